Context: an optimization exercise on an open-source flow, tuned for a short achievable clock period. The choices shown serve that exercise and are no tape-out recipe.
At most, simulation tests tie the RTL to the original design; equivalence was not proved.
The runs stand in the order in which they began. Some may have run side by side, so a run need not build on the results above it, and the first need not be the original design.
The series may have gaps, and a smaller design here may also do less where the tests do not look.
The RTL of run 15 was laid out without a check of its function.
Power is estimated from default activity; no workload was simulated.

--- design.v ---
module UM6845R
(
	input            CLOCK,
	input            CLKEN,
	input            nRESET,
	input            CRTC_TYPE,
	input            ENABLE,
	input            nCS,
	input            R_nW,
	input            RS,
	input      [7:0] DI,
	output reg [7:0] DO,
	output reg       VSYNC,
	output reg       HSYNC,
	output           DE,
	output           FIELD,
	output           CURSOR,
	output    [13:0] MA,
	output     [4:0] RA
);
/*verilator lint_off WIDTH*/
assign FIELD = ~field & interlace[0];
assign MA = row_addr + hcc;
assign RA = line | (field & interlace[0]);
assign DE = de[R8_skew & ~{2{CRTC_TYPE}}];
reg [7:0] R0_h_total;
reg [7:0] R1_h_displayed;
reg [7:0] R2_h_sync_pos;
reg [3:0] R3_v_sync_width;
reg [3:0] R3_h_sync_width;
reg [6:0] R4_v_total;
reg [4:0] R5_v_total_adj;
reg [6:0] R6_v_displayed;
reg [6:0] R7_v_sync_pos;
reg [1:0] R8_skew;
reg [1:0] R8_interlace;
reg [4:0] R9_v_max_line;
reg [1:0] R10_cursor_mode;
reg [4:0] R10_cursor_start;
reg [4:0] R11_cursor_end;
reg [5:0] R12_start_addr_h;
reg [7:0] R13_start_addr_l;
reg [5:0] R14_cursor_h;
reg [7:0] R15_cursor_l;
reg [4:0] addr;
always @(*) begin
	DO = 8'hFF;
	if (ENABLE & ~nCS) begin
		if (RS) begin
			case (addr)
				10: DO = {R10_cursor_mode, R10_cursor_start};
				11: DO = R11_cursor_end;
				12: DO = CRTC_TYPE ? 8'h00 : R12_start_addr_h;
				13: DO = CRTC_TYPE ? 8'h00 : R13_start_addr_l;
				14: DO = R14_cursor_h;
				15: DO = R15_cursor_l;
				31: DO = CRTC_TYPE ? 8'hFF : 8'h00;
			 default: DO = 0;
			endcase
		end
		else if(CRTC_TYPE) begin
			DO = vde ? 8'h00 : 8'h20;  
		end
	end
end
always @(posedge CLOCK) begin
	if (ENABLE & ~nCS & ~R_nW) begin
		if (~RS) addr <= DI[4:0];
		else begin
			case (addr)
				00: R0_h_total <= DI;
				01: R1_h_displayed <= DI;
				02: R2_h_sync_pos <= DI;
				03: {R3_v_sync_width,R3_h_sync_width} <= DI;
				04: R4_v_total <= DI[6:0];
				05: R5_v_total_adj <= DI[4:0];
				06: R6_v_displayed <= DI[6:0];
				07: R7_v_sync_pos <= DI[6:0];
				08: {R8_skew, R8_interlace} <= {DI[5:4],DI[1:0]};
				09: R9_v_max_line <= DI[4:0];
				10: {R10_cursor_mode,R10_cursor_start} <= DI[6:0];
				11: R11_cursor_end <= DI[4:0];
				12: R12_start_addr_h <= DI[5:0];
				13: R13_start_addr_l <= DI[7:0];
				14: R14_cursor_h <= DI[5:0];
				15: R15_cursor_l <= DI[7:0];
			endcase
		end
	end
end
wire [4:0] interlace = &R8_interlace[1:0];
reg        in_adj;
reg  [7:0] hcc;
wire       hcc_last  = (hcc == R0_h_total) && (CRTC_TYPE || R0_h_total);  
wire [7:0] hcc_next  = hcc_last ? 8'h00 : hcc + 1'd1;
reg  [4:0] line;
wire [4:0] line_max  = (in_adj ? R5_v_total_adj-1'd1 : R9_v_max_line) & ~interlace;
wire       line_last = (line == line_max) || !line_max;
wire [4:0] line_next = (line_last ? 5'd0 : line + 1'd1 + interlace) & ~interlace;
wire       line_new  = hcc_last;
reg  [6:0] row;
wire       row_last  = (row == R4_v_total) || !R4_v_total;
wire [6:0] row_next  = (row_last & ~frame_adj) ? 7'd0 : row + 1'd1;
wire       row_new   = line_new & line_last;
wire       frame_adj = row_last && ~in_adj && R5_v_total_adj;
wire       frame_new = row_new & (row_last | in_adj) & ~frame_adj;
reg  field;
always @(posedge CLOCK) begin
	if(~nRESET) begin
		hcc    <= 0;
		line   <= 0;
		row    <= 0;
		in_adj <= 0;
		field  <= 0;
	end
	else if(CLKEN) begin
		hcc <= hcc_next;
		if(line_new) line <= line_next;
		if(row_new) begin
			if(frame_adj) in_adj <= 1;
			else if(frame_new) begin
				in_adj <= 0;
				row <= 0;
				field <= ~field & R8_interlace[0];
			end
			else row <= row_next;
		end
	end
end
wire CRTC1_reload =  CRTC_TYPE & ~line_last & !row & !hcc_next;  
wire CRTC0_reload = ~CRTC_TYPE & line_new & !R4_v_total & !R9_v_max_line;
reg  [13:0] row_addr;
always @(posedge CLOCK) begin
	if(~nRESET) row_addr <= {R12_start_addr_h, R13_start_addr_l};
	else if(CLKEN) begin
		if(hcc_next == R1_h_displayed && line_last) row_addr <= row_addr + R1_h_displayed;
		if(frame_new | CRTC0_reload | CRTC1_reload) row_addr <= {R12_start_addr_h, R13_start_addr_l};
	end
end
reg hde;
always @(posedge CLOCK) begin
	reg [3:0] hsc;
	if(~nRESET) begin
		hsc    <= 0;
		hde    <= 0;
		HSYNC  <= 0;
	end
	else if (CLKEN) begin
		if(line_new)                   hde <= 1;
		if(hcc_next == R1_h_displayed) hde <= 0;
		if(hsc) hsc <= hsc - 1'd1;
		else if (hcc_next == R2_h_sync_pos) begin
			if(R3_h_sync_width) begin
				HSYNC <= 1;
				hsc <= R3_h_sync_width - 1'd1;
			end
		end
		else HSYNC <= 0;
	end
end
reg vde;
always @(posedge CLOCK) begin
	reg  [3:0] vsc;
	reg        vsync_allow;
	if (ENABLE & ~nCS & ~R_nW & addr == 5'd07) vsync_allow <= 1;
	if(~nRESET) begin
		vsc    <= 0;
		vde    <= 0;
		VSYNC  <= 0;
		vsync_allow <= 1;
	end
	else if (CLKEN) begin
		if(row_new) begin
			if((frame_new & row !=0) | row_next != row) vsync_allow <= 1;
			if(frame_new)                  vde <= 1;
			if(row_next == R6_v_displayed) vde <= 0;
		end
		if(field ? (hcc_next == {1'b0, R0_h_total[7:1]}) : line_new) begin
			if(vsc) vsc <= vsc - 1'd1;
			else if (vsync_allow & (field ? (row == R7_v_sync_pos && !line) : (row_next == R7_v_sync_pos && line_last))) begin
				VSYNC <= 1;
				vsync_allow <= 0;
				vsc <= (CRTC_TYPE ? 4'd0 : R3_v_sync_width) - 1'd1;
			end
			else VSYNC <= 0;
		end
	end
end
wire [3:0] de = {1'b0, dde[1:0], hde & vde & |R6_v_displayed};
reg  [1:0] dde;
always @(posedge CLOCK) if (~nRESET) dde <= 2'b00; else if (CLKEN) dde <= {dde[0],de[0]};
reg cursor_line;
assign CURSOR = hde & vde & MA == {R14_cursor_h, R15_cursor_l} & cursor_line;
always @(posedge CLOCK) begin
	if(~nRESET) begin
		cursor_line <= 0;
	end
	else if (CLKEN) begin
		if (line == R10_cursor_start)
			cursor_line <= 1;
		else if (line == R11_cursor_end)
			cursor_line <= 0;
		end
	end
endmodule
--- run.sh ---
#!/bin/bash
# synth_recipe.tcl (not shown) runs the flow's synth.tcl, then flattens the netlist and writes it again
# the make line also repeats each setting of config.mk as NAME=value (left out here)
make -C /OpenROAD-flow-scripts/flow DESIGN_CONFIG=/design/flow/config.mk WORK_HOME=/design/flow/orfs CLKGATE_MAP_FILE= SYNTH_SCRIPT=/design/flow/synth_recipe.tcl finish
--- config.mk ---
export PLATFORM = sky130hd
export DESIGN_NAME = UM6845R
export DESIGN_NICKNAME = UM6845R
export VERILOG_FILES = /design/flow/design.v
export SDC_FILE = /design/flow/constraint.sdc
export NUM_CORES = 4
export LEC_CHECK = 0
export CAP_MARGIN = 20
export CORE_MARGIN = 2
export CORE_UTILIZATION = 40
export PLACE_DENSITY = 0.6
export SLEW_MARGIN = 20
--- constraint.sdc ---
create_clock -name core_clock -period 6.0 [get_ports {CLOCK}]
set_input_delay 1.2000 -clock core_clock [delete_from_list [all_inputs] [get_ports {CLOCK}]]
set_output_delay 1.2000 -clock core_clock [all_outputs]
set_load 0.01 [all_outputs]
==> results of run 1 <==
-- power by group --
group | switching, mW | total, mW | internal, mW
clock | 0.484 | 1.07 | 0.584
combinational | 0.126 | 0.226 | 0.100
sequential | 0.0163 | 1.25 | 1.24
total | 0.627 | 2.55 | 1.92
-- per-layer routing --
layer	vias to the layer above	track usage	routed length, um
met3	46	0.0351	1870
met5	-	0	0
met1	3634	0.306	12500
met2	288	0.339	12500
met4	0	0.0778	733
li1	3524	-	-
-- worst paths after layout --
check | to | slack (ns) | cells past startpoint
hold / removal | dde[1] | 0.50 | 2
setup / recovery | CURSOR | 0.94 | 11
setup reg to reg | row_addr[7] | 2.32 | 9
hold reg to reg | dde[1] | 0.50 | 2
-- cells by family (layout without fill, tap and decap cells) --
| family | count (synthesis) | count (layout) |
|---|---|---|
| compound gates | 201 | 201 |
| simple gates | 334 | 334 |
| xor+xnor | 111 | 111 |
| fa+ha+maj | 26 | 26 |
| buf+inv | 64 | 109 |
| flops | 164 | 164 |
| mux | 21 | 21 |
-- state kept, by name, summed over array words and instances (netlist names), 7 cells and up, named ones only --
| register | cells |
|---|---|
| row | 7 |
| R13_start_addr_l | 8 |
| R15_cursor_l | 8 |
| R2_h_sync_pos | 8 |
| row_addr | 14 |
| hcc | 8 |
| R0_h_total | 8 |
| R1_h_displayed | 8 |
| R7_v_sync_pos | 7 |
| R6_v_displayed | 7 |
| R4_v_total | 7 |
-- synth_stat cells, types with 5 or more instances --
cell / n
clkbuf_1: 19
or4_1: 5
nand3_1: 30
and2_1: 9
a31oi_1: 6
mux2_4: 8
nand4_1: 10
nor4_1: 17
xor2_1: 51
nand2b_1: 15
buf_6: 8
or2_2: 8
buf_4: 5
xnor3_1: 10
a222oi_1: 6
edfxtp_1: 126
nor3_1: 23
or3_1: 5
mux2i_1: 7
a211oi_1: 6
o32ai_1: 8
xnor2_1: 45
nor2_1: 77
nand2_1: 81
dfxtp_1: 38
o21ai_0: 36
nor3b_1: 6
buf_2: 10
nor2b_1: 15
mux2_2: 6
a221oi_1: 7
inv_1: 21
a32oi_1: 7
a21o_1: 5
and3_1: 10
nor4b_1: 5
a21oi_1: 52
ha_1: 24
o31ai_1: 6
-- stage by stage --
step | power [mW] | worst slack (ns) | cells | hold WS [ns]
CTS | 2.56 | 0.859 | 1290 | 0.493
global placement | 1.50 | 1.13 | 1258 | 0.472
finish | 2.55 | 0.937 | 1290 | 0.497
detailed placement | 1.50 | 1.09 | 1258 | 0.475
global route | 2.62 | 0.662 | 1290 | 0.506
floorplan | 1.40 | 2.07 | 921 | 0.449
-- worst reg2reg max path: cells and delay by family (launching register included) --
kind / cells / cell delay, ns
AOI/OAI and AO/OA: 3 / 1.17
buffers and inverters: 3 / 0.73
DFF: 1 / 0.71
and+or+nand+nor: 3 / 0.74
-- cell type report --
| class | instances | share of cell area |
|---|---|---|
| Inverter | 21 | 0.00714 |
| Clock buffer | 18 | 0.0389 |
| Clock inverter | 14 | 0.0129 |
| Multi-Input combinational cell | 693 | 0.444 |
| Timing Repair Buffer | 56 | 0.0487 |
| Tap cell | 324 | 0.0367 |
| Sequential cell | 164 | 0.412 |
==> results_dict.tcl, run 1 <==
set metrics [dict create \
    synth_mux_area_frac 0.0264 \
    synthFlopType "edfxtp_1" \
    fin_area_sq_um 11000 \
    worst_path_max_delay_cell "clkdlybuf4s50_1" \
    synth_top_family_by_area "simple AND/OR/NAND/NOR gates" \
    synth_area_sq_um 9760 \
    cp.arrival_ns 3.86 \
    grt_pass1_wl_um 42200 \
    async_reset_ff_frac 0 \
    grt_usage 0.217 \
    synth_top_area_frac 0.388 \
    end_kind "primary output" \
    regArea_sq_um 4540 \
    layout-drive-gt1-share 0.0932 \
    critPathBufInv 1 \
    cts_resized 0 \
    synth_xor_area_frac 0.118 \
    n_fill_cell 2312 \
    yosys-top-cells-area "edfxtp_1, dfxtp_1, xor2_1, xnor2_1, nand2_1" \
    yosys.area_share.simple 0.175 \
    place_area_sq_um 10500 \
    setup_tns_ns 0 \
    fin_crit_ns 5.06 \
    clkTransAtPathRegs_ns 0.07 \
    fin_nets 995 \
    cts_setup_buffers 0 \
    antenna_cells 0 \
    leakagePower_nw 3.92 \
    drtIter0Drc 769 \
    hold_violations 0 \
    insertion_delay_ns 0.43 \
    dieArea_sq_um 25700 \
    wire_per_inst_um 21.4 \
    clockBufferDepth 2 \
    min_period_over_period 0.844 \
    ys_types 86 \
    ys_ff_latch 164 \
    port_buffers 47 \
    cts_max_level 4 \
    grt_antenna_before_repair 0 \
    rsz0062_at_grt "no" \
    std_cell_rows 57 \
    final_cell_mix "edfxtp_1, nand2_1, nor2_1" \
    io_pins 48 \
    worstHoldStart "dde[1]" \
    cp.required_ns 4.80 \
    dr.pass1.iters 6 \
    multiInputGateArea_sq_um 4900 \
    syn_area_per_cell_sq_um 10.6 \
    detail-route-antenna-nets 0 \
    vias 7492 \
    hp-class "reg -> reg" \
    cts_tree "done" \
    grt_max_degree 23 \
    drc_errors 0 \
    grt-ovfl-total 0 \
    synth_seq_area_share 0.466 \
    cts_made_buffers 17 \
    setup.worst_path.class "reg -> out" \
    syn-instance-count 921 \
    max_freq_mhz 198 \
    slowest_delay_ns 0.53 \
    via_per_inst 5.81 \
    tightest_slew_ns 1.15 \
    fin_util 0.458 \
    die_w_um 160 \
    outcome "finished clean" \
    syn_nets 963 \
    gp_congestion 0.929 \
    power_density_nw_per_um2 231 \
    cts_hold_buffers 0 \
    skew_ns 0.0117 \
    grt_pass1_vias 7036 \
    die_h_um 160 \
    final-setup-viol-count 0 \
    core_area_sq_um 24100 \
    cts_sinks 164 \
    crit_family "compound AO/OA/AOI/OAI gates" \
    startpoint "hcc[0]" \
    reg2reg_from "hcc[6]" \
    drv_slew 0 \
    synth_warnings 1 \
    initial_core_util 0.405 \
    worstSetupStartpointType "register" \
    synth_adder_area_share 0.0349 \
    drt_wl_total_um 27600 \
    slew-limit-headroom 0.228 \
    maxCapViolCount 0 \
    worstPathCellList "ha_1, fa_1, a21o_1, a41oi_1, o21ai_0, o221a_2, xnor3_1, nand4_1, nor4_1, and4_1, clkdlybuf4s50_1" \
    ir_worst_vdd_mv 0.216 \
    clockRootBuffer "clkbuf_16" \
    place_hpwl_um 20200 \
    yosys.area.top_type "edfxtp_1" \
    path_max_fanout 8 \
    area.growth.synth_to_final_pct 13.1 \
    synth_compound_area_frac 0.146 \
    final_common_cell "edfxtp_1" \
    synth_edf_count 126 \
]
==> inputs of run 2 (changes only) <==
==> design.v (replaced) <==
module UM6845R
(
	input            CLOCK,
	input            CLKEN,
	input            nRESET,
	input            CRTC_TYPE,
	input            ENABLE,
	input            nCS,
	input            R_nW,
	input            RS,
	input      [7:0] DI,
	output reg [7:0] DO,
	output reg       VSYNC,
	output reg       HSYNC,
	output           DE,
	output reg       FIELD,
	output reg       CURSOR,
	output reg [13:0] MA,
	output reg  [4:0] RA
);
/*verilator lint_off WIDTH*/
reg [7:0] R0_h_total;
reg [7:0] R1_h_displayed;
reg [7:0] R2_h_sync_pos;
reg [3:0] R3_v_sync_width;
reg [3:0] R3_h_sync_width;
reg [6:0] R4_v_total;
reg [4:0] R5_v_total_adj;
reg [6:0] R6_v_displayed;
reg [6:0] R7_v_sync_pos;
reg [1:0] R8_skew;
reg [1:0] R8_interlace;
reg [4:0] R9_v_max_line;
reg [1:0] R10_cursor_mode;
reg [4:0] R10_cursor_start;
reg [4:0] R11_cursor_end;
reg [5:0] R12_start_addr_h;
reg [7:0] R13_start_addr_l;
reg [5:0] R14_cursor_h;
reg [7:0] R15_cursor_l;
reg [4:0] addr;
reg ct;
always @(posedge CLOCK) ct <= CRTC_TYPE;
wire wr   = ENABLE & ~nCS & ~R_nW;
wire wr_a = wr & ~RS;
wire wr_d = wr & RS;
wire wr8  = wr_d & (addr == 5'd8);
wire wr6  = wr_d & (addr == 5'd6);
wire wr14 = wr_d & (addr == 5'd14);
wire wr15 = wr_d & (addr == 5'd15);
always @(posedge CLOCK) begin
	if (wr_a) addr <= DI[4:0];
	if (wr_d) begin
		case (addr)
			00: R0_h_total <= DI;
			01: R1_h_displayed <= DI;
			02: R2_h_sync_pos <= DI;
			03: {R3_v_sync_width,R3_h_sync_width} <= DI;
			04: R4_v_total <= DI[6:0];
			05: R5_v_total_adj <= DI[4:0];
			06: R6_v_displayed <= DI[6:0];
			07: R7_v_sync_pos <= DI[6:0];
			08: {R8_skew, R8_interlace} <= {DI[5:4],DI[1:0]};
			09: R9_v_max_line <= DI[4:0];
			10: {R10_cursor_mode,R10_cursor_start} <= DI[6:0];
			11: R11_cursor_end <= DI[4:0];
			12: R12_start_addr_h <= DI[5:0];
			13: R13_start_addr_l <= DI[7:0];
			14: R14_cursor_h <= DI[5:0];
			15: R15_cursor_l <= DI[7:0];
		endcase
	end
end
wire [6:0]  R6_n   = wr6  ? DI[6:0] : R6_v_displayed;
wire [1:0]  skew_n = wr8  ? DI[5:4] : R8_skew;
wire        il_n   = wr8  ? &DI[1:0] : &R8_interlace;
wire [13:0] C_n    = {wr14 ? DI[5:0] : R14_cursor_h, wr15 ? DI[7:0] : R15_cursor_l};
function [7:0] rsel0(input [4:0] a, input [6:0] r10, input [4:0] r11, input [5:0] r12,
                     input [7:0] r13, input [5:0] r14, input [7:0] r15);
	case (a)
		10: rsel0 = r10;
		11: rsel0 = r11;
		12: rsel0 = r12;
		13: rsel0 = r13;
		14: rsel0 = r14;
		15: rsel0 = r15;
		default: rsel0 = 8'h00;
	endcase
endfunction
function [7:0] rsel1(input [4:0] a, input [6:0] r10, input [4:0] r11,
                     input [5:0] r14, input [7:0] r15);
	case (a)
		10: rsel1 = r10;
		11: rsel1 = r11;
		14: rsel1 = r14;
		15: rsel1 = r15;
		31: rsel1 = 8'hFF;
		default: rsel1 = 8'h00;
	endcase
endfunction
reg [7:0] rd0, rd1;
always @(posedge CLOCK) begin
	if (wr_a) begin
		rd0 <= rsel0(DI[4:0], {R10_cursor_mode,R10_cursor_start}, R11_cursor_end, R12_start_addr_h,
		             R13_start_addr_l, R14_cursor_h, R15_cursor_l);
		rd1 <= rsel1(DI[4:0], {R10_cursor_mode,R10_cursor_start}, R11_cursor_end,
		             R14_cursor_h, R15_cursor_l);
	end
	else if (wr_d) begin
		case (addr)
			10: begin rd0 <= DI[6:0]; rd1 <= DI[6:0]; end
			11: begin rd0 <= DI[4:0]; rd1 <= DI[4:0]; end
			12: begin rd0 <= DI[5:0]; rd1 <= 8'h00;   end
			13: begin rd0 <= DI[7:0]; rd1 <= 8'h00;   end
			14: begin rd0 <= DI[5:0]; rd1 <= DI[5:0]; end
			15: begin rd0 <= DI[7:0]; rd1 <= DI[7:0]; end
		endcase
	end
end
reg vde;
always @(*) begin
	if (RS) DO = CRTC_TYPE ? rd1 : rd0;
	else    DO = CRTC_TYPE ? {2'b00, ~vde, 5'b00000} : 8'hFF;
end
wire il = &R8_interlace;
reg  [7:0] hcc, hcc1;            
reg  [4:0] line;
reg  [6:0] row;
reg        in_adj;
reg        field;
reg [13:0] row_addr;
wire R0_z = ~|R0_h_total;
wire hcc_last = (hcc == R0_h_total) & (ct | ~R0_z);
wire hn_R1  = hcc_last ? ~|R1_h_displayed : (hcc1 == R1_h_displayed);
wire hn_R2  = hcc_last ? ~|R2_h_sync_pos  : (hcc1 == R2_h_sync_pos);
wire hn_R0h = hcc_last ? ~|R0_h_total[7:1] : (hcc1 == {1'b0, R0_h_total[7:1]});
wire hn_0   = hcc_last | ~|hcc1;
wire [4:0] R5m1   = R5_v_total_adj - 1'd1;
wire [4:0] lmax_a = {R5m1[4:1], R5m1[0] & ~il};
wire [4:0] lmax_n = {R9_v_max_line[4:1], R9_v_max_line[0] & ~il};
wire ll_a = (line == lmax_a) | ~|lmax_a;
wire ll_n = (line == lmax_n) | ~|lmax_n;
wire line_last = in_adj ? ll_a : ll_n;
wire [4:0] line_inc  = line + 1'd1 + il;
wire [4:0] line_next = line_last ? 5'd0 : {line_inc[4:1], line_inc[0] & ~il};
wire R4_z  = ~|R4_v_total;
wire R5_nz = |R5_v_total_adj;
wire row_last  = (row == R4_v_total) | R4_z;
wire frame_adj = row_last & ~in_adj & R5_nz;
wire row_zero  = row_last & (in_adj | ~R5_nz);           
wire fn_c      = in_adj | (row_last & ~R5_nz);            
wire [6:0] row1 = row + 1'd1;
wire rn_R6 = row_zero ? ~|R6_v_displayed : (row1 == R6_v_displayed);
wire rn_R7 = row_zero ? ~|R7_v_sync_pos  : (row1 == R7_v_sync_pos);
wire row_nz = |row;
wire row_new   = hcc_last & line_last;
wire frame_new = row_new & fn_c;
wire CRTC1_reload =  ct & ~line_last & ~row_nz & hn_0;
wire CRTC0_reload = ~ct & hcc_last & R4_z & ~|R9_v_max_line;
wire reload = frame_new | CRTC0_reload | CRTC1_reload;
wire adv    = hn_R1 & line_last;
wire [7:0]  hcc_n   = hcc_last ? 8'd0 : hcc1;
wire [7:0]  hcc1_n  = hcc_last ? 8'd1 : hcc1 + 1'd1;
wire [4:0]  line_n  = hcc_last ? line_next : line;
wire        in_adj_n = row_new ? (frame_adj | (in_adj & ~fn_c)) : in_adj;
wire        field_n = frame_new ? (~field & R8_interlace[0]) : field;
wire [13:0] row_addr_n = reload ? {R12_start_addr_h, R13_start_addr_l} :
                         adv ? row_addr + R1_h_displayed : row_addr;
wire [13:0] MA_inc = MA + 1'd1;
wire [13:0] MA_adv = MA + R1_h_displayed + 1'd1;
wire [13:0] MA_n = reload ? {R12_start_addr_h, R13_start_addr_l} :
                   hn_0 ? row_addr : adv ? MA_adv : MA_inc;
wire        eq_n = reload ? ({R12_start_addr_h, R13_start_addr_l} == C_n) :
                   hn_0 ? (row_addr == C_n) : adv ? (MA_adv == C_n) : (MA_inc == C_n);
wire        eq_h = (MA == C_n);
always @(posedge CLOCK) begin
	if(~nRESET) begin
		hcc    <= 0;
		hcc1   <= 1;
		line   <= 0;
		row    <= 0;
		in_adj <= 0;
		field  <= 0;
	end
	else if(CLKEN) begin
		hcc  <= hcc_n;
		hcc1 <= hcc1_n;
		line <= line_n;
		in_adj <= in_adj_n;
		field <= field_n;
		if (row_new & ~frame_adj) row <= fn_c ? 7'd0 : row1;
	end
end
always @(posedge CLOCK) begin
	if(~nRESET) begin
		row_addr <= {R12_start_addr_h, R13_start_addr_l};
		MA       <= {R12_start_addr_h, R13_start_addr_l};
	end
	else if(CLKEN) begin
		row_addr <= row_addr_n;
		MA       <= MA_n;
	end
end
reg hde;
reg [3:0] hsc;
wire hde_n = hn_R1 ? 1'b0 : hcc_last ? 1'b1 : hde;
always @(posedge CLOCK) begin
	if(~nRESET) begin
		hsc    <= 0;
		hde    <= 0;
		HSYNC  <= 0;
	end
	else if (CLKEN) begin
		hde <= hde_n;
		if(|hsc) hsc <= hsc - 1'd1;
		else if (hn_R2) begin
			if(|R3_h_sync_width) begin
				HSYNC <= 1;
				hsc <= R3_h_sync_width - 1'd1;
			end
		end
		else HSYNC <= 0;
	end
end
reg [3:0] vsc;
reg       vsync_allow;
wire vs_tick  = field ? hn_R0h : hcc_last;
wire vmatch   = field ? ((row == R7_v_sync_pos) & ~|line) : (rn_R7 & line_last);
wire vs_fire  = vs_tick & ~|vsc & vsync_allow & vmatch;
wire vde_n    = row_new ? (rn_R6 ? 1'b0 : frame_new ? 1'b1 : vde) : vde;
always @(posedge CLOCK) begin
	if(~nRESET) begin
		vsc    <= 0;
		vde    <= 0;
		VSYNC  <= 0;
		vsync_allow <= 1;
	end
	else begin
		if (CLKEN & vs_fire) vsync_allow <= 0;
		else if ((wr & addr == 5'd07) | (CLKEN & row_new & (~row_zero | row_nz))) vsync_allow <= 1;
		if (CLKEN) begin
			vde <= vde_n;
			if(vs_tick) begin
				if(|vsc) vsc <= vsc - 1'd1;
				else if (vsync_allow & vmatch) begin
					VSYNC <= 1;
					vsc <= (ct ? 4'd0 : R3_v_sync_width) - 1'd1;
				end
				else VSYNC <= 0;
			end
		end
	end
end
reg cursor_line;
wire cursor_line_n = (line == R10_cursor_start) ? 1'b1 : (line == R11_cursor_end) ? 1'b0 : cursor_line;
reg       de0;                   
reg [1:0] dde;
reg       desk;                  
wire       de0_n = hde_n & vde_n & |R6_n;
wire [1:0] dde_n = {dde[0], de0};
function skewsel(input [1:0] s, input d0, input [1:0] dd);
	case (s)
		2'd0: skewsel = d0;
		2'd1: skewsel = dd[0];
		2'd2: skewsel = dd[1];
		default: skewsel = 1'b0;
	endcase
endfunction
assign DE = CRTC_TYPE ? de0 : desk;
always @(posedge CLOCK) begin
	if(~nRESET) begin
		cursor_line <= 0;
		de0    <= 0;
		dde    <= 2'b00;
		desk   <= 0;
		CURSOR <= 0;
		FIELD  <= il_n;
		RA     <= 5'd0;
	end
	else if (CLKEN) begin
		cursor_line <= cursor_line_n;
		de0    <= de0_n;
		dde    <= dde_n;
		desk   <= skewsel(skew_n, de0_n, dde_n);
		CURSOR <= hde_n & vde_n & cursor_line_n & eq_n;
		FIELD  <= ~field_n & il_n;
		RA     <= {line_n[4:1], line_n[0] | (field_n & il_n)};
	end
	else begin
		desk   <= skewsel(skew_n, hde & vde & |R6_n, dde);
		de0    <= hde & vde & |R6_n;
		CURSOR <= hde & vde & cursor_line & eq_h;
		FIELD  <= ~field & il_n;
		RA     <= {line[4:1], line[0] | (field & il_n)};
	end
end
endmodule
--- a/config.mk
+++ b/config.mk
@@ -7,2 +7,3 @@
 export LEC_CHECK = 0
+export ABC_CLOCK_PERIOD_IN_PS = 2500
 export CAP_MARGIN = 20
@@ -11,2 +12,4 @@
 export PLACE_DENSITY = 0.6
+export SETUP_SLACK_MARGIN = 3.5
 export SLEW_MARGIN = 20
+export TNS_END_PERCENT = 100
==> results_dict.tcl, run 2 <==
set metrics [dict create \
    die_w_um 177 \
    ir_worst_vdd_mv 0.173 \
    setup_tns_ns 0 \
    drt_wl_total_um 41300 \
    syn-instance-count 1173 \
    grt_max_degree 34 \
    ys_types 82 \
    grt_pass1_vias 10228 \
    met2_length_um 20200 \
    top_layer "met4" \
    cts_max_level 1 \
    setup.worst_path.class "reg -> reg" \
    leakagePower_nw 6.16 \
    synthTopCellsByCount "edfxtp_1, nand2_1, nor2_1" \
    cp.required_ns 6.44 \
    grt_usage 0.255 \
    synth_top_area_frac 0.393 \
    cts_made_buffers 24 \
    drv_slew 0 \
    drc_errors 0 \
    gp_congestion 0.935 \
    final_cell_mix "edfxtp_1, buf_4, nand2_1" \
    grt-ovfl-total 0 \
    hold_violations 0 \
    max_freq_mhz 290 \
    syn_area_per_cell_sq_um 10.2 \
    insertion_delay_ns 0.53 \
    startpoint "R0_h_total[1]" \
    final_common_cell "edfxtp_1" \
    dr.pass1.iters 7 \
    dieArea_sq_um 31200 \
    maxCapViolCount 0 \
    path_max_fanout 8 \
    power_density_nw_per_um2 227 \
    layout-drive-gt1-share 0.369 \
    cts_tree "done" \
    top_regs "MA: 14 flops, row_addr: 14 flops" \
    synth_seq_area_share 0.487 \
    cp.arrival_ns 3.89 \
    grt_antenna_before_repair 0 \
    area.growth.synth_to_final_pct 42.7 \
    initial_core_util 0.405 \
    place_hpwl_um 25900 \
    std_cell_rows 63 \
    clockRootBuffer "clkbuf_16" \
    outcome "finished clean" \
    synth_area_sq_um 11900 \
    yosys.area.top_type "edfxtp_1" \
    min_period_over_period 0.575 \
    hp-class "reg -> reg" \
    io_pins 48 \
    antenna_cells 0 \
    end_kind "register" \
    synthFlopType "edfxtp_1" \
    route.met3.wl_um 3110 \
    tightest_slew_ns 0.863 \
    syn_nets 1217 \
    synth_most_common_cell "edfxtp_1" \
    fin_nets 1446 \
    clockBufferDepth 3 \
    power_mw 3.87 \
    synth_warnings 1 \
    core_area_sq_um 29500 \
    die_h_um 177 \
    r2r-end "CURSOR" \
    slew-limit-headroom 0.419 \
    drtIter0Drc 1013 \
    fin_crit_ns 3.45 \
    grt_pass1_wl_um 60500 \
    vias 10664 \
    yosys-top-cells-area "edfxtp_1, dfxtp_1, xnor2_1, xor2_1, nand2_1" \
    clkTransAtPathRegs_ns 0.06 \
    port_buffers 47 \
    skew_ns 0.00898 \
    r2r_cells 14 \
    wire_per_inst_um 22.8 \
    final-setup-viol-count 0 \
    critical_path.endpoint "CURSOR" \
    reg2reg_from "R0_h_total[1]" \
    met1_length_um 16800 \
    worstSetupStartpointType "register" \
    rsz0062_at_grt "yes" \
    rrSetupSlack_ns 2.55 \
    cts_sinks 212 \
    hold_slack_ns 0.475 \
    fin_util 0.577 \
    via_per_inst 5.89 \
    async_reset_ff_frac 0 \
    detail-route-antenna-nets 0 \
    synth_edf_count 156 \
    ys_ff_latch 212 \
]
==> run 2: cell count changes after synthesis, moves of 21 or more <==
cell | previous run | this run
xnor2_1 | 45 | 88
nand2_1 | 81 | 115
edfxtp_1 | 126 | 156
o21ai_0 | 36 | 62
clkbuf_1 | 19 | 40
==> run 2: final cells by class <==
cell class | count | area [sq um]
flip-flops and latches | 212 | 5820
repair buffers | 255 | 2470
fillers | 2408 | 12500
clock inverters | 16 | 244
well taps | 390 | 488
clock buffers | 28 | 667
multi-input cells | 880 | 7210
inverters | 29 | 116
==> run 2: what timing repair did <==
| action | 4_1_cts | 5_1_grt |
|---|---|---|
| gates resized for setup | 290 | 150 |
| endpoints found under the setup margin | 238 | 175 |
| cloned | 5 | 4 |
| hold endpoints to repair | 0 | 0 |
| setup buffers | 137 | 52 |
| hold buffers | 0 | 0 |
| pin swaps | 58 | 60 |
==> run 2: critical path: stages (launching register included) <==
cell and delay, ns:
edfxtp_1 0.45, buf_4 0.17, nor3_2 0.23, nand3_1 0.16, nor3b_4 0.19, buf_6 0.14
mux2_4 0.35, buf_4 0.18, and4_1 0.23, o31ai_4 0.23, mux2i_1 0.13, xor2_1 0.19
a2111oi_4 0.34, o2111ai_1 0.15, o31ai_1 0.21
==> run 2: worst min-delay path by stage <==
stage	cells after the start	slack, ns	from	end
3_3_place_gp	2	0.46	hcc[1]	hcc[1]
2_1_floorplan	2	0.45	hcc[1]	hcc[1]
5_1_grt	2	0.50	hcc[3]	hcc[3]
6_report	2	0.48	hcc[5]	hcc[5]
3_5_place_dp	2	0.47	hcc[1]	hcc[1]
4_1_cts	2	0.47	hcc[1]	hcc[1]
==> run 2: layer usage <==
metal,vias up,global-route usage
li1,4810,-
met1,5238,0.342
met2,529,0.421
met3,87,0.0387
met4,0,0.0909
met5,-,0
==> run 2: through the flow <==
step                      setup WS, ns  instances  cell area, sq um
final                             2.55       1810             17000
after global routing              2.45       1810             17000
after CTS                         2.52       1754             16000
after detailed placement          1.13       1568             13200
after global placement            1.25       1568             13200
after floorplan                   2.26       1173             12500
==> run 2: cells by family after synthesis <==
family / Yosys count / synth area share
DFF: 212 / 0.487
buffers and inverters: 85 / 0.0295
muxes: 35 / 0.0306
AOI/OAI and AO/OA: 261 / 0.145
and+or+nand+nor: 411 / 0.173
xor gates and xnor gates: 141 / 0.105
adders and majority gates: 28 / 0.0306
==> run 2: power breakdown <==
group          leakage, nW  switching (mW)  total [mW]  internal (mW)
Clock                0.440           0.631        1.69           1.05
Combinational         3.82           0.297       0.545          0.248
Sequential            1.90          0.0331        1.64           1.60
==> inputs of run 3 (changes only) <==
--- a/design.v
+++ b/design.v
@@ -131,4 +131,3 @@
 reg [13:0] row_addr;
-wire R0_z = ~|R0_h_total;
-wire hcc_last = (hcc == R0_h_total) & (ct | ~R0_z);
+reg        hcc_last, line_last, row_last;
 wire hn_R1  = hcc_last ? ~|R1_h_displayed : (hcc1 == R1_h_displayed);
@@ -137,8 +136,2 @@
 wire hn_0   = hcc_last | ~|hcc1;
-wire [4:0] R5m1   = R5_v_total_adj - 1'd1;
-wire [4:0] lmax_a = {R5m1[4:1], R5m1[0] & ~il};
-wire [4:0] lmax_n = {R9_v_max_line[4:1], R9_v_max_line[0] & ~il};
-wire ll_a = (line == lmax_a) | ~|lmax_a;
-wire ll_n = (line == lmax_n) | ~|lmax_n;
-wire line_last = in_adj ? ll_a : ll_n;
 wire [4:0] line_inc  = line + 1'd1 + il;
@@ -147,3 +140,2 @@
 wire R5_nz = |R5_v_total_adj;
-wire row_last  = (row == R4_v_total) | R4_z;
 wire frame_adj = row_last & ~in_adj & R5_nz;
@@ -166,11 +158,39 @@
 wire        field_n = frame_new ? (~field & R8_interlace[0]) : field;
-wire [13:0] row_addr_n = reload ? {R12_start_addr_h, R13_start_addr_l} :
-                         adv ? row_addr + R1_h_displayed : row_addr;
+wire [6:0]  row_n   = (row_new & ~frame_adj) ? (fn_c ? 7'd0 : row1) : row;
+wire [13:0] R1213   = {R12_start_addr_h, R13_start_addr_l};
+wire [13:0] row_addr_n = reload ? R1213 : adv ? row_addr + R1_h_displayed : row_addr;
 wire [13:0] MA_inc = MA + 1'd1;
 wire [13:0] MA_adv = MA + R1_h_displayed + 1'd1;
-wire [13:0] MA_n = reload ? {R12_start_addr_h, R13_start_addr_l} :
-                   hn_0 ? row_addr : adv ? MA_adv : MA_inc;
-wire        eq_n = reload ? ({R12_start_addr_h, R13_start_addr_l} == C_n) :
-                   hn_0 ? (row_addr == C_n) : adv ? (MA_adv == C_n) : (MA_inc == C_n);
+wire s_rl  = reload;
+wire s_ra  = ~reload & hn_0;
+wire s_adv = ~reload & ~hn_0 & adv;
+wire s_inc = ~reload & ~hn_0 & ~adv;
+wire [13:0] MA_n = ({14{s_rl}} & R1213) | ({14{s_ra}} & row_addr) |
+                   ({14{s_adv}} & MA_adv) | ({14{s_inc}} & MA_inc);
+wire        eq_n = (s_rl & (R1213 == C_n)) | (s_ra & (row_addr == C_n)) |
+                   (s_adv & (MA_adv == C_n)) | (s_inc & (MA_inc == C_n));
 wire        eq_h = (MA == C_n);
+wire [7:0] R0_n = (wr_d & addr == 5'd0) ? DI : R0_h_total;
+wire [6:0] R4_n = (wr_d & addr == 5'd4) ? DI[6:0] : R4_v_total;
+wire [4:0] R5_n = (wr_d & addr == 5'd5) ? DI[4:0] : R5_v_total_adj;
+wire [4:0] R9_n = (wr_d & addr == 5'd9) ? DI[4:0] : R9_v_max_line;
+wire       R0_nz_n = |R0_n;
+wire [4:0] R5m1_n  = R5_n - 1'd1;
+wire [4:0] lmax_a  = {R5m1_n[4:1], R5m1_n[0] & ~il_n};
+wire [4:0] lmax_b  = {R9_n[4:1], R9_n[0] & ~il_n};
+wire       R4_z_n  = ~|R4_n;
+wire hl_r = ~R0_nz_n & CRTC_TYPE;
+wire hl_c = hcc_last ? (~R0_nz_n & CRTC_TYPE) : ((hcc1 == R0_n) & (CRTC_TYPE | R0_nz_n));
+wire hl_h = (hcc == R0_n) & (CRTC_TYPE | R0_nz_n);
+wire ll_r = ~|lmax_b;
+wire ll_c = in_adj_n ? ((line_n == lmax_a) | ~|lmax_a) : ((line_n == lmax_b) | ~|lmax_b);
+wire ll_h = in_adj ? ((line == lmax_a) | ~|lmax_a) : ((line == lmax_b) | ~|lmax_b);
+wire rl_r = R4_z_n;
+wire rl_c = (row_n == R4_n) | R4_z_n;
+wire rl_h = (row == R4_n) | R4_z_n;
+always @(posedge CLOCK) begin
+	hcc_last  <= ~nRESET ? hl_r : CLKEN ? hl_c : hl_h;
+	line_last <= ~nRESET ? ll_r : CLKEN ? ll_c : ll_h;
+	row_last  <= ~nRESET ? rl_r : CLKEN ? rl_c : rl_h;
+end
 always @(posedge CLOCK) begin
@@ -190,3 +210,3 @@
 		field <= field_n;
-		if (row_new & ~frame_adj) row <= fn_c ? 7'd0 : row1;
+		row  <= row_n;
 	end
@@ -195,4 +215,4 @@
 	if(~nRESET) begin
-		row_addr <= {R12_start_addr_h, R13_start_addr_l};
-		MA       <= {R12_start_addr_h, R13_start_addr_l};
+		row_addr <= R1213;
+		MA       <= R1213;
 	end
==> results_dict.tcl, run 3 <==
set metrics [dict create \
    std_cell_rows 65 \
    power_mw 3.86 \
    skew_ns 0.00966 \
    power_density_nw_per_um2 226 \
    worstHoldStart "hcc[5]" \
    hp-class "reg -> reg" \
    antenna_cells 0 \
    async_reset_ff_frac 0 \
    leakagePower_nw 6.37 \
    maxCapViolCount 0 \
    core_area_sq_um 31700 \
    clockBufferDepth 3 \
    initial_core_util 0.408 \
    worstSetupStartpointType "input pin" \
    drv_slew 0 \
    startpoint "RS" \
    hold_violations 0 \
    cts_made_buffers 24 \
    cts_max_level 1 \
    top_regs "MA: 14 flops, row_addr: 14 flops" \
    dieArea_sq_um 33800 \
    synth_warnings 1 \
    ir_worst_vdd_mv 0.185 \
    tightest_slew_ns 0.821 \
    min_period_over_period 0.525 \
    setup.worst_path.class "in -> out" \
    ys_types 79 \
    fin_nets 1482 \
    synth_area_sq_um 12900 \
    grt-ovfl-total 0 \
    cts_tree "done" \
    cp.required_ns 4.80 \
    insertion_delay_ns 0.53 \
    worst_path_max_delay_cell "clkbuf_16" \
    path_max_fanout 6 \
    synthFlopType "edfxtp_1" \
    syn-instance-count 1280 \
    layout-drive-gt1-share 0.294 \
    vias 11003 \
    ys_ff_latch 215 \
    via_per_inst 5.92 \
    synth_seq_area_share 0.453 \
    place_hpwl_um 27600 \
    dr.pass1.iters 6 \
    cts_sinks 215 \
    grt_antenna_before_repair 0 \
    drc_errors 0 \
    cp.arrival_ns 1.95 \
    die_h_um 184 \
    die_w_um 184 \
    grt_max_degree 43 \
    grt_pass1_vias 10593 \
    yosys.area.top_type "edfxtp_1" \
    port_buffers 47 \
    syn_area_per_cell_sq_um 10.1 \
    drt_wl_total_um 41600 \
    area.growth.synth_to_final_pct 32.1 \
    rsz0062_at_grt "yes" \
    grt_pass1_wl_um 62900 \
    end_kind "primary output" \
    io_pins 48 \
    worstPathCellList "buf_8, buf_12, buf_4, clkbuf_16, nand2_4, a21oi_2, buf_2" \
    clkTransAtPathRegs_ns 0.06 \
    setup_tns_ns 0 \
    clockRootBuffer "clkbuf_16" \
    final_cell_mix "edfxtp_1, nand2_1, buf_4" \
    synth_top_area_frac 0.362 \
    detail-route-antenna-nets 0 \
    drtIter0Drc 1128 \
    grt_usage 0.242 \
    final-setup-viol-count 0 \
    synth_edf_count 156 \
    slew-limit-headroom 0.453 \
    synthTopCellsByCount "edfxtp_1, nand2_1, nor2_1" \
    fin_crit_ns 3.15 \
    outcome "finished clean" \
    gp_congestion 0.874 \
    yosys-top-cells-area "edfxtp_1, dfxtp_1, xnor2_1, xor2_1, mux2i_1" \
    slowest_delay_ns 0.16 \
    final_common_cell "edfxtp_1" \
    syn_nets 1323 \
    synth_most_common_cell "edfxtp_1" \
    reg2reg_from "addr[4]" \
    max_freq_mhz 318 \
    wire_per_inst_um 22.4 \
]
-- run 3: cell types whose count changed after synthesis, moves of 7 or more --
cell and delta:
a22oi_1 +8, nand2b_1 -7, nor4_1 +13, mux2i_1 +19, clkbuf_1 +13, xor2_1 +34, a21oi_1 -12, nor2b_1 +11
-- run 3: timing repair --
action / 4_1_cts / 5_1_grt
pin swaps: 47 / 59
gates resized for setup: 252 / 112
setup endpoints to repair: 235 / 95
gates cloned: 4 / 2
hold buffers: 0 / 0
setup buffers: 86 / 47
-- run 3: per-layer routing --
metal / vias up / routed length [um] / track usage
li1: 5091 / - / -
met1: 5333 / 18100 / 0.343
met2: 479 / 18800 / 0.389
met3: 100 / 3270 / 0.0279
met4: 0 / 1350 / 0.0701
met5: - / 0 / 0
-- run 3: cells by family (layout without fill, tap and decap cells) --
logic type / count (synthesis) / in the layout / share of synthesized area
AO/OA/AOI/OAI: 254 / 254 / 0.128
XOR/XNOR: 188 / 188 / 0.136
adder cells (fa/ha/maj): 27 / 27 / 0.0273
buffers and inverters: 101 / 275 / 0.0314
flip-flops: 215 / 215 / 0.453
multiplexers: 59 / 59 / 0.0501
AND/OR/NAND/NOR: 436 / 439 / 0.174
-- run 3: worst paths after layout --
path / endpoint / slack (ns) / cells after the start
worst max-delay path: DO[7] / 2.85 / 7
worst min-delay path: hcc[5] / 0.49 / 2
worst max register to register: CURSOR / 2.96 / 11
worst min register to register: hcc[5] / 0.49 / 2
-- run 3: final cells by class --
cell class | count | area, sq um
Clock inverter | 13 | 133
Tap cell | 402 | 503
Fill cell | 2689 | 14600
Multi-Input combinational cell | 967 | 7830
Inverter | 33 | 136
Clock buffer | 31 | 691
Sequential cell | 215 | 5890
Timing Repair Buffer | 198 | 1910
-- run 3: through the flow --
stage / setup WS (ns) / hold slack (ns) / instance area [sq um] / cells / utilization
finish: 2.85 / 0.486 / 17100 / 1859 / 0.539
global route: 2.75 / 0.514 / 17100 / 1859 / 0.539
CTS: 2.83 / 0.486 / 16300 / 1810 / 0.512
detailed placement: 1.46 / 0.471 / 14200 / 1676 / 0.447
global placement: 1.50 / 0.467 / 14200 / 1676 / 0.447
floorplan: 2.53 / 0.449 / 13500 / 1280 / -
-- run 3: critical path, delay by kind of cell --
kind,cells,cell delay (ns)
buf+inv,5,0.65
simple gates,1,0.05
compound gates,1,0.05
-- run 3: where the power goes --
part	switching, mW	internal (mW)	leakage (nW)	total [mW]
sequential	0.0505	1.63	1.92	1.68
clock	0.625	0.904	0.410	1.53
combinational	0.364	0.278	4.03	0.642
==> inputs of run 4 (changes only) <==
==> design.v (replaced) <==
module UM6845R
(
	input            CLOCK,
	input            CLKEN,
	input            nRESET,
	input            CRTC_TYPE,
	input            ENABLE,
	input            nCS,
	input            R_nW,
	input            RS,
	input      [7:0] DI,
	output reg [7:0] DO,
	output reg       VSYNC,
	output reg       HSYNC,
	output           DE,
	output reg       FIELD,
	output           CURSOR,
	output reg [13:0] MA,
	output reg  [4:0] RA
);
/*verilator lint_off WIDTH*/
reg [7:0] R0_h_total;
reg [7:0] R1_h_displayed;
reg [7:0] R2_h_sync_pos;
reg [3:0] R3_v_sync_width;
reg [3:0] R3_h_sync_width;
reg [6:0] R4_v_total;
reg [4:0] R5_v_total_adj;
reg [6:0] R6_v_displayed;
reg [6:0] R7_v_sync_pos;
reg [1:0] R8_skew;
reg [1:0] R8_interlace;
reg [4:0] R9_v_max_line;
reg [1:0] R10_cursor_mode;
reg [4:0] R10_cursor_start;
reg [4:0] R11_cursor_end;
reg [5:0] R12_start_addr_h;
reg [7:0] R13_start_addr_l;
reg [5:0] R14_cursor_h;
reg [7:0] R15_cursor_l;
reg [15:0] asel;
reg ct;
always @(posedge CLOCK) ct <= CRTC_TYPE;
wire wr   = ENABLE & ~nCS & ~R_nW;
wire wr_a = wr & ~RS;
wire wr_d = wr & RS;
wire [15:0] w = {16{wr_d}} & asel;         
wire [15:0] dsel = DI[4] ? 16'd0 : (16'd1 << DI[3:0]);
always @(posedge CLOCK) begin
	if (wr_a) asel <= dsel;
	if (w[0])  R0_h_total <= DI;
	if (w[1])  R1_h_displayed <= DI;
	if (w[2])  R2_h_sync_pos <= DI;
	if (w[3])  {R3_v_sync_width,R3_h_sync_width} <= DI;
	if (w[4])  R4_v_total <= DI[6:0];
	if (w[5])  R5_v_total_adj <= DI[4:0];
	if (w[6])  R6_v_displayed <= DI[6:0];
	if (w[7])  R7_v_sync_pos <= DI[6:0];
	if (w[8])  {R8_skew, R8_interlace} <= {DI[5:4],DI[1:0]};
	if (w[9])  R9_v_max_line <= DI[4:0];
	if (w[10]) {R10_cursor_mode,R10_cursor_start} <= DI[6:0];
	if (w[11]) R11_cursor_end <= DI[4:0];
	if (w[12]) R12_start_addr_h <= DI[5:0];
	if (w[13]) R13_start_addr_l <= DI[7:0];
	if (w[14]) R14_cursor_h <= DI[5:0];
	if (w[15]) R15_cursor_l <= DI[7:0];
end
wire [6:0]  R6_n   = w[6] ? DI[6:0] : R6_v_displayed;
wire [1:0]  skew_n = w[8] ? DI[5:4] : R8_skew;
wire        il_n   = w[8] ? &DI[1:0] : &R8_interlace;
function [7:0] rsel0(input [15:0] a, input [6:0] r10, input [4:0] r11, input [5:0] r12,
                     input [7:0] r13, input [5:0] r14, input [7:0] r15);
	rsel0 = ({8{a[10]}} & r10) | ({8{a[11]}} & r11) | ({8{a[12]}} & r12) |
	        ({8{a[13]}} & r13) | ({8{a[14]}} & r14) | ({8{a[15]}} & r15);
endfunction
reg [7:0] rd0n, rd1;
always @(posedge CLOCK) begin
	if (wr_a) begin
		rd0n <= ~rsel0(dsel, {R10_cursor_mode,R10_cursor_start}, R11_cursor_end, R12_start_addr_h,
		               R13_start_addr_l, R14_cursor_h, R15_cursor_l);
		rd1  <= rsel0(dsel & 16'b1100_1111_1111_1111, {R10_cursor_mode,R10_cursor_start}, R11_cursor_end,
		              R12_start_addr_h, R13_start_addr_l, R14_cursor_h, R15_cursor_l) |
		        {8{DI[4:0] == 5'd31}};
	end
	else if (wr_d & |asel[15:10]) begin
		rd0n <= ~(DI & {~(asel[10] | asel[11] | asel[12] | asel[14]), ~(asel[11] | asel[12] | asel[14]), ~asel[11], 5'h1F});
		rd1  <= (asel[12] | asel[13]) ? 8'h00 : DI & {~(asel[10] | asel[11] | asel[14]), ~(asel[11] | asel[14]), ~asel[11], 5'h1F};
	end
end
reg nvde;    
always @(*) begin
	if (CRTC_TYPE) DO = RS ? rd1 : {2'b00, nvde, 5'b00000};
	else           DO = ~({8{RS}} & rd0n);
end
wire il = &R8_interlace;
reg  [7:0] hcc, hcc1;            
reg  [4:0] line;
reg  [6:0] row;
reg        in_adj;
reg        field;
reg [13:0] row_addr;
reg        hcc_last, line_last, row_last;
wire hn_R1  = hcc_last ? ~|R1_h_displayed : (hcc1 == R1_h_displayed);
wire hn_R2  = hcc_last ? ~|R2_h_sync_pos  : (hcc1 == R2_h_sync_pos);
wire hn_R0h = hcc_last ? ~|R0_h_total[7:1] : (hcc1 == {1'b0, R0_h_total[7:1]});
wire hn_0   = hcc_last | ~|hcc1;
wire [4:0] line_inc  = line + 1'd1 + il;
wire [4:0] line_next = line_last ? 5'd0 : {line_inc[4:1], line_inc[0] & ~il};
wire R4_z  = ~|R4_v_total;
wire R5_nz = |R5_v_total_adj;
wire frame_adj = row_last & ~in_adj & R5_nz;
wire row_zero  = row_last & (in_adj | ~R5_nz);           
wire fn_c      = in_adj | (row_last & ~R5_nz);            
wire [6:0] row1 = row + 1'd1;
wire rn_R6 = row_zero ? ~|R6_v_displayed : (row1 == R6_v_displayed);
wire rn_R7 = row_zero ? ~|R7_v_sync_pos  : (row1 == R7_v_sync_pos);
wire row_nz = |row;
wire row_new   = hcc_last & line_last;
wire frame_new = row_new & fn_c;
wire CRTC1_reload =  ct & ~line_last & ~row_nz & hn_0;
wire CRTC0_reload = ~ct & hcc_last & R4_z & ~|R9_v_max_line;
wire reload = frame_new | CRTC0_reload | CRTC1_reload;
wire adv    = hn_R1 & line_last;
wire [7:0]  hcc_n   = hcc_last ? 8'd0 : hcc1;
wire [7:0]  hcc1_n  = hcc_last ? 8'd1 : hcc1 + 1'd1;
wire [4:0]  line_n  = hcc_last ? line_next : line;
wire        in_adj_n = row_new ? (frame_adj | (in_adj & ~fn_c)) : in_adj;
wire        field_n = frame_new ? (~field & R8_interlace[0]) : field;
wire [6:0]  row_n   = (row_new & ~frame_adj) ? (fn_c ? 7'd0 : row1) : row;
wire [13:0] R1213   = {R12_start_addr_h, R13_start_addr_l};
wire [13:0] row_addr_n = reload ? R1213 : adv ? row_addr + R1_h_displayed : row_addr;
wire [13:0] MA_inc = MA + 1'd1;
wire [13:0] MA_adv = MA + R1_h_displayed + 1'd1;
wire s_rl  = reload;
wire s_ra  = ~reload & hn_0;
wire s_adv = ~reload & ~hn_0 & adv;
wire s_inc = ~reload & ~hn_0 & ~adv;
wire [13:0] MA_n = ({14{s_rl}} & R1213) | ({14{s_ra}} & row_addr) |
                   ({14{s_adv}} & MA_adv) | ({14{s_inc}} & MA_inc);
always @(posedge CLOCK) begin
	if(~nRESET) begin
		hcc    <= 0;
		hcc1   <= 1;
		line   <= 0;
		row    <= 0;
		in_adj <= 0;
		field  <= 0;
	end
	else if(CLKEN) begin
		hcc  <= hcc_n;
		hcc1 <= hcc1_n;
		line <= line_n;
		in_adj <= in_adj_n;
		field <= field_n;
		row  <= row_n;
	end
end
always @(posedge CLOCK) begin
	if(~nRESET) begin
		row_addr <= R1213;
		MA       <= R1213;
	end
	else if(CLKEN) begin
		row_addr <= row_addr_n;
		MA       <= MA_n;
	end
end
function hlf(input [7:0] r0, input cty, input rst, input cke, input last,
             input [7:0] h, input [7:0] h1);
	reg r0nz;
	begin
		r0nz = |r0;
		hlf = ~rst ? (~r0nz & cty) :
		      cke ? (last ? (~r0nz & cty) : ((h1 == r0) & (cty | r0nz))) :
		            ((h == r0) & (cty | r0nz));
	end
endfunction
function llf(input [4:0] ln, input adj, input [4:0] r5, input [4:0] r9, input i);
	reg [4:0] r5m1, la, lb;
	begin
		r5m1 = r5 - 1'd1;
		la = {r5m1[4:1], r5m1[0] & ~i};
		lb = {r9[4:1], r9[0] & ~i};
		llf = adj ? ((ln == la) | ~|la) : ((ln == lb) | ~|lb);
	end
endfunction
function rlf(input [6:0] r, input [6:0] r4);
	rlf = (r == r4) | ~|r4;
endfunction
wire [4:0] line_f   = ~nRESET ? 5'd0 : CLKEN ? line_n : line;
wire       in_adj_f = nRESET & (CLKEN ? in_adj_n : in_adj);
wire [6:0] row_f    = ~nRESET ? 7'd0 : CLKEN ? row_n : row;
wire       w_il     = w[5] | w[8] | w[9];
wire hl_R = hlf(R0_h_total, CRTC_TYPE, nRESET, CLKEN, hcc_last, hcc, hcc1);
wire hl_D = hlf(DI,         CRTC_TYPE, nRESET, CLKEN, hcc_last, hcc, hcc1);
wire ll_R  = llf(line_f, in_adj_f, R5_v_total_adj, R9_v_max_line, il);
wire ll_5  = llf(line_f, in_adj_f, DI[4:0],        R9_v_max_line, il);
wire ll_9  = llf(line_f, in_adj_f, R5_v_total_adj, DI[4:0],       il);
wire ll_8  = llf(line_f, in_adj_f, R5_v_total_adj, R9_v_max_line, &DI[1:0]);
wire rl_R = rlf(row_f, R4_v_total);
wire rl_D = rlf(row_f, DI[6:0]);
always @(posedge CLOCK) begin
	hcc_last  <= (w[0] & hl_D) | (~w[0] & hl_R);
	line_last <= (w[5] & ll_5) | (w[9] & ll_9) | (w[8] & ll_8) | (~w_il & ll_R);
	row_last  <= (w[4] & rl_D) | (~w[4] & rl_R);
end
reg hde;
reg [3:0] hsc;
wire hde_n = hn_R1 ? 1'b0 : hcc_last ? 1'b1 : hde;
always @(posedge CLOCK) begin
	if(~nRESET) begin
		hsc    <= 0;
		hde    <= 0;
		HSYNC  <= 0;
	end
	else if (CLKEN) begin
		hde <= hde_n;
		if(|hsc) hsc <= hsc - 1'd1;
		else if (hn_R2) begin
			if(|R3_h_sync_width) begin
				HSYNC <= 1;
				hsc <= R3_h_sync_width - 1'd1;
			end
		end
		else HSYNC <= 0;
	end
end
reg vde;
reg [3:0] vsc;
reg       vsync_allow;
wire vs_tick  = field ? hn_R0h : hcc_last;
wire vmatch   = field ? ((row == R7_v_sync_pos) & ~|line) : (rn_R7 & line_last);
wire vs_fire  = vs_tick & ~|vsc & vsync_allow & vmatch;
wire vde_n    = row_new ? (rn_R6 ? 1'b0 : frame_new ? 1'b1 : vde) : vde;
always @(posedge CLOCK) begin
	if(~nRESET) begin
		vsc    <= 0;
		vde    <= 0;
		nvde   <= 1;
		VSYNC  <= 0;
		vsync_allow <= 1;
	end
	else begin
		if (CLKEN & vs_fire) vsync_allow <= 0;
		else if ((wr & asel[7]) | (CLKEN & row_new & (~row_zero | row_nz))) vsync_allow <= 1;
		if (CLKEN) begin
			vde  <= vde_n;
			nvde <= ~vde_n;
			if(vs_tick) begin
				if(|vsc) vsc <= vsc - 1'd1;
				else if (vsync_allow & vmatch) begin
					VSYNC <= 1;
					vsc <= (ct ? 4'd0 : R3_v_sync_width) - 1'd1;
				end
				else VSYNC <= 0;
			end
		end
	end
end
reg cursor_line;
wire cursor_line_n = (line == R10_cursor_start) ? 1'b1 : (line == R11_cursor_end) ? 1'b0 : cursor_line;
reg cpre, ceqh, ceql;
assign CURSOR = cpre & ceqh & ceql;
function [0:0] eqw6(input [5:0] x, input wr, input [5:0] d, input [5:0] r);
	eqw6 = (wr & (x == d)) | (~wr & (x == r));
endfunction
function [0:0] eqw8(input [7:0] x, input wr, input [7:0] d, input [7:0] r);
	eqw8 = (wr & (x == d)) | (~wr & (x == r));
endfunction
wire rst_or_rl = ~nRESET | (CLKEN & s_rl);
wire c_ra  = nRESET & CLKEN & s_ra;
wire c_adv = nRESET & CLKEN & s_adv;
wire c_inc = nRESET & CLKEN & s_inc;
wire c_h   = nRESET & ~CLKEN;
wire ceqh_n = (rst_or_rl & eqw6(R1213[13:8],    w[14], DI[5:0], R14_cursor_h)) |
              (c_ra      & eqw6(row_addr[13:8], w[14], DI[5:0], R14_cursor_h)) |
              (c_adv     & eqw6(MA_adv[13:8],   w[14], DI[5:0], R14_cursor_h)) |
              (c_inc     & eqw6(MA_inc[13:8],   w[14], DI[5:0], R14_cursor_h)) |
              (c_h       & eqw6(MA[13:8],       w[14], DI[5:0], R14_cursor_h));
wire ceql_n = (rst_or_rl & eqw8(R1213[7:0],    w[15], DI, R15_cursor_l)) |
              (c_ra      & eqw8(row_addr[7:0], w[15], DI, R15_cursor_l)) |
              (c_adv     & eqw8(MA_adv[7:0],   w[15], DI, R15_cursor_l)) |
              (c_inc     & eqw8(MA_inc[7:0],   w[15], DI, R15_cursor_l)) |
              (c_h       & eqw8(MA[7:0],       w[15], DI, R15_cursor_l));
always @(posedge CLOCK) begin
	ceqh <= ceqh_n;
	ceql <= ceql_n;
	if(~nRESET) begin
		cursor_line <= 0;
		cpre <= 0;
	end
	else if (CLKEN) begin
		cursor_line <= cursor_line_n;
		cpre <= hde_n & vde_n & cursor_line_n;
	end
end
reg       nde0;                  
reg [1:0] dde;
reg       ndesk;                 
wire       de0_n = hde_n & vde_n & |R6_n;
wire       de0_h = hde & vde & |R6_n;
wire [1:0] dde_n = {dde[0], ~nde0};
function skewsel(input [1:0] s, input d0, input [1:0] dd);
	case (s)
		2'd0: skewsel = d0;
		2'd1: skewsel = dd[0];
		2'd2: skewsel = dd[1];
		default: skewsel = 1'b0;
	endcase
endfunction
assign DE = ~(CRTC_TYPE ? nde0 : ndesk);
always @(posedge CLOCK) begin
	if(~nRESET) begin
		nde0   <= 1;
		dde    <= 2'b00;
		ndesk  <= 1;
		FIELD  <= il_n;
		RA     <= 5'd0;
	end
	else if (CLKEN) begin
		nde0   <= ~de0_n;
		dde    <= dde_n;
		ndesk  <= ~skewsel(skew_n, de0_n, dde_n);
		FIELD  <= ~field_n & il_n;
		RA     <= {line_n[4:1], line_n[0] | (field_n & il_n)};
	end
	else begin
		nde0   <= ~de0_h;
		ndesk  <= ~skewsel(skew_n, de0_h, dde);
		FIELD  <= ~field & il_n;
		RA     <= {line[4:1], line[0] | (field & il_n)};
	end
end
endmodule
==> results_dict.tcl, run 4 <==
set metrics [dict create \
    syn_nets 1523 \
    ir_worst_vdd_mv 0.212 \
    synthFlopType "edfxtp_1" \
    cts_sinks 229 \
    gp_congestion 0.919 \
    synth_warnings 1 \
    hp-class "reg -> reg" \
    startpoint "CRTC_TYPE" \
    grt_pass1_vias 12379 \
    worstSetupStartpointType "input pin" \
    cp.required_ns 4.80 \
    dpl.cell_count 1905 \
    detail-route-antenna-nets 0 \
    ys_types 103 \
    synth_seq_area_share 0.425 \
    path_max_fanout 6 \
    rsz0062_at_grt "yes" \
    core_area_sq_um 35700 \
    drv_slew 0 \
    synth_area_sq_um 14500 \
    fin_crit_ns 3.15 \
    via_per_inst 5.94 \
    hold_violations 0 \
    grt-ovfl-total 0 \
    final-setup-viol-count 0 \
    initial_core_util 0.407 \
    largest_reg_flops 16 \
    yosys.area.top_type "edfxtp_1" \
    synth_top_area_frac 0.327 \
    setup.worst_path.class "in -> out" \
    io_pins 48 \
    clockRootBuffer "clkbuf_16" \
    async_reset_ff_frac 0 \
    fin_nets 1693 \
    final_cell_mix "edfxtp_1, buf_4, xor2_1" \
    power_mw 4.54 \
    drt_wl_total_um 49300 \
    drc_errors 0 \
    met1_length_um 21000 \
    place_hpwl_um 31200 \
    top_layer "met4" \
    drtIter0Drc 1160 \
    place_area_sq_um 15600 \
    syn-instance-count 1473 \
    met2_length_um 22600 \
    clockBufferDepth 3 \
    final_cells 2125 \
    synth_most_common_cell "edfxtp_1" \
    n_fill_cell 3042 \
    cts_tree "done" \
    hold_slack_ns 0.473 \
    grt_usage 0.253 \
    slew-limit-headroom 0.367 \
    final_common_cell "edfxtp_1" \
    grt_max_degree 42 \
    grt_pass1_wl_um 74000 \
    tightest_slew_ns 0.941 \
    syn_area_per_cell_sq_um 9.85 \
    top_regs "asel: 16 flops, MA: 14 flops, row_addr: 14 flops" \
    reg2reg_from "R5_v_total_adj[1]" \
    synthTopCellsByCount "edfxtp_1, xor2_1, xnor2_1" \
    dr.pass1.iters 6 \
    port_buffers 47 \
    cts_max_level 1 \
    max_freq_mhz 318 \
    synth_edf_count 158 \
    insertion_delay_ns 0.56 \
    die_h_um 194 \
    die_w_um 194 \
    maxCapViolCount 0 \
    cts_made_buffers 27 \
    worstHoldStart "cursor_line" \
    layout-drive-gt1-share 0.308 \
    power_density_nw_per_um2 238 \
    end_kind "primary output" \
    cp.arrival_ns 1.95 \
    route.met3.wl_um 3430 \
    leakagePower_nw 7.15 \
    timing.final.ws_setup_ns 2.85 \
    vias 12613 \
    clkTransAtPathRegs_ns 0.06 \
    outcome "finished clean" \
    fin_util 0.535 \
    antenna_cells 0 \
    wire_per_inst_um 23.2 \
    regMostFlops "asel" \
    grt_antenna_before_repair 0 \
    fin_area_sq_um 19100 \
    ys_ff_latch 229 \
    yosys-top-cells-area "edfxtp_1, dfxtp_1, xor2_1, xnor2_1, nand2_1" \
    area.growth.synth_to_final_pct 31.4 \
    dieArea_sq_um 37800 \
    skew_ns 0.0215 \
    min_period_over_period 0.525 \
    std_cell_rows 69 \
    setup_tns_ns 0 \
    dp_slack_ns 1.42 \
]
==> run 4: cell count changes in the layout (fill, tap and decap cells not counted), moves of 14 or more <==
cell,delta
xor2_1,+56
buf_4,+46
mux2i_4,-14
nor3_1,+20
o21ai_2,+18
xnor2_1,+32
==> run 4: path summary, 6_finish.rpt <==
| check | endpoint | slack [ns] | depth (start not counted) |
|---|---|---|---|
| hold / removal | cursor_line | 0.47 | 1 |
| setup reg to reg | ceql | 3.20 | 12 |
| hold reg to reg | cursor_line | 0.47 | 1 |
| setup / recovery | DO[1] | 2.85 | 6 |
==> run 4: worst max-delay path: stages <==
cell and delay [ns]:
buf_6 0.09, buf_12 0.13, nor2b_4 0.18, buf_6 0.14
a22oi_2 0.06, buf_2 0.14
==> run 4: area by class of cell <==
| cell class | count | area [sq um] | area share |
|---|---|---|---|
| Sequential cell | 229 | 6190 | 0.325 |
| Timing Repair Buffer | 234 | 2200 | 0.115 |
| Clock inverter | 12 | 181 | 0.00951 |
| Tap cell | 461 | 577 | 0.0302 |
| Clock buffer | 38 | 759 | 0.0398 |
| Multi-Input combinational cell | 1100 | 8950 | 0.469 |
| Inverter | 51 | 221 | 0.0116 |
==> run 4: power breakdown <==
part	switching, mW	internal, mW	leakage, nW
Clock	0.691	1.06	0.467
Combinational	0.522	0.433	4.66
Sequential	0.0746	1.76	2.03
==> run 4: kinds of logic after synthesis <==
| kind of cell | share of synthesized area |
|---|---|
| simple gates | 0.176 |
| compound gates | 0.141 |
| xor+xnor | 0.162 |
| flops | 0.425 |
| buf+inv | 0.0437 |
| fa+ha+maj | 0.0303 |
| mux | 0.0227 |
==> run 4: what timing repair did <==
item                                    in CTS  in global routing
pin swaps                                   58                 59
endpoints found under the setup margin     263                102
hold buffers                                 0                  0
hold endpoints to repair                     0                  0
gates cloned                                 8                  1
setup buffers                              135                 26
gates resized for setup                    309                101
==> run 4: metal layers <==
metal | global-route usage | vias up
met5 | 0 | -
met4 | 0.105 | 0
met3 | 0.0331 | 145
met2 | 0.407 | 557
met1 | 0.344 | 6172
li1 | - | 5739
==> inputs of run 5 (changes only) <==
--- a/config.mk
+++ b/config.mk
@@ -7,8 +7,8 @@
 export LEC_CHECK = 0
-export ABC_CLOCK_PERIOD_IN_PS = 2500
+export ABC_CLOCK_PERIOD_IN_PS = 1500
 export CAP_MARGIN = 20
 export CORE_MARGIN = 2
-export CORE_UTILIZATION = 40
-export PLACE_DENSITY = 0.6
-export SETUP_SLACK_MARGIN = 3.5
+export CORE_UTILIZATION = 30
+export PLACE_DENSITY = 0.5
+export SETUP_SLACK_MARGIN = 4.0
 export SLEW_MARGIN = 20
==> results_dict.tcl, run 5 <==
set metrics [dict create \
    n_fill_cell 4489 \
    switching_power_mw 1.33 \
    grt_max_degree 42 \
    path_max_fanout 5 \
    grt-ovfl-total 0 \
    die_h_um 224 \
    insertion_delay_ns 0.57 \
    ys_types 103 \
    cts_made_buffers 26 \
    fin_nets 1737 \
    std_cell_rows 80 \
    synth_top_area_frac 0.327 \
    max_freq_mhz 318 \
    setup_tns_ns 0 \
    async_reset_ff_frac 0 \
    end_kind "primary output" \
    power_mw 4.53 \
    synthTopCellsByCount "edfxtp_1, xor2_1, xnor2_1" \
    drtIter0Drc 1235 \
    ys_ff_latch 229 \
    leakagePower_nw 7.50 \
    worstSetupStartpointType "input pin" \
    syn_nets 1523 \
    clkTransAtPathRegs_ns 0.06 \
    synth_area_sq_um 14500 \
    drt_wl_total_um 53800 \
    core_area_sq_um 47700 \
    syn_area_per_cell_sq_um 9.85 \
    outcome "finished clean" \
    yosys.area.top_type "edfxtp_1" \
    largest_reg_flops 16 \
    port_buffers 47 \
    ir_worst_vdd_mv 0.210 \
    min_period_over_period 0.524 \
    area.growth.synth_to_final_pct 39.2 \
    tightest_slew_ns 1.10 \
    rsz0062_at_grt "yes" \
    clockBufferDepth 3 \
    p_sw_frac 0.293 \
    initial_core_util 0.304 \
    antenna_cells 0 \
    final_cell_mix "edfxtp_1, buf_4, xor2_1" \
    hp-class "reg -> reg" \
    wire_per_inst_um 23.2 \
    power_density_nw_per_um2 224 \
    comb_power_share 0.223 \
    grt_pass1_vias 12282 \
    cts_tree "done" \
    vias 12740 \
    final-setup-viol-count 0 \
    slew-limit-headroom 0.266 \
    yosys-top-cells-area "edfxtp_1, dfxtp_1, xor2_1, xnor2_1, nand2_1" \
    synth_seq_area_share 0.425 \
    p_int_mw 3.20 \
    io_pins 48 \
    setup.worst_path.class "in -> out" \
    top_regs "asel: 16 flops, MA: 14 flops, row_addr: 14 flops" \
    die_w_um 224 \
    cts_sinks 229 \
    dr.pass1.iters 5 \
    hold_violations 0 \
    grt_usage 0.206 \
    cp.arrival_ns 1.94 \
    p_seq_frac 0.406 \
    cp.required_ns 4.80 \
    via_per_inst 5.49 \
    synthFlopType "edfxtp_1" \
    regMostFlops "asel" \
    gp_congestion 0.896 \
    drv_slew 0 \
    power_frac_clock 0.371 \
    dieArea_sq_um 50200 \
    layout-drive-gt1-share 0.362 \
    cts_hold_buffers 0 \
    maxCapViolCount 0 \
    synth_warnings 1 \
    grt_antenna_before_repair 0 \
    final_common_cell "edfxtp_1" \
    grt_pass1_wl_um 78600 \
    syn-instance-count 1473 \
    synth_edf_count 158 \
    skew_ns 0.0161 \
    cts_max_level 1 \
    drc_errors 0 \
    detail-route-antenna-nets 0 \
    place_hpwl_um 33900 \
    clockRootBuffer "clkbuf_16" \
    synth_most_common_cell "edfxtp_1" \
    fin_crit_ns 3.14 \
]
==> run 5: cell counts after synthesis <==
No cell type changed its count.
==> run 5: power by group through the flow <==
stage / clock, mW / combinational [mW] / sequential (mW)
floorplan: 0 / 0.573 / 1.84
global placement: 0 / 0.703 / 1.90
detailed placement: 0 / 0.707 / 1.90
CTS: 1.71 / 0.905 / 1.84
global route: 1.77 / 1.08 / 1.85
finish: 1.68 / 1.01 / 1.84
==> run 5: stage by stage <==
step | util | std cells | hold WS, ns | area, sq um | setup WS (ns)
3_3_place_gp | 0.337 | 2057 | 0.445 | 16100 | 1.45
3_5_place_dp | 0.337 | 2057 | 0.448 | 16100 | 1.40
4_1_cts | 0.401 | 2257 | 0.463 | 19200 | 2.85
5_1_grt | 0.423 | 2322 | 0.497 | 20200 | 2.82
6_report | 0.423 | 2322 | 0.465 | 20200 | 2.86
2_1_floorplan | - | 1473 | 0.426 | 15600 | 3.12
==> run 5: final cells by class <==
type,count,area (sq um),area share
well taps,615,769,0.0381
clock inverters,12,158,0.00781
clock buffers,36,718,0.0356
multi-input cells,1106,9200,0.456
inverters,51,270,0.0134
flip-flops and latches,229,6220,0.308
repair buffers,273,2860,0.141
==> run 5: critical path, cell delays in order <==
cell and delay, ns:
buf_6 0.09, buf_12 0.12, nor2b_4 0.19, buf_6 0.13
a22oi_2 0.06, buf_2 0.14
==> run 5: timing repair <==
action,CTS,global route
gates cloned,12,3
endpoints found under the setup margin,333,193
gates resized for setup,401,127
setup buffers,140,62
pin swaps,77,80
==> run 5: kinds of logic after synthesis <==
group / share of synthesized area
flops: 0.425
simple gates: 0.176
compound gates: 0.141
mux: 0.0227
buf+inv: 0.0437
xor+xnor: 0.162
fa+ha+maj: 0.0303
==> run 5: per-layer routing <==
layer / vias up / share of wire / global-route usage
met5: - / 0 / 0
met4: 0 / 0.034 / 0.0566
met3: 102 / 0.062 / 0.0294
met2: 455 / 0.46 / 0.338
met1: 6332 / 0.44 / 0.284
li1: 5851 / - / -
==> run 5: final timing paths <==
path                                  start     endpoint  slack (ns)  cells past startpoint
worst max-delay path              CRTC_TYPE        DO[0]        2.86                      6
worst min-delay path            cursor_line  cursor_line        0.47                      1
worst max register to register        MA[0]         ceqh        3.19                     13
worst min register to register  cursor_line  cursor_line        0.47                      1
==> inputs of run 6 (changes only) <==
==> flow/run.sh (new file) <==
#!/bin/bash
# The standard layout, with the ports of the RS / CRTC_TYPE -> DO / DE paths placed together.
set -euo pipefail
bash standard.sh IO_CONSTRAINTS="$PWD/flow/io.tcl" finish > flow_make.log 2>&1
==> flow/io.tcl (new file) <==
# Keep the ports of the combinational read and display-enable paths together on one edge.
set_io_pin_constraint -group -order -region left:* -pin_names {DO[7] DO[6] DO[5] DO[4] RS CRTC_TYPE DE DO[3] DO[2] DO[1] DO[0]}
==> standard.sh (new file) <==
#!/bin/bash
# synth_recipe.tcl (not shown) runs the flow's synth.tcl, then flattens the netlist and writes it again
# the make line also repeats each setting of config.mk as NAME=value (left out here)
make -C /OpenROAD-flow-scripts/flow DESIGN_CONFIG=/design/flow/config.mk WORK_HOME=/design/flow/orfs CLKGATE_MAP_FILE= SYNTH_SCRIPT=/design/flow/synth_recipe.tcl "${@:-finish}"
--- a/config.mk
+++ b/config.mk
@@ -7,8 +7,8 @@
 export LEC_CHECK = 0
-export ABC_CLOCK_PERIOD_IN_PS = 1500
+export ABC_CLOCK_PERIOD_IN_PS = 2500
 export CAP_MARGIN = 20
 export CORE_MARGIN = 2
-export CORE_UTILIZATION = 30
-export PLACE_DENSITY = 0.5
-export SETUP_SLACK_MARGIN = 4.0
+export CORE_UTILIZATION = 40
+export PLACE_DENSITY = 0.6
+export SETUP_SLACK_MARGIN = 3.5
 export SLEW_MARGIN = 20
removed: run.sh
==> results_dict.tcl, run 6 <==
set metrics [dict create \
    cts_max_level 1 \
    drv_slew 0 \
    met2_length_um 23300 \
    synth_area_sq_um 14500 \
    initial_core_util 0.407 \
    grt_antenna_before_repair 0 \
    rrSetupSlack_ns 3.13 \
    hp-class "reg -> reg" \
    skew_ns 0.0231 \
    detail-route-antenna-nets 0 \
    final-setup-viol-count 0 \
    core_area_sq_um 35700 \
    power_mw 4.40 \
    n_fill_cell 3094 \
    dpl.cell_count 1907 \
    synth_edf_count 158 \
    cp.arrival_ns 1.93 \
    hold_depth 2 \
    synth_top_family_by_area "simple AND/OR/NAND/NOR gates" \
    power_density_nw_per_um2 234 \
    synth_adder_area_share 0.0303 \
    layout-drive-gt1-share 0.290 \
    worstHoldStart "vsc[1]" \
    slew-limit-headroom 0.337 \
    route.met3.wl_um 4590 \
    insertion_delay_ns 0.55 \
    synth_warnings 1 \
    grt_max_degree 36 \
    final_common_cell "edfxtp_1" \
    tightest_slew_ns 0.995 \
    ir_worst_vdd_mv 0.202 \
    ys_types 103 \
    port_buffers 47 \
    async_reset_ff_frac 0 \
    via_per_inst 6.07 \
    hold_slack_ns 0.489 \
    drt_wl_total_um 50800 \
    path_max_fanout 5 \
    cts_tree "done" \
    crit_top_cell "buf_12" \
    startpoint "CRTC_TYPE" \
    yosys.area.top_type "edfxtp_1" \
    place_hpwl_um 32700 \
    fin_nets 1679 \
    reg2reg_from "R5_v_total_adj[0]" \
    die_h_um 194 \
    clockRootBuffer "clkbuf_16" \
    leakagePower_nw 6.98 \
    maxCapViolCount 0 \
    std_cell_rows 69 \
    vias 12793 \
    grt_usage 0.260 \
    cp.required_ns 4.80 \
    largest_reg_flops 16 \
    dp_slack_ns 1.40 \
    ys_ff_latch 229 \
    setup.worst_path.class "in -> out" \
    fin_area_sq_um 18800 \
    outcome "finished clean" \
    grt-ovfl-total 0 \
    drtIter0Drc 1348 \
    cts_hold_buffers 0 \
    fin_util 0.527 \
    place_area_sq_um 15600 \
    crit_family "buffers and inverters" \
    clkTransAtPathRegs_ns 0.06 \
    slowest_delay_ns 0.18 \
    hold_end "vsc[1]" \
    grt_pass1_wl_um 76300 \
    cts_made_buffers 25 \
    io_pins 48 \
    met1_length_um 21200 \
    synthTopCellsByCount "edfxtp_1, xor2_1, xnor2_1" \
    grt_pass1_vias 12451 \
    antenna_cells 0 \
    final_cells 2109 \
    drc_errors 0 \
    area.growth.synth_to_final_pct 29.4 \
    synth_most_common_cell "edfxtp_1" \
    r2r-end "ceql" \
    worst_path_max_delay_cell "nor2b_4" \
    min_period_over_period 0.522 \
    max_freq_mhz 319 \
    top_layer "met4" \
    syn_nets 1523 \
    critPathBufInv 4 \
    synth_seq_area_share 0.425 \
    yosys.area_share.simple 0.176 \
    cts_sinks 229 \
    syn_area_per_cell_sq_um 9.85 \
    regMostFlops "asel" \
    setup_tns_ns 0 \
    r2r_cells 12 \
    timing.final.ws_setup_ns 2.87 \
    synth_mux_area_frac 0.0227 \
    synth_compound_area_frac 0.141 \
    dr.pass1.iters 6 \
    clockBufferDepth 3 \
    wire_per_inst_um 24.1 \
    synthFlopType "edfxtp_1" \
    end_kind "primary output" \
    rsz0062_at_grt "yes" \
    syn-instance-count 1473 \
    gp_congestion 0.898 \
    final_cell_mix "edfxtp_1, xor2_1, buf_4" \
    top_regs "asel: 16 flops, MA: 14 flops, row_addr: 14 flops" \
    die_w_um 194 \
    synth_xor_area_frac 0.162 \
    dieArea_sq_um 37800 \
    hold_violations 0 \
    worstSetupStartpointType "input pin" \
    synth_top_area_frac 0.327 \
    worstPathCellList "buf_6, buf_12, nor2b_4, buf_12, a22oi_2, buf_2" \
    yosys-top-cells-area "edfxtp_1, dfxtp_1, xor2_1, xnor2_1, nand2_1" \
    fin_crit_ns 3.13 \
]
-- run 6: changes by cell type in the layout (fill, tap and decap cells not counted), sizes merged, moves of 4 or more --
cell         delta
nand2           -4
buf            -61
dlygate4sd2     +9
clkinv          +4
-- run 6: where the power goes --
group,leakage (nW),internal (mW),total [mW],switching [mW]
logic,4.53,0.431,0.959,0.528
clock network,0.414,0.947,1.60,0.653
registers,2.03,1.76,1.84,0.0786
-- run 6: cell type report --
type	instances	area (sq um)	area share
inverters	51	228	0.0121
multi-input cells	1101	8820	0.470
repair buffers	221	2120	0.113
flip-flops and latches	229	6190	0.330
clock buffers	33	697	0.0371
clock inverters	13	148	0.00786
well taps	461	577	0.0307
-- run 6: logic make-up after synthesis --
logic type,count (synthesis)
compound gates,294
xor+xnor,266
fa+ha+maj,34
buf+inv,145
flops,229
mux,31
simple gates,474
-- run 6: metal layers --
metal,track usage,up-vias
met5,0,-
met4,0.0869,0
met3,0.0430,140
met2,0.421,680
met1,0.355,6275
li1,-,5698
-- run 6: worst max path at each step --
stage                     endpoint  cells after the start
final                        DO[1]                      6
after global placement       DO[1]                      4
after CTS                    DO[1]                      6
after floorplan              DO[0]                      3
after detailed placement     DO[1]                      4
after global routing         DO[3]                      6
-- run 6: tightest hold or removal path: cells and delay by family, from the launching register on --
family           cells  cell delay, ns
flip-flops           1            0.32
AND/OR/NAND/NOR      1            0.07
AO/OA/AOI/OAI        1            0.05
-- run 6: timing repair --
action / 4_1_cts / 5_1_grt
pin swaps: 68 / 56
setup buffers: 119 / 29
endpoints found under the setup margin: 302 / 86
cloned: 6 / 2
gates resized for setup: 350 / 87
==> inputs of run 7 (changes only) <==
==> run.sh (new file) <==
#!/bin/bash
# synth_recipe.tcl (not shown) runs the flow's synth.tcl, then flattens the netlist and writes it again
# the make line also repeats each setting of config.mk as NAME=value (left out here)
make -C /OpenROAD-flow-scripts/flow DESIGN_CONFIG=/design/flow/config.mk WORK_HOME=/design/flow/orfs CLKGATE_MAP_FILE= SYNTH_SCRIPT=/design/flow/synth_recipe.tcl finish
--- a/config.mk
+++ b/config.mk
@@ -10,4 +10,4 @@
 export CORE_MARGIN = 2
-export CORE_UTILIZATION = 40
-export PLACE_DENSITY = 0.6
+export CORE_UTILIZATION = 60
+export PLACE_DENSITY = 0.75
 export SETUP_SLACK_MARGIN = 3.5
removed: flow/run.sh
removed: flow/io.tcl
removed: standard.sh
==> results_dict.tcl, run 7 <==
set metrics [dict create \
    grt-ovfl-total 0 \
    setup.worst_path.class "in -> out" \
    cts_max_level 1 \
    largest_reg_flops 16 \
    clockRootBuffer "clkbuf_16" \
    worstSetupStartpointType "input pin" \
    syn_area_per_cell_sq_um 9.85 \
    final_cell_mix "edfxtp_1, xor2_1, buf_4" \
    gp_congestion 0.990 \
    std_cell_rows 56 \
    detail-route-antenna-nets 0 \
    insertion_delay_ns 0.55 \
    fin_crit_ns 3.26 \
    fin_area_sq_um 18900 \
    fin_util 0.800 \
    via_per_inst 6.70 \
    cts_made_buffers 25 \
    area.growth.synth_to_final_pct 30.1 \
    top_regs "asel: 16 flops, MA: 14 flops, row_addr: 14 flops" \
    synth_warnings 1 \
    syn_nets 1523 \
    worst_path_max_delay_cell "buf_2" \
    worstPathCellList "buf_6, buf_6, nor2b_4, buf_6, buf_6, a22oi_2, buf_2" \
    leakagePower_nw 7.08 \
    p_int_mw 3.09 \
    clkTransAtPathRegs_ns 0.06 \
    rrSetupSlack_ns 3.13 \
    synth_edf_count 158 \
    cts_hold_buffers 0 \
    dpl.cell_count 1763 \
    timing.final.ws_setup_ns 2.74 \
    port_buffers 47 \
    setup_tns_ns 0 \
    yosys.area.top_type "edfxtp_1" \
    vias 13227 \
    fin_nets 1685 \
    clockBufferDepth 3 \
    n_fill_cell 1391 \
    core_area_sq_um 23600 \
    power_frac_clock 0.355 \
    critPathBufInv 5 \
    drt_wl_total_um 50500 \
    drtIter0Drc 1809 \
    end_kind "primary output" \
    rsz0062_at_grt "yes" \
    place_area_sq_um 15400 \
    die_w_um 160 \
    initial_core_util 0.615 \
    die_h_um 160 \
    drc_errors 0 \
    cts_tree "done" \
    p_sw_frac 0.294 \
    wire_per_inst_um 25.6 \
    dp_slack_ns 1.60 \
    yosys-top-cells-area "edfxtp_1, dfxtp_1, xor2_1, xnor2_1, nand2_1" \
    max_freq_mhz 307 \
    place_hpwl_um 30300 \
    synthFlopType "edfxtp_1" \
    ys_types 103 \
    grt_antenna_before_repair 0 \
    synth_top_area_frac 0.327 \
    syn-instance-count 1473 \
    cp.required_ns 4.80 \
    hold_slack_ns 0.475 \
    maxCapViolCount 0 \
    ys_ff_latch 229 \
    synth_most_common_cell "edfxtp_1" \
    skew_ns 0.0175 \
    hp-class "reg -> reg" \
    switching_power_mw 1.29 \
    comb_power_share 0.224 \
    dieArea_sq_um 25400 \
    synth_area_sq_um 14500 \
    final_common_cell "edfxtp_1" \
    dr.pass1.iters 6 \
    tightest_slew_ns 0.967 \
    drv_slew 0 \
    power_mw 4.38 \
    cp.arrival_ns 2.06 \
    power_density_nw_per_um2 232 \
    synthTopCellsByCount "edfxtp_1, xor2_1, xnor2_1" \
    layout-drive-gt1-share 0.300 \
    grt_max_degree 36 \
    outcome "finished clean" \
    grt_pass1_wl_um 72100 \
    cts_sinks 229 \
    final_cells 1973 \
    slew-limit-headroom 0.349 \
    synth_seq_area_share 0.425 \
    path_max_fanout 4 \
    final-setup-viol-count 0 \
    crit_family "buffers and inverters" \
    ir_worst_vdd_mv 0.275 \
    antenna_cells 0 \
    regMostFlops "asel" \
    crit_top_cell "buf_6" \
    async_reset_ff_frac 0 \
    grt_pass1_vias 12424 \
    io_pins 48 \
    p_seq_frac 0.420 \
    grt_usage 0.365 \
    min_period_over_period 0.543 \
    hold_violations 0 \
    slowest_delay_ns 0.15 \
]
==> run 7: cell counts after synthesis <==
Identical to the previous run, type by type.
==> run 7: layout make-up <==
| cell class | count | area [sq um] | share of cell area |
|---|---|---|---|
| Clock inverter | 15 | 134 | 0.00709 |
| Timing Repair Buffer | 229 | 2200 | 0.117 |
| Multi-Input combinational cell | 1099 | 9050 | 0.479 |
| Clock buffer | 31 | 679 | 0.0360 |
| Tap cell | 319 | 399 | 0.0211 |
| Inverter | 51 | 229 | 0.0121 |
| Sequential cell | 229 | 6190 | 0.328 |
==> run 7: logic make-up (layout without fill, tap and decap cells) <==
group / count (synthesis) / in the layout / share of synthesized area
simple gates: 474 / 474 / 0.176
compound gates: 294 / 294 / 0.141
xor+xnor: 266 / 266 / 0.162
flops: 229 / 229 / 0.425
buf+inv: 145 / 326 / 0.0437
fa+ha+maj: 34 / 34 / 0.0303
mux: 31 / 31 / 0.0227
==> run 7: repair_timing <==
action | in CTS | in global routing
pin swaps | 67 | 38
gates resized for setup | 326 | 114
endpoints found under the hold margin | 0 | 0
buffers inserted | 129 | 30
gates cloned | 4 | 1
setup endpoints to repair | 260 | 125
==> run 7: power groups by stage <==
stage          registers [mW]  logic [mW]  clock network (mW)
2_1_floorplan            1.84       0.525                   0
3_3_place_gp             1.90       0.654                   0
3_5_place_dp             1.90       0.662                   0
4_1_cts                  1.83       0.862                1.54
5_1_grt                  1.84        1.03                1.62
6_report                 1.84       0.982                1.55
==> run 7: worst reg2reg max path, cell delays in order, from the launching register on <==
cell,delay [ns]
edfxtp_1,0.47
inv_4,0.09
ha_4,0.13
inv_2,0.04
fa_2,0.33
a21o_1,0.23
buf_6,0.12
a22o_4,0.24
o41ai_4,0.22
buf_6,0.19
mux2_4,0.21
nor2_4,0.06
xnor2_2,0.19
o211ai_2,0.10
==> run 7: metal layers <==
layer,GRT usage,vias to the layer above,part of all wire
met5,0,-,0
met4,0.141,0,0.046
met3,0.0693,185,0.12
met2,0.567,963,0.45
met1,0.508,6364,0.39
li1,-,5715,-
==> run 7: worst paths after layout <==
| check | startpoint | endpoint | cells past startpoint |
|---|---|---|---|
| worst min-delay path | cursor_line | cursor_line | 1 |
| worst max-delay path | RS | DO[7] | 7 |
| worst min register to register | cursor_line | cursor_line | 1 |
| worst max register to register | MA[0] | MA[10] | 13 |
==> inputs of run 8 (changes only) <==
--- a/design.v
+++ b/design.v
@@ -67,4 +67,18 @@
 end
-wire [6:0]  R6_n   = w[6] ? DI[6:0] : R6_v_displayed;
-wire [1:0]  skew_n = w[8] ? DI[5:4] : R8_skew;
+reg R0h_z, R1_z, R2_z, R3h_nz, R4_z, R5_nz, R6_z, R7_z, R9_z;
+reg [6:0] R6m1, R7m1;
+always @(posedge CLOCK) begin
+	if (w[0]) R0h_z  <= ~|DI[7:1];
+	if (w[1]) R1_z   <= ~|DI;
+	if (w[2]) R2_z   <= ~|DI;
+	if (w[3]) R3h_nz <= |DI[3:0];
+	if (w[4]) R4_z   <= ~|DI[6:0];
+	if (w[5]) R5_nz  <= |DI[4:0];
+	if (w[6]) R6_z   <= ~|DI[6:0];
+	if (w[6]) R6m1   <= DI[6:0] - 1'd1;
+	if (w[7]) R7_z   <= ~|DI[6:0];
+	if (w[7]) R7m1   <= DI[6:0] - 1'd1;
+	if (w[9]) R9_z   <= ~|DI[4:0];
+end
+wire        R6nz_n = w[6] ? |DI[6:0] : ~R6_z;
 wire        il_n   = w[8] ? &DI[1:0] : &R8_interlace;
@@ -102,5 +116,5 @@
 reg        hcc_last, line_last, row_last;
-wire hn_R1  = hcc_last ? ~|R1_h_displayed : (hcc1 == R1_h_displayed);
-wire hn_R2  = hcc_last ? ~|R2_h_sync_pos  : (hcc1 == R2_h_sync_pos);
-wire hn_R0h = hcc_last ? ~|R0_h_total[7:1] : (hcc1 == {1'b0, R0_h_total[7:1]});
+wire hn_R1  = hcc_last ? R1_z  : (hcc1 == R1_h_displayed);
+wire hn_R2  = hcc_last ? R2_z  : (hcc1 == R2_h_sync_pos);
+wire hn_R0h = hcc_last ? R0h_z : (hcc1 == {1'b0, R0_h_total[7:1]});
 wire hn_0   = hcc_last | ~|hcc1;
@@ -108,4 +122,2 @@
 wire [4:0] line_next = line_last ? 5'd0 : {line_inc[4:1], line_inc[0] & ~il};
-wire R4_z  = ~|R4_v_total;
-wire R5_nz = |R5_v_total_adj;
 wire frame_adj = row_last & ~in_adj & R5_nz;
@@ -114,4 +126,4 @@
 wire [6:0] row1 = row + 1'd1;
-wire rn_R6 = row_zero ? ~|R6_v_displayed : (row1 == R6_v_displayed);
-wire rn_R7 = row_zero ? ~|R7_v_sync_pos  : (row1 == R7_v_sync_pos);
+wire rn_R6 = row_zero ? R6_z : (row == R6m1);
+wire rn_R7 = row_zero ? R7_z : (row == R7m1);
 wire row_nz = |row;
@@ -120,3 +132,3 @@
 wire CRTC1_reload =  ct & ~line_last & ~row_nz & hn_0;
-wire CRTC0_reload = ~ct & hcc_last & R4_z & ~|R9_v_max_line;
+wire CRTC0_reload = ~ct & hcc_last & R4_z & R9_z;
 wire reload = frame_new | CRTC0_reload | CRTC1_reload;
@@ -130,5 +142,11 @@
 wire [13:0] R1213   = {R12_start_addr_h, R13_start_addr_l};
-wire [13:0] row_addr_n = reload ? R1213 : adv ? row_addr + R1_h_displayed : row_addr;
-wire [13:0] MA_inc = MA + 1'd1;
-wire [13:0] MA_adv = MA + R1_h_displayed + 1'd1;
+wire [8:0]  ra_lo  = row_addr[7:0] + R1_h_displayed;
+wire [5:0]  ra_hi1 = row_addr[13:8] + 1'd1;
+wire [13:0] ra_adv = {ra_lo[8] ? ra_hi1 : row_addr[13:8], ra_lo[7:0]};
+wire [5:0]  MA_hi1 = MA[13:8] + 1'd1;
+wire [8:0]  MA_lo1 = MA[7:0] + 1'd1;
+wire [8:0]  MA_loa = MA[7:0] + R1_h_displayed + 1'd1;
+wire [13:0] MA_inc = {MA_lo1[8] ? MA_hi1 : MA[13:8], MA_lo1[7:0]};
+wire [13:0] MA_adv = {MA_loa[8] ? MA_hi1 : MA[13:8], MA_loa[7:0]};
+wire [13:0] row_addr_n = reload ? R1213 : adv ? ra_adv : row_addr;
 wire s_rl  = reload;
@@ -219,3 +237,3 @@
 		else if (hn_R2) begin
-			if(|R3_h_sync_width) begin
+			if(R3h_nz) begin
 				HSYNC <= 1;
@@ -299,4 +317,4 @@
 reg       ndesk;                 
-wire       de0_n = hde_n & vde_n & |R6_n;
-wire       de0_h = hde & vde & |R6_n;
+wire       de0_n = hde_n & vde_n & R6nz_n;
+wire       de0_h = hde & vde & R6nz_n;
 wire [1:0] dde_n = {dde[0], ~nde0};
@@ -322,3 +340,3 @@
 		dde    <= dde_n;
-		ndesk  <= ~skewsel(skew_n, de0_n, dde_n);
+		ndesk  <= ~((w[8] & skewsel(DI[5:4], de0_n, dde_n)) | (~w[8] & skewsel(R8_skew, de0_n, dde_n)));
 		FIELD  <= ~field_n & il_n;
@@ -328,3 +346,3 @@
 		nde0   <= ~de0_h;
-		ndesk  <= ~skewsel(skew_n, de0_h, dde);
+		ndesk  <= ~((w[8] & skewsel(DI[5:4], de0_h, dde)) | (~w[8] & skewsel(R8_skew, de0_h, dde)));
 		FIELD  <= ~field & il_n;
--- a/config.mk
+++ b/config.mk
@@ -10,4 +10,4 @@
 export CORE_MARGIN = 2
-export CORE_UTILIZATION = 60
-export PLACE_DENSITY = 0.75
+export CORE_UTILIZATION = 40
+export PLACE_DENSITY = 0.6
 export SETUP_SLACK_MARGIN = 3.5
==> results_dict.tcl, run 8 <==
set metrics [dict create \
    ir_worst_vdd_mv 0.207 \
    final_common_cell "edfxtp_1" \
    hold_violations 0 \
    maxCapViolCount 0 \
    comb_power_share 0.203 \
    outcome "finished clean" \
    switching_power_mw 1.25 \
    cp.arrival_ns 2.03 \
    p_int_mw 3.20 \
    min_period_over_period 0.538 \
    worstHoldStart "vsc[1]" \
    cp.required_ns 4.80 \
    top_regs "asel: 16 flops, MA: 14 flops, row_addr: 14 flops" \
    clockBufferDepth 3 \
    cts_tree "done" \
    p_sw_frac 0.281 \
    synthTopCellsByCount "edfxtp_1, xnor2_1, nand2_1" \
    cts_max_level 1 \
    clkTransAtPathRegs_ns 0.06 \
    n_fill_cell 3439 \
    dieArea_sq_um 39900 \
    yosys.area.top_type "edfxtp_1" \
    ys_types 101 \
    synth_top_area_frac 0.359 \
    p_seq_frac 0.438 \
    dr.pass1.iters 6 \
    multiInputGateArea_sq_um 8920 \
    max_freq_mhz 310 \
    synth_edf_count 183 \
    place_hpwl_um 34100 \
    rrSetupSlack_ns 3.12 \
    clockRootBuffer "clkbuf_16" \
    synth_most_common_cell "edfxtp_1" \
    fin_crit_ns 3.23 \
    vias 13317 \
    hold_end "vsc[1]" \
    drt_wl_total_um 53300 \
    cts_sinks 245 \
    grt_max_degree 35 \
    synth_warnings 1 \
    hold_depth 2 \
    synth_seq_area_share 0.440 \
    regMostFlops "asel" \
    grt_pass1_vias 12980 \
    tightest_slew_ns 0.854 \
    drv_slew 0 \
    hp-class "reg -> reg" \
    syn_area_per_cell_sq_um 9.96 \
    grt_pass1_wl_um 79400 \
    fin_nets 1732 \
    insertion_delay_ns 0.55 \
    syn_nets 1589 \
    hold_slack_ns 0.498 \
    die_w_um 200 \
    cts_made_buffers 28 \
    skew_ns 0.0122 \
    drc_errors 0 \
    grt-ovfl-total 0 \
    synth_area_sq_um 15300 \
    r2r-end "ceql" \
    path_max_fanout 7 \
    ys_ff_latch 245 \
    power_frac_clock 0.359 \
    power_density_nw_per_um2 228 \
    io_pins 48 \
    grt_usage 0.264 \
    yosys-top-cells-area "edfxtp_1, xnor2_1, dfxtp_1, xor2_1, nand2_1" \
    setup.worst_path.class "in -> out" \
    largest_reg_flops 16 \
    area.growth.synth_to_final_pct 27.2 \
    grt_antenna_before_repair 0 \
    core_area_sq_um 37700 \
    die_h_um 200 \
    wire_per_inst_um 24.1 \
    antenna_cells 0 \
    worstSetupStartpointType "input pin" \
    detail-route-antenna-nets 0 \
    syn-instance-count 1539 \
    port_buffers 47 \
    leakagePower_nw 6.85 \
    r2r_cells 12 \
    reg2reg_from "R1_h_displayed[0]" \
    end_kind "primary output" \
    synthFlopType "edfxtp_1" \
    via_per_inst 6.01 \
    setup_tns_ns 0 \
    slew-limit-headroom 0.426 \
    initial_core_util 0.407 \
    async_reset_ff_frac 0 \
    regArea_sq_um 6760 \
    drtIter0Drc 1296 \
    layout-drive-gt1-share 0.251 \
    final-setup-viol-count 0 \
    final_cell_mix "edfxtp_1, xnor2_1, nand2_1" \
    rsz0062_at_grt "yes" \
    gp_congestion 0.888 \
    std_cell_rows 71 \
]
## run 8: cell count changes after synthesis, sizes merged, moves of 9 or more
cell,previous run,this run
mux2i,19,10
edfxtp,158,183
a21oi,68,78
xor2,142,79
nand2,113,130
o21ai,65,50
xnor2,123,182
o211ai,6,18
dfxtp,71,62
nand3,33,49
## run 8: kinds of logic (layout without fill, tap and decap cells)
group,count (synthesis),count (layout),synth area share
buffers and inverters,156,319,0.0483
xor gates and xnor gates,265,265,0.155
DFF,245,245,0.440
AOI/OAI and AO/OA,321,321,0.144
muxes,14,14,0.00947
and+or+nand+nor,503,505,0.174
adders and majority gates,35,35,0.0294
## run 8: through the flow
stage          cell area [sq um]  power, mW   util  setup slack, ns  instances
3_3_place_gp               16300       2.63  0.433             1.48       2013
2_1_floorplan              15800       2.45      -             2.78       1539
3_5_place_dp               16300       2.64  0.433             1.46       2013
5_1_grt                    19500       4.60  0.518             2.77       2215
6_report                   19500       4.45  0.518             2.77       2215
4_1_cts                    18800       4.38  0.500             2.76       2180
## run 8: worst max-delay path, cell delays in order
cell     delay, ns
buf_6         0.09
buf_6         0.12
nor2b_4       0.13
buf_12        0.13
a22oi_2       0.17
buf_2         0.17
## run 8: layer usage
layer | GRT usage | vias up | share of wire
met5 | 0 | - | 0
met4 | 0.114 | 0 | 0.046
met3 | 0.0536 | 168 | 0.082
met2 | 0.425 | 646 | 0.47
met1 | 0.346 | 6548 | 0.41
li1 | - | 5955 | -
## run 8: worst max path at each step
| stage | startpoint | endpoint | slack [ns] | cells after the start |
|---|---|---|---|---|
| 2_1_floorplan | DI[0] | ndesk | 2.78 | 12 |
| 3_3_place_gp | CRTC_TYPE | DO[6] | 1.48 | 4 |
| 3_5_place_dp | CRTC_TYPE | DO[6] | 1.46 | 4 |
| 4_1_cts | RS | DO[6] | 2.76 | 6 |
| 5_1_grt | RS | DO[6] | 2.77 | 6 |
| 6_report | RS | DO[6] | 2.77 | 6 |
## run 8: timing repair
item	4_1_cts	5_1_grt
hold buffers	0	0
pin swaps	66	57
setup endpoints to repair	282	74
cloned	4	3
gates resized for setup	288	93
buffers inserted	111	32
## run 8: power groups by stage
stage	sequential (mW)	clock, mW	combinational [mW]
floorplan	1.96	0	0.488
global placement	2.00	0	0.626
detailed placement	2.00	0	0.636
CTS	1.94	1.61	0.826
global route	1.95	1.68	0.963
finish	1.95	1.59	0.905
## run 8: cell type report
| cell class | instances | area share |
|---|---|---|
| multi-input combinational | 1140 | 0.457 |
| sequential | 245 | 0.346 |
| timing repair buffer | 210 | 0.106 |
| clock buffer | 46 | 0.0410 |
| tap | 511 | 0.0328 |
| inverter | 56 | 0.0146 |
| clock inverter | 6 | 0.00141 |
| timing repair inverter | 1 | 0.000578 |
==> inputs of run 9 (changes only) <==
==> flow/run.sh (new file) <==
#!/bin/bash
# The standard layout, with the ports of the RS / CRTC_TYPE -> DO / DE paths
# placed together and the DO logic rebuilt after floorplan (flow/io.tcl).
set -euo pipefail
bash standard.sh IO_CONSTRAINTS="$PWD/flow/io.tcl" finish > flow_make.log 2>&1
==> flow/io.tcl (new file) <==
# Sourced at the end of floorplan (IO_CONSTRAINTS): keep the ports of the
# RS / CRTC_TYPE -> DO / DE paths together on one edge, and rebuild the DO logic.
set_io_pin_constraint -group -order -region left:* -pin_names {DO[7] DO[6] DO[5] DO[4] RS CRTC_TYPE DE DO[3] DO[2] DO[1] DO[0]}
source [file join [file dirname [info script]] surg.tcl]
==> flow/surg.tcl (new file) <==
# Rebuild the read-data output logic as two gate levels per bit:
#   DO[i] = mux2i(S=CRTC_TYPE, A0=and2(RS, rd0n[i]), A1=nand2(RS, rd1[i]))
#   DO[5] = mux2i(S=CRTC_TYPE, A0=and2(RS, rd0n[5]), A1=mux2i(S=RS, A0=nvde, A1=rd1[5]))
# which is the function the RTL gives DO, then remove the logic left without loads.
set surg_block [ord::get_db_block]
proc surg_master {n} { return [[ord::get_db] findMaster $n] }
proc surg_inst {cell name conns} {
  set inst [odb::dbInst_create $::surg_block [surg_master $cell] $name]
  foreach {pin net} $conns { [$inst findITerm $pin] connect $net }
  return $inst
}
array set surg_q {}
foreach inst [$surg_block getInsts] {
  set n [$inst getName]
  if {[regexp {^(rd0n|rd1)\\\[(\d)\\\]\$} $n -> b i]} { set surg_q($b,$i) [[$inst findITerm Q] getNet] }
  if {[regexp {^nvde\$} $n]} { set surg_q(nvde) [[$inst findITerm Q] getNet] }
}
if {[array size surg_q] != 17} { error "surgery: found [array size surg_q] of 17 register outputs" }
set surg_rs [$surg_block findNet RS]
set surg_ct [$surg_block findNet CRTC_TYPE]
for {set i 0} {$i < 8} {incr i} {
  set out [$surg_block findNet "DO\[$i\]"]
  if {$out eq "NULL"} { error "surgery: no net DO\[$i\]" }
  foreach it [$out getITerms] { if {[$it isOutputSignal]} { $it disconnect } }
  set na [odb::dbNet_create $surg_block "do_a_$i"]
  set nb [odb::dbNet_create $surg_block "do_b_$i"]
  surg_inst sky130_fd_sc_hd__and2_2 "do_and_$i" [list A $surg_rs B $surg_q(rd0n,$i) X $na]
  if {$i == 5} {
    surg_inst sky130_fd_sc_hd__mux2i_2 "do_st_$i" [list S $surg_rs A0 $surg_q(nvde) A1 $surg_q(rd1,$i) Y $nb]
  } else {
    surg_inst sky130_fd_sc_hd__nand2_2 "do_nand_$i" [list A $surg_rs B $surg_q(rd1,$i) Y $nb]
  }
  surg_inst sky130_fd_sc_hd__mux2i_2 "do_mux_$i" [list S $surg_ct A0 $na A1 $nb Y $out]
}
# remove combinational cells whose outputs drive nothing
set surg_removed 0
set surg_changed 1
while {$surg_changed} {
  set surg_changed 0
  foreach inst [$surg_block getInsts] {
    set m [[$inst getMaster] getName]
    if {![string match sky130_fd_sc_hd__* $m] || [string match *df* $m] || [string match *dl* $m]} { continue }
    set hasout 0
    set dead 1
    foreach it [$inst getITerms] {
      if {[$it isOutputSignal]} {
        set hasout 1
        set net [$it getNet]
        if {$net ne "NULL" && ([llength [$net getITerms]] > 1 || [llength [$net getBTerms]] > 0)} { set dead 0 }
      }
    }
    if {$hasout && $dead} {
      set nets {}
      foreach it [$inst getITerms] { set net [$it getNet]; if {$net ne "NULL"} { lappend nets $net } }
      odb::dbInst_destroy $inst
      foreach net $nets { if {[llength [$net getITerms]] == 0 && [llength [$net getBTerms]] == 0} { odb::dbNet_destroy $net } }
      incr surg_removed
      set surg_changed 1
    }
  }
}
puts "surgery: rebuilt DO\[7:0\], removed $surg_removed cells"
==> standard.sh (new file) <==
#!/bin/bash
# synth_recipe.tcl (not shown) runs the flow's synth.tcl, then flattens the netlist and writes it again
# the make line also repeats each setting of config.mk as NAME=value (left out here)
make -C /OpenROAD-flow-scripts/flow DESIGN_CONFIG=/design/flow/config.mk WORK_HOME=/design/flow/orfs CLKGATE_MAP_FILE= SYNTH_SCRIPT=/design/flow/synth_recipe.tcl "${@:-finish}"
removed: run.sh
==> results_dict.tcl, run 9 <==
set metrics [dict create \
    outcome "did not finish" \
    lastStage "floorplan" \
    error_line "Error: floorplan.tcl, 162 can't read \"::surg_block\": no such variable" \
    synthTopCellsByCount "edfxtp_1, xnor2_1, nand2_1" \
    synth_most_common_cell "edfxtp_1" \
    syn_nets 1589 \
    initial_core_util 0.407 \
    syn_area_per_cell_sq_um 9.96 \
    yosys-top-cells-area "edfxtp_1, xnor2_1, dfxtp_1, xor2_1, nand2_1" \
    die_h_um 200 \
    synth_top_area_frac 0.359 \
    synth_area_sq_um 15300 \
    std_cell_rows 71 \
    yosys.area.top_type "edfxtp_1" \
    syn-instance-count 1539 \
    ys_ff_latch 245 \
    ys_types 101 \
    synth_edf_count 183 \
    async_reset_ff_frac 0 \
    synth_seq_area_share 0.440 \
    synthFlopType "edfxtp_1" \
    die_w_um 200 \
    synth_warnings 1 \
]
[run 9: cells by family after synthesis]
family | Yosys count | share of synthesized area
simple gates | 503 | 0.174
mux | 14 | 0.00947
compound gates | 321 | 0.144
fa+ha+maj | 35 | 0.0294
flops | 245 | 0.440
xor+xnor | 265 | 0.155
buf+inv | 156 | 0.0483
==> inputs of run 10 (changes only) <==
--- a/flow/surg.tcl
+++ b/flow/surg.tcl
@@ -4,3 +4,5 @@
 # which is the function the RTL gives DO, then remove the logic left without loads.
-set surg_block [ord::get_db_block]
+set ::surg_block [ord::get_db_block]
+proc surg_main {} {
+set surg_block $::surg_block
 proc surg_master {n} { return [[ord::get_db] findMaster $n] }
@@ -62 +64,3 @@
 puts "surgery: rebuilt DO\[7:0\], removed $surg_removed cells"
+}
+surg_main
==> results_dict.tcl, run 10 <==
set metrics [dict create \
    syn_nets 1589 \
    wire_per_inst_um 24.7 \
    grt_max_degree 38 \
    dieArea_sq_um 39900 \
    critPathBufInv 2 \
    final-setup-viol-count 0 \
    drc_errors 0 \
    dp_slack_ns 1.55 \
    cts_made_buffers 27 \
    core_area_sq_um 37700 \
    outcome "finished clean" \
    skew_ns 0.0175 \
    via_per_inst 6.04 \
    worstHoldStart "cursor_line" \
    maxCapViolCount 0 \
    ys_types 101 \
    reg2reg_from "R1_h_displayed[0]" \
    die_h_um 200 \
    p_seq_frac 0.409 \
    synth_compound_area_frac 0.144 \
    grt_antenna_before_repair 0 \
    initial_core_util 0.407 \
    cts_tree "done" \
    clockRootBuffer "clkbuf_16" \
    switching_power_mw 1.30 \
    std_cell_rows 71 \
    power_density_nw_per_um2 242 \
    final_common_cell "edfxtp_1" \
    ir_worst_vdd_mv 0.276 \
    grt_pass1_wl_um 78700 \
    cp.required_ns 4.80 \
    path_max_fanout 6 \
    dpl.cell_count 2017 \
    tightest_slew_ns 0.874 \
    grt_usage 0.263 \
    regMostFlops "asel" \
    cts_sinks 245 \
    gp_congestion 0.930 \
    grt_pass1_vias 12677 \
    worstSetupStartpointType "input pin" \
    hold_end "cursor_line" \
    grt-ovfl-total 0 \
    cp.depth 4 \
    slew-limit-headroom 0.412 \
    synthFlopType "edfxtp_1" \
    min_period_over_period 0.500 \
    synthTopCellsByCount "edfxtp_1, xnor2_1, nand2_1" \
    crit_family "multiplexers" \
    antenna_cells 0 \
    r2r-end "ceqh" \
    cts_max_level 1 \
    cp.arrival_ns 1.80 \
    ys_ff_latch 245 \
    hold_violations 0 \
    p_sw_frac 0.273 \
    drv_slew 0 \
    synth_edf_count 183 \
    final_cell_mix "edfxtp_1, xnor2_1, nand2_1" \
    layout-drive-gt1-share 0.263 \
    yosys.area_share.simple 0.174 \
    r2r_cells 11 \
    synth_mux_area_frac 0.00947 \
    port_buffers 47 \
    end_kind "primary output" \
    comb_power_share 0.190 \
    synth_top_family_by_area "simple AND/OR/NAND/NOR gates" \
    hp-class "reg -> reg" \
    synth_seq_area_share 0.440 \
    rrSetupSlack_ns 3.20 \
    dr.pass1.iters 6 \
    hold_depth 1 \
    setup_tns_ns 0 \
    yosys.area.top_type "edfxtp_1" \
    async_reset_ff_frac 0 \
    final_cells 2206 \
    io_pins 48 \
    max_freq_mhz 333 \
    synth_warnings 1 \
    drt_wl_total_um 54400 \
    leakagePower_nw 6.96 \
    insertion_delay_ns 0.56 \
    p_int_mw 3.46 \
    fin_crit_ns 3.00 \
    syn_area_per_cell_sq_um 9.96 \
    synth_top_area_frac 0.359 \
    fin_nets 1724 \
    place_hpwl_um 34700 \
    synth_adder_area_share 0.0294 \
    yosys-top-cells-area "edfxtp_1, xnor2_1, dfxtp_1, xor2_1, nand2_1" \
    syn-instance-count 1539 \
    worstPathCellList "buf_16, mux2i_2, mux2i_2, buf_2" \
    top_regs "asel: 16 flops, MA: 14 flops, row_addr: 14 flops" \
    die_w_um 200 \
    power_frac_clock 0.401 \
    synth_xor_area_frac 0.155 \
    area.growth.synth_to_final_pct 28.4 \
    vias 13326 \
    drtIter0Drc 1525 \
    clockBufferDepth 3 \
    slowest_delay_ns 0.25 \
    largest_reg_flops 16 \
    rsz0062_at_grt "yes" \
    crit_top_cell "mux2i_2" \
    worst_path_max_delay_cell "mux2i_2" \
    synth_area_sq_um 15300 \
    timing.final.ws_setup_ns 3.00 \
    setup.worst_path.class "in -> out" \
    detail-route-antenna-nets 0 \
    cts_hold_buffers 0 \
    synth_most_common_cell "edfxtp_1" \
    clkTransAtPathRegs_ns 0.07 \
]
run 10: worst max-delay path by stage:
| stage | start | to | slack [ns] |
|---|---|---|---|
| floorplan | DI[0] | ndesk | 2.78 |
| global placement | CRTC_TYPE | DE | 1.61 |
| detailed placement | CRTC_TYPE | DE | 1.55 |
| CTS | RS | DO[5] | 3.03 |
| global route | RS | DO[5] | 2.98 |
| finish | RS | DO[5] | 3.00 |
run 10: area by class of cell:
type                       count  area [sq um]
fill                        3380         18000
timing repair buffer         200          2050
inverter                      56           274
clock inverter                14           215
clock buffer                  36           813
multi-input combinational   1144          8910
sequential                   245          6770
tap                          511           639
run 10: per-layer routing:
layer	routed length, um	GRT usage	share of wire
met1	22800	0.365	0.42
met2	24800	0.420	0.46
met3	4710	0.0363	0.087
met4	2110	0.0968	0.039
met5	0	0	0
run 10: cells by family after synthesis:
| kind of cell | after synthesis |
|---|---|
| AO/OA/AOI/OAI | 321 |
| XOR/XNOR | 265 |
| adder cells (fa/ha/maj) | 35 |
| buffers and inverters | 156 |
| flip-flops | 245 |
| multiplexers | 14 |
| AND/OR/NAND/NOR | 503 |
run 10: metrics by stage:
stage	utilization	total power [mW]	hold WS [ns]	area [sq um]
5_1_grt	0.522	4.90	0.490	19700
4_1_cts	0.497	4.68	0.462	18700
2_1_floorplan	-	2.45	0.426	15800
6_report	0.522	4.76	0.461	19700
3_5_place_dp	0.434	2.66	0.441	16400
3_3_place_gp	0.434	2.65	0.439	16400
run 10: power groups by stage:
stage	registers [mW]	logic [mW]	clock network [mW]
5_1_grt	1.95	0.957	1.99
2_1_floorplan	1.96	0.488	0
6_report	1.95	0.903	1.91
3_3_place_gp	2.01	0.645	0
3_5_place_dp	2.00	0.651	0
4_1_cts	1.94	0.817	1.92
run 10: timing repair:
action / CTS / global route
gates resized for setup: 275 / 111
cloned: 6 / 6
endpoints found under the setup margin: 267 / 70
buffers inserted: 79 / 48
pin swaps: 59 / 56
run 10: worst register-to-register path: cells and delay by family (launching register included):
family	cells	cell delay, ns
simple gates	2	0.61
flops	1	0.52
buf+inv	2	0.15
fa+ha+maj	2	0.58
compound gates	5	0.85
==> inputs of run 11 (changes only) <==
--- a/design.v
+++ b/design.v
@@ -142,3 +142,17 @@
 wire [13:0] R1213   = {R12_start_addr_h, R13_start_addr_l};
-wire [8:0]  ra_lo  = row_addr[7:0] + R1_h_displayed;
+function [8:0] add8(input [7:0] a, input [7:0] b, input cin);
+	reg [8:0] G, P;
+	integer i, d;
+	begin
+		G = {a & b, cin};
+		P = {a ^ b, 1'b0};
+		for (d = 1; d < 9; d = d * 2)
+			for (i = 8; i >= d; i = i - 1) begin
+				G[i] = G[i] | (P[i] & G[i-d]);
+				P[i] = P[i] & P[i-d];
+			end
+		add8 = {G[8], (a ^ b) ^ G[7:0]};
+	end
+endfunction
+wire [8:0]  ra_lo  = add8(row_addr[7:0], R1_h_displayed, 1'b0);
 wire [5:0]  ra_hi1 = row_addr[13:8] + 1'd1;
@@ -147,3 +161,3 @@
 wire [8:0]  MA_lo1 = MA[7:0] + 1'd1;
-wire [8:0]  MA_loa = MA[7:0] + R1_h_displayed + 1'd1;
+wire [8:0]  MA_loa = add8(MA[7:0], R1_h_displayed, 1'b1);
 wire [13:0] MA_inc = {MA_lo1[8] ? MA_hi1 : MA[13:8], MA_lo1[7:0]};
@@ -287,17 +301,28 @@
 endfunction
-wire rst_or_rl = ~nRESET | (CLKEN & s_rl);
 wire c_ra  = nRESET & CLKEN & s_ra;
-wire c_adv = nRESET & CLKEN & s_adv;
 wire c_inc = nRESET & CLKEN & s_inc;
 wire c_h   = nRESET & ~CLKEN;
-wire ceqh_n = (rst_or_rl & eqw6(R1213[13:8],    w[14], DI[5:0], R14_cursor_h)) |
-              (c_ra      & eqw6(row_addr[13:8], w[14], DI[5:0], R14_cursor_h)) |
-              (c_adv     & eqw6(MA_adv[13:8],   w[14], DI[5:0], R14_cursor_h)) |
-              (c_inc     & eqw6(MA_inc[13:8],   w[14], DI[5:0], R14_cursor_h)) |
-              (c_h       & eqw6(MA[13:8],       w[14], DI[5:0], R14_cursor_h));
-wire ceql_n = (rst_or_rl & eqw8(R1213[7:0],    w[15], DI, R15_cursor_l)) |
-              (c_ra      & eqw8(row_addr[7:0], w[15], DI, R15_cursor_l)) |
-              (c_adv     & eqw8(MA_adv[7:0],   w[15], DI, R15_cursor_l)) |
-              (c_inc     & eqw8(MA_inc[7:0],   w[15], DI, R15_cursor_l)) |
-              (c_h       & eqw8(MA[7:0],       w[15], DI, R15_cursor_l));
+function addeq8(input [7:0] a, input [7:0] b, input cin, input [7:0] c);
+	reg [7:0] k;
+	reg [6:0] kk;
+	begin
+		k = a ^ b ^ c;
+		kk = (a[6:0] & b[6:0]) | (a[6:0] & k[6:0]) | (b[6:0] & k[6:0]);
+		addeq8 = (k[0] == cin) & (k[7:1] == kk);
+	end
+endfunction
+wire lo_inc_R = addeq8(MA[7:0], 8'd0, 1'b1, R15_cursor_l);
+wire lo_inc_D = addeq8(MA[7:0], 8'd0, 1'b1, DI);
+wire cy_inc   = &MA[7:0];
+wire hi0_eq   = eqw6(MA[13:8], w[14], DI[5:0], R14_cursor_h);
+wire hi1_eq   = eqw6(MA_hi1,   w[14], DI[5:0], R14_cursor_h);
+wire c_rl     = nRESET & CLKEN & s_rl;
+wire ceqh_n = (c_rl  & eqw6(R1213[13:8],    w[14], DI[5:0], R14_cursor_h)) |
+              (c_ra  & eqw6(row_addr[13:8], w[14], DI[5:0], R14_cursor_h)) |
+              (c_inc & ((cy_inc & hi1_eq) | (~cy_inc & hi0_eq))) |
+              (c_h   & hi0_eq);
+wire ceql_n = (c_rl  & eqw8(R1213[7:0],    w[15], DI, R15_cursor_l)) |
+              (c_ra  & eqw8(row_addr[7:0], w[15], DI, R15_cursor_l)) |
+              (c_inc & ((w[15] & lo_inc_D) | (~w[15] & lo_inc_R))) |
+              (c_h   & eqw8(MA[7:0],       w[15], DI, R15_cursor_l));
 always @(posedge CLOCK) begin
==> flow/run.sh (replaced) <==
#!/bin/bash
# The standard layout, with the ports of the RS / CRTC_TYPE -> DO / DE paths
# placed together and the DO logic rebuilt after floorplan (flow/io.tcl), and
# strong output buffers on DO / DE before global routing (flow/ports.tcl).
set -euo pipefail
bash standard.sh IO_CONSTRAINTS="$PWD/flow/io.tcl" PRE_GLOBAL_ROUTE_TCL="$PWD/flow/ports.tcl" finish > flow_make.log 2>&1
==> flow/ports.tcl (new file) <==
# Before global routing: give the DO / DE output ports and the RS / CRTC_TYPE
# input ports strong buffers; the repair and legalisation that follow in
# global_route.tcl keep the placement legal.
proc ports_upsize {} {
  set block [ord::get_db_block]
  set n 0
  foreach bt [$block getBTerms] {
    set name [$bt getName]
    set net [$bt getNet]
    if {[string match {DO\[*} $name] || $name eq "DE"} {
      foreach it [$net getITerms] {
        if {[$it isOutputSignal]} {
          set inst [$it getInst]
          if {[string match sky130_fd_sc_hd__buf_* [[$inst getMaster] getName]]} {
            replace_cell [$inst getName] sky130_fd_sc_hd__buf_6
            incr n
          }
        }
      }
    }
  }
  puts "ports: resized $n output buffers"
}
ports_upsize
--- a/flow/surg.tcl
+++ b/flow/surg.tcl
@@ -30,3 +30,3 @@
   if {$i == 5} {
-    surg_inst sky130_fd_sc_hd__mux2i_2 "do_st_$i" [list S $surg_rs A0 $surg_q(nvde) A1 $surg_q(rd1,$i) Y $nb]
+    surg_inst sky130_fd_sc_hd__mux2i_4 "do_st_$i" [list S $surg_rs A0 $surg_q(nvde) A1 $surg_q(rd1,$i) Y $nb]
   } else {
==> results_dict.tcl, run 11 <==
set metrics [dict create \
    end_kind "primary output" \
    vias 12204 \
    synth_seq_area_share 0.471 \
    ys_types 72 \
    grt_usage 0.254 \
    fin_util 0.531 \
    insertion_delay_ns 0.56 \
    setup_tns_ns 0 \
    clkTransAtPathRegs_ns 0.06 \
    final-setup-viol-count 0 \
    grt_max_degree 35 \
    fin_nets 1636 \
    skew_ns 0.0139 \
    outcome "finished clean" \
    synth_warnings 1 \
    synth_compound_area_frac 0.131 \
    power_mw 4.53 \
    drtIter0Drc 1317 \
    grt_pass1_wl_um 71200 \
    yosys.area.top_type "edfxtp_1" \
    rsz0062_at_grt "yes" \
    cp.arrival_ns 1.83 \
    cts_max_level 1 \
    top_regs "asel: 16 flops, MA: 14 flops, row_addr: 14 flops" \
    busiest_layer "met2" \
    grtUsageMet1 0.335 \
    drt_wl_total_um 48600 \
    detail-route-antenna-nets 0 \
    initial_core_util 0.404 \
    clockBufferDepth 3 \
    power_density_nw_per_um2 241 \
    drv_slew 0 \
    dr.pass1.iters 6 \
    layout-drive-gt1-share 0.272 \
    regMostFlops "asel" \
    worstSetupStartpointType "input pin" \
    async_reset_ff_frac 0 \
    largest_reg_flops 16 \
    cts_tree "done" \
    cts_made_buffers 27 \
    yosys-top-cells-area "edfxtp_1, xnor2_1, dfxtp_1, xor2_1, ha_1" \
    io_pins 48 \
    std_cell_rows 69 \
    port_buffers 47 \
    grt-ovfl-total 0 \
    final_cell_mix "edfxtp_1, xnor2_1, buf_4" \
    hold_violations 0 \
    synth_mux_area_frac 0.0110 \
    hp-class "reg -> reg" \
    syn-instance-count 1414 \
    synth_most_common_cell "edfxtp_1" \
    syn_area_per_cell_sq_um 10.1 \
    yosys.area_share.simple 0.153 \
    cts_hold_buffers 0 \
    fin_crit_ns 3.03 \
    synthTopCellsByCount "edfxtp_1, xnor2_1, nand2_1" \
    tightest_slew_ns 1.02 \
    rrSetupSlack_ns 3.36 \
    maxCapViolCount 0 \
    grt_antenna_before_repair 1 \
    cp.required_ns 4.80 \
    die_w_um 193 \
    syn_nets 1478 \
    area.growth.synth_to_final_pct 31.4 \
    final_common_cell "edfxtp_1" \
    leakagePower_nw 6.90 \
    cts_sinks 245 \
    setup.worst_path.class "in -> out" \
    ir_worst_vdd_mv 0.217 \
    die_h_um 193 \
    wire_per_inst_um 23.7 \
    antenna_cells 0 \
    grt_use_met3 0.0413 \
    grt_pass1_vias 11713 \
    synth_adder_area_share 0.0425 \
    core_area_sq_um 35400 \
    gp_congestion 0.909 \
    via_per_inst 5.94 \
    synth_xor_area_frac 0.152 \
    min_period_over_period 0.505 \
    synth_top_family_by_area "simple AND/OR/NAND/NOR gates" \
    synthFlopType "edfxtp_1" \
    slew-limit-headroom 0.320 \
    max_freq_mhz 330 \
    ys_ff_latch 245 \
    place_hpwl_um 30400 \
    synth_area_sq_um 14300 \
    grtUsageMet2 0.425 \
    path_max_fanout 8 \
    clockRootBuffer "clkbuf_16" \
    drc_errors 0 \
    dieArea_sq_um 37300 \
    synth_edf_count 183 \
    synth_top_area_frac 0.384 \
]
run 11: cell types whose count changed after synthesis, sizes merged, moves of 10 or more:
cell | previous run | this run
a21oi | 78 | 60
a31oi | 27 | 13
and2 | 25 | 9
buf | 48 | 25
ha | 32 | 47
nand2 | 130 | 116
nor2 | 82 | 100
o211ai | 18 | 8
o21ai | 50 | 61
xnor2 | 182 | 154
xor2 | 79 | 94
run 11: worst paths after layout:
check                            startpoint          end  cells past startpoint
worst max-delay path                     RS        DO[5]                      4
worst min-delay path            cursor_line  cursor_line                      1
worst max register to register        MA[0]       MA[13]                     13
worst min register to register  cursor_line  cursor_line                      1
run 11: power breakdown:
group	switching, mW	total, mW	internal, mW	leakage [nW]
Clock	0.706	1.70	0.992	0.440
Combinational	0.461	0.872	0.411	4.26
Sequential	0.0735	1.96	1.88	2.20
Total	1.24	4.53	3.29	6.90
run 11: layer usage:
metal / vias up / part of all wire / wire [um]
met2: 611 / 0.48 / 23200
met5: - / 0 / 0
met3: 142 / 0.079 / 3850
met1: 5985 / 0.41 / 19900
li1: 5466 / - / -
met4: 0 / 0.035 / 1730
run 11: area by class of cell:
class / count / area, sq um
Fill cell: 3075 / 16600
Multi-Input combinational cell: 1032 / 8070
Sequential cell: 245 / 6770
Timing Repair Buffer: 208 / 2210
Clock buffer: 28 / 679
Tap cell: 461 / 577
Inverter: 58 / 274
Clock inverter: 21 / 211
run 11: logic make-up after synthesis:
family / count (synthesis)
AOI/OAI and AO/OA: 273
adders and majority gates: 48
muxes: 15
and+or+nand+nor: 442
DFF: 245
buffers and inverters: 143
xor gates and xnor gates: 248
run 11: worst max-delay path, cell delays in order:
cell and delay (ns):
buf_16 0.12, mux2i_4 0.18, mux2i_2 0.20, buf_6 0.13
run 11: what timing repair did:
action | in CTS | in global routing
gates cloned | 6 | 3
endpoints found under the hold margin | 0 | 0
pin swaps | 50 | 71
buffers inserted | 100 | 37
setup endpoints to repair | 274 | 74
gates resized for setup | 261 | 114
run 11: through the flow:
step	setup slack, ns	cell area, sq um	hold WS [ns]	cells
finish	2.97	18800	0.490	2053
floorplan	3.01	14900	0.426	1414
detailed placement	1.51	15600	0.483	1858
CTS	2.97	17900	0.497	2013
global placement	1.53	15600	0.486	1858
global route	2.95	18800	0.513	2053
==> inputs of run 12 (changes only) <==
==> flow/run.sh (replaced) <==
#!/bin/bash
# The standard layout, with the ports of the RS / CRTC_TYPE -> DO / DE paths
# placed together and the DO logic rebuilt after floorplan (flow/io.tcl), and
# timing repair free to change a cell's footprint.
set -euo pipefail
bash standard.sh IO_CONSTRAINTS="$PWD/flow/io.tcl" MATCH_CELL_FOOTPRINT=0 finish > flow_make.log 2>&1
removed: flow/ports.tcl
==> results_dict.tcl, run 12 <==
set metrics [dict create \
    outcome "finished clean" \
    path_max_fanout 5 \
    syn_area_per_cell_sq_um 10.1 \
    insertion_delay_ns 0.55 \
    largest_reg_flops 16 \
    drtIter0Drc 1201 \
    syn_nets 1478 \
    detail-route-antenna-nets 0 \
    synth_edf_count 183 \
    cp.arrival_ns 1.79 \
    tightest_slew_ns 0.978 \
    final_common_cell "edfxtp_1" \
    synthFlopType "edfxtp_1" \
    power_density_nw_per_um2 244 \
    final-setup-viol-count 0 \
    grt_max_degree 35 \
    crit_family "multiplexers" \
    fin_nets 1637 \
    core_area_sq_um 35400 \
    regMostFlops "asel" \
    clockBufferDepth 3 \
    end_kind "primary output" \
    synth_warnings 1 \
    ir_worst_vdd_mv 0.253 \
    leakagePower_nw 7.09 \
    cts_max_level 1 \
    multiInputGateArea_sq_um 8000 \
    synth_seq_area_share 0.471 \
    initial_core_util 0.404 \
    gp_congestion 0.882 \
    drt_wl_total_um 48500 \
    synth_area_sq_um 14300 \
    std_cell_rows 69 \
    hp-class "reg -> reg" \
    skew_ns 0.0117 \
    top_regs "asel: 16 flops, MA: 14 flops, row_addr: 14 flops" \
    port_buffers 47 \
    wire_per_inst_um 23.6 \
    cts_made_buffers 28 \
    maxCapViolCount 0 \
    async_reset_ff_frac 0 \
    clockRootBuffer "clkbuf_16" \
    syn-instance-count 1414 \
    yosys-top-cells-area "edfxtp_1, xnor2_1, dfxtp_1, xor2_1, ha_1" \
    layout-drive-gt1-share 0.259 \
    final_cell_mix "edfxtp_1, xnor2_1, buf_4" \
    setup.worst_path.class "in -> out" \
    max_freq_mhz 335 \
    hold_violations 0 \
    drv_slew 0 \
    place_hpwl_um 30700 \
    vias 12138 \
    min_period_over_period 0.498 \
    grt_usage 0.251 \
    dr.pass1.iters 5 \
    worstPathCellList "buf_16, mux2i_4, mux2i_2, buf_2" \
    cts_sinks 245 \
    n_fill_cell 3038 \
    slowest_delay_ns 0.17 \
    cp.required_ns 4.80 \
    slew-limit-headroom 0.346 \
    ys_ff_latch 245 \
    die_h_um 193 \
    fin_crit_ns 2.99 \
    critPathBufInv 2 \
    setup_tns_ns 0 \
    dieArea_sq_um 37300 \
    via_per_inst 5.90 \
    synth_top_area_frac 0.384 \
    clkTransAtPathRegs_ns 0.06 \
    cts_hold_buffers 0 \
    grt_pass1_wl_um 70400 \
    grt_pass1_vias 11372 \
    worstSetupStartpointType "input pin" \
    rsz0062_at_grt "yes" \
    area.growth.synth_to_final_pct 31.0 \
    antenna_cells 0 \
    drc_errors 0 \
    synthTopCellsByCount "edfxtp_1, xnor2_1, nand2_1" \
    yosys.area.top_type "edfxtp_1" \
    final_cells 2056 \
    cts_tree "done" \
    grt-ovfl-total 0 \
    ys_types 72 \
    synth_most_common_cell "edfxtp_1" \
    io_pins 48 \
    worst_path_max_delay_cell "mux2i_4" \
    dpl.cell_count 1858 \
    die_w_um 193 \
    regArea_sq_um 6770 \
    grt_antenna_before_repair 0 \
]
-- run 12: cell counts after synthesis --
Identical to the previous run, type by type.
-- run 12: what timing repair did --
| action | CTS | global route |
|---|---|---|
| pin swaps | 30 | 53 |
| gates cloned | 6 | 4 |
| gates resized for setup | 191 | 118 |
| setup endpoints to repair | 262 | 64 |
| buffers inserted | 77 | 59 |
-- run 12: cells by family after synthesis --
family,share of synthesized area
muxes,0.0110
DFF,0.471
adders and majority gates,0.0425
xor gates and xnor gates,0.152
AOI/OAI and AO/OA,0.131
and+or+nand+nor,0.153
buffers and inverters,0.0397
-- run 12: final cells by class --
cell class | count | area share
tap | 461 | 0.0308
multi-input combinational | 1032 | 0.427
clock inverter | 16 | 0.00982
timing repair buffer | 208 | 0.117
inverter | 58 | 0.0139
clock buffer | 36 | 0.0401
sequential | 245 | 0.362
-- run 12: worst register-to-register path, cell delays in order (launching register included) --
cell	delay, ns
edfxtp_1	0.43
buf_6	0.15
buf_6	0.12
ha_4	0.27
o21a_1	0.13
o21a_1	0.18
o2111ai_4	0.14
a31oi_4	0.21
buf_12	0.15
mux2i_1	0.19
nor2_1	0.05
a221oi_1	0.21
o21ai_1	0.09
-- run 12: power by group --
part           internal [mW]  total [mW]  switching [mW]
registers               1.89        1.96          0.0765
clock network           1.05        1.75           0.704
logic                  0.395       0.849           0.454
total                   3.33        4.57            1.23
-- run 12: routing by layer --
metal  part of all wire  vias up  global-route usage
met5                  0        -                   0
met4              0.033        0              0.0795
met3              0.084      114              0.0418
met2               0.48      616               0.418
met1               0.41     5924               0.334
li1                   -     5484                   -
-- run 12: through the flow --
step	power, mW	instance area [sq um]	setup slack [ns]	utilization	hold WS (ns)
floorplan	2.41	14800	3.02	-	0.426
global placement	2.61	15600	1.50	0.440	0.458
detailed placement	2.62	15600	1.46	0.440	0.463
CTS	4.47	17700	3.01	0.499	0.488
global route	4.71	18700	2.97	0.529	0.506
finish	4.57	18700	3.01	0.529	0.503
-- run 12: final timing paths --
| kind | startpoint | end | slack, ns | cells after the start |
|---|---|---|---|---|
| setup reg to reg | MA[1] | MA[9] | 3.43 | 12 |
| setup / recovery | RS | DO[5] | 3.01 | 4 |
| hold / removal | cursor_line | cursor_line | 0.50 | 1 |
| hold reg to reg | cursor_line | cursor_line | 0.50 | 1 |
==> inputs of run 13 (changes only) <==
--- a/design.v
+++ b/design.v
@@ -89,7 +89,7 @@
 endfunction
-reg [7:0] rd0n, rd1;
+reg [7:0] rd0, rd1;
 always @(posedge CLOCK) begin
 	if (wr_a) begin
-		rd0n <= ~rsel0(dsel, {R10_cursor_mode,R10_cursor_start}, R11_cursor_end, R12_start_addr_h,
-		               R13_start_addr_l, R14_cursor_h, R15_cursor_l);
+		rd0  <= rsel0(dsel, {R10_cursor_mode,R10_cursor_start}, R11_cursor_end, R12_start_addr_h,
+		              R13_start_addr_l, R14_cursor_h, R15_cursor_l);
 		rd1  <= rsel0(dsel & 16'b1100_1111_1111_1111, {R10_cursor_mode,R10_cursor_start}, R11_cursor_end,
@@ -99,3 +99,3 @@
 	else if (wr_d & |asel[15:10]) begin
-		rd0n <= ~(DI & {~(asel[10] | asel[11] | asel[12] | asel[14]), ~(asel[11] | asel[12] | asel[14]), ~asel[11], 5'h1F});
+		rd0  <= (DI & {~(asel[10] | asel[11] | asel[12] | asel[14]), ~(asel[11] | asel[12] | asel[14]), ~asel[11], 5'h1F});
 		rd1  <= (asel[12] | asel[13]) ? 8'h00 : DI & {~(asel[10] | asel[11] | asel[14]), ~(asel[11] | asel[14]), ~asel[11], 5'h1F};
@@ -103,6 +103,6 @@
 end
-reg nvde;    
+reg vde;
 always @(*) begin
-	if (CRTC_TYPE) DO = RS ? rd1 : {2'b00, nvde, 5'b00000};
-	else           DO = ~({8{RS}} & rd0n);
+	if (CRTC_TYPE) DO = RS ? rd1 : {2'b00, ~vde, 5'b00000};
+	else           DO = RS ? rd0 : 8'hFF;
 end
@@ -259,3 +259,2 @@
 end
-reg vde;
 reg [3:0] vsc;
@@ -270,3 +269,2 @@
 		vde    <= 0;
-		nvde   <= 1;
 		VSYNC  <= 0;
@@ -279,3 +277,2 @@
 			vde  <= vde_n;
-			nvde <= ~vde_n;
 			if(vs_tick) begin
==> flow/surg.tcl (replaced) <==
# Rebuild the read-data output logic with one gate level before the output mux:
#   DO[i] = mux2i(S=CRTC_TYPE, A0=nor2(~RS, rd0[i]), A1=nand2(RS, rd1[i]))
#   DO[5] = mux2i(S=CRTC_TYPE, A0=nor2(~RS, rd0[5]), A1=a2bb2oi(A1_N=RS, A2_N=vde, B1=RS, B2=rd1[5]))
# which is the function the RTL gives DO, then remove the logic left without loads.
set ::surg_block [ord::get_db_block]
proc surg_master {n} { return [[ord::get_db] findMaster $n] }
proc surg_inst {cell name conns} {
  set inst [odb::dbInst_create $::surg_block [surg_master $cell] $name]
  foreach {pin net} $conns { [$inst findITerm $pin] connect $net }
  return $inst
}
proc surg_main {} {
  set block $::surg_block
  array set q {}
  foreach inst [$block getInsts] {
    set n [$inst getName]
    if {[regexp {^(rd0|rd1)\\\[(\d)\\\]\$} $n -> b i]} { set q($b,$i) [[$inst findITerm Q] getNet] }
    if {[regexp {^vde\$} $n]} { set q(vde) [[$inst findITerm Q] getNet] }
  }
  if {[array size q] != 17} { error "surgery: found [array size q] of 17 register outputs" }
  set rs [$block findNet RS]
  set ct [$block findNet CRTC_TYPE]
  set rsn [odb::dbNet_create $block "do_rs_n"]
  surg_inst sky130_fd_sc_hd__inv_4 "do_rs_inv" [list A $rs Y $rsn]
  for {set i 0} {$i < 8} {incr i} {
    set out [$block findNet "DO\[$i\]"]
    if {$out eq "NULL"} { error "surgery: no net DO\[$i\]" }
    foreach it [$out getITerms] { if {[$it isOutputSignal]} { $it disconnect } }
    set na [odb::dbNet_create $block "do_a_$i"]
    set nb [odb::dbNet_create $block "do_b_$i"]
    surg_inst sky130_fd_sc_hd__nor2_2 "do_nor_$i" [list A $rsn B $q(rd0,$i) Y $na]
    if {$i == 5} {
      surg_inst sky130_fd_sc_hd__a2bb2oi_2 "do_st_$i" [list A1_N $rs A2_N $q(vde) B1 $rs B2 $q(rd1,$i) Y $nb]
    } else {
      surg_inst sky130_fd_sc_hd__nand2_2 "do_nand_$i" [list A $rs B $q(rd1,$i) Y $nb]
    }
    surg_inst sky130_fd_sc_hd__mux2i_2 "do_mux_$i" [list S $ct A0 $na A1 $nb Y $out]
  }
  # remove combinational cells whose outputs drive nothing
  set removed 0
  set changed 1
  while {$changed} {
    set changed 0
    foreach inst [$block getInsts] {
      set m [[$inst getMaster] getName]
      if {![string match sky130_fd_sc_hd__* $m] || [string match *df* $m] || [string match *dl* $m]} { continue }
      set hasout 0
      set dead 1
      foreach it [$inst getITerms] {
        if {[$it isOutputSignal]} {
          set hasout 1
          set net [$it getNet]
          if {$net ne "NULL" && ([llength [$net getITerms]] > 1 || [llength [$net getBTerms]] > 0)} { set dead 0 }
        }
      }
      if {$hasout && $dead} {
        set nets {}
        foreach it [$inst getITerms] { set net [$it getNet]; if {$net ne "NULL"} { lappend nets $net } }
        odb::dbInst_destroy $inst
        foreach net $nets { if {[llength [$net getITerms]] == 0 && [llength [$net getBTerms]] == 0} { odb::dbNet_destroy $net } }
        incr removed
        set changed 1
      }
    }
  }
  puts "surgery: rebuilt DO\[7:0\], removed $removed cells"
}
surg_main
==> results_dict.tcl, run 13 <==
set metrics [dict create \
    cp.required_ns 4.80 \
    ir_worst_vdd_mv 0.222 \
    cts_max_level 1 \
    met2_length_um 22300 \
    p_int_mw 3.23 \
    switching_power_mw 1.20 \
    synth_area_sq_um 14300 \
    hold_violations 0 \
    dpl.cell_count 1845 \
    cts_hold_buffers 0 \
    antenna_cells 0 \
    core_area_sq_um 35300 \
    initial_core_util 0.404 \
    fin_area_sq_um 18100 \
    hold_slack_ns 0.459 \
    timing.final.ws_setup_ns 3.00 \
    worstSetupStartpointType "input pin" \
    clkTransAtPathRegs_ns 0.06 \
    tightest_slew_ns 0.996 \
    fin_crit_ns 3.00 \
    critPathBufInv 2 \
    synth_most_common_cell "edfxtp_1" \
    insertion_delay_ns 0.56 \
    dieArea_sq_um 37200 \
    setup.worst_path.class "in -> out" \
    min_period_over_period 0.500 \
    via_per_inst 5.84 \
    final_common_cell "edfxtp_1" \
    detail-route-antenna-nets 0 \
    top_layer "met4" \
    place_hpwl_um 30300 \
    die_h_um 193 \
    max_freq_mhz 333 \
    slowest_delay_ns 0.16 \
    syn_area_per_cell_sq_um 10.2 \
    dr.pass1.iters 8 \
    p_sw_frac 0.271 \
    power_density_nw_per_um2 244 \
    drv_slew 0 \
    syn_nets 1469 \
    syn-instance-count 1405 \
    synth_top_area_frac 0.385 \
    worst_path_max_delay_cell "a2bb2oi_2" \
    rrSetupSlack_ns 3.31 \
    clockRootBuffer "clkbuf_16" \
    synth_edf_count 183 \
    drtIter0Drc 1124 \
    layout-drive-gt1-share 0.243 \
    grt_antenna_before_repair 0 \
    top_regs "asel: 16 flops, MA: 14 flops, row_addr: 14 flops" \
    fin_util 0.514 \
    grt-ovfl-total 0 \
    end_kind "primary output" \
    slew-limit-headroom 0.330 \
    grt_max_degree 41 \
    path_max_fanout 5 \
    crit_family "buffers and inverters" \
    skew_ns 0.0284 \
    yosys-top-cells-area "edfxtp_1, xnor2_1, dfxtp_1, xor2_1, ha_1" \
    met1_length_um 19500 \
    grt_pass1_vias 11397 \
    hp-class "reg -> reg" \
    drt_wl_total_um 46600 \
    port_buffers 47 \
    final_cells 2006 \
    die_w_um 193 \
    ys_ff_latch 244 \
    outcome "finished clean" \
    cts_made_buffers 29 \
    grt_usage 0.249 \
    cts_tree "done" \
    cts_sinks 244 \
    async_reset_ff_frac 0 \
    drc_errors 0 \
    std_cell_rows 69 \
    fin_nets 1586 \
    vias 11714 \
    setup_tns_ns 0 \
    rsz0062_at_grt "yes" \
    yosys.area.top_type "edfxtp_1" \
    io_pins 48 \
    route.met3.wl_um 3340 \
    clockBufferDepth 3 \
    maxCapViolCount 0 \
    power_mw 4.43 \
    cp.arrival_ns 1.80 \
    final_cell_mix "edfxtp_1, xnor2_1, xor2_1" \
    wire_per_inst_um 23.2 \
    ys_types 80 \
    leakagePower_nw 6.80 \
    comb_power_share 0.174 \
    p_seq_frac 0.440 \
    largest_reg_flops 16 \
    synthFlopType "edfxtp_1" \
    synth_seq_area_share 0.471 \
    final-setup-viol-count 0 \
    place_area_sq_um 15300 \
    worstPathCellList "buf_16, a2bb2oi_2, mux2i_2, buf_2" \
    area.growth.synth_to_final_pct 27.2 \
    dp_slack_ns 1.49 \
    regMostFlops "asel" \
    synth_warnings 1 \
    gp_congestion 0.895 \
    grt_pass1_wl_um 69700 \
    synthTopCellsByCount "edfxtp_1, xnor2_1, nand2_1" \
    power_frac_clock 0.386 \
]
-- run 13: cell count changes after synthesis, sizes merged, moves of 5 or more --
cell,before,now
and2,9,20
a222oi,2,8
xor2,94,105
nor3,35,30
clkbuf,60,52
nor4,37,31
a21oi,60,77
a22oi,19,6
nand3,40,45
o211ai,8,1
xnor2,154,147
nor2,100,95
-- run 13: worst paths after layout --
| kind | start | end | cells past startpoint |
|---|---|---|---|
| worst max-delay path | RS | DO[5] | 4 |
| worst min-delay path | VSYNC | VSYNC | 2 |
| worst max register to register | MA[0] | MA[13] | 13 |
| worst min register to register | VSYNC | VSYNC | 2 |
-- run 13: cell families after synthesis --
group,share of synthesized area
flip-flops,0.471
AO/OA/AOI/OAI,0.125
AND/OR/NAND/NOR,0.160
XOR/XNOR,0.155
adder cells (fa/ha/maj),0.0426
buffers and inverters,0.0386
multiplexers,0.00859
-- run 13: timing repair --
action                     4_1_cts  5_1_grt
buffers inserted                72       27
cloned                           7        1
hold endpoints to repair         0        0
setup endpoints to repair      263       54
gates resized for setup        227      115
pin swaps                       48       56
-- run 13: cell type report --
class	instances	area [sq um]
fill	3074	17200
multi-input combinational	1026	7880
sequential	244	6750
timing repair buffer	165	1710
clock buffer	47	885
tap	461	577
inverter	56	293
clock inverter	7	40.0
-- run 13: power groups by stage --
stage	registers (mW)	clock network [mW]	logic (mW)
2_1_floorplan	1.96	0	0.438
3_3_place_gp	2.01	0	0.575
3_5_place_dp	2.01	0	0.584
4_1_cts	1.95	1.73	0.711
5_1_grt	1.95	1.79	0.835
6_report	1.95	1.71	0.771
-- run 13: layer usage --
| metal | global-route usage | up-vias |
|---|---|---|
| li1 | - | 5346 |
| met1 | 0.336 | 5748 |
| met2 | 0.419 | 513 |
| met3 | 0.0313 | 107 |
| met4 | 0.0749 | 0 |
| met5 | 0 | - |
-- run 13: worst register-to-register path, cell delays in order (launching register included) --
cell and delay, ns:
edfxtp_1 0.42, buf_4 0.16, buf_6 0.11, inv_4 0.04, ha_4 0.18, o21a_1 0.19
o21a_1 0.22, o2111ai_4 0.24, a31oi_4 0.20, buf_6 0.18, nor2b_1 0.13, xnor2_1 0.13
o221ai_1 0.13, o21a_1 0.13
==> inputs of run 14 (changes only) <==
--- a/flow/surg.tcl
+++ b/flow/surg.tcl
@@ -3,3 +3,5 @@
 #   DO[5] = mux2i(S=CRTC_TYPE, A0=nor2(~RS, rd0[5]), A1=a2bb2oi(A1_N=RS, A2_N=vde, B1=RS, B2=rd1[5]))
-# which is the function the RTL gives DO, then remove the logic left without loads.
+#   DE    = mux2i(S=CRTC_TYPE, A0=ndesk, A1=nde0)
+# which is the function the RTL gives DO and DE, with RS and CRTC_TYPE reaching the
+# rest of the logic through a buffer of their own; then remove the logic left without loads.
 set ::surg_block [ord::get_db_block]
@@ -18,6 +20,22 @@
     if {[regexp {^vde\$} $n]} { set q(vde) [[$inst findITerm Q] getNet] }
+    if {[regexp {^(nde0|ndesk)\$} $n -> b]} { set q($b) [[$inst findITerm Q] getNet] }
   }
-  if {[array size q] != 17} { error "surgery: found [array size q] of 17 register outputs" }
+  if {[array size q] != 19} { error "surgery: found [array size q] of 19 register outputs" }
   set rs [$block findNet RS]
   set ct [$block findNet CRTC_TYPE]
+  set de [$block findNet DE]
+  # the logic other than DO and DE that reads RS / CRTC_TYPE goes through a buffer of its own
+  foreach {net tag} [list $rs rs $ct ct] {
+    set iso [odb::dbNet_create $block "do_${tag}_other"]
+    set moved 0
+    foreach it [$net getITerms] {
+      if {![$it isInputSignal]} { continue }
+      $it disconnect; $it connect $iso; incr moved
+    }
+    surg_inst sky130_fd_sc_hd__buf_2 "do_${tag}_iso" [list A $net X $iso]
+    puts "surgery: $moved loads of $tag moved behind a buffer"
+  }
+  # DE = ~(CRTC_TYPE ? nde0 : ndesk)
+  foreach it [$de getITerms] { if {[$it isOutputSignal]} { $it disconnect } }
+  surg_inst sky130_fd_sc_hd__mux2i_4 "de_mux" [list S $ct A0 $q(ndesk) A1 $q(nde0) Y $de]
   set rsn [odb::dbNet_create $block "do_rs_n"]
==> results_dict.tcl, run 14 <==
set metrics [dict create \
    reg2reg_from "MA[0]" \
    grt_use_met3 0.0402 \
    largest_reg_flops 16 \
    syn-instance-count 1405 \
    regMostFlops "asel" \
    synthFlopType "edfxtp_1" \
    io_pins 48 \
    ys_ff_latch 244 \
    final_cell_mix "edfxtp_1, xnor2_1, xor2_1" \
    busiest_layer "met2" \
    cts_max_level 1 \
    cp.required_ns 4.80 \
    ir_worst_vdd_mv 0.213 \
    drc_errors 0 \
    insertion_delay_ns 0.58 \
    crit_family "buffers and inverters" \
    cts_tree "done" \
    place_area_sq_um 15300 \
    synth_most_common_cell "edfxtp_1" \
    min_period_over_period 0.496 \
    hp-class "reg -> reg" \
    syn_nets 1469 \
    end_kind "primary output" \
    leakagePower_nw 6.86 \
    antenna_cells 0 \
    path_max_fanout 6 \
    hold_violations 0 \
    syn_area_per_cell_sq_um 10.2 \
    grt_pass1_wl_um 68500 \
    place_hpwl_um 30300 \
    port_buffers 47 \
    dr.pass1.iters 7 \
    grt_usage 0.243 \
    synth_warnings 1 \
    worstPathCellList "buf_16, a2bb2oi_2, mux2i_2, buf_2" \
    fin_util 0.517 \
    detail-route-antenna-nets 0 \
    grt_pass1_vias 11258 \
    worstHoldStart "VSYNC" \
    timing.final.ws_setup_ns 3.02 \
    cts_hold_buffers 0 \
    cp.arrival_ns 1.78 \
    area.growth.synth_to_final_pct 28.0 \
    async_reset_ff_frac 0 \
    fin_crit_ns 2.98 \
    layout-drive-gt1-share 0.244 \
    dp_slack_ns 1.39 \
    final_common_cell "edfxtp_1" \
    drtIter0Drc 1021 \
    synth_area_sq_um 14300 \
    std_cell_rows 69 \
    final_cells 2003 \
    die_w_um 193 \
    synth_seq_area_share 0.471 \
    yosys-top-cells-area "edfxtp_1, xnor2_1, dfxtp_1, xor2_1, ha_1" \
    dieArea_sq_um 37200 \
    synth_edf_count 183 \
    gp_congestion 0.901 \
    yosys.area.top_type "edfxtp_1" \
    cts_made_buffers 29 \
    clockRootBuffer "clkbuf_16" \
    worstSetupStartpointType "input pin" \
    top_regs "asel: 16 flops, MA: 14 flops, row_addr: 14 flops" \
    rsz0062_at_grt "yes" \
    dpl.cell_count 1847 \
    cts_sinks 244 \
    multiInputGateArea_sq_um 7960 \
    grt-ovfl-total 0 \
    wire_per_inst_um 22.9 \
    hold_slack_ns 0.453 \
    synthTopCellsByCount "edfxtp_1, xnor2_1, nand2_1" \
    startpoint "RS" \
    power_mw 4.57 \
    outcome "finished clean" \
    final-setup-viol-count 0 \
    clkTransAtPathRegs_ns 0.06 \
    worst_path_max_delay_cell "a2bb2oi_2" \
    slew-limit-headroom 0.579 \
    vias 11680 \
    core_area_sq_um 35300 \
    critPathBufInv 2 \
    initial_core_util 0.404 \
    grtUsageMet1 0.319 \
    skew_ns 0.0328 \
    grtUsageMet2 0.407 \
    clockBufferDepth 3 \
    setup.worst_path.class "in -> out" \
    n_fill_cell 3078 \
    via_per_inst 5.83 \
    drv_slew 0 \
    fin_area_sq_um 18300 \
    fin_nets 1583 \
    die_h_um 193 \
    maxCapViolCount 0 \
    tightest_slew_ns 0.626 \
    power_density_nw_per_um2 250 \
    rrSetupSlack_ns 3.29 \
    drt_wl_total_um 45800 \
    regArea_sq_um 6750 \
    synth_top_area_frac 0.385 \
    ys_types 80 \
    max_freq_mhz 336 \
    grt_antenna_before_repair 0 \
    slowest_delay_ns 0.16 \
    grt_max_degree 41 \
    setup_tns_ns 0 \
]
==> run 14: final cells by class <==
class                   count  share of cell area
clock buffers              45              0.0469
multi-input cells        1024               0.436
well taps                 461              0.0316
repair buffers            164              0.0919
clock inverters             9             0.00774
inverters                  56              0.0161
flip-flops and latches    244               0.370
==> run 14: layer usage <==
metal	routed length (um)	vias up
li1	-	5313
met1	19300	5794
met2	22000	479
met3	3170	94
met4	1400	0
met5	0	-
==> run 14: where the power goes <==
part	total (mW)	internal, mW	switching (mW)
sequential	1.95	1.88	0.0694
clock	1.84	1.11	0.730
combinational	0.775	0.347	0.428
==> run 14: final timing paths <==
path             to  cells after the start
min           VSYNC                      2
max           DO[5]                      4
max reg2reg  MA[11]                     13
min reg2reg   VSYNC                      2
==> run 14: cell families (layout without fill, tap and decap cells) <==
logic type	Yosys count	after routing	synth area share
simple gates	448	447	0.160
compound gates	265	257	0.125
xor+xnor	252	252	0.155
flops	244	244	0.471
buf+inv	136	274	0.0386
fa+ha+maj	48	48	0.0426
mux	12	20	0.00859
==> run 14: timing repair <==
action,in CTS,in global routing
setup buffers,66,32
gates cloned,3,1
endpoints found under the setup margin,279,81
resized for setup,224,125
pin swaps,34,67
==> run 14: tightest hold or removal path, cell delays in order, from the launching register on <==
cell and delay (ns):
dfxtp_1 0.31, nand2_1 0.05, a21oi_1 0.05
==> inputs of run 15 (changes only) <==
--- a/design.v
+++ b/design.v
@@ -156,7 +156,18 @@
 endfunction
+function [5:0] inc6(input [5:0] a);
+	reg [5:0] P;
+	integer i, d;
+	begin
+		P = a;
+		for (d = 1; d < 6; d = d * 2)
+			for (i = 5; i >= d; i = i - 1)
+				P[i] = P[i] & P[i-d];
+		inc6 = a ^ {P[4:0], 1'b1};
+	end
+endfunction
 wire [8:0]  ra_lo  = add8(row_addr[7:0], R1_h_displayed, 1'b0);
-wire [5:0]  ra_hi1 = row_addr[13:8] + 1'd1;
+wire [5:0]  ra_hi1 = inc6(row_addr[13:8]);
 wire [13:0] ra_adv = {ra_lo[8] ? ra_hi1 : row_addr[13:8], ra_lo[7:0]};
-wire [5:0]  MA_hi1 = MA[13:8] + 1'd1;
-wire [8:0]  MA_lo1 = MA[7:0] + 1'd1;
+wire [5:0]  MA_hi1 = inc6(MA[13:8]);
+wire [8:0]  MA_lo1 = add8(MA[7:0], 8'd0, 1'b1);
 wire [8:0]  MA_loa = add8(MA[7:0], R1_h_displayed, 1'b1);
==> flow/run.sh (replaced) <==
#!/bin/bash
# The standard layout, with the ports of the RS / CRTC_TYPE -> DO / DE paths
# placed together and the DO / DE logic rebuilt after floorplan (flow/io.tcl),
# timing repair free to change a cell's footprint, and strong output buffers
# on DO / DE before global routing (flow/ports.tcl).
set -euo pipefail
bash standard.sh IO_CONSTRAINTS="$PWD/flow/io.tcl" PRE_GLOBAL_ROUTE_TCL="$PWD/flow/ports.tcl" MATCH_CELL_FOOTPRINT=0 finish > flow_make.log 2>&1
==> flow/ports.tcl (new file) <==
# Before global routing: give the DO / DE output ports and the RS / CRTC_TYPE
# input ports strong buffers; the repair and legalisation that follow in
# global_route.tcl keep the placement legal.
proc ports_upsize {} {
  set block [ord::get_db_block]
  set n 0
  foreach bt [$block getBTerms] {
    set name [$bt getName]
    set net [$bt getNet]
    if {[string match {DO\[*} $name] || $name eq "DE"} {
      foreach it [$net getITerms] {
        if {[$it isOutputSignal]} {
          set inst [$it getInst]
          if {[string match sky130_fd_sc_hd__buf_* [[$inst getMaster] getName]]} {
            replace_cell [$inst getName] sky130_fd_sc_hd__buf_6
            incr n
          }
        }
      }
    }
  }
  puts "ports: resized $n output buffers"
}
ports_upsize
--- a/flow/surg.tcl
+++ b/flow/surg.tcl
@@ -54,3 +54,3 @@
     }
-    surg_inst sky130_fd_sc_hd__mux2i_2 "do_mux_$i" [list S $ct A0 $na A1 $nb Y $out]
+    surg_inst sky130_fd_sc_hd__mux2i_4 "do_mux_$i" [list S $ct A0 $na A1 $nb Y $out]
   }
@@ -84,2 +84,12 @@
   puts "surgery: rebuilt DO\[7:0\], removed $removed cells"
+  # the weakest (_0) gates become their _1 versions
+  set swapped 0
+  foreach inst [$block getInsts] {
+    set m [[$inst getMaster] getName]
+    if {[regexp {^(sky130_fd_sc_hd__\w+)_0$} $m -> base]} {
+      set new [surg_master ${base}_1]
+      if {$new ne "NULL" && [$inst swapMaster $new]} { incr swapped }
+    }
+  }
+  puts "surgery: $swapped _0 gates made _1"
 }
==> results_dict.tcl, run 15 <==
set metrics [dict create \
    synthFlopType "edfxtp_1" \
    io_pins 48 \
    switching_power_mw 1.30 \
    cp.required_ns 4.80 \
    synthTopCellsByCount "edfxtp_1, xnor2_1, nand2_1" \
    leakagePower_nw 6.87 \
    reg2reg_from "MA[6]" \
    cts_tree "done" \
    detail-route-antenna-nets 0 \
    antenna_cells 0 \
    die_h_um 194 \
    clockBufferDepth 3 \
    p_seq_frac 0.417 \
    final_cell_mix "edfxtp_1, xnor2_1, nand2_1" \
    startpoint "RS" \
    synth_warnings 1 \
    dieArea_sq_um 37800 \
    grt_pass1_vias 11776 \
    p_sw_frac 0.277 \
    power_frac_clock 0.402 \
    syn_area_per_cell_sq_um 9.87 \
    via_per_inst 6.12 \
    grt_usage 0.252 \
    worstSetupStartpointType "input pin" \
    grt-ovfl-total 0 \
    dr.pass1.iters 6 \
    place_hpwl_um 31900 \
    slew-limit-headroom 0.365 \
    cp.arrival_ns 1.79 \
    die_w_um 194 \
    grt_pass1_wl_um 73400 \
    r2r_cells 8 \
    critPathBufInv 2 \
    drtIter0Drc 1616 \
    layout-drive-gt1-share 0.243 \
    wire_per_inst_um 24.2 \
    setup.worst_path.class "in -> out" \
    drt_wl_total_um 49800 \
    hold_slack_ns 0.499 \
    timing.final.ws_setup_ns 3.01 \
    outcome "finished clean" \
    top_regs "asel: 16 flops, MA: 14 flops, row_addr: 14 flops" \
    final-setup-viol-count 0 \
    cts_made_buffers 28 \
    power_density_nw_per_um2 252 \
    slowest_delay_ns 0.17 \
    cts_sinks 244 \
    tightest_slew_ns 0.944 \
    syn_nets 1534 \
    ys_types 75 \
    hold_depth 2 \
    largest_reg_flops 16 \
    cts_max_level 1 \
    drv_slew 0 \
    regMostFlops "asel" \
    area.growth.synth_to_final_pct 28.8 \
    async_reset_ff_frac 0 \
    min_period_over_period 0.498 \
    port_buffers 47 \
    rsz0062_at_grt "yes" \
    setup_tns_ns 0 \
    core_area_sq_um 35700 \
    r2r-end "MA[10]" \
    clkTransAtPathRegs_ns 0.06 \
    gp_congestion 0.905 \
    maxCapViolCount 0 \
    grt_antenna_before_repair 2 \
    vias 12566 \
    max_freq_mhz 335 \
    synth_seq_area_share 0.463 \
    dp_slack_ns 1.41 \
    ys_ff_latch 244 \
    rrSetupSlack_ns 3.30 \
    worst_path_max_delay_cell "a2bb2oi_4" \
    comb_power_share 0.182 \
    grt_max_degree 41 \
    ir_worst_vdd_mv 0.233 \
    std_cell_rows 69 \
    power_mw 4.70 \
    hold_end "vsc[0]" \
    path_max_fanout 6 \
    clockRootBuffer "clkbuf_16" \
    synth_edf_count 183 \
    final_common_cell "edfxtp_1" \
    initial_core_util 0.407 \
    fin_nets 1635 \
    worstHoldStart "vsc[0]" \
    yosys-top-cells-area "edfxtp_1, dfxtp_1, xnor2_1, xor2_1, ha_1" \
    p_int_mw 3.40 \
    hold_violations 0 \
    worstPathCellList "buf_16, a2bb2oi_4, mux2i_4, buf_6" \
    skew_ns 0.0413 \
    hp-class "reg -> reg" \
    end_kind "primary output" \
    synth_most_common_cell "edfxtp_1" \
    cts_hold_buffers 0 \
    fin_crit_ns 2.99 \
    synth_top_area_frac 0.379 \
    synth_area_sq_um 14500 \
    yosys.area.top_type "edfxtp_1" \
    insertion_delay_ns 0.60 \
    crit_family "buffers and inverters" \
    syn-instance-count 1470 \
    drc_errors 0 \
]
[run 15: changes by cell type in the layout (fill, tap and decap cells not counted), moves of 11 or more]
| cell | change |
|---|---|
| o21ai_1 | +39 |
| xnor2_1 | -11 |
| o21ai_0 | -42 |
| xor2_1 | -17 |
| dlymetal6s2s_1 | -11 |
| inv_1 | +13 |
[run 15: worst max path at each step]
| stage | cells after the start | end |
|---|---|---|
| global placement | 3 | DO[3] |
| floorplan | 12 | ndesk |
| finish | 4 | DO[5] |
| CTS | 4 | DO[5] |
| global route | 4 | DO[5] |
| detailed placement | 3 | DO[1] |
[run 15: stage by stage]
| stage | cell area [sq um] | cells | utilization |
|---|---|---|---|
| after global placement | 15700 | 1894 | 0.439 |
| after floorplan | 15000 | 1470 | - |
| after CTS | 17900 | 2022 | 0.503 |
| after detailed placement | 15700 | 1894 | 0.439 |
| after global routing | 18700 | 2054 | 0.524 |
| final | 18700 | 2054 | 0.524 |
[run 15: logic make-up after synthesis]
| family | synth area share |
|---|---|
| xor gates and xnor gates | 0.138 |
| and+or+nand+nor | 0.170 |
| AOI/OAI and AO/OA | 0.136 |
| DFF | 0.463 |
| buffers and inverters | 0.0435 |
| muxes | 0.00767 |
| adders and majority gates | 0.0419 |
[run 15: power groups by stage]
stage	registers [mW]	logic, mW	clock network (mW)
floorplan	1.96	0.447	0
global placement	2.03	0.586	0
global route	1.96	0.909	1.99
finish	1.96	0.854	1.89
detailed placement	2.03	0.596	0
CTS	1.96	0.754	1.92
[run 15: per-layer routing]
metal	GRT usage	routed length (um)	vias to the layer above
li1	-	-	5595
met1	0.352	21000	6129
met2	0.388	22100	705
met3	0.0449	4820	133
met4	0.0983	1900	4
met5	0	16	-
[run 15: final cells by class]
class                   instances  area, sq um
clock buffers                  34          733
clock inverters                18          284
fillers                      3067        17000
inverters                      69          338
multi-input cells            1061         8250
flip-flops and latches        244         6750
well taps                     461          577
repair buffers                167         1760
[run 15: worst min-delay path, cell delays in order (launching register included)]
cell	delay, ns
dfxtp_1	0.34
nand3_1	0.07
o21ai_1	0.05
[run 15: what timing repair did]
item	CTS	global route
resized for setup	246	99
pin swaps	53	59
endpoints found under the setup margin	285	51
buffers inserted	70	30
cloned	6	2
==> inputs of run 16 (changes only) <==
--- a/design.v
+++ b/design.v
@@ -156,18 +156,7 @@
 endfunction
-function [5:0] inc6(input [5:0] a);
-	reg [5:0] P;
-	integer i, d;
-	begin
-		P = a;
-		for (d = 1; d < 6; d = d * 2)
-			for (i = 5; i >= d; i = i - 1)
-				P[i] = P[i] & P[i-d];
-		inc6 = a ^ {P[4:0], 1'b1};
-	end
-endfunction
 wire [8:0]  ra_lo  = add8(row_addr[7:0], R1_h_displayed, 1'b0);
-wire [5:0]  ra_hi1 = inc6(row_addr[13:8]);
+wire [5:0]  ra_hi1 = row_addr[13:8] + 1'd1;
 wire [13:0] ra_adv = {ra_lo[8] ? ra_hi1 : row_addr[13:8], ra_lo[7:0]};
-wire [5:0]  MA_hi1 = inc6(MA[13:8]);
-wire [8:0]  MA_lo1 = add8(MA[7:0], 8'd0, 1'b1);
+wire [5:0]  MA_hi1 = MA[13:8] + 1'd1;
+wire [8:0]  MA_lo1 = MA[7:0] + 1'd1;
 wire [8:0]  MA_loa = add8(MA[7:0], R1_h_displayed, 1'b1);
--- a/flow/surg.tcl
+++ b/flow/surg.tcl
@@ -84,12 +84,2 @@
   puts "surgery: rebuilt DO\[7:0\], removed $removed cells"
-  # the weakest (_0) gates become their _1 versions
-  set swapped 0
-  foreach inst [$block getInsts] {
-    set m [[$inst getMaster] getName]
-    if {[regexp {^(sky130_fd_sc_hd__\w+)_0$} $m -> base]} {
-      set new [surg_master ${base}_1]
-      if {$new ne "NULL" && [$inst swapMaster $new]} { incr swapped }
-    }
-  }
-  puts "surgery: $swapped _0 gates made _1"
 }
==> results_dict.tcl, run 16 <==
set metrics [dict create \
    outcome "finished clean" \
    final_cells 2018 \
    worstSetupStartpointType "input pin" \
    port_buffers 47 \
    leakagePower_nw 6.99 \
    final_cell_mix "edfxtp_1, xnor2_1, xor2_1" \
    cp.arrival_ns 1.76 \
    syn-instance-count 1405 \
    core_area_sq_um 35300 \
    clockBufferDepth 3 \
    synthTopCellsByCount "edfxtp_1, xnor2_1, nand2_1" \
    clkTransAtPathRegs_ns 0.06 \
    skew_ns 0.0216 \
    grt_pass1_vias 11207 \
    std_cell_rows 69 \
    io_pins 48 \
    worst_path_max_delay_cell "a2bb2oi_4" \
    synth_top_area_frac 0.385 \
    critPathBufInv 2 \
    synth_most_common_cell "edfxtp_1" \
    ir_worst_vdd_mv 0.196 \
    drc_errors 0 \
    via_per_inst 5.78 \
    place_area_sq_um 15400 \
    n_fill_cell 2997 \
    setup.worst_path.class "in -> out" \
    slew-limit-headroom 0.471 \
    regMostFlops "asel" \
    fin_util 0.526 \
    cts_made_buffers 28 \
    dr.pass1.iters 5 \
    yosys.area.top_type "edfxtp_1" \
    path_max_fanout 6 \
    die_h_um 193 \
    clockRootBuffer "clkbuf_16" \
    hold_violations 0 \
    ys_ff_latch 244 \
    antenna_cells 0 \
    insertion_delay_ns 0.56 \
    grt_usage 0.248 \
    grt_max_degree 41 \
    setup_tns_ns 0 \
    regArea_sq_um 6750 \
    max_freq_mhz 337 \
    rsz0062_at_grt "yes" \
    dpl.cell_count 1845 \
    largest_reg_flops 16 \
    area.growth.synth_to_final_pct 30.2 \
    synth_edf_count 183 \
    cts_tree "done" \
    grt-ovfl-total 0 \
    fin_crit_ns 2.96 \
    yosys-top-cells-area "edfxtp_1, xnor2_1, dfxtp_1, xor2_1, ha_1" \
    syn_area_per_cell_sq_um 10.2 \
    cts_sinks 244 \
    hp-class "reg -> reg" \
    drtIter0Drc 1031 \
    power_mw 4.48 \
    detail-route-antenna-nets 0 \
    ys_types 80 \
    dieArea_sq_um 37200 \
    tightest_slew_ns 0.793 \
    grt_antenna_before_repair 1 \
    hold_slack_ns 0.459 \
    synth_seq_area_share 0.471 \
    final-setup-viol-count 0 \
    vias 11674 \
    place_hpwl_um 29900 \
    synth_area_sq_um 14300 \
    top_regs "asel: 16 flops, MA: 14 flops, row_addr: 14 flops" \
    dp_slack_ns 1.36 \
    grt_pass1_wl_um 69200 \
    cts_max_level 1 \
    wire_per_inst_um 23.2 \
    fin_nets 1600 \
    timing.final.ws_setup_ns 3.04 \
    maxCapViolCount 0 \
    synth_warnings 1 \
    gp_congestion 0.897 \
    slowest_delay_ns 0.17 \
    layout-drive-gt1-share 0.252 \
    crit_family "buffers and inverters" \
    power_density_nw_per_um2 241 \
    fin_area_sq_um 18600 \
    worstPathCellList "buf_16, a2bb2oi_4, mux2i_4, buf_6" \
    initial_core_util 0.404 \
    final_common_cell "edfxtp_1" \
    cts_hold_buffers 0 \
    min_period_over_period 0.494 \
    multiInputGateArea_sq_um 8080 \
    drt_wl_total_um 46800 \
    async_reset_ff_frac 0 \
    die_w_um 193 \
    drv_slew 0 \
    cp.required_ns 4.80 \
    synthFlopType "edfxtp_1" \
    end_kind "primary output" \
    syn_nets 1469 \
]
[run 16: what timing repair did]
item,4_1_cts,5_1_grt
hold endpoints to repair,0,0
pin swaps,32,56
gates resized for setup,239,128
setup endpoints to repair,283,58
buffers inserted,67,47
cloned,6,2
[run 16: per-layer routing]
metal	vias up	track usage	part of all wire
met1	5795	0.340	0.43
met5	-	0	0.00028
met4	2	0.0652	0.025
met2	432	0.414	0.48
li1	5363	-	-
met3	82	0.0280	0.061
[run 16: final timing paths]
| check | from | to | slack (ns) | cells past startpoint |
|---|---|---|---|---|
| worst min register to register | cursor_line | cursor_line | 0.46 | 1 |
| worst max register to register | MA[4] | MA[11] | 3.10 | 10 |
| worst min-delay path | cursor_line | cursor_line | 0.46 | 1 |
| worst max-delay path | RS | DO[5] | 3.04 | 4 |
[run 16: cell families after synthesis]
group	Yosys count	share of synthesized area
xor+xnor	252	0.155
buf+inv	136	0.0386
flops	244	0.471
fa+ha+maj	48	0.0426
mux	12	0.00859
simple gates	448	0.160
compound gates	265	0.125
[run 16: worst reg2reg max path: stages (launching register included)]
cell and delay (ns):
edfxtp_1 0.41, buf_4 0.19, ha_1 0.39, and2_1 0.22, o21ai_0 0.54, a31oi_4 0.18
buf_12 0.19, nand2_4 0.07, xor2_2 0.15, o221ai_2 0.10, a22o_1 0.21
[run 16: where the power goes]
part	switching [mW]	internal [mW]
clock	0.717	1.01
sequential	0.0717	1.88
combinational	0.438	0.368
[run 16: layout make-up]
class                           count  share of cell area
Timing Repair Buffer              180               0.105
Sequential cell                   244               0.363
Timing Repair inverter              1            0.000606
Tap cell                          461              0.0310
Inverter                           56              0.0160
Clock buffer                       34              0.0400
Multi-Input combinational cell   1025               0.435
Clock inverter                     17             0.00923
==> inputs of run 17 (changes only) <==
--- a/design.v
+++ b/design.v
@@ -103,5 +103,5 @@
 end
-reg vde;
+reg vde, nvde;    
 always @(*) begin
-	if (CRTC_TYPE) DO = RS ? rd1 : {2'b00, ~vde, 5'b00000};
+	if (CRTC_TYPE) DO = RS ? rd1 : {2'b00, nvde, 5'b00000};
 	else           DO = RS ? rd0 : 8'hFF;
@@ -156,7 +156,18 @@
 endfunction
+function [5:0] inc6(input [5:0] a);
+	reg [5:0] P;
+	integer i, d;
+	begin
+		P = a;
+		for (d = 1; d < 6; d = d * 2)
+			for (i = 5; i >= d; i = i - 1)
+				P[i] = P[i] & P[i-d];
+		inc6 = a ^ {P[4:0], 1'b1};
+	end
+endfunction
 wire [8:0]  ra_lo  = add8(row_addr[7:0], R1_h_displayed, 1'b0);
-wire [5:0]  ra_hi1 = row_addr[13:8] + 1'd1;
+wire [5:0]  ra_hi1 = inc6(row_addr[13:8]);
 wire [13:0] ra_adv = {ra_lo[8] ? ra_hi1 : row_addr[13:8], ra_lo[7:0]};
-wire [5:0]  MA_hi1 = MA[13:8] + 1'd1;
-wire [8:0]  MA_lo1 = MA[7:0] + 1'd1;
+wire [5:0]  MA_hi1 = inc6(MA[13:8]);
+wire [8:0]  MA_lo1 = add8(MA[7:0], 8'd0, 1'b1);
 wire [8:0]  MA_loa = add8(MA[7:0], R1_h_displayed, 1'b1);
@@ -269,2 +280,3 @@
 		vde    <= 0;
+		nvde   <= 1;
 		VSYNC  <= 0;
@@ -277,2 +289,3 @@
 			vde  <= vde_n;
+			nvde <= ~vde_n;
 			if(vs_tick) begin
--- a/flow/surg.tcl
+++ b/flow/surg.tcl
@@ -2,3 +2,3 @@
 #   DO[i] = mux2i(S=CRTC_TYPE, A0=nor2(~RS, rd0[i]), A1=nand2(RS, rd1[i]))
-#   DO[5] = mux2i(S=CRTC_TYPE, A0=nor2(~RS, rd0[5]), A1=a2bb2oi(A1_N=RS, A2_N=vde, B1=RS, B2=rd1[5]))
+#   DO[5] = mux2i(S=CRTC_TYPE, A0=nor2(~RS, rd0[5]), A1=a22oi(A1=RS, A2=rd1[5], B1=~RS, B2=nvde))
 #   DE    = mux2i(S=CRTC_TYPE, A0=ndesk, A1=nde0)
@@ -19,3 +19,3 @@
     if {[regexp {^(rd0|rd1)\\\[(\d)\\\]\$} $n -> b i]} { set q($b,$i) [[$inst findITerm Q] getNet] }
-    if {[regexp {^vde\$} $n]} { set q(vde) [[$inst findITerm Q] getNet] }
+    if {[regexp {^nvde\$} $n]} { set q(nvde) [[$inst findITerm Q] getNet] }
     if {[regexp {^(nde0|ndesk)\$} $n -> b]} { set q($b) [[$inst findITerm Q] getNet] }
@@ -50,3 +50,3 @@
     if {$i == 5} {
-      surg_inst sky130_fd_sc_hd__a2bb2oi_2 "do_st_$i" [list A1_N $rs A2_N $q(vde) B1 $rs B2 $q(rd1,$i) Y $nb]
+      surg_inst sky130_fd_sc_hd__a22oi_2 "do_st_$i" [list A1 $rs A2 $q(rd1,$i) B1 $rsn B2 $q(nvde) Y $nb]
     } else {
@@ -84,2 +84,12 @@
   puts "surgery: rebuilt DO\[7:0\], removed $removed cells"
+  # the weakest (_0) gates become their _1 versions
+  set swapped 0
+  foreach inst [$block getInsts] {
+    set m [[$inst getMaster] getName]
+    if {[regexp {^(sky130_fd_sc_hd__\w+)_0$} $m -> base]} {
+      set new [surg_master ${base}_1]
+      if {$new ne "NULL" && [$inst swapMaster $new]} { incr swapped }
+    }
+  }
+  puts "surgery: $swapped _0 gates made _1"
 }
==> results_dict.tcl, run 17 <==
set metrics [dict create \
    outcome "finished clean" \
    cp.arrival_ns 1.76 \
    setup_tns_ns 0 \
    grt-ovfl-total 0 \
    synth_edf_count 183 \
    cp.required_ns 4.80 \
    final_common_cell "edfxtp_1" \
    clockRootBuffer "clkbuf_16" \
    power_mw 4.79 \
    clockBufferDepth 3 \
    dieArea_sq_um 37200 \
    synthTopCellsByCount "edfxtp_1, xnor2_1, nand2_1" \
    max_freq_mhz 338 \
    timing.final.ws_setup_ns 3.04 \
    drtIter0Drc 1204 \
    power_density_nw_per_um2 256 \
    final-setup-viol-count 0 \
    final_cells 2019 \
    synth_area_sq_um 14300 \
    syn_nets 1467 \
    fin_util 0.529 \
    core_area_sq_um 35400 \
    dr.pass1.iters 6 \
    slew-limit-headroom 0.371 \
    synth_most_common_cell "edfxtp_1" \
    leakagePower_nw 7.12 \
    via_per_inst 5.93 \
    crit_family "buffers and inverters" \
    skew_ns 0.0175 \
    worst_path_max_delay_cell "a22oi_2" \
    cts_max_level 1 \
    hold_violations 0 \
    rrSetupSlack_ns 3.41 \
    drc_errors 0 \
    grt_pass1_vias 11419 \
    fin_crit_ns 2.96 \
    place_hpwl_um 31200 \
    std_cell_rows 69 \
    tightest_slew_ns 0.943 \
    cts_made_buffers 29 \
    io_pins 48 \
    cts_tree "done" \
    synth_seq_area_share 0.471 \
    yosys.area.top_type "edfxtp_1" \
    startpoint "RS" \
    syn_area_per_cell_sq_um 10.2 \
    gp_congestion 0.920 \
    area.growth.synth_to_final_pct 31.0 \
    vias 11966 \
    r2r-end "MA[7]" \
    setup.worst_path.class "in -> out" \
    r2r_cells 12 \
    ys_ff_latch 245 \
    yosys-top-cells-area "edfxtp_1, dfxtp_1, xnor2_1, xor2_1, ha_1" \
    cts_sinks 245 \
    path_max_fanout 9 \
    end_kind "primary output" \
    wire_per_inst_um 24.1 \
    detail-route-antenna-nets 0 \
    insertion_delay_ns 0.55 \
    drt_wl_total_um 48700 \
    worstPathCellList "buf_16, inv_8, a22oi_2, mux2i_4, buf_2" \
    top_regs "asel: 16 flops, MA: 14 flops, row_addr: 14 flops" \
    synth_top_area_frac 0.385 \
    cts_hold_buffers 0 \
    ir_worst_vdd_mv 0.212 \
    hp-class "reg -> reg" \
    rsz0062_at_grt "yes" \
    grt_antenna_before_repair 0 \
    synthFlopType "edfxtp_1" \
    port_buffers 47 \
    grt_pass1_wl_um 72100 \
    antenna_cells 0 \
    initial_core_util 0.404 \
    hold_depth 2 \
    min_period_over_period 0.493 \
    grt_usage 0.259 \
    layout-drive-gt1-share 0.255 \
    dpl.cell_count 1843 \
    die_h_um 193 \
    final_cell_mix "edfxtp_1, xnor2_1, buf_4" \
    clkTransAtPathRegs_ns 0.06 \
    drv_slew 0 \
    worstHoldStart "cursor_line" \
    die_w_um 193 \
    worstSetupStartpointType "input pin" \
    synth_warnings 1 \
    reg2reg_from "MA[1]" \
    async_reset_ff_frac 0 \
    ys_types 83 \
    critPathBufInv 3 \
    fin_nets 1600 \
    slowest_delay_ns 0.16 \
    n_fill_cell 3064 \
    maxCapViolCount 0 \
    largest_reg_flops 16 \
    syn-instance-count 1403 \
    regMostFlops "asel" \
    dp_slack_ns 1.41 \
    hold_end "cursor_line" \
    grt_max_degree 40 \
]
[run 17: timing repair]
| action | in CTS | in global routing |
|---|---|---|
| setup buffers | 81 | 35 |
| setup endpoints to repair | 286 | 75 |
| resized for setup | 223 | 95 |
| pin swaps | 51 | 45 |
| gates cloned | 5 | 2 |
[run 17: where the power goes]
| part | internal, mW | total (mW) | switching (mW) | leakage [nW] |
|---|---|---|---|---|
| Sequential | 1.89 | 1.96 | 0.0751 | 2.20 |
| Combinational | 0.395 | 0.871 | 0.476 | 4.40 |
| Clock | 1.21 | 1.95 | 0.741 | 0.516 |
[run 17: cell families (layout without fill, tap and decap cells)]
| kind of cell | Yosys count | after routing | share of synthesized area |
|---|---|---|---|
| compound gates | 261 | 255 | 0.125 |
| xor+xnor | 243 | 243 | 0.149 |
| fa+ha+maj | 48 | 48 | 0.0426 |
| buf+inv | 144 | 298 | 0.0406 |
| flops | 245 | 245 | 0.471 |
| mux | 17 | 24 | 0.0120 |
| simple gates | 445 | 445 | 0.160 |
[run 17: final cells by class]
type	instances	area (sq um)	area share
clock buffer	35	801	0.0428
clock inverter	18	263	0.0140
inverter	60	290	0.0155
multi-input combinational	1015	8040	0.429
sequential	245	6770	0.362
tap	461	577	0.0308
timing repair buffer	185	1980	0.106
[run 17: metal layers]
| metal | GRT usage | up-vias | wire [um] | part of all wire |
|---|---|---|---|---|
| li1 | - | 5381 | - | - |
| met1 | 0.358 | 5908 | 20600 | 0.42 |
| met2 | 0.425 | 584 | 22900 | 0.47 |
| met3 | 0.0342 | 93 | 3820 | 0.078 |
| met4 | 0.0758 | 0 | 1310 | 0.027 |
| met5 | 0 | - | 0 | 0 |
[run 17: worst max-delay path by stage]
| stage | end | cells after the start | slack, ns |
|---|---|---|---|
| floorplan | ndesk | 13 | 2.81 |
| global placement | DO[3] | 3 | 1.45 |
| detailed placement | DO[3] | 3 | 1.41 |
| CTS | DO[5] | 5 | 3.02 |
| global route | DO[5] | 5 | 3.02 |
| finish | DO[5] | 5 | 3.04 |
[run 17: tightest hold or removal path, delay by kind of cell (launching register included)]
kind | cells | cell delay (ns)
flops | 1 | 0.32
simple gates | 2 | 0.10
[run 17: per-stage QoR]
| step | hold WS (ns) | instance area [sq um] |
|---|---|---|
| 6_report | 0.462 | 18700 |
| 5_1_grt | 0.479 | 18700 |
| 4_1_cts | 0.461 | 17900 |
| 3_5_place_dp | 0.441 | 15500 |
| 3_3_place_gp | 0.446 | 15500 |
| 2_1_floorplan | 0.417 | 14700 |

==> port drivers added, routing unchanged <==
The results above use ideal ports. As a check the final layouts listed here were re-extracted and re-timed, cells and wires unchanged. Step 1 sets driving cells, clkbuf_16 on the clock port and buf_2 on the other inputs (assumed; they add their load-dependent delay and slew). Step 2 moves the port delays by t, midway between the first and last clock arrival at a register: inputs arrive t later, outputs are due t later. That takes back most of the time a late clock gives input paths. Three values: no drivers, after step 1, after step 2; two values: the first two.
run	shift t [ns]	setup slack, ns	hold slack, ns	worst register clock-pin slew, ns
run 1	0.473	0.937 / 0.889 / 1.021	0.497 / 0.497 / 0.497	0.07 / 0.07
run 2	0.577	2.550 / 2.550 / 2.059	0.475 / 0.475 / 0.475	0.07 / 0.07
run 3	0.578	2.851 / 2.813 / 2.281	0.486 / 0.486 / 0.486	0.06 / 0.06
run 4	0.601	2.850 / 2.818 / 2.663	0.473 / 0.473 / 0.473	0.07 / 0.07
run 5	0.613	2.858 / 2.815 / 2.617	0.465 / 0.465 / 0.465	0.08 / 0.08
run 6	0.589	2.867 / 2.835 / 2.678	0.489 / 0.489 / 0.489	0.07 / 0.07
run 7	0.593	2.743 / 2.710 / 2.613	0.475 / 0.475 / 0.475	0.08 / 0.08
run 8	0.595	2.774 / 2.744 / 2.659	0.498 / 0.498 / 0.498	0.07 / 0.07
run 10	0.609	2.998 / 2.770 / 2.645	0.461 / 0.461 / 0.461	0.07 / 0.07
run 11	0.599	2.969 / 2.862 / 2.689	0.490 / 0.490 / 0.490	0.06 / 0.06
run 12	0.601	3.011 / 2.849 / 2.754	0.503 / 0.503 / 0.503	0.07 / 0.07
run 13	0.596	2.997 / 2.890 / 2.828	0.459 / 0.459 / 0.459	0.06 / 0.06
run 14	0.611	3.021 / 2.933 / 2.757	0.453 / 0.453 / 0.453	0.06 / 0.06
run 15	0.634	3.011 / 2.922 / 2.750	0.499 / 0.499 / 0.499	0.07 / 0.07
run 16	0.609	3.036 / 2.934 / 2.686	0.459 / 0.459 / 0.459	0.06 / 0.06
run 17	0.596	3.044 / 2.955 / 2.784	0.462 / 0.462 / 0.462	0.07 / 0.07
After both steps every run listed still meets setup and hold. The setup slack of run 3, which loses most, moves by -0.038 ns with the drivers and by -0.570 ns with both steps.
